What follows belongs to an exercise in optimizing a design on an open flow for small area; a production flow would make more cautious choices. RTL that was checked went through simulation tests only; none was proved equivalent to the original. Order is by start time. A run may have started before the one above it ended, and the first run may already hold edits. Some runs may be left out. An edit can pass the tests and still lose a function that they never use. Only the layout flow was run in runs 17 and 23; the RTL was not checked for function there. The clock cells of runs 12 to 25 come from the design's own scripts or RTL, not from TritonCTS. The clock port is modelled as an ideal driver, which makes a skipped or thinned clock tree look cheaper than it is; a real chip needs a root buffer or a tree.

==> flow/config.mk <==
export PLATFORM = sky130hd
export DESIGN_NAME = ds1302_all_time_rw
export DESIGN_NICKNAME = ds1302_all_time_rw
export VERILOG_FILES = /design/flow/design.v
export SDC_FILE = /design/flow/constraint.sdc
export NUM_CORES = 4
export LEC_CHECK = 0
export CAP_MARGIN = 20
export CORE_MARGIN = 2
export CORE_UTILIZATION = 40
export SLEW_MARGIN = 20
==> flow/constraint.sdc <==
create_clock -name core_clock -period 10.0 [get_ports {sclk}]
set_input_delay 2.0000 -clock core_clock [delete_from_list [all_inputs] [get_ports {sclk}]]
set_output_delay 2.0000 -clock core_clock [all_outputs]
set_load 0.01 [all_outputs]
==> flow/design.v <==
module ds1302_single_byte_rw #(
    parameter sys_clk_freq = 50_000_000,  
    parameter ds1302_clk_speed = 200_000  
)
(
    input wire sclk,  
    input wire nrst,  
    input wire[7:0] addr,  
    input wire[7:0] write_byte,  
    output reg[7:0] read_byte,  
    input wire write_trigger,  
    input wire read_trigger,  
    output reg write_done,  
    output reg read_done,  
    output reg ds1302_ce,  
    output reg ds1302_sclk,  
    output wire ds1302_io_out,  
    output wire ds1302_io_oe,  
    input wire ds1302_io_in  
);
reg io_ctrl;  
reg io_out_reg;  
wire io_in_reg;  
assign ds1302_io_out = io_out_reg;
assign ds1302_io_oe = io_ctrl;
assign io_in_reg = ds1302_io_in;
reg[31:0] cnt_prescaler;
parameter cnt_prescaler_MAX = (sys_clk_freq / ds1302_clk_speed / 4) - 1;
always @(posedge sclk or negedge nrst) begin
    if(nrst == 0) cnt_prescaler <= 0;
    else if(cnt_prescaler == cnt_prescaler_MAX) cnt_prescaler <= 0;
    else cnt_prescaler <= cnt_prescaler + 1;
end
reg signal_prescaler;
parameter cnt_prescaler_MAX_minus_1 = cnt_prescaler_MAX - 1;
always @(posedge sclk or negedge nrst) begin
    if(nrst == 0) signal_prescaler <= 0;
    else if(cnt_prescaler == cnt_prescaler_MAX_minus_1) signal_prescaler <= 1;
    else signal_prescaler <= 0;
end
reg[16:0] rw_step_cnt;  
parameter write_step_cnt_MAX = 65;  
parameter read_step_cnt_MAX = 65;  
reg is_writing;  
reg is_reading;  
always @(posedge sclk or negedge nrst) begin
    if(nrst == 0) rw_step_cnt <= 0;
    else if(is_writing && signal_prescaler && rw_step_cnt == write_step_cnt_MAX) rw_step_cnt <= 0;
    else if(is_writing && signal_prescaler) rw_step_cnt <= rw_step_cnt + 1;
    else if(is_writing) rw_step_cnt <= rw_step_cnt;
    else if(is_reading && signal_prescaler && rw_step_cnt == read_step_cnt_MAX) rw_step_cnt <= 0;
    else if(is_reading && signal_prescaler) rw_step_cnt <= rw_step_cnt + 1;
    else if(is_reading) rw_step_cnt <= rw_step_cnt;
    else rw_step_cnt <= 0;
end
always @(posedge sclk or negedge nrst) begin
    if(nrst == 0) begin
        is_writing <= 0;  
        is_reading <= 0;  
    end
    else if(is_writing && signal_prescaler && rw_step_cnt == write_step_cnt_MAX) is_writing <= 0;
    else if(is_reading && signal_prescaler && rw_step_cnt == read_step_cnt_MAX) is_reading <= 0;
    else if(!is_writing && !is_reading && write_trigger && read_trigger) begin
        is_writing <= is_writing;
        is_reading <= is_reading;
    end
    else if(!is_writing && !is_reading && write_trigger) is_writing <= 1;
    else if(!is_writing && !is_reading && read_trigger) is_reading <= 1;
    else begin
        is_writing <= is_writing;
        is_reading <= is_reading;
    end
end
reg[7:0] reg_send_byte;
reg[7:0] reg_recv_byte;
always @(posedge sclk or negedge nrst) begin
    if(nrst == 0) begin
        ds1302_ce <= 0;  
        ds1302_sclk <= 0;  
        io_ctrl <= 1;  
        io_out_reg <= 1'b0;  
        reg_send_byte <= 8'b1111_1111;
        reg_recv_byte <= 8'b1111_1101;
        read_byte <= 8'b1111_1111;
    end
    else if(is_writing && signal_prescaler) begin
        case(rw_step_cnt)
            0  : begin
                ds1302_ce <= 1;          
                ds1302_sclk <= 0;        
                io_ctrl <= 1;            
                io_out_reg <= 0;         
                reg_send_byte <= addr;   
                end
            1  : begin io_ctrl <= 1; io_out_reg <= reg_send_byte[0];    end
            2  : begin ds1302_sclk <= 1;                                end
            4  : begin ds1302_sclk <= 0;                                end
            5  : begin io_ctrl <= 1; io_out_reg <= reg_send_byte[1];    end
            6  : begin ds1302_sclk <= 1;                                end
            8  : begin ds1302_sclk <= 0;                                end
            9  : begin io_ctrl <= 1; io_out_reg <= reg_send_byte[2];    end
            10 : begin ds1302_sclk <= 1;                                end
            12 : begin ds1302_sclk <= 0;                                end
            13 : begin io_ctrl <= 1; io_out_reg <= reg_send_byte[3];    end
            14 : begin ds1302_sclk <= 1;                                end
            16 : begin ds1302_sclk <= 0;                                end
            17 : begin io_ctrl <= 1; io_out_reg <= reg_send_byte[4];    end
            18 : begin ds1302_sclk <= 1;                                end
            20 : begin ds1302_sclk <= 0;                                end
            21 : begin io_ctrl <= 1; io_out_reg <= reg_send_byte[5];    end
            22 : begin ds1302_sclk <= 1;                                end
            24 : begin ds1302_sclk <= 0;                                end
            25 : begin io_ctrl <= 1; io_out_reg <= reg_send_byte[6];    end
            26 : begin ds1302_sclk <= 1;                                end
            28 : begin ds1302_sclk <= 0;                                end
            29 : begin io_ctrl <= 1; io_out_reg <= reg_send_byte[7];    end
            30 : begin ds1302_sclk <= 1;                                end
            32 : begin ds1302_sclk <= 0; reg_send_byte <= write_byte;   end
            33 : begin io_ctrl <= 1; io_out_reg <= reg_send_byte[0];    end
            34 : begin ds1302_sclk <= 1;                                end
            36 : begin ds1302_sclk <= 0;                                end
            37 : begin io_ctrl <= 1; io_out_reg <= reg_send_byte[1];    end
            38 : begin ds1302_sclk <= 1;                                end
            40 : begin ds1302_sclk <= 0;                                end
            41 : begin io_ctrl <= 1; io_out_reg <= reg_send_byte[2];    end
            42 : begin ds1302_sclk <= 1;                                end
            44 : begin ds1302_sclk <= 0;                                end
            45 : begin io_ctrl <= 1; io_out_reg <= reg_send_byte[3];    end
            46 : begin ds1302_sclk <= 1;                                end
            48 : begin ds1302_sclk <= 0;                                end
            49 : begin io_ctrl <= 1; io_out_reg <= reg_send_byte[4];    end
            50 : begin ds1302_sclk <= 1;                                end
            52 : begin ds1302_sclk <= 0;                                end
            53 : begin io_ctrl <= 1; io_out_reg <= reg_send_byte[5];    end
            54 : begin ds1302_sclk <= 1;                                end
            56 : begin ds1302_sclk <= 0;                                end
            57 : begin io_ctrl <= 1; io_out_reg <= reg_send_byte[6];    end
            58 : begin ds1302_sclk <= 1;                                end
            60 : begin ds1302_sclk <= 0;                                end
            61 : begin io_ctrl <= 1; io_out_reg <= reg_send_byte[7];    end
            62 : begin ds1302_sclk <= 1;                                end
            64 : begin ds1302_sclk <= 0;                                end
            65 : begin
                ds1302_ce <= 0;
                ds1302_sclk <= 0;
                io_ctrl <= 1;
                io_out_reg <= 0;
            end
            default: begin io_out_reg <= io_out_reg; end
        endcase
    end
    else if(is_reading && signal_prescaler) begin
        case (rw_step_cnt)
            0  : begin
                ds1302_ce <= 1;          
                ds1302_sclk <= 0;        
                io_ctrl <= 1;            
                io_out_reg <= 0;         
                reg_send_byte <= addr|8'b0000_0001;   
            end
            1  : begin io_ctrl <= 1; io_out_reg <= reg_send_byte[0];    end
            2  : begin ds1302_sclk <= 1;                                end
            4  : begin ds1302_sclk <= 0;                                end
            5  : begin io_ctrl <= 1; io_out_reg <= reg_send_byte[1];    end
            6  : begin ds1302_sclk <= 1;                                end
            8  : begin ds1302_sclk <= 0;                                end
            9  : begin io_ctrl <= 1; io_out_reg <= reg_send_byte[2];    end
            10 : begin ds1302_sclk <= 1;                                end
            12 : begin ds1302_sclk <= 0;                                end
            13 : begin io_ctrl <= 1; io_out_reg <= reg_send_byte[3];    end
            14 : begin ds1302_sclk <= 1;                                end
            16 : begin ds1302_sclk <= 0;                                end
            17 : begin io_ctrl <= 1; io_out_reg <= reg_send_byte[4];    end
            18 : begin ds1302_sclk <= 1;                                end
            20 : begin ds1302_sclk <= 0;                                end
            21 : begin io_ctrl <= 1; io_out_reg <= reg_send_byte[5];    end
            22 : begin ds1302_sclk <= 1;                                end
            24 : begin ds1302_sclk <= 0;                                end
            25 : begin io_ctrl <= 1; io_out_reg <= reg_send_byte[6];    end
            26 : begin ds1302_sclk <= 1;                                end
            28 : begin ds1302_sclk <= 0;                                end
            29 : begin io_ctrl <= 1; io_out_reg <= reg_send_byte[7];    end
            30 : begin ds1302_sclk <= 1;                                end
            32 : begin
                ds1302_sclk <= 0;
                io_ctrl <= 0;  
                reg_recv_byte <= 8'b1111_1111;  
                end
            33 : begin io_ctrl <= 0; reg_recv_byte[0] <= io_in_reg;     end
            34 : begin ds1302_sclk <= 1;                                end
            36 : begin ds1302_sclk <= 0;                                end
            37 : begin io_ctrl <= 0; reg_recv_byte[1] <= io_in_reg;     end
            38 : begin ds1302_sclk <= 1;                                end
            40 : begin ds1302_sclk <= 0;                                end
            41 : begin io_ctrl <= 0; reg_recv_byte[2] <= io_in_reg;     end
            42 : begin ds1302_sclk <= 1;                                end
            44 : begin ds1302_sclk <= 0;                                end
            45 : begin io_ctrl <= 0; reg_recv_byte[3] <= io_in_reg;     end
            46 : begin ds1302_sclk <= 1;                                end
            48 : begin ds1302_sclk <= 0;                                end
            49 : begin io_ctrl <= 0; reg_recv_byte[4] <= io_in_reg;     end
            50 : begin ds1302_sclk <= 1;                                end
            52 : begin ds1302_sclk <= 0;                                end
            53 : begin io_ctrl <= 0; reg_recv_byte[5] <= io_in_reg;     end
            54 : begin ds1302_sclk <= 1;                                end
            56 : begin ds1302_sclk <= 0;                                end
            57 : begin io_ctrl <= 0; reg_recv_byte[6] <= io_in_reg;     end
            58 : begin ds1302_sclk <= 1;                                end
            60 : begin ds1302_sclk <= 0;                                end
            61 : begin io_ctrl <= 0; reg_recv_byte[7] <= io_in_reg;     end
            64 : begin read_byte <= reg_recv_byte;  end
            65 : begin
                ds1302_ce <= 0;
                ds1302_sclk <= 0;
                io_ctrl <= 1;
                io_out_reg <= 0;
                end
            default: begin io_out_reg <= io_out_reg; end
        endcase
    end
    else begin
        ds1302_ce <= ds1302_ce;
        ds1302_sclk <= ds1302_sclk;
        io_ctrl <= io_ctrl;
        io_out_reg <= io_out_reg;
        reg_send_byte <= reg_send_byte;
        reg_recv_byte <= reg_recv_byte;
        read_byte <= read_byte;
    end
end
always @(posedge sclk or negedge nrst) begin
    if(nrst == 0) begin
        write_done <= 0;
        read_done <= 0;
    end
    else if(signal_prescaler && is_writing && rw_step_cnt == write_step_cnt_MAX) write_done <= 1;
    else if(signal_prescaler && is_reading && rw_step_cnt == read_step_cnt_MAX) read_done <= 1;
    else begin
        write_done <= 0;
        read_done <= 0;
    end
end
endmodule
module ds1302_all_time_rw #(
    parameter sys_clk_freq = 50_000_000,  
    parameter ds1302_clk_speed = 200_000  
)
(
    input wire sclk,
    input wire nrst,
    input wire set_trig,
    input wire get_trig,
    input wire[63:0] bcd_time_set,
    output reg[63:0] bcd_time_get,
    output wire ds1302_ce,  
    output wire ds1302_sclk,  
    output wire ds1302_io_out,  
    output wire ds1302_io_oe,  
    input wire ds1302_io_in  
);
reg[16:0] sg_step_cnt;
parameter set_step_cnt_MAX = 8;
parameter get_step_cnt_MAX = 8;
reg is_setting, is_getting;
wire write_done, read_done;
always @(posedge sclk or negedge nrst) begin
    if(nrst == 0) sg_step_cnt <= 0;
    else if(is_setting && write_done && sg_step_cnt == set_step_cnt_MAX) sg_step_cnt <= 0;
    else if(is_setting && write_done) sg_step_cnt <= sg_step_cnt + 1;
    else if(is_setting) sg_step_cnt <= sg_step_cnt;
    else if(is_getting && read_done && sg_step_cnt == get_step_cnt_MAX) sg_step_cnt <= 0;
    else if(is_getting && read_done) sg_step_cnt <= sg_step_cnt + 1;
    else if(is_getting) sg_step_cnt <= sg_step_cnt;
    else sg_step_cnt <= 0;
end
always @(posedge sclk or negedge nrst) begin
    if(nrst == 0) begin
        is_setting <= 0;
        is_getting <= 0;
    end
    else if(is_setting && write_done && sg_step_cnt == set_step_cnt_MAX) is_setting <= 0;
    else if(is_getting && read_done && sg_step_cnt == get_step_cnt_MAX) is_getting <= 0;
    else if(!is_setting && !is_getting && set_trig && get_trig) begin
        is_setting <= is_setting;
        is_getting <= is_getting;
    end
    else if(!is_setting && !is_getting && set_trig) is_setting <= 1;
    else if(!is_setting && !is_getting && get_trig) is_getting <= 1;
    else begin
        is_setting <= is_setting;
        is_getting <= is_getting;
    end
end
reg first_operation_signal;  
always @(posedge sclk or negedge nrst) begin
    if(nrst == 0) first_operation_signal <= 0;
    else if(!is_setting && !is_getting && set_trig && get_trig) first_operation_signal <= 0;
    else if(!is_setting && !is_getting && (set_trig || get_trig)) first_operation_signal <= 1;
    else first_operation_signal <= 0;
end
localparam DS1302_SECOND_REG = 8'h80;
localparam DS1302_MINUTE_REG = 8'h82;
localparam DS1302_HOUR_REG   = 8'h84;
localparam DS1302_DATE_REG   = 8'h86;
localparam DS1302_MONTH_REG  = 8'h88;
localparam DS1302_DAY_REG    = 8'h8A;
localparam DS1302_YEAR_REG   = 8'h8C;
localparam DS1302_WP_REG     = 8'h8E;
reg[7:0] addr, write_byte;
wire[7:0] read_byte;
reg write_trigger, read_trigger;
always @(posedge sclk or negedge nrst) begin
    if(nrst == 0) begin
        addr <= 0; write_byte <= 0;
        write_trigger <= 0; read_trigger <= 0;
        bcd_time_get <= 0;
    end
    else if(is_setting && (first_operation_signal || write_done)) begin
        case(sg_step_cnt)
            0: begin write_byte <= bcd_time_set[63:56]; addr <= DS1302_WP_REG;     write_trigger <= 1; end
            1: begin write_byte <= bcd_time_set[55:48]; addr <= DS1302_YEAR_REG;   write_trigger <= 1; end
            2: begin write_byte <= bcd_time_set[47:40]; addr <= DS1302_DAY_REG;    write_trigger <= 1; end
            3: begin write_byte <= bcd_time_set[39:32]; addr <= DS1302_MONTH_REG;  write_trigger <= 1; end
            4: begin write_byte <= bcd_time_set[31:24]; addr <= DS1302_DATE_REG;   write_trigger <= 1; end
            5: begin write_byte <= bcd_time_set[23:16]; addr <= DS1302_HOUR_REG;   write_trigger <= 1; end
            6: begin write_byte <= bcd_time_set[15: 8]; addr <= DS1302_MINUTE_REG; write_trigger <= 1; end
            7: begin write_byte <= bcd_time_set[ 7: 0]; addr <= DS1302_SECOND_REG; write_trigger <= 1; end
            8: begin write_byte <= 0; addr <= 0; write_trigger <= 0; end
            default: begin write_byte <= write_byte; addr <= addr; write_trigger <= write_trigger;  end
        endcase
    end
    else if(is_getting && (first_operation_signal || read_done)) begin
        case(sg_step_cnt)
            0: begin addr <= DS1302_WP_REG; read_trigger <= 1; end
            1: begin bcd_time_get[63:56] <= read_byte; addr <= DS1302_YEAR_REG;   read_trigger <= 1; end
            2: begin bcd_time_get[55:48] <= read_byte; addr <= DS1302_DAY_REG;    read_trigger <= 1; end
            3: begin bcd_time_get[47:40] <= read_byte; addr <= DS1302_MONTH_REG;  read_trigger <= 1; end
            4: begin bcd_time_get[39:32] <= read_byte; addr <= DS1302_DATE_REG;   read_trigger <= 1; end
            5: begin bcd_time_get[31:24] <= read_byte; addr <= DS1302_HOUR_REG;   read_trigger <= 1; end
            6: begin bcd_time_get[23:16] <= read_byte; addr <= DS1302_MINUTE_REG; read_trigger <= 1; end
            7: begin bcd_time_get[15: 8] <= read_byte; addr <= DS1302_SECOND_REG; read_trigger <= 1; end
            8: begin bcd_time_get[ 7: 0] <= read_byte; end
            default: begin bcd_time_get <= bcd_time_get; addr <= addr; read_trigger <= read_trigger; end
        endcase
    end
    else begin
        addr <= addr;
        write_byte <= write_byte;
        write_trigger <= 0; read_trigger <= 0;
        bcd_time_get <= bcd_time_get;
    end
end
ds1302_single_byte_rw #(
    .sys_clk_freq (sys_clk_freq),  
    .ds1302_clk_speed (ds1302_clk_speed)  
) ds1302_single_byte_rw_inst (
    .sclk(sclk),  
    .nrst(nrst),  
    .addr(addr),  
    .write_byte(write_byte),  
    .read_byte(read_byte),  
    .write_trigger(write_trigger),  
    .read_trigger(read_trigger),  
    .write_done(write_done),  
    .read_done(read_done),  
    .ds1302_ce(ds1302_ce),  
    .ds1302_sclk(ds1302_sclk),  
    .ds1302_io_out(ds1302_io_out),
    .ds1302_io_oe(ds1302_io_oe),
    .ds1302_io_in(ds1302_io_in)
);
endmodule
==> flow/run.sh <==
#!/bin/bash
# synth_recipe.tcl (not shown) runs the flow's synth.tcl, then flattens the netlist and writes it again
# the make line also repeats each setting of config.mk as NAME=value (left out here)
make -C /OpenROAD-flow-scripts/flow DESIGN_CONFIG=/design/flow/config.mk WORK_HOME=/design/flow/orfs CLKGATE_MAP_FILE= SYNTH_SCRIPT=/design/flow/synth_recipe.tcl finish
==> flow_summary.ini, run 1 <==
[outcome]
outcome = finished clean

[worst_setup_path]
worstPathArrival_ps = 1530
crit_chain = clkdlybuf4s50_1
startpoint_type = flop
worstSetupEndpointType = output pin
critPathSlowestCell = dfstp_2
slowest_delay_ps = 550
r2r_cells = 5
cp_num_buf_inv = 1
crit_family = flip-flops
worstSetupPathType = reg -> out
r2r_end = bcd_time_get[5]$_DFFE_PN0P_
cp_max_fo = 3
cp_data_required_time_ps = 8000
reg2reg_setup_slack_ps = 7060
r2r_start = sg_step_cnt[11]$_DFFE_PN0P_

[clocking]
post_cts_buffers = 0
cts_buffer_depth = 2
cts_resized = 0
h-tree-depth = 4
cts_tree = yes
cts_made_buffers = 17
cts_hold_buf = 0
clkTransAtPathRegs_ps = 80
root_buffer = clkbuf_16
insertion_delay_ps = 440
cts_sinks = 180

[place]
gp_congestion = 0.816
post-dp-hpwl_mm = 15.5
placed_cells = 1198
io_buffers = 136

[cells_and_area]
fill_cells = 2011
antenna_cells = 0
layout-drive-gt1-share_pct = 17.4
layoutNonFillerInstCount = 1230
largest_reg_flops = 64
top_register = bcd_time_get
nNetsFinal = 1017
reg_top3 = bcd_time_get x64, ds1302_single_byte_rw_inst.cnt_prescaler x32
area_growth_pct = 24.7

[global_route]
antenna_found_initial = 0
grt_pass1_wl_mm = 35.6
overflow = 0
grt_pass1_vias = 6480
grt_use_total_pct = 18.8
grt_max_degree = 71

[min_path]
whs_path_depth = 2
hold_end = ds1302_single_byte_rw_inst.reg_send_byte[3]$_DFFE_PN1P_
hp-start = ds1302_single_byte_rw_inst.reg_send_byte[3]$_DFFE_PN1P_
hold_path.class = reg -> reg

[timing]
hold_viol = 0
min_period_ps = 3530
finalCritPeriodShare_pct = 35.3
rsz0062_at_grt = no
fin_tns_setup_ps = 0
slew_viol_final = 0
fin_worst_skew_ps = 11.5
timing.slew.headroom_pct = 39.0
max_freq_ghz = 0.283
setup_viol = 0
tightest_slew_ps = 915

[yosys]
synth_top_area_share_pct = 43.7
synth_mux_area_share_pct = 11.6
synthAdderAreaFrac_pct = 1.54
synth-simple-area-share_pct = 18.2
synth_compound_area_share_pct = 10.6
syn_avg_cell_area_um2 = 11.0
ys_top_cells_by_area = dfrtp_1 (44%), mux2_2 (8.3%), dfstp_2 (7.1%)
ys_ff_latch = 180
seq_area_frac_synth_pct = 50.8
yosysWarningCount = 2
yosysTopAreaCell = dfrtp_1
synth_edf_count = 0
netlist-cell-type-count = 79
synth-xor-area-share_pct = 4.81
syn_nets = 894
synth_top_family_by_area = simple AND/OR/NAND/NOR gates
async_flop_share_pct = 100
synthFlopType = dfrtp_1
mappedNetlistArea_um2 = 8930
netlist_instances = 814

[floorplan]
dieWidth_um = 153
ioPinCount = 137
start_util_pct = 40.8
die-area_um2 = 23500
die_h_um = 153
row_count = 54
core_um2 = 21900

[detailed_routing]
vias = 6657
ant_nets = 0
drc = 0
dr.pass1.iters = 5
drt_wl_total_mm = 21.7
wl_per_cell_um = 17.6
via_per_inst = 5.41
drtIter0Drc = 401

[run]
maxCapViolations = 0
==> layout make-up <==
cell class / instances / area [µm²] / area share [%]
timing repair buffer: 139 / 1390 / 12.4
sequential: 180 / 4530 / 40.7
clock buffer: 17 / 425 / 3.82
multi-input combinational: 582 / 4170 / 37.5
clock inverter: 15 / 199 / 1.79
tap: 280 / 350 / 3.15
inverter: 17 / 63.8 / 0.573
==> synthesized netlist by cell type (all sizes together) (3+ instances only) <==
cell type    n
o21ai       34
a41oi        4
xnor2       28
dfrtp      156
nor2        75
and3        17
nor4        12
o22ai        3
nand4       23
nor3        20
nand3       30
or3          4
a21oi       43
nand2       57
a22oi        7
and2        10
clkbuf      22
a21o         3
a22o         4
o31ai        4
a221oi       8
nor3b        7
ha          11
a31oi       12
or4          3
inv         17
xor2        21
and4         8
mux2i        6
nand2b       3
a222oi       8
nor2b        5
or2          4
mux2        82
dfstp       24
buf         13
==> layer usage <==
metal / routed length [µm] / global-route usage, %
met5: 0 / 0
met2: 9930 / 29.6
met1: 10600 / 26.7
met4: 261 / 4.76
met3: 881 / 3.74
==> worst max-delay path by stage <==
stage / startpoint / to / depth (start not counted)
2_1_floorplan: bcd_time_set[23] / write_byte[7]$_DFFE_PN0P_ / 6
3_3_place_gp: nrst / bcd_time_get[18]$_DFFE_PN0P_ / 3
3_5_place_dp: nrst / bcd_time_get[18]$_DFFE_PN0P_ / 3
4_1_cts: nrst / ds1302_single_byte_rw_inst.cnt_prescaler[14]$_DFF_PN0_ / 3
5_1_grt: nrst / bcd_time_get[62]$_DFFE_PN0P_ / 3
6_report: ds1302_single_byte_rw_inst.io_ctrl$_DFFE_PN1P_ / ds1302_io_oe / 1
==> through the flow <==
stage          setup slack [ps]  hold slack [ps]  instance area, µm²  utilization, %
2_1_floorplan              6890              439                8930               -
3_3_place_gp               5880              449               10500            48.0
3_5_place_dp               5910              453               10500            48.0
4_1_cts                    6390              465               11100            50.9
5_1_grt                    6090              485               11100            50.9
6_report                   6470              465               11100            50.9
==> cells in the final DEF, fill, tap and decap left out, types with 5 or more instances in the layout <==
cell type / count
dfrtp_1: 156
nand2_1: 53
nor3_1: 18
inv_1: 16
nor2b_1: 5
clkinv_8: 7
mux2i_1: 6
and2_1: 8
mux2_2: 66
nor2_1: 70
nor3b_1: 7
clkbuf_16: 17
xnor2_1: 28
mux2_1: 8
a221oi_1: 8
a21oi_1: 42
a222oi_1: 8
and4_1: 8
a22oi_1: 7
a31oi_1: 12
nand3_1: 26
nand4_1: 22
clkdlybuf4s50_1: 135
dfstp_2: 24
ha_1: 11
nor4_1: 11
and3_1: 17
o21ai_0: 32
xor2_1: 21
mux2_4: 8
==> cell families (layout without fill, tap and decap cells) <==
| logic type | count (synthesis) | count (layout) |
|---|---|---|
| mux | 89 | 89 |
| buf+inv | 52 | 188 |
| fa+ha+maj | 11 | 11 |
| simple gates | 287 | 287 |
| flops | 180 | 180 |
| xor+xnor | 49 | 49 |
| compound gates | 146 | 146 |
Power of run 1 is not shown: the default activity estimate is doubtful for this run.
==> inputs of run 2 (changes only) <==
==> flow/design.v (replaced) <==
module ds1302_all_time_rw #(
    parameter sys_clk_freq = 50_000_000,
    parameter ds1302_clk_speed = 200_000
)
(
    input wire sclk,
    input wire nrst,
    input wire set_trig,
    input wire get_trig,
    input wire[63:0] bcd_time_set,
    output reg[63:0] bcd_time_get,
    output wire ds1302_ce,
    output wire ds1302_sclk,
    output wire ds1302_io_out,
    output wire ds1302_io_oe,
    input wire ds1302_io_in
);
localparam PRE_MAX = (sys_clk_freq / ds1302_clk_speed / 4) - 1;
reg [5:0] pre;
wire stp = (pre == PRE_MAX);
always @(posedge sclk or negedge nrst) begin
    if (!nrst) pre <= 0;
    else if (stp) pre <= 0;
    else pre <= pre + 1'b1;
end
reg [6:0] v;
reg [3:0] q;
reg get;
wire idle    = (q == 4'd0) && v[6] && !v[5] && (v[1] || v[0]);
wire accept  = idle && (set_trig ^ get_trig);
wire in_xfer = !v[6] || v[5];
wire post    = v[6] && !v[5] && !(v[1] && v[0]);
wire start   = (v == 7'd67) && stp && (q != 4'd0);
always @(posedge sclk or negedge nrst) begin
    if (!nrst) begin
        v <= 7'd67;
        q <= 4'd0;
    end
    else if (accept) begin
        v <= 7'd65;
        q <= 4'd9;
    end
    else if (post || (in_xfer && stp)) v <= v + 1'b1;
    else if (start) begin
        v <= 7'd127;
        q <= q - 1'b1;
    end
end
always @(posedge sclk)
    if (idle) get <= get_trig;
wire [2:0] r = q[3] ? 3'd7 : q[2:0];
wire [7:0] cmd = {1'b1, 3'b000, r, get};
wire [7:0] dat = bcd_time_set[{r, 3'b000} +: 8];
assign ds1302_ce     = in_xfer;
assign ds1302_sclk   = !v[6] && (v[1] ^ v[0]) && !(get && v[5:2] == 4'b1111);
assign ds1302_io_oe  = !(get && !v[6] && (v[5] || v[4:0] == 5'b11111));
assign ds1302_io_out = !v[6] && (v[5] ? dat[v[4:2]] : cmd[v[4:2]]);
wire shift = get && stp && !v[6] && v[1] && v[0] &&
             (v[5] ? (v[4:2] != 3'b111) : (v[4:2] == 3'b111));
wire [63:0] shifted;
genvar k;
generate
    for (k = 0; k < 8; k = k + 1) begin : g_byte
        assign shifted[8*k+6 -: 7] = bcd_time_get[8*k+7 -: 7];
        if (k == 0) begin : g_in
            assign shifted[7] = ds1302_io_in;
        end else begin : g_link
            assign shifted[8*k+7] = bcd_time_get[8*k-8];
        end
    end
endgenerate
always @(posedge sclk or negedge nrst) begin
    if (!nrst) bcd_time_get <= 64'd0;
    else if (shift) bcd_time_get <= shifted;
end
endmodule
==> flow_summary.ini, run 2 <==
[clocking]
cts_buffer_depth = 2
root_buffer = clkbuf_8
h-tree-depth = 3
cts_hold_buf = 0
cts_resized = 0
clkTransAtPathRegs_ps = 90
cts_sinks = 82
post_cts_buffers = 0
insertion_delay_ps = 350
cts_tree = yes
cts_made_buffers = 9

[timing]
fin_tns_setup_ps = 0
setup_viol = 0
tightest_slew_ps = 977
timing.slew.headroom_pct = 34.2
slew_viol_final = 0
finalCritPeriodShare_pct = 63.5
hold_viol = 0
max_freq_ghz = 0.158
min_period_ps = 6350
rsz0062_at_grt = no
whs_ps = 503
fin_worst_skew_ps = 16.6

[yosys]
ys_top_cells_by_area = dfrtp_1 (48%), mux2_2 (18%), mux2i_1 (2.2%)
yosysTopAreaCell = dfrtp_1
ys_ff_latch = 82
synthTopCellsByCount = dfrtp_1 (78), mux2_2 (66), nand2_1 (18)
seq_area_frac_synth_pct = 50.6
syn_nets = 423
mappedNetlistArea_um2 = 4080
netlist_instances = 348
syn_avg_cell_area_um2 = 11.7
synthFlopType = dfrtp_1
synth_edf_count = 1
yosysMostFrequentCell = dfrtp_1
yosysWarningCount = 1
netlist-cell-type-count = 57
synth_top_area_share_pct = 47.9
async_flop_share_pct = 98.8

[cells_and_area]
largest_reg_flops = 64
area_growth_pct = 41.4
final_common_cell = clkdlybuf4s50_1
layout-drive-gt1-share_pct = 19.8
fin_area_um2 = 5760
final_cell_mix = clkdlybuf4s50_1 (135), dfrtp_1 (78), mux2_2 (66)
reg_top3 = bcd_time_get x64, v x7, pre x6
nNetsFinal = 551
top_register = bcd_time_get
antenna_cells = 0

[floorplan]
start_util_pct = 41.5
row_count = 36
die-area_um2 = 11000
core_um2 = 9820
dieWidth_um = 105
ioPinCount = 137
die_h_um = 105

[worst_setup_path]
cp_data_required_time_ps = 8000
worstSetupEndpointType = output pin
worstPathArrival_ps = 4350
startpoint_type = input port
cp_max_fo = 1
worstSetupPathType = in -> out

[global_route]
grt_use_total_pct = 19.5
antenna_found_initial = 0
overflow = 0
grt_max_degree = 82
grt_pass1_vias = 3201
grt_pass1_wl_mm = 17.3

[detailed_routing]
wl_per_cell_um = 16.6
drc = 0
via_per_inst = 5.24
vias = 3219
drt_wl_total_mm = 10.2
drtIter0Drc = 119
dr.pass1.iters = 5
ant_nets = 0

[place]
gp_congestion = 0.810
post-dp-hpwl_mm = 7.13
io_buffers = 136
placed_cell_area_um2 = 5510

[min_path]
hold_path.class = reg -> reg

[outcome]
outcome = finished clean

[run]
maxCapViolations = 0
-- run 2: changes by cell type after synthesis, moves of 23 or more --
cell / previous run / this run
xnor2_1: 28 / 5
dfrtp_1: 156 / 78
nor2_1: 70 / 17
a21oi_1: 42 / 14
nand2_1: 53 / 18
-- run 2: per-stage QoR --
stage | cells | setup WS (ps) | utilization [%]
floorplan | 348 | 4600 | -
global placement | 597 | 3640 | 56.1
detailed placement | 597 | 3640 | 56.1
CTS | 613 | 3640 | 58.5
global route | 614 | 3550 | 58.7
finish | 614 | 3650 | 58.7
-- run 2: critical path, cell delays in order --
cell             delay (ps)
clkdlybuf4s50_1         390
or2_0                   180
mux4_2                  510
a2111oi_2               350
or4_1                   160
nor3_1                   40
a32o_1                  220
clkdlybuf4s50_1         490
-- run 2: final timing paths --
path | slack, ps | cells past startpoint | from | to
setup / recovery | 3650 | 8 | bcd_time_set[33] | ds1302_io_out
min in group asynchronous | 1590 | 1 | nrst | bcd_time_get[28]$_DFFE_PN0P_
max in group asynchronous | 7810 | 2 | nrst | q[3]$_DFFE_PN0P_
hold reg to reg | 500 | 1 | pre[5]$_DFF_PN0_ | pre[5]$_DFF_PN0_
hold / removal | 500 | 1 | pre[5]$_DFF_PN0_ | pre[5]$_DFF_PN0_
setup reg to reg | 7040 | 7 | q[0]$_DFFE_PN0P_ | v[5]$_DFFE_PN0P_
-- run 2: cell families (layout without fill, tap and decap cells) --
logic type	count (synthesis)	count (layout)	synth area share (%)
AOI/OAI and AO/OA	67	67	11.5
xor gates and xnor gates	7	7	1.50
adders and majority gates	6	6	1.84
buffers and inverters	31	164	3.47
DFF	82	82	50.6
muxes	77	77	21.6
and+or+nand+nor	78	78	9.52
-- run 2: routing by layer --
metal  GRT usage (%)  routed length (µm)
met4            4.95                 138
met3            6.43                 600
met1            27.3                4780
met2            29.2                4660
met5               0                   0
-- run 2: area by class of cell --
cell class	instances	area, µm²
inverter	10	37.5
clock inverter	6	93.8
fill	859	4060
sequential	82	2060
tap	133	166
multi-input combinational	235	1880
clock buffer	10	138
timing repair buffer	138	1390
Power of run 2 is not shown: the default activity estimate is doubtful for this run.
==> inputs of run 3 (changes only) <==
--- a/flow/config.mk
+++ b/flow/config.mk
@@ -9,3 +9,3 @@
 export CORE_MARGIN = 2
-export CORE_UTILIZATION = 40
+export CORE_UTILIZATION = 70
 export SLEW_MARGIN = 20
==> flow_summary.ini, run 3 <==
[outcome]
outcome = did not finish
haltStage = global placement (3_3_place_gp)
stop_error = [ERROR GPL-0301] Utilization 104.030 % exceeds 100%.

[yosys]
syn_avg_cell_area_um2 = 11.7
synthTopCellsByCount = dfrtp_1 (78), mux2_2 (66), nand2_1 (18)
mappedNetlistArea_um2 = 4080
synth_top_area_share_pct = 47.9
yosysTopAreaCell = dfrtp_1
syn_nets = 423
ys_top_cells_by_area = dfrtp_1 (48%), mux2_2 (18%), mux2i_1 (2.2%)
yosysWarningCount = 1
seq_area_frac_synth_pct = 50.6
synthFlopType = dfrtp_1
netlist-cell-type-count = 57
yosysMostFrequentCell = dfrtp_1
netlist_instances = 348
async_flop_share_pct = 98.8
ys_ff_latch = 82
synth_edf_count = 1

[floorplan]
start_util_pct = 73.1
die_h_um = 80.3
ioPinCount = 137
dieWidth_um = 80.3
row_count = 27

[place]
io_buffers = 136
run 3: cell counts after synthesis:
No cell type changed its count.
run 3: logic make-up after synthesis:
group / after synthesis / synth area share (%)
buffers and inverters: 31 / 3.47
muxes: 77 / 21.6
and+or+nand+nor: 78 / 9.52
DFF: 82 / 50.6
xor gates and xnor gates: 7 / 1.50
adders and majority gates: 6 / 1.84
AOI/OAI and AO/OA: 67 / 11.5
==> inputs of run 4 (changes only) <==
==> flow/flow/run.sh (new file) <==
#!/bin/bash
# Standard ORFS layout, with the smallest buffer on every input and output port.
set -euo pipefail
cd "$(dirname "$0")/.."
echo 'export BUFFER_PORTS_ARGS = -buffer_cell sky130_fd_sc_hd__buf_1' >> config.mk
bash standard.sh > standard_flow.log 2>&1
==> flow/standard.sh (new file) <==
#!/bin/bash
# synth_recipe.tcl (not shown) runs the flow's synth.tcl, then flattens the netlist and writes it again
# the make line also repeats each setting of config.mk as NAME=value (left out here)
make -C /OpenROAD-flow-scripts/flow DESIGN_CONFIG=/design/flow/config.mk WORK_HOME=/design/flow/orfs CLKGATE_MAP_FILE= SYNTH_SCRIPT=/design/flow/synth_recipe.tcl "${@:-finish}"
--- a/flow/config.mk
+++ b/flow/config.mk
@@ -9,3 +9,4 @@
 export CORE_MARGIN = 2
-export CORE_UTILIZATION = 70
+export CORE_UTILIZATION = 40
 export SLEW_MARGIN = 20
+export BUFFER_PORTS_ARGS = -buffer_cell sky130_fd_sc_hd__buf_1
removed: flow/run.sh
==> flow_summary.ini, run 4 <==
[cells_and_area]
nNetsFinal = 550
top_register = bcd_time_get
area_growth_pct = 18.9
final_cell_mix = buf_1 (135), dfrtp_1 (78), mux2_2 (66)
reg_top3 = bcd_time_get x64, v x7, pre x6
layout-drive-gt1-share_pct = 19.4
antenna_cells = 0
layoutNonFillerInstCount = 613
fill_cells = 976
final_common_cell = buf_1
largest_reg_flops = 64

[floorplan]
start_util_pct = 41.5
dieWidth_um = 105
row_count = 36
ioPinCount = 137
core_um2 = 9820
die_h_um = 105
die-area_um2 = 11000

[yosys]
seq_area_frac_synth_pct = 50.6
synth_top_area_share_pct = 47.9
ys_ff_latch = 82
async_flop_share_pct = 98.8
netlist_instances = 348
yosysMostFrequentCell = dfrtp_1
syn_nets = 423
yosysWarningCount = 1
mappedNetlistArea_um2 = 4080
ys_top_cells_by_area = dfrtp_1 (48%), mux2_2 (18%), mux2i_1 (2.2%)
netlist-cell-type-count = 57
synthTopCellsByCount = dfrtp_1 (78), mux2_2 (66), nand2_1 (18)
synthFlopType = dfrtp_1
synth_edf_count = 1
syn_avg_cell_area_um2 = 11.7
yosysTopAreaCell = dfrtp_1

[timing]
min_period_ps = 5680
finalWorstSetupSlack_ps = 4320
whs_ps = 492
setup_viol = 0
fin_tns_setup_ps = 0
timing.slew.headroom_pct = 26.7
max_freq_ghz = 0.176
finalCritPeriodShare_pct = 56.8
fin_worst_skew_ps = 10.1
tightest_slew_ps = 1090
hold_viol = 0
slew_viol_final = 0
rsz0062_at_grt = no

[global_route]
grt_max_degree = 82
grt_pass1_wl_mm = 15.7
antenna_found_initial = 0
grt_pass1_vias = 3192
grt_use_total_pct = 17.5
overflow = 0

[clocking]
clkTransAtPathRegs_ps = 80
h-tree-depth = 3
cts_sinks = 82
cts_hold_buf = 0
insertion_delay_ps = 350
cts_tree = yes
cts_buffer_depth = 2
root_buffer = clkbuf_8
cts_made_buffers = 9
post_cts_buffers = 0
cts_resized = 0

[worst_setup_path]
cp_num_buf_inv = 2
startpoint = bcd_time_set[33]
startpoint_type = input port
crit_family = compound AO/OA/AOI/OAI gates
cp_data_required_time_ps = 8000
r2r_cells = 7
worstSetupPathType = in -> out
worst-path-stages = 8
cp-endpoint = ds1302_io_out
r2r_end = v[5]$_DFFE_PN0P_
r2r_start = q[0]$_DFFE_PN0P_
cp_max_fo = 1
critPathMostFrequentCell = buf_1
critPathSlowestCell = mux4_2
worstSetupEndpointType = output pin
worstPathArrival_ps = 3680
crit_chain = buf_1 -> or2_0 -> mux4_2 -> a2111oi_2 -> or4_1 -> nor3_1 -> a32o_1 -> buf_1
slowest_delay_ps = 510
reg2reg_setup_slack_ps = 7040

[detailed_routing]
wl_per_cell_um = 15.2
vias = 3200
drt_wl_total_mm = 9.32
drtIter0Drc = 104
dr.pass1.iters = 4
ant_nets = 0
drc = 0
via_per_inst = 5.22

[outcome]
outcome = finished clean

[min_path]
hold_path.class = reg -> reg

[run]
maxCapViolations = 0

[place]
io_buffers = 136
post-dp-hpwl_mm = 6.59
gp_congestion = 0.851
dp_slack_ps = 4320
placed_cells = 597
run 4: cell counts after synthesis:
No cell type changed its count.
run 4: worst register-to-register path, delay by kind of cell (launching register included):
family          cells  cell delay [ps]
buf+inv             1              560
flops               1              990
compound gates      2              340
fa+ha+maj           1              380
simple gates        3              590
run 4: routing by layer:
metal	GRT usage [%]	vias up	share of wire, %
met5	0	-	0
met4	4.95	0	1.0
met3	4.99	8	6.3
met2	28.9	103	48
met1	22.3	1543	45
li1	-	1546	-
run 4: worst min-delay path by stage:
stage | depth (start not counted) | startpoint | end
2_1_floorplan | 1 | pre[5]$_DFF_PN0_ | pre[5]$_DFF_PN0_
3_3_place_gp | 1 | pre[5]$_DFF_PN0_ | pre[5]$_DFF_PN0_
3_5_place_dp | 1 | pre[5]$_DFF_PN0_ | pre[5]$_DFF_PN0_
4_1_cts | 1 | pre[5]$_DFF_PN0_ | pre[5]$_DFF_PN0_
5_1_grt | 1 | bcd_time_get[56]$_DFFE_PN0P_ | bcd_time_get[56]$_DFFE_PN0P_
6_report | 1 | pre[5]$_DFF_PN0_ | pre[5]$_DFF_PN0_
run 4: area by class of cell:
type | count | area [µm²] | share of cell area, %
flip-flops and latches | 82 | 2060 | 42.5
clock inverters | 6 | 48.8 | 1.01
inverters | 10 | 37.5 | 0.775
well taps | 133 | 166 | 3.43
repair buffers | 137 | 526 | 10.8
multi-input cells | 235 | 1880 | 38.8
clock buffers | 10 | 128 | 2.63
run 4: kinds of logic after synthesis:
family / after synthesis / share of synthesized area, %
AND/OR/NAND/NOR: 78 / 9.52
adder cells (fa/ha/maj): 6 / 1.84
buffers and inverters: 31 / 3.47
flip-flops: 82 / 50.6
multiplexers: 77 / 21.6
XOR/XNOR: 7 / 1.50
AO/OA/AOI/OAI: 67 / 11.5
run 4: metrics by stage:
stage                     utilization (%)  cell area (µm²)
final                                49.3             4840
after global routing                 49.3             4840
after CTS                            49.3             4840
after detailed placement             47.5             4660
after global placement               47.5             4660
after floorplan                         -             4080
Power of run 4 is not shown: the default activity estimate is doubtful for this run.
==> inputs of run 5 (changes only) <==
--- a/flow/design.v
+++ b/flow/design.v
@@ -19,7 +19,6 @@
 reg [5:0] pre;
-wire stp = (pre == PRE_MAX);
+wire stp = (pre == 6'b100000);
 always @(posedge sclk or negedge nrst) begin
-    if (!nrst) pre <= 0;
-    else if (stp) pre <= 0;
-    else pre <= pre + 1'b1;
+    if (!nrst) pre <= 6'b000001;
+    else pre <= {pre[4:0], ~(pre[5] ^ pre[4]) ^ stp};
 end
==> flow/flow/run.sh (replaced) <==
#!/bin/bash
# Standard ORFS layout with two changes: synthesis maps the logic with ABC's
# area-oriented mapper, and every input and output port gets the smallest buffer.
set -euo pipefail
cd "$(dirname "$0")/.."
W=$PWD
echo 'export BUFFER_PORTS_ARGS = -buffer_cell sky130_fd_sc_hd__buf_1' >> config.mk
export AREA_ABC_SCRIPT=$W/flow/area.abc
export FLOW_SYNTH_TCL=$W/synth_recipe.tcl
sed "s|SYNTH_SCRIPT=[^ ]*|SYNTH_SCRIPT=$W/flow/synth.tcl|" standard.sh > own_standard.sh
grep -q "SYNTH_SCRIPT=$W/flow/synth.tcl" own_standard.sh
bash own_standard.sh > own_standard.log 2>&1
==> flow/flow/area.abc (new file) <==
strash
dch -f
amap -m
==> flow/flow/synth.tcl (new file) <==
# The standard synthesis (synth_recipe.tcl), with ABC's technology mapping
# done for area (amap) instead of ORFS's delay-driven script.
proc abc {args} {
  set i [lsearch -exact $args -script]
  set args [lreplace $args [expr {$i + 1}] [expr {$i + 1}] $::env(AREA_ABC_SCRIPT)]
  puts "abc (area script): $args"
  yosys abc {*}$args
}
source $::env(FLOW_SYNTH_TCL)
==> flow_summary.ini, run 5 <==
[yosys]
yosysWarningCount = 1
ys_ff_latch = 82
netlist_instances = 298
synth_top_area_share_pct = 54.8
yosysTopAreaCell = dfrtp_1
ys_top_cells_by_area = dfrtp_1 (55%), o22a_1 (17%), o22ai_1 (5.0%)
synthFlopType = dfrtp_1
mappedNetlistArea_um2 = 3520
seq_area_frac_synth_pct = 58.6
synthTopCellsByCount = dfrtp_1 (77), o22a_1 (67), o22ai_1 (28)
syn_nets = 371
syn_avg_cell_area_um2 = 11.8
yosysMostFrequentCell = dfrtp_1
synth_edf_count = 1
netlist-cell-type-count = 27
async_flop_share_pct = 98.8

[detailed_routing]
drt_wl_total_mm = 8.62
ant_nets = 0
dr.pass1.iters = 4
drtIter0Drc = 165
drc = 0
via_per_inst = 5.61
vias = 3144
wl_per_cell_um = 15.4

[global_route]
grt_pass1_vias = 2974
grt_max_degree = 82
grt_use_total_pct = 17.9
grt_pass1_wl_mm = 14.2
antenna_found_initial = 0
overflow = 0

[floorplan]
ioPinCount = 137
die_h_um = 97.8
start_util_pct = 40.7
die-area_um2 = 9560
row_count = 34
dieWidth_um = 97.8
core_um2 = 8640

[cells_and_area]
area_growth_pct = 25.0
layoutNonFillerInstCount = 560
nNetsFinal = 520
top_register = bcd_time_get
layout-drive-gt1-share_pct = 5.75
final_common_cell = buf_1
antenna_cells = 0
largest_reg_flops = 64
final_cell_mix = buf_1 (135), dfrtp_1 (77), o22a_1 (67)
reg_top3 = bcd_time_get x64, v x7, pre x6

[clocking]
cts_tree = yes
cts_sinks = 82
h-tree-depth = 3
cts_buffer_depth = 2
post_cts_buffers = 0
cts_resized = 0
cts_made_buffers = 9
insertion_delay_ps = 350
cts_hold_buf = 0
root_buffer = clkbuf_8
clkTransAtPathRegs_ps = 90

[place]
io_buffers = 136
gp_congestion = 0.865
placed_cells = 544
post-dp-hpwl_mm = 5.83

[timing]
rsz0062_at_grt = no
fin_tns_setup_ps = 0
setup_viol = 0
hold_viol = 0
max_freq_ghz = 0.177
timing.slew.headroom_pct = 29.0
finalCritPeriodShare_pct = 56.5
tightest_slew_ps = 1060
fin_worst_skew_ps = 14.4
slew_viol_final = 0
min_period_ps = 5650

[worst_setup_path]
worstPathArrival_ps = 3650
critPathSlowestCell = clkinv_1
crit_chain = nor2_1 -> clkinv_1 -> o221ai_1 -> o21ai_0 -> and3_1 -> o32a_1 -> o22ai_1 -> a221oi_1 -> buf_1
startpoint_type = flop
worstSetupEndpointType = output pin
worstSetupPathType = reg -> out
slowest_delay_ps = 740
cp_data_required_time_ps = 8000
cp_max_fo = 22

[outcome]
outcome = finished clean

[min_path]
hold_path.class = reg -> reg

[run]
maxCapViolations = 0
## run 5: cell types whose count changed after synthesis, moves of 7 or more
| cell | change |
|---|---|
| a22oi_1 | +7 |
| buf_2 | -14 |
| clkinv_1 | +21 |
| inv_1 | -8 |
| mux2_2 | -66 |
| mux2i_1 | -9 |
| nand2_1 | -9 |
| nand3_1 | -9 |
| o22a_1 | +67 |
| o22ai_1 | +21 |
## run 5: layout make-up
cell class	instances	area, µm²
Multi-Input combinational cell	193	1380
Inverter	23	86.3
Clock inverter	7	76.3
Fill cell	825	4240
Timing Repair Buffer	138	533
Tap cell	108	135
Sequential cell	82	2060
Clock buffer	9	124
## run 5: metrics by stage
stage	hold WS, ps	cell area, µm²	utilization (%)	setup WS (ps)
final	380	4400	50.9	4350
after global routing	393	4400	50.9	3980
after CTS	383	4390	50.8	3960
after detailed placement	361	4190	48.5	4350
after global placement	356	4190	48.5	4480
after floorplan	346	3520	-	2240
## run 5: final timing paths
path / to / start / slack [ps] / depth (start not counted)
worst max-delay path: ds1302_io_out / q[3]$_DFFE_PN0P_ / 4350 / 9
worst min-delay path: pre[4]$_DFF_PN0_ / pre[3]$_DFF_PN0_ / 380 / 0
worst max register to register: bcd_time_get[43]$_DFFE_PN0P_ / pre[3]$_DFF_PN0_ / 6960 / 7
worst min register to register: pre[4]$_DFF_PN0_ / pre[3]$_DFF_PN0_ / 380 / 0
max in group asynchronous: pre[1]$_DFF_PN0_ / nrst / 7840 / 1
min in group asynchronous: bcd_time_get[9]$_DFFE_PN0P_ / nrst / 1680 / 1
## run 5: cells by family after synthesis
family | synth area share (%)
buffers and inverters | 2.45
AND/OR/NAND/NOR | 4.41
adder cells (fa/ha/maj) | 1.42
flip-flops | 58.6
AO/OA/AOI/OAI | 33.1
## run 5: worst max-delay path, delay by kind of cell (launching register included)
kind	cells	cell delay, ps
AND/OR/NAND/NOR	2	900
buffers and inverters	2	890
AO/OA/AOI/OAI	5	1090
flip-flops	1	440
## run 5: per-layer routing
metal  track usage (%)  vias up  part of all wire [%]
met3              5.73       12                   9.0
met5                 0        -                     0
met1              24.1     1499                    43
met4              7.05        0                   1.4
li1                  -     1517                     -
met2              27.2      116                    46
Power of run 5 is not shown: the default activity estimate is doubtful for this run.
==> inputs of run 6 (changes only) <==
--- a/flow/config.mk
+++ b/flow/config.mk
@@ -10,2 +10,5 @@
 export CORE_UTILIZATION = 40
+export CTS_BUF_LIST = sky130_fd_sc_hd__clkbuf_16
+export CTS_CLUSTER_DIAMETER = 500
+export CTS_CLUSTER_SIZE = 100
 export SLEW_MARGIN = 20
==> flow_summary.ini, run 6 <==
[yosys]
synth_edf_count = 1
netlist-cell-type-count = 27
syn_avg_cell_area_um2 = 11.8
netlist_instances = 298
yosysMostFrequentCell = dfrtp_1
synth_top_area_share_pct = 54.8
ys_ff_latch = 82
yosysWarningCount = 1
synthFlopType = dfrtp_1
yosysTopAreaCell = dfrtp_1
synthTopCellsByCount = dfrtp_1 (77), o22a_1 (67), o22ai_1 (28)
seq_area_frac_synth_pct = 58.6
async_flop_share_pct = 98.8
syn_nets = 371
ys_top_cells_by_area = dfrtp_1 (55%), o22a_1 (17%), o22ai_1 (5.0%)
mappedNetlistArea_um2 = 3520

[timing]
fin_tns_setup_ps = 0
whs_ps = 374
tightest_slew_ps = 895
rsz0062_at_grt = no
fin_worst_skew_ps = 9.61
finalCritPeriodShare_pct = 56.5
timing.slew.headroom_pct = 40.1
hold_viol = 0
setup_viol = 0
max_freq_ghz = 0.177
slew_viol_final = 0
finalWorstSetupSlack_ps = 4350
min_period_ps = 5650

[worst_setup_path]
cp_max_fo = 22
worstSetupPathType = reg -> out
r2r_start = pre[3]$_DFF_PN0_
reg2reg_setup_slack_ps = 7000
worstPathArrival_ps = 3650
r2r_end = bcd_time_get[56]$_DFFE_PN0P_
r2r_cells = 8
startpoint_type = flop
worstSetupEndpointType = output pin
cp_data_required_time_ps = 8000

[detailed_routing]
drtIter0Drc = 169
drc = 0
vias = 3183
wl_per_cell_um = 15.4
drt_wl_total_mm = 8.63
via_per_inst = 5.67
dr.pass1.iters = 4
ant_nets = 0

[clocking]
cts_made_buffers = 9
root_buffer = clkbuf_16
post_cts_buffers = 0
h-tree-depth = 3
cts_hold_buf = 0
cts_buffer_depth = 2
cts_resized = 0
insertion_delay_ps = 330
clkTransAtPathRegs_ps = 60
cts_tree = yes
cts_sinks = 82

[floorplan]
die_h_um = 97.8
core_um2 = 8640
die-area_um2 = 9560
row_count = 34
dieWidth_um = 97.8
ioPinCount = 137
start_util_pct = 40.7

[global_route]
grt_max_degree = 82
grt_pass1_vias = 2967
antenna_found_initial = 0
overflow = 0
grt_use_total_pct = 17.8
grt_pass1_wl_mm = 14.2

[cells_and_area]
final_common_cell = buf_1
layoutNonFillerInstCount = 561
nNetsFinal = 521
largest_reg_flops = 64
area_growth_pct = 28.7
layout-drive-gt1-share_pct = 5.96
antenna_cells = 0
top_register = bcd_time_get
reg_top3 = bcd_time_get x64, v x7, pre x6
final_cell_mix = buf_1 (135), dfrtp_1 (77), o22a_1 (67)

[place]
placed_cells = 544
post-dp-hpwl_mm = 5.83
gp_congestion = 0.865
dp_slack_ps = 4350
io_buffers = 136

[outcome]
outcome = finished clean

[run]
maxCapViolations = 0

[min_path]
hp-start = pre[3]$_DFF_PN0_
hold_end = pre[4]$_DFF_PN0_
hold_path.class = reg -> reg
whs_path_depth = 0
-- run 6: critical path, cell delays in order (launching register included) --
cell and delay, ps:
dfrtp_1 430, nor2_1 710, clkinv_1 740, o221ai_1 390
o21ai_0 130, and3_1 200, o32a_1 320, o22ai_1 150
a221oi_1 100, buf_1 150
-- run 6: worst max path at each step --
stage	depth (start not counted)	slack, ps	from	to
global placement	11	4480	q[3]$_DFFE_PN0P_	ds1302_io_out
CTS	11	4000	q[3]$_DFFE_PN0P_	ds1302_io_out
detailed placement	11	4350	q[3]$_DFFE_PN0P_	ds1302_io_out
finish	9	4350	q[3]$_DFFE_PN0P_	ds1302_io_out
floorplan	6	2240	pre[3]$_DFF_PN0_	bcd_time_get[0]$_DFFE_PN0P_
global route	10	4010	q[3]$_DFFE_PN0P_	ds1302_io_out
-- run 6: metal layers --
| layer | up-vias | wire length (µm) | share of wire [%] | track usage, % |
|---|---|---|---|---|
| li1 | 1525 | - | - | - |
| met1 | 1528 | 3770 | 44 | 24.6 |
| met2 | 118 | 4010 | 46 | 27.0 |
| met3 | 12 | 734 | 8.5 | 6.01 |
| met4 | 0 | 114 | 1.3 | 5.34 |
| met5 | - | 0 | 0 | 0 |
-- run 6: logic make-up after synthesis --
family	Yosys count	synth area share, %
adder cells (fa/ha/maj)	4	1.42
AND/OR/NAND/NOR	35	4.41
AO/OA/AOI/OAI	154	33.1
flip-flops	82	58.6
buffers and inverters	23	2.45
-- run 6: area by class of cell --
| type | count | area [µm²] |
|---|---|---|
| clock buffers | 9 | 225 |
| clock inverters | 7 | 76.3 |
| fillers | 808 | 4110 |
| inverters | 23 | 86.3 |
| multi-input cells | 193 | 1380 |
| flip-flops and latches | 82 | 2060 |
| well taps | 108 | 135 |
| repair buffers | 139 | 561 |
-- run 6: per-stage QoR --
stage | cell area [µm²] | util [%]
after global routing | 4530 | 52.4
after detailed placement | 4190 | 48.5
after floorplan | 3520 | -
after global placement | 4190 | 48.5
after CTS | 4490 | 52.0
final | 4530 | 52.4
Power of run 6 is not shown: the default activity estimate is doubtful for this run.
==> inputs of run 7 (changes only) <==
--- a/flow/flow/run.sh
+++ b/flow/flow/run.sh
@@ -6,2 +6,3 @@
 W=$PWD
+echo 'export CTS_ARGS = -sink_clustering_enable -repair_clock_nets -dont_use_dummy_load -buf_list sky130_fd_sc_hd__clkbuf_8' >> config.mk
 echo 'export BUFFER_PORTS_ARGS = -buffer_cell sky130_fd_sc_hd__buf_1' >> config.mk
--- a/flow/config.mk
+++ b/flow/config.mk
@@ -10,6 +10,4 @@
 export CORE_UTILIZATION = 40
-export CTS_BUF_LIST = sky130_fd_sc_hd__clkbuf_16
-export CTS_CLUSTER_DIAMETER = 500
-export CTS_CLUSTER_SIZE = 100
 export SLEW_MARGIN = 20
+export CTS_ARGS = -sink_clustering_enable -repair_clock_nets -dont_use_dummy_load -buf_list sky130_fd_sc_hd__clkbuf_8
 export BUFFER_PORTS_ARGS = -buffer_cell sky130_fd_sc_hd__buf_1
==> flow_summary.ini, run 7 <==
[clocking]
cts_buffer_depth = 2
cts_sinks = 82
cts_made_buffers = 9
insertion_delay_ps = 350
root_buffer = clkbuf_8
cts_resized = 0
cts_tree = yes
h-tree-depth = 3
post_cts_buffers = 0
clkTransAtPathRegs_ps = 70
cts_hold_buf = 0

[worst_setup_path]
worstSetupEndpointType = output pin
cp_data_required_time_ps = 8000
crit_family = compound AO/OA/AOI/OAI gates
worstSetupPathType = reg -> out
crit_chain = nor2_1 -> clkinv_1 -> o221ai_1 -> o21ai_0 -> and3_1 -> o32a_1 -> o22ai_1 -> a221oi_1 -> buf_1
cp_num_buf_inv = 2
startpoint_type = flop
cp_max_fo = 22
critPathSlowestCell = clkinv_1
worstPathArrival_ps = 3630
slowest_delay_ps = 740

[detailed_routing]
ant_nets = 0
dr.pass1.iters = 4
wl_per_cell_um = 15.5
drc = 0
vias = 3135
drtIter0Drc = 158
drt_wl_total_mm = 8.58
via_per_inst = 5.67

[floorplan]
die_h_um = 97.8
row_count = 34
die-area_um2 = 9560
start_util_pct = 40.7
ioPinCount = 137
core_um2 = 8640
dieWidth_um = 97.8

[place]
io_buffers = 136
post-dp-hpwl_mm = 5.83
gp_congestion = 0.865

[global_route]
grt_use_total_pct = 17.9
grt_max_degree = 82
overflow = 0
grt_pass1_wl_mm = 14.1
antenna_found_initial = 0
grt_pass1_vias = 2951

[yosys]
syn_nets = 371
yosysMostFrequentCell = dfrtp_1
ys_ff_latch = 82
async_flop_share_pct = 98.8
synthTopCellsByCount = dfrtp_1 (77), o22a_1 (67), o22ai_1 (28)
yosysTopAreaCell = dfrtp_1
mappedNetlistArea_um2 = 3520
synth_top_area_share_pct = 54.8
syn_avg_cell_area_um2 = 11.8
synth_edf_count = 1
seq_area_frac_synth_pct = 58.6
netlist_instances = 298
ys_top_cells_by_area = dfrtp_1 (55%), o22a_1 (17%), o22ai_1 (5.0%)
synthFlopType = dfrtp_1
yosysWarningCount = 1
netlist-cell-type-count = 27

[timing]
fin_tns_setup_ps = 0
timing.slew.headroom_pct = 29.2
setup_viol = 0
tightest_slew_ps = 1060
fin_worst_skew_ps = 31.5
finalCritPeriodShare_pct = 56.3
min_period_ps = 5630
hold_viol = 0
whs_ps = 359
rsz0062_at_grt = no
slew_viol_final = 0
max_freq_ghz = 0.178

[cells_and_area]
final_cell_mix = buf_1 (135), dfrtp_1 (77), o22a_1 (67)
nNetsFinal = 520
largest_reg_flops = 64
antenna_cells = 0
layout-drive-gt1-share_pct = 4.27
reg_top3 = bcd_time_get x64, v x7, pre x6
area_growth_pct = 22.9
final_common_cell = buf_1
top_register = bcd_time_get

[outcome]
outcome = finished clean

[min_path]
hold_path.class = reg -> reg

[run]
maxCapViolations = 0
[run 7: cell counts after synthesis]
No cell type changed its count.
[run 7: cell type report]
type / instances / area (µm²)
flip-flops and latches: 82 / 2060
fillers: 839 / 4310
inverters: 23 / 86.3
multi-input cells: 193 / 1380
clock buffers: 9 / 124
repair buffers: 138 / 533
well taps: 108 / 135
[run 7: kinds of logic (layout without fill, tap and decap cells)]
kind of cell,count (synthesis),after routing,share of synthesized area [%]
simple gates,35,35,4.41
fa+ha+maj,4,4,1.42
compound gates,154,154,33.1
flops,82,82,58.6
buf+inv,23,170,2.45
[run 7: per-stage QoR]
stage          utilization (%)  worst slack, ps  cells  area (µm²)
2_1_floorplan                -             2240    298        3520
3_3_place_gp              48.5             4480    544        4190
3_5_place_dp              48.5             4350    544        4190
4_1_cts                   49.9             3990    553        4310
5_1_grt                   50.0             4000    553        4320
6_report                  50.0             4370    553        4320
[run 7: worst paths after layout]
kind | from | to | slack [ps] | cells after the start
min in group asynchronous | nrst | bcd_time_get[9]$_DFFE_PN0P_ | 1690 | 1
hold reg to reg | pre[1]$_DFF_PN0_ | pre[2]$_DFF_PN0_ | 360 | 0
hold / removal | pre[1]$_DFF_PN0_ | pre[2]$_DFF_PN0_ | 360 | 0
setup / recovery | q[3]$_DFFE_PN0P_ | ds1302_io_out | 4370 | 9
setup reg to reg | pre[3]$_DFF_PN0_ | bcd_time_get[43]$_DFFE_PN0P_ | 6970 | 7
max in group asynchronous | nrst | bcd_time_get[61]$_DFFE_PN0P_ | 7810 | 1
[run 7: layer usage]
metal  up-vias  part of all wire (%)  track usage (%)
met5         -                     0                0
met4         0                   1.3             5.02
met3        13                   8.8             7.09
met2       119                    47             27.0
met1      1492                    43             24.2
li1       1511                     -                -
[run 7: worst reg2reg max path, stage by stage, from the launching register on]
cell	delay, ps
dfrtp_1	370
or4_1	510
nor2_1	150
clkinv_1	130
nor3_2	180
buf_4	550
inv_2	640
o22a_1	370
Power of run 7 is not shown: the default activity estimate is doubtful for this run.
==> inputs of run 8 (changes only) <==
--- a/flow/flow/run.sh
+++ b/flow/flow/run.sh
@@ -6,3 +6,3 @@
 W=$PWD
-echo 'export CTS_ARGS = -sink_clustering_enable -repair_clock_nets -dont_use_dummy_load -buf_list sky130_fd_sc_hd__clkbuf_8' >> config.mk
+echo 'export CTS_ARGS = -sink_clustering_enable -repair_clock_nets -dont_use_dummy_load -sink_clustering_size 40 -sink_clustering_max_diameter 300 -sink_clustering_levels 1 -buf_list sky130_fd_sc_hd__clkbuf_16' >> config.mk
 echo 'export BUFFER_PORTS_ARGS = -buffer_cell sky130_fd_sc_hd__buf_1' >> config.mk
--- a/flow/config.mk
+++ b/flow/config.mk
@@ -11,3 +11,3 @@
 export SLEW_MARGIN = 20
-export CTS_ARGS = -sink_clustering_enable -repair_clock_nets -dont_use_dummy_load -buf_list sky130_fd_sc_hd__clkbuf_8
+export CTS_ARGS = -sink_clustering_enable -repair_clock_nets -dont_use_dummy_load -sink_clustering_size 40 -sink_clustering_max_diameter 300 -sink_clustering_levels 1 -buf_list sky130_fd_sc_hd__clkbuf_16
 export BUFFER_PORTS_ARGS = -buffer_cell sky130_fd_sc_hd__buf_1
==> flow_summary.ini, run 8 <==
[global_route]
grt_max_degree = 82
overflow = 0
antenna_found_initial = 0
grt_pass1_wl_mm = 14.2
grt_use_total_pct = 17.9
grt_pass1_vias = 2974

[detailed_routing]
drt_wl_total_mm = 8.55
drtIter0Drc = 155
wl_per_cell_um = 15.5
via_per_inst = 5.71
dr.pass1.iters = 5
vias = 3156
drc = 0
ant_nets = 0

[floorplan]
start_util_pct = 40.7
row_count = 34
die-area_um2 = 9560
dieWidth_um = 97.8
ioPinCount = 137
core_um2 = 8640
die_h_um = 97.8

[worst_setup_path]
slowest_delay_ps = 730
cp_data_required_time_ps = 8000
cp_max_fo = 22
critPathSlowestCell = clkinv_1
worstPathArrival_ps = 3620
r2r_end = bcd_time_get[43]$_DFFE_PN0P_
startpoint = q[3]$_DFFE_PN0P_
r2r_cells = 7
crit_chain = nor2_1 -> clkinv_1 -> o221ai_1 -> o21ai_0 -> and3_1 -> o32a_1 -> o22ai_1 -> a221oi_1 -> buf_1
reg2reg_setup_slack_ps = 6980
r2r_start = pre[3]$_DFF_PN0_
startpoint_type = flop
worstSetupPathType = reg -> out
worstSetupEndpointType = output pin

[yosys]
syn_avg_cell_area_um2 = 11.8
synth_edf_count = 1
ys_ff_latch = 82
yosysMostFrequentCell = dfrtp_1
netlist_instances = 298
seq_area_frac_synth_pct = 58.6
yosysTopAreaCell = dfrtp_1
yosysWarningCount = 1
ys_top_cells_by_area = dfrtp_1 (55%), o22a_1 (17%), o22ai_1 (5.0%)
async_flop_share_pct = 98.8
mappedNetlistArea_um2 = 3520
syn_nets = 371
synthTopCellsByCount = dfrtp_1 (77), o22a_1 (67), o22ai_1 (28)
synthFlopType = dfrtp_1
netlist-cell-type-count = 27
synth_top_area_share_pct = 54.8

[timing]
rsz0062_at_grt = no
fin_worst_skew_ps = 20.0
timing.slew.headroom_pct = 29.8
max_freq_ghz = 0.178
setup_viol = 0
hold_viol = 0
tightest_slew_ps = 1050
fin_tns_setup_ps = 0
finalCritPeriodShare_pct = 56.2
slew_viol_final = 0
min_period_ps = 5620

[place]
gp_congestion = 0.865
post-dp-hpwl_mm = 5.83
placed_cell_area_um2 = 4190
placed_cells = 544
io_buffers = 136

[clocking]
root_buffer = clkbuf_16
cts_buffer_depth = 2
post_cts_buffers = 0
insertion_delay_ps = 330
cts_tree = yes
cts_hold_buf = 0
cts_made_buffers = 9
h-tree-depth = 3
clkTransAtPathRegs_ps = 50
cts_sinks = 82
cts_resized = 0

[cells_and_area]
antenna_cells = 0
fin_util_pct = 51.2
layout-drive-gt1-share_pct = 4.27
top_register = bcd_time_get
final_common_cell = buf_1
nNetsFinal = 520
layoutNonFillerInstCount = 553
area_growth_pct = 25.8
final_cell_mix = buf_1 (135), dfrtp_1 (77), o22a_1 (67)
largest_reg_flops = 64
fill_cells = 825
reg_top3 = bcd_time_get x64, v x7, pre x6
fin_area_um2 = 4420

[min_path]
hold_path.class = reg -> reg
hp-start = pre[1]$_DFF_PN0_
whs_path_depth = 0
hold_end = pre[2]$_DFF_PN0_

[outcome]
outcome = finished clean

[run]
maxCapViolations = 0
[run 8: worst max path at each step]
stage                                             end  slack [ps]  cells past startpoint
after floorplan           bcd_time_get[0]$_DFFE_PN0P_        2240                      6
after global placement                  ds1302_io_out        4480                     11
after detailed placement                ds1302_io_out        4350                     11
after CTS                               ds1302_io_out        4010                     11
after global routing                    ds1302_io_out        4030                     10
final                                   ds1302_io_out        4380                      9
[run 8: logic make-up (layout without fill, tap and decap cells)]
family / after synthesis / after routing / synth area share [%]
and+or+nand+nor: 35 / 35 / 4.41
adders and majority gates: 4 / 4 / 1.42
AOI/OAI and AO/OA: 154 / 154 / 33.1
buffers and inverters: 23 / 170 / 2.45
DFF: 82 / 82 / 58.6
[run 8: through the flow]
| step | worst slack (ps) | hold slack (ps) |
|---|---|---|
| floorplan | 2240 | 346 |
| detailed placement | 4350 | 361 |
| global route | 4030 | 376 |
| CTS | 4010 | 365 |
| global placement | 4480 | 356 |
| finish | 4380 | 360 |
[run 8: layer usage]
metal / part of all wire, % / global-route usage (%) / vias up
met3: 8.9 / 6.66 / 12
met4: 1.3 / 5.02 / 0
met2: 46 / 27.2 / 118
li1: - / - / 1516
met1: 43 / 24.3 / 1510
met5: 0 / 0 / -
[run 8: layout make-up]
cell class | count | area, µm² | share of cell area, %
Sequential cell | 82 | 2060 | 46.6
Multi-Input combinational cell | 193 | 1380 | 31.2
Timing Repair Buffer | 138 | 533 | 12.1
Clock buffer | 9 | 225 | 5.09
Tap cell | 108 | 135 | 3.06
Inverter | 23 | 86.3 | 1.95
[run 8: critical path, delay by kind of cell (launching register included)]
family                 cells  cell delay, ps
AOI/OAI and AO/OA          5            1090
buffers and inverters      2             880
DFF                        1             430
and+or+nand+nor            2             900
Power of run 8 is not shown: the default activity estimate is doubtful for this run.
==> inputs of run 9 (changes only) <==
--- a/flow/design.v
+++ b/flow/design.v
@@ -17,3 +17,2 @@
 );
-localparam PRE_MAX = (sys_clk_freq / ds1302_clk_speed / 4) - 1;
 reg [5:0] pre;
@@ -24,13 +23,16 @@
 end
-reg [6:0] v;
+reg [4:0] u;
+reg [1:0] g;
 reg [3:0] q;
 reg get;
-wire idle    = (q == 4'd0) && v[6] && !v[5] && (v[1] || v[0]);
+wire in_xfer = !u[4] || u[0];
+wire wait_st = u[4] && !u[0] && g[1] && !g[0];
+wire post    = u[4] && !u[0] && !(g[1] && !g[0]);
+wire idle    = (q == 4'd0) && u[4] && !u[0] && (g[1] || g[0]);
 wire accept  = idle && (set_trig ^ get_trig);
-wire in_xfer = !v[6] || v[5];
-wire post    = v[6] && !v[5] && !(v[1] && v[0]);
-wire start   = (v == 7'd67) && stp && (q != 4'd0);
+wire start   = wait_st && stp && (q != 4'd0);
 always @(posedge sclk or negedge nrst) begin
     if (!nrst) begin
-        v <= 7'd67;
+        u <= 5'd16;
+        g <= 2'b10;
         q <= 4'd0;
@@ -38,8 +40,12 @@
     else if (accept) begin
-        v <= 7'd65;
+        u <= 5'd16;
+        g <= 2'b01;
         q <= 4'd9;
     end
-    else if (post || (in_xfer && stp)) v <= v + 1'b1;
+    else if (post || (in_xfer && stp)) begin
+        g <= {g[0], ~g[1]};
+        if (g[1] && !g[0]) u <= u + 1'b1;
+    end
     else if (start) begin
-        v <= 7'd127;
+        u <= 5'd31;
         q <= q - 1'b1;
@@ -53,7 +59,7 @@
 assign ds1302_ce     = in_xfer;
-assign ds1302_sclk   = !v[6] && (v[1] ^ v[0]) && !(get && v[5:2] == 4'b1111);
-assign ds1302_io_oe  = !(get && !v[6] && (v[5] || v[4:0] == 5'b11111));
-assign ds1302_io_out = !v[6] && (v[5] ? dat[v[4:2]] : cmd[v[4:2]]);
-wire shift = get && stp && !v[6] && v[1] && v[0] &&
-             (v[5] ? (v[4:2] != 3'b111) : (v[4:2] == 3'b111));
+assign ds1302_sclk   = !u[4] && g[0] && !(get && u[3:0] == 4'b1111);
+assign ds1302_io_oe  = !(get && !u[4] && (u[3] || (u[2:0] == 3'b111 && g == 2'b10)));
+assign ds1302_io_out = !u[4] && (u[3] ? dat[u[2:0]] : cmd[u[2:0]]);
+wire shift = get && stp && !u[4] && g == 2'b10 &&
+             (u[3] ? (u[2:0] != 3'b111) : (u[2:0] == 3'b111));
 wire [63:0] shifted;
==> flow/flow/run.sh (replaced) <==
#!/bin/bash
# Standard ORFS layout with these changes:
#  - synthesis maps the logic with ABC's area-oriented mapper (flow/synth.tcl);
#  - every input and output port gets the smallest buffer;
#  - CTS inserts no dummy loads, and after CTS the clock tree is rebuilt as a
#    single buffer driving all flip-flops (flow/clock.tcl).
set -euo pipefail
cd "$(dirname "$0")/.."
W=$PWD
cat >> config.mk <<EOC
export BUFFER_PORTS_ARGS = -buffer_cell sky130_fd_sc_hd__buf_1
export CTS_ARGS = -sink_clustering_enable -repair_clock_nets -dont_use_dummy_load -buf_list sky130_fd_sc_hd__clkbuf_8
export POST_CTS_TCL = $W/flow/clock.tcl
EOC
export CLOCK_ROOT_BUF=sky130_fd_sc_hd__clkbuf_16
export CLOCK_PORT=sclk
export AREA_ABC_SCRIPT=$W/flow/area.abc
export FLOW_SYNTH_TCL=$W/synth_recipe.tcl
sed "s|SYNTH_SCRIPT=[^ ]*|SYNTH_SCRIPT=$W/flow/synth.tcl|" standard.sh > own_standard.sh
grep -q "SYNTH_SCRIPT=$W/flow/synth.tcl" own_standard.sh
bash own_standard.sh > own_standard.log 2>&1
==> flow/flow/clock.tcl (new file) <==
# POST_CTS hook: replace the H-tree that CTS built with a single clock buffer
# that the clock port drives and that drives every flip-flop clock pin, so all
# registers see the same clock arrival. Then legalize the placement again.
set block [ord::get_db_block]
set db [ord::get_db]
set buf_master [$db findMaster $::env(CLOCK_ROOT_BUF)]
set port_net [$block findNet $::env(CLOCK_PORT)]

# the clock buffers CTS inserted, and the flip-flop clock pins they drive
set old_bufs {}
set old_nets {}
set sinks {}
proc walk {net} {
  global old_bufs old_nets sinks
  foreach it [$net getITerms] {
    if { ![$it isInputSignal] } { continue }
    set inst [$it getInst]
    set m [[$inst getMaster] getName]
    if { [string match "sky130_fd_sc_hd__clkbuf_*" $m] } {
      lappend old_bufs $inst
      set out [$inst findITerm X]
      set onet [$out getNet]
      if { $onet ne "NULL" } {
        lappend old_nets $onet
        walk $onet
      }
    } else {
      lappend sinks $it
    }
  }
}
walk $port_net
puts "clock.tcl: [llength $old_bufs] CTS buffers, [llength $sinks] clock sinks"

set net [odb::dbNet_create $block clknet_root_$::env(CLOCK_PORT)]
$net setSigType CLOCK
set buf [odb::dbInst_create $block $buf_master clkbuf_root_$::env(CLOCK_PORT)]
[$buf findITerm A] connect $port_net
[$buf findITerm X] connect $net
set sx 0
set sy 0
foreach it $sinks {
  $it disconnect
  $it connect $net
  set b [[$it getInst] getBBox]
  set sx [expr {$sx + ([$b xMin] + [$b xMax]) / 2}]
  set sy [expr {$sy + ([$b yMin] + [$b yMax]) / 2}]
}
foreach inst $old_bufs { odb::dbInst_destroy $inst }
foreach n $old_nets { odb::dbNet_destroy $n }
set n [llength $sinks]
$buf setLocation [expr {$sx / $n}] [expr {$sy / $n}]
$buf setPlacementStatus PLACED
detailed_placement
check_placement -verbose
estimate_parasitics -placement
report_clock_min_period
report_check_types -max_slew -max_capacitance
set worst 0
foreach it $sinks {
  set pin [get_pins [[$it getInst] getName]/[[$it getMTerm] getName]]
  foreach s [get_property $pin slew_max] {
    if { $s > $worst } { set worst $s }
  }
}
puts "clock.tcl: worst clock pin slew (estimate) $worst"
--- a/flow/config.mk
+++ b/flow/config.mk
@@ -11,3 +11,4 @@
 export SLEW_MARGIN = 20
-export CTS_ARGS = -sink_clustering_enable -repair_clock_nets -dont_use_dummy_load -sink_clustering_size 40 -sink_clustering_max_diameter 300 -sink_clustering_levels 1 -buf_list sky130_fd_sc_hd__clkbuf_16
 export BUFFER_PORTS_ARGS = -buffer_cell sky130_fd_sc_hd__buf_1
+export CTS_ARGS = -sink_clustering_enable -repair_clock_nets -dont_use_dummy_load -buf_list sky130_fd_sc_hd__clkbuf_8
+export POST_CTS_TCL = /design/flow/flow/clock.tcl
==> flow_summary.ini, run 9 <==
[place]
gp_congestion = 0.805
placed_cell_area_um2 = 4200
io_buffers = 136
post-dp-hpwl_mm = 5.60

[yosys]
syn_avg_cell_area_um2 = 11.9
yosysWarningCount = 1
netlist_instances = 294
mappedNetlistArea_um2 = 3500
ys_top_cells_by_area = dfrtp_1 (56%), o22a_1 (17%), o22ai_1 (3.9%)
syn_nets = 366
yosysMostFrequentCell = dfrtp_1
synth_top_area_share_pct = 55.8
synthTopCellsByCount = dfrtp_1 (78), o22a_1 (68), clkinv_1 (23)
async_flop_share_pct = 98.8
yosysTopAreaCell = dfrtp_1
netlist-cell-type-count = 31
synthFlopType = dfrtp_1
ys_ff_latch = 82
seq_area_frac_synth_pct = 58.9
synth_edf_count = 1

[floorplan]
ioPinCount = 137
start_util_pct = 40.7
die_h_um = 97.5
row_count = 34
dieWidth_um = 97.5

[outcome]
haltStage = clock tree synthesis (4_1_cts)
outcome = did not finish
stop_error = Error: cts.tcl, 90 divide by zero

[clocking]
cts_sinks = 82
[run 9: per-stage QoR]
stage	std cells	utilization, %	hold WS [ps]	setup WS, ps
2_1_floorplan	294	-	346	2840
3_3_place_gp	542	48.8	358	4690
3_5_place_dp	542	48.8	360	4670
[run 9: cells by family after synthesis]
kind of cell    Yosys count  synth area share (%)
flops                    82                  58.9
compound gates          146                  32.7
fa+ha+maj                 3                  1.07
buf+inv                  23                  2.47
simple gates             40                  4.86
[run 9: how the worst min path moves through the flow]
stage,startpoint,endpoint,slack (ps),depth (start not counted)
detailed placement,pre[3]$_DFF_PN0_,pre[4]$_DFF_PN0_,360,0
global placement,pre[2]$_DFF_PN0_,pre[3]$_DFF_PN0_,360,0
floorplan,pre[2]$_DFF_PN0_,pre[3]$_DFF_PN0_,350,0
==> inputs of run 10 (changes only) <==
--- a/flow/flow/run.sh
+++ b/flow/flow/run.sh
@@ -14,3 +14,4 @@
 EOC
-export CLOCK_ROOT_BUF=sky130_fd_sc_hd__clkbuf_16
+export CLOCK_LEAF_BUF=sky130_fd_sc_hd__clkbuf_8
+export CLOCK_LEAVES=4
 export CLOCK_PORT=sclk
==> flow/flow/clock.tcl (replaced) <==
# POST_CTS hook: replace the tree that CTS built with CLOCK_LEAVES (1, 2 or 4)
# buffers of type CLOCK_LEAF_BUF, each driven straight from the clock port and
# driving the flip-flops of one region of the die (split at the median x, then
# at the median y). Then legalize the placement again.
set block [ord::get_db_block]
set db [ord::get_db]
set buf_master [$db findMaster $::env(CLOCK_LEAF_BUF)]
set port_net [$block findNet $::env(CLOCK_PORT)]
set nleaves $::env(CLOCK_LEAVES)

# the clock buffers CTS inserted, and the clock pins they drive
set old_bufs {}
set old_nets {}
set sinks {}
proc walk {net} {
  global old_bufs old_nets sinks
  foreach it [$net getITerms] {
    if { [$it getIoType] ne "INPUT" } { continue }
    set inst [$it getInst]
    set m [[$inst getMaster] getName]
    if { [string match "sky130_fd_sc_hd__clkbuf_*" $m] } {
      lappend old_bufs $inst
      set onet [[$inst findITerm X] getNet]
      if { $onet ne "NULL" } {
        lappend old_nets $onet
        walk $onet
      }
    } else {
      lappend sinks $it
    }
  }
}
walk $port_net
puts "clock.tcl: [llength $old_bufs] CTS buffers, [llength $sinks] clock sinks"

proc center {it} {
  set b [[$it getInst] getBBox]
  return [list [expr {([$b xMin] + [$b xMax]) / 2}] [expr {([$b yMin] + [$b yMax]) / 2}]]
}
proc split_by {items axis} {
  set keyed {}
  foreach it $items { lappend keyed [list [lindex [center $it] $axis] $it] }
  set keyed [lsort -integer -index 0 $keyed]
  set half [expr {[llength $keyed] / 2}]
  set a {}
  set b {}
  set i 0
  foreach k $keyed {
    if { $i < $half } { lappend a [lindex $k 1] } else { lappend b [lindex $k 1] }
    incr i
  }
  return [list $a $b]
}
if { $nleaves == 1 } {
  set groups [list $sinks]
} elseif { $nleaves == 2 } {
  set groups [split_by $sinks 0]
} else {
  set groups {}
  foreach h [split_by $sinks 0] {
    foreach q [split_by $h 1] { lappend groups $q }
  }
}

foreach inst $old_bufs { odb::dbInst_destroy $inst }
foreach n $old_nets { odb::dbNet_destroy $n }

set k 0
foreach grp $groups {
  set net [odb::dbNet_create $block clknet_leaf_${k}_$::env(CLOCK_PORT)]
  $net setSigType CLOCK
  set buf [odb::dbInst_create $block $buf_master clkbuf_leaf_${k}_$::env(CLOCK_PORT)]
  [$buf findITerm A] connect $port_net
  [$buf findITerm X] connect $net
  set sx 0
  set sy 0
  foreach it $grp {
    $it disconnect
    $it connect $net
    lassign [center $it] x y
    set sx [expr {$sx + $x}]
    set sy [expr {$sy + $y}]
  }
  set n [llength $grp]
  $buf setLocation [expr {$sx / $n}] [expr {$sy / $n}]
  $buf setPlacementStatus PLACED
  puts "clock.tcl: buffer $k drives $n sinks"
  incr k
}
detailed_placement
check_placement -verbose
estimate_parasitics -placement
set worst 0
foreach it $sinks {
  set pin [get_pins [[$it getInst] getName]/[[$it getMTerm] getName]]
  foreach s [get_property $pin slew_max] {
    if { $s > $worst } { set worst $s }
  }
}
puts "clock.tcl: worst clock pin slew (placement estimate) $worst"
--- a/flow/config.mk
+++ b/flow/config.mk
@@ -9,3 +9,3 @@
 export CORE_MARGIN = 2
-export CORE_UTILIZATION = 40
+export CORE_UTILIZATION = 60
 export SLEW_MARGIN = 20
==> flow_summary.ini, run 10 <==
[place]
gp_congestion = 0.819
post-dp-hpwl_mm = 6.05
io_buffers = 136

[yosys]
yosysTopAreaCell = dfrtp_1
synthFlopType = dfrtp_1
seq_area_frac_synth_pct = 58.9
syn_nets = 366
synthTopCellsByCount = dfrtp_1 (78), o22a_1 (68), clkinv_1 (23)
yosysMostFrequentCell = dfrtp_1
syn_avg_cell_area_um2 = 11.9
synth_top_area_share_pct = 55.8
synth_edf_count = 1
async_flop_share_pct = 98.8
netlist-cell-type-count = 31
netlist_instances = 294
yosysWarningCount = 1
ys_ff_latch = 82
mappedNetlistArea_um2 = 3500
ys_top_cells_by_area = dfrtp_1 (56%), o22a_1 (17%), o22ai_1 (3.9%)

[floorplan]
start_util_pct = 62.8
die_h_um = 80.4
ioPinCount = 137
dieWidth_um = 80.4
row_count = 27

[outcome]
outcome = did not finish
haltStage = clock tree synthesis (4_1_cts)
stop_error = Error: cts.tcl, 90 divide by zero

[clocking]
cts_sinks = 82
## run 10: cell counts after synthesis
No cell type changed its count.
## run 10: worst min-delay path by stage
stage                      from          endpoint  slack (ps)  cells past startpoint
3_5_place_dp   pre[1]$_DFF_PN0_  pre[2]$_DFF_PN0_         370                      0
3_3_place_gp   pre[2]$_DFF_PN0_  pre[3]$_DFF_PN0_         360                      0
2_1_floorplan  pre[2]$_DFF_PN0_  pre[3]$_DFF_PN0_         350                      0
## run 10: stage by stage
| stage | cells | hold WS [ps] | setup slack [ps] | utilization [%] | instance area, µm² |
|---|---|---|---|---|---|
| detailed placement | 506 | 368 | 4660 | 74.5 | 4150 |
| global placement | 506 | 356 | 4640 | 74.5 | 4150 |
| floorplan | 294 | 346 | 2840 | - | 3500 |
## run 10: cell families after synthesis
kind of cell / Yosys count / share of synthesized area (%)
AOI/OAI and AO/OA: 146 / 32.7
DFF: 82 / 58.9
and+or+nand+nor: 40 / 4.86
buffers and inverters: 23 / 2.47
adders and majority gates: 3 / 1.07
==> inputs of run 11 (changes only) <==
--- a/flow/flow/run.sh
+++ b/flow/flow/run.sh
@@ -12,6 +12,4 @@
 export CTS_ARGS = -sink_clustering_enable -repair_clock_nets -dont_use_dummy_load -buf_list sky130_fd_sc_hd__clkbuf_8
-export POST_CTS_TCL = $W/flow/clock.tcl
 EOC
-export CLOCK_LEAF_BUF=sky130_fd_sc_hd__clkbuf_8
-export CLOCK_LEAVES=4
+export CLOCK_ROOT_BUF=sky130_fd_sc_hd__clkbuf_16
 export CLOCK_PORT=sclk
--- a/flow/config.mk
+++ b/flow/config.mk
@@ -13,2 +13 @@
 export CTS_ARGS = -sink_clustering_enable -repair_clock_nets -dont_use_dummy_load -buf_list sky130_fd_sc_hd__clkbuf_8
-export POST_CTS_TCL = /design/flow/flow/clock.tcl
==> flow_summary.ini, run 11 <==
[outcome]
outcome = finished clean

[worst_setup_path]
startpoint = bcd_time_set[63]
cp_max_fo = 1
cp_data_required_time_ps = 8000
worstSetupEndpointType = output pin
worstSetupPathType = in -> out
reg2reg_setup_slack_ps = 7060
r2r_end = bcd_time_get[45]$_DFFE_PN0P_
startpoint_type = input port
r2r_cells = 8
worstPathArrival_ps = 3330
cp-endpoint = ds1302_io_out
r2r_start = pre[1]$_DFF_PN0_

[place]
io_buffers = 136
post-dp-hpwl_mm = 6.05
gp_congestion = 0.819
dp_slack_ps = 4660
placed_cell_area_um2 = 4150

[timing]
min_period_ps = 5330
setup_viol = 0
fin_tns_setup_ps = 0
rsz0062_at_grt = no
tightest_slew_ps = 897
timing.slew.headroom_pct = 39.9
hold_viol = 0
slew_viol_final = 0
max_freq_ghz = 0.187
finalCritPeriodShare_pct = 53.3
fin_worst_skew_ps = 20.6
finalWorstSetupSlack_ps = 4670

[yosys]
synth_top_area_share_pct = 55.8
yosysMostFrequentCell = dfrtp_1
synth_edf_count = 1
netlist_instances = 294
netlist-cell-type-count = 31
ys_ff_latch = 82
synthFlopType = dfrtp_1
yosysTopAreaCell = dfrtp_1
yosysWarningCount = 1
syn_avg_cell_area_um2 = 11.9
mappedNetlistArea_um2 = 3500
async_flop_share_pct = 98.8
seq_area_frac_synth_pct = 58.9
ys_top_cells_by_area = dfrtp_1 (56%), o22a_1 (17%), o22ai_1 (3.9%)
syn_nets = 366
synthTopCellsByCount = dfrtp_1 (78), o22a_1 (68), clkinv_1 (23)

[detailed_routing]
ant_nets = 0
vias = 3184
wl_per_cell_um = 16.9
via_per_inst = 6.18
drt_wl_total_mm = 8.71
drc = 0
dr.pass1.iters = 4
drtIter0Drc = 208

[floorplan]
die-area_um2 = 6460
die_h_um = 80.4
core_um2 = 5570
dieWidth_um = 80.4
start_util_pct = 62.8
row_count = 27
ioPinCount = 137

[global_route]
grt_pass1_vias = 2897
overflow = 0
grt_max_degree = 82
grt_pass1_wl_mm = 13.3
antenna_found_initial = 0
grt_use_total_pct = 27.2

[cells_and_area]
nNetsFinal = 517
top_register = bcd_time_get
fill_cells = 414
fin_area_um2 = 4280
final_common_cell = buf_1
area_growth_pct = 22.3
largest_reg_flops = 64
final_cell_mix = buf_1 (135), dfrtp_1 (78), o22a_1 (68)
reg_top3 = bcd_time_get x64, pre x6, u x5
antenna_cells = 0
layout-drive-gt1-share_pct = 4.06

[run]
maxCapViolations = 0

[clocking]
insertion_delay_ps = 350
cts_sinks = 82
clkTransAtPathRegs_ps = 70
cts_tree = yes

[min_path]
hold_path.class = reg -> reg
[run 11: cell counts after synthesis]
Identical to the previous run, type by type.
[run 11: logic make-up after synthesis]
logic type,Yosys count,synth area share (%)
compound gates,146,32.7
flops,82,58.9
simple gates,40,4.86
buf+inv,23,2.47
fa+ha+maj,3,1.07
[run 11: worst max-delay path: stages]
cell	delay, ps
buf_1	70
o221ai_1	220
and3_1	200
a31oi_1	40
o32a_1	290
a221oi_1	290
nor3_1	80
buf_1	140
[run 11: final cells by class, clock buffers not listed]
| class | count | area, µm² | area share [%] |
|---|---|---|---|
| Timing Repair Buffer | 140 | 548 | 12.8 |
| Tap cell | 72 | 90.1 | 2.11 |
| Sequential cell | 82 | 2060 | 48.2 |
| Multi-Input combinational cell | 189 | 1370 | 32.0 |
| Inverter | 23 | 86.3 | 2.02 |
[run 11: routing by layer]
layer	vias to the layer above	wire length [µm]	GRT usage, %	part of all wire [%]
met5	-	0	0	0
met4	0	150	11.4	1.7
met3	17	605	6.85	6.9
met2	130	4220	45.3	48
met1	1543	3740	34.0	43
li1	1494	-	-	-
[run 11: worst min path at each step]
stage / startpoint / endpoint / slack, ps / cells past startpoint
after floorplan: pre[2]$_DFF_PN0_ / pre[3]$_DFF_PN0_ / 350 / 0
after global placement: pre[2]$_DFF_PN0_ / pre[3]$_DFF_PN0_ / 360 / 0
after detailed placement: pre[1]$_DFF_PN0_ / pre[2]$_DFF_PN0_ / 370 / 0
after global routing: pre[1]$_DFF_PN0_ / pre[2]$_DFF_PN0_ / 400 / 0
final: pre[1]$_DFF_PN0_ / pre[2]$_DFF_PN0_ / 380 / 0
[run 11: through the flow]
step           hold WS [ps]  std cells  utilization, %
3_5_place_dp            368        506            74.5
5_1_grt                 398        515            76.8
6_report                380        515            76.8
2_1_floorplan           346        294               -
3_3_place_gp            356        506            74.5
Power of run 11 is not shown: the default activity estimate is doubtful for this run.
==> inputs of run 12 (changes only) <==
--- a/flow/flow/run.sh
+++ b/flow/flow/run.sh
@@ -4,4 +4,5 @@
 #  - every input and output port gets the smallest buffer;
-#  - CTS inserts no dummy loads, and after CTS the clock tree is rebuilt as a
-#    single buffer driving all flip-flops (flow/clock.tcl).
+#  - CTS inserts no dummy loads, and after CTS the clock tree is rebuilt as one
+#    root buffer driving four leaf buffers, each driving the flip-flops of one
+#    quarter of the die (flow/clock.tcl).
 set -euo pipefail
@@ -12,4 +13,7 @@
 export CTS_ARGS = -sink_clustering_enable -repair_clock_nets -dont_use_dummy_load -buf_list sky130_fd_sc_hd__clkbuf_8
+export POST_CTS_TCL = $W/flow/clock.tcl
 EOC
-export CLOCK_ROOT_BUF=sky130_fd_sc_hd__clkbuf_16
+export CLOCK_ROOT_BUF=sky130_fd_sc_hd__clkbuf_4
+export CLOCK_LEAF_BUF=sky130_fd_sc_hd__buf_4
+export CLOCK_LEAVES=8
 export CLOCK_PORT=sclk
==> flow/flow/clock.tcl (replaced) <==
set block [ord::get_db_block]
set db [ord::get_db]
set port_net [$block findNet $::env(CLOCK_PORT)]
set nleaves $::env(CLOCK_LEAVES)

namespace eval ::clkfix {
  variable old_bufs {}
  variable old_nets {}
  variable sinks {}
}

# the clock buffers CTS inserted, and the clock pins they drive
proc ::clkfix::walk {net} {
  variable old_bufs
  variable old_nets
  variable sinks
  foreach it [$net getITerms] {
    if { [$it getIoType] ne "INPUT" } { continue }
    set inst [$it getInst]
    set m [[$inst getMaster] getName]
    if { [string match "sky130_fd_sc_hd__clkbuf_*" $m] } {
      lappend old_bufs $inst
      set onet [[$inst findITerm X] getNet]
      if { $onet ne "NULL" } {
        lappend old_nets $onet
        ::clkfix::walk $onet
      }
    } else {
      lappend sinks $it
    }
  }
}

proc ::clkfix::center {it} {
  set b [[$it getInst] getBBox]
  return [list [expr {([$b xMin] + [$b xMax]) / 2}] [expr {([$b yMin] + [$b yMax]) / 2}]]
}

proc ::clkfix::split_by {items axis} {
  set keyed {}
  foreach it $items { lappend keyed [list [lindex [::clkfix::center $it] $axis] $it] }
  set keyed [lsort -integer -index 0 $keyed]
  set half [expr {[llength $keyed] / 2}]
  set a {}
  set b {}
  set i 0
  foreach k $keyed {
    if { $i < $half } { lappend a [lindex $k 1] } else { lappend b [lindex $k 1] }
    incr i
  }
  return [list $a $b]
}

# a new buffer or inverter cell, its input on net in, its output on net out
proc ::clkfix::add_cell {block master name in out} {
  set inst [odb::dbInst_create $block $master $name]
  foreach m [$master getMTerms] {
    set sig [$m getSigType]
    if { $sig eq "POWER" || $sig eq "GROUND" } { continue }
    if { [$m getIoType] eq "OUTPUT" } {
      [$inst findITerm [$m getName]] connect $out
    } else {
      [$inst findITerm [$m getName]] connect $in
    }
  }
  return $inst
}

::clkfix::walk $port_net
set sinks $::clkfix::sinks
puts "clock.tcl: [llength $::clkfix::old_bufs] CTS buffers, [llength $sinks] clock sinks"

set groups [list $sinks]
set axis 0
while { [llength $groups] < $nleaves } {
  set next {}
  foreach grp $groups {
    foreach h [::clkfix::split_by $grp $axis] { lappend next $h }
  }
  set groups $next
  set axis [expr {1 - $axis}]
}

foreach inst $::clkfix::old_bufs { odb::dbInst_destroy $inst }
foreach n $::clkfix::old_nets { odb::dbNet_destroy $n }

set port $::env(CLOCK_PORT)
set leaf_in $port_net
if { $::env(CLOCK_ROOT_BUF) ne "" } {
  set leaf_in [odb::dbNet_create $block clknet_root_$port]
  $leaf_in setSigType CLOCK
  set root [::clkfix::add_cell $block [$db findMaster $::env(CLOCK_ROOT_BUF)] \
    clkbuf_root_$port $port_net $leaf_in]
}

set leaf_master [$db findMaster $::env(CLOCK_LEAF_BUF)]
set rx 0
set ry 0
set k 0
foreach grp $groups {
  set net [odb::dbNet_create $block clknet_leaf_${k}_$port]
  $net setSigType CLOCK
  set buf [::clkfix::add_cell $block $leaf_master clkbuf_leaf_${k}_$port $leaf_in $net]
  set sx 0
  set sy 0
  foreach it $grp {
    $it disconnect
    $it connect $net
    lassign [::clkfix::center $it] x y
    set sx [expr {$sx + $x}]
    set sy [expr {$sy + $y}]
  }
  set n [llength $grp]
  set bx [expr {$sx / $n}]
  set by [expr {$sy / $n}]
  $buf setLocation $bx $by
  $buf setPlacementStatus PLACED
  set rx [expr {$rx + $bx}]
  set ry [expr {$ry + $by}]
  puts "clock.tcl: leaf $k drives $n sinks"
  incr k
}
if { $::env(CLOCK_ROOT_BUF) ne "" } {
  $root setLocation [expr {$rx / $k}] [expr {$ry / $k}]
  $root setPlacementStatus PLACED
}

detailed_placement
check_placement -verbose
estimate_parasitics -placement
set worst 0
foreach it $sinks {
  set pin [get_pins [[$it getInst] getName]/[[$it getMTerm] getName]]
  foreach s [get_property $pin slew_max] {
    if { $s > $worst } { set worst $s }
  }
}
puts "clock.tcl: worst clock pin slew (placement estimate) $worst"
--- a/flow/config.mk
+++ b/flow/config.mk
@@ -13 +13,2 @@
 export CTS_ARGS = -sink_clustering_enable -repair_clock_nets -dont_use_dummy_load -buf_list sky130_fd_sc_hd__clkbuf_8
+export POST_CTS_TCL = /design/flow/flow/clock.tcl
==> flow_summary.ini, run 12 <==
[place]
placed_cell_area_um2 = 4150
post-dp-hpwl_mm = 6.05
io_buffers = 136
gp_congestion = 0.819
placed_cells = 506

[worst_setup_path]
worstPathArrival_ps = 3380
cp_max_fo = 29
cp_num_buf_inv = 3
startpoint_type = flop
worstSetupEndpointType = output pin
crit_chain = nor2_1 -> buf_4 -> clkinv_1 -> o221ai_1 -> and3_1 -> a31oi_1 -> o32a_1 -> a221oi_1 -> nor3_1 -> buf_1
critPathSlowestCell = clkinv_1
cp_data_required_time_ps = 8000
worstSetupPathType = reg -> out
crit_family = compound AO/OA/AOI/OAI gates
slowest_delay_ps = 600

[cells_and_area]
fill_cells = 416
reg_top3 = bcd_time_get x64, pre x6, u x5
largest_reg_flops = 64
nNetsFinal = 517
top_register = bcd_time_get
layoutNonFillerInstCount = 515
antenna_cells = 0
fin_area_um2 = 4220
area_growth_pct = 20.7
final_cell_mix = buf_1 (135), dfrtp_1 (78), o22a_1 (68)
final_common_cell = buf_1
layout-drive-gt1-share_pct = 4.06

[yosys]
seq_area_frac_synth_pct = 58.9
netlist-cell-type-count = 31
async_flop_share_pct = 98.8
yosysWarningCount = 1
synthFlopType = dfrtp_1
mappedNetlistArea_um2 = 3500
netlist_instances = 294
ys_top_cells_by_area = dfrtp_1 (56%), o22a_1 (17%), o22ai_1 (3.9%)
synthTopCellsByCount = dfrtp_1 (78), o22a_1 (68), clkinv_1 (23)
yosysMostFrequentCell = dfrtp_1
synth_top_area_share_pct = 55.8
syn_avg_cell_area_um2 = 11.9
yosysTopAreaCell = dfrtp_1
ys_ff_latch = 82
syn_nets = 366
synth_edf_count = 1

[clocking]
insertion_delay_ps = 400
cts_sinks = 82
clkTransAtPathRegs_ps = 110

[detailed_routing]
vias = 3145
drc = 0
drt_wl_total_mm = 8.64
dr.pass1.iters = 4
wl_per_cell_um = 16.8
drtIter0Drc = 169
via_per_inst = 6.11
ant_nets = 0

[timing]
fin_worst_skew_ps = 18.8
setup_viol = 0
timing.slew.headroom_pct = 38.7
min_period_ps = 5380
finalCritPeriodShare_pct = 53.8
max_freq_ghz = 0.186
fin_tns_setup_ps = 0
hold_viol = 0
tightest_slew_ps = 916
slew_viol_final = 0
rsz0062_at_grt = no

[global_route]
overflow = 0
grt_pass1_wl_mm = 13.3
grt_pass1_vias = 2892
antenna_found_initial = 0
grt_use_total_pct = 26.1
grt_max_degree = 82

[min_path]
hold_path.class = reg -> reg

[floorplan]
row_count = 27
die_h_um = 80.4
ioPinCount = 137
dieWidth_um = 80.4
die-area_um2 = 6460
start_util_pct = 62.8
core_um2 = 5570

[outcome]
outcome = finished clean

[run]
maxCapViolations = 0
[run 12: cell count changes in the layout (fill, tap and decap cells not counted), sizes merged]
cell / delta
buf: +8
clkbuf: -8
[run 12: through the flow]
stage	setup WS [ps]	hold WS [ps]	util [%]
detailed placement	4660	368	74.5
finish	4620	386	75.8
global placement	4640	356	74.5
global route	4370	403	75.8
floorplan	2840	346	-
[run 12: cells by family (layout without fill, tap and decap cells)]
kind of cell / after synthesis / after routing / share of synthesized area (%)
simple gates: 40 / 40 / 4.86
fa+ha+maj: 3 / 3 / 1.07
flops: 82 / 82 / 58.9
buf+inv: 23 / 172 / 2.47
compound gates: 146 / 146 / 32.7
[run 12: final cells by class]
class	count	area, µm²	share of cell area (%)
Buffer	9	67.6	1.60
Inverter	23	86.3	2.04
Multi-Input combinational cell	189	1370	32.4
Sequential cell	82	2060	48.8
Tap cell	72	90.1	2.13
Timing Repair Buffer	140	548	13.0
[run 12: worst paths after layout]
path | start | endpoint | slack (ps) | cells past startpoint
max | q[0]$_DFFE_PN0P_ | ds1302_io_out | 4620 | 10
min | pre[1]$_DFF_PN0_ | pre[2]$_DFF_PN0_ | 390 | 0
max reg2reg | pre[1]$_DFF_PN0_ | bcd_time_get[43]$_DFFE_PN0P_ | 7060 | 8
min reg2reg | pre[1]$_DFF_PN0_ | pre[2]$_DFF_PN0_ | 390 | 0
max in group asynchronous | nrst | bcd_time_get[19]$_DFFE_PN0P_ | 7890 | 1
min in group asynchronous | nrst | q[2]$_DFFE_PN0P_ | 1640 | 1
[run 12: worst reg2reg max path, stage by stage, from the launching register on]
cell and delay, ps:
dfrtp_1 390, or4_1 520, nor2_1 140, clkinv_1 170
a2111oi_4 220, buf_4 600, clkinv_1 170, buf_4 340
o22a_1 280
[run 12: per-layer routing]
layer  vias up  wire, µm  GRT usage [%]
met1      1507      3600           33.1
met5         -         0              0
met2       132      4230           46.1
li1       1493         -              -
met3        13       677           5.39
met4         0       133           6.10
Power of run 12 is not shown: the default activity estimate is doubtful for this run.
==> inputs of run 13 (changes only) <==
--- a/flow/flow/run.sh
+++ b/flow/flow/run.sh
@@ -15,5 +15,5 @@
 EOC
-export CLOCK_ROOT_BUF=sky130_fd_sc_hd__clkbuf_4
-export CLOCK_LEAF_BUF=sky130_fd_sc_hd__buf_4
-export CLOCK_LEAVES=8
+export CLOCK_ROOT_BUF=sky130_fd_sc_hd__clkbuf_2
+export CLOCK_LEAF_BUF=sky130_fd_sc_hd__buf_8
+export CLOCK_LEAVES=4
 export CLOCK_PORT=sclk
==> flow_summary.ini, run 13 <==
[outcome]
outcome = finished clean

[clocking]
insertion_delay_ps = 430
clkTransAtPathRegs_ps = 110
cts_sinks = 82

[cells_and_area]
reg_top3 = bcd_time_get x64, pre x6, u x5
largest_reg_flops = 64
fill_cells = 416
multiInputGateArea_um2 = 1370
final_cell_mix = buf_1 (135), dfrtp_1 (78), o22a_1 (68)
layout-drive-gt1-share_pct = 3.19
top_register = bcd_time_get
antenna_cells = 0
area_growth_pct = 20.6
regArea_um2 = 2060
nNetsFinal = 513
final_common_cell = buf_1

[worst_setup_path]
crit_chain = nor2_1 -> buf_4 -> clkinv_1 -> o221ai_1 -> and3_1 -> a31oi_1 -> o32a_1 -> a221oi_1 -> nor3_1 -> buf_1
startpoint_type = flop
worstPathArrival_ps = 3420
critPathSlowestCell = clkinv_1
cp_data_required_time_ps = 8000
worstSetupPathType = reg -> out
worstSetupEndpointType = output pin
cp_max_fo = 29
slowest_delay_ps = 610

[yosys]
synth_mux_area_share_pct = 0
synth_top_family_by_area = compound AO/OA/AOI/OAI gates
synth_compound_area_share_pct = 32.7
synthAdderAreaFrac_pct = 1.07
yosysWarningCount = 1
syn_nets = 366
synth-xor-area-share_pct = 0
ys_top_cells_by_area = dfrtp_1 (56%), o22a_1 (17%), o22ai_1 (3.9%)
seq_area_frac_synth_pct = 58.9
synthFlopType = dfrtp_1
synth_top_area_share_pct = 55.8
netlist_instances = 294
synth-simple-area-share_pct = 4.86
yosysMostFrequentCell = dfrtp_1
synth_edf_count = 1
yosysTopAreaCell = dfrtp_1
netlist-cell-type-count = 31
ys_ff_latch = 82
mappedNetlistArea_um2 = 3500
async_flop_share_pct = 98.8
synthTopCellsByCount = dfrtp_1 (78), o22a_1 (68), clkinv_1 (23)
syn_avg_cell_area_um2 = 11.9

[timing]
hold_viol = 0
fin_worst_skew_ps = 13.6
tightest_slew_ps = 898
fin_tns_setup_ps = 0
rsz0062_at_grt = no
slew_viol_final = 0
timing.slew.headroom_pct = 39.9
max_freq_ghz = 0.184
setup_viol = 0
min_period_ps = 5420
finalCritPeriodShare_pct = 54.2

[detailed_routing]
ant_nets = 0
wl_per_cell_um = 16.7
drc = 0
drtIter0Drc = 192
dr.pass1.iters = 4
vias = 3145
via_per_inst = 6.15
drt_wl_total_mm = 8.55

[global_route]
grt_max_degree = 82
grt_pass1_wl_mm = 13.2
antenna_found_initial = 0
grt_pass1_vias = 2866
grt_use_total_pct = 25.7
overflow = 0

[place]
post-dp-hpwl_mm = 6.05
gp_congestion = 0.819
io_buffers = 136

[floorplan]
row_count = 27
start_util_pct = 62.8
ioPinCount = 137
dieWidth_um = 80.4
core_um2 = 5570
die-area_um2 = 6460
die_h_um = 80.4

[run]
maxCapViolations = 0

[min_path]
hold_path.class = reg -> reg
## run 13: path summary, 6_finish.rpt
check | startpoint | end | slack, ps | depth (start not counted)
worst max-delay path | q[0]$_DFFE_PN0P_ | ds1302_io_out | 4580 | 10
worst min-delay path | pre[4]$_DFF_PN0_ | pre[5]$_DFF_PN0_ | 380 | 0
max in group asynchronous | nrst | bcd_time_get[22]$_DFFE_PN0P_ | 7920 | 1
worst min register to register | pre[4]$_DFF_PN0_ | pre[5]$_DFF_PN0_ | 380 | 0
worst max register to register | pre[1]$_DFF_PN0_ | bcd_time_get[18]$_DFFE_PN0P_ | 7080 | 8
min in group asynchronous | nrst | bcd_time_get[5]$_DFFE_PN0P_ | 1590 | 1
## run 13: logic make-up (layout without fill, tap and decap cells)
group,Yosys count,in the layout
buffers and inverters,23,168
adder cells (fa/ha/maj),3,3
flip-flops,82,82
AND/OR/NAND/NOR,40,40
AO/OA/AOI/OAI,146,146
## run 13: routing by layer
layer  share of wire (%)  GRT usage [%]  vias up
met4                 1.5           5.25        0
met3                 7.0           4.61       14
met2                  49           45.3      125
met5                   0              0        -
met1                  42           33.6     1515
li1                    -              -     1491
## run 13: through the flow
stage	worst slack (ps)	cells	hold WS, ps	cell area (µm²)	util (%)
6_report	4580	511	375	4220	75.7
5_1_grt	4340	511	387	4220	75.7
3_5_place_dp	4660	506	368	4150	74.5
3_3_place_gp	4640	506	356	4150	74.5
2_1_floorplan	2840	294	346	3500	-
## run 13: cell type report
type / instances / share of cell area, %
sequential: 82 / 48.8
timing repair buffer: 140 / 13.0
buffer: 5 / 1.54
tap: 72 / 2.13
inverter: 23 / 2.05
multi-input combinational: 189 / 32.5
## run 13: critical path, delay by kind of cell, from the launching register on
kind | cells | cell delay (ps)
buf+inv | 3 | 1040
compound gates | 4 | 1070
simple gates | 3 | 410
flops | 1 | 480
Power of run 13 is not shown: the default activity estimate is doubtful for this run.
==> inputs of run 14 (changes only) <==
--- a/flow/flow/run.sh
+++ b/flow/flow/run.sh
@@ -2,3 +2,4 @@
 # Standard ORFS layout with these changes:
-#  - synthesis maps the logic with ABC's area-oriented mapper (flow/synth.tcl);
+#  - synthesis maps the logic with ABC's area-oriented mapper, keeping the
+#    smallest of a few ABC scripts (flow/synth.tcl, flow/abc/);
 #  - every input and output port gets the smallest buffer;
@@ -16,6 +17,6 @@
 export CLOCK_ROOT_BUF=sky130_fd_sc_hd__clkbuf_2
-export CLOCK_LEAF_BUF=sky130_fd_sc_hd__buf_8
+export CLOCK_LEAF_BUF=sky130_fd_sc_hd__buf_12
 export CLOCK_LEAVES=4
 export CLOCK_PORT=sclk
-export AREA_ABC_SCRIPT=$W/flow/area.abc
+export AREA_ABC_DIR=$W/flow/abc
 export FLOW_SYNTH_TCL=$W/synth_recipe.tcl
==> flow/flow/abc/amap.abc (new file) <==
strash
dch -f
amap
==> flow/flow/abc/amap_long.abc (new file) <==
strash
dch -f
amap -m -F 4 -A 10 -C 1000
==> flow/flow/abc/amap_mux.abc (new file) <==
strash
dch -f
amap -m
==> flow/flow/abc/amap_twice.abc (new file) <==
strash
dch -f
amap -m
strash
dch -f
amap -m
==> flow/flow/abc/resyn_amap.abc (new file) <==
strash
balance
rewrite
refactor
balance
rewrite
rewrite -z
balance
refactor -z
rewrite -z
balance
balance
rewrite
refactor
balance
rewrite
rewrite -z
balance
refactor -z
rewrite -z
balance
dch -f
amap -m
==> flow/flow/abc/synch_amap.abc (new file) <==
strash
&get -n
&synch2
&put
dch -f
amap -m
==> flow/flow/synth.tcl (replaced) <==
# The standard synthesis (synth_recipe.tcl), with ABC's technology mapping
# done for area: each script in flow/abc/ maps the logic with ABC's
# area-oriented mapper (amap) after a different restructuring, and the
# smallest result (by the library's cell areas) is kept. Only the
# combinational logic changes; the flip-flops are mapped before this step.
proc abc {args} {
  set i [lsearch -exact $args -script]
  set lib_args {}
  foreach lib $::env(LIB_FILES) { lappend lib_args -liberty $lib }
  yosys design -save before_abc
  set best ""
  set best_area 0
  foreach script [lsort [glob $::env(AREA_ABC_DIR)/*.abc]] {
    yosys design -load before_abc
    yosys abc {*}[lreplace $args [expr {$i + 1}] [expr {$i + 1}] $script]
    set stat_file $::env(OBJECTS_DIR)/abc_area_[file rootname [file tail $script]].json
    yosys tee -q -o $stat_file stat -json {*}$lib_args
    set f [open $stat_file r]
    set text [read $f]
    close $f
    if { ![regexp {"area":\s*([0-9.eE+-]+)} $text -> area] } {
      error "no area in $stat_file"
    }
    puts "abc script [file tail $script]: area $area"
    if { $best eq "" || $area < $best_area } {
      set best $script
      set best_area $area
    }
  }
  puts "abc: keeping [file tail $best] (area $best_area)"
  yosys design -load before_abc
  yosys abc {*}[lreplace $args [expr {$i + 1}] [expr {$i + 1}] $best]
}
source $::env(FLOW_SYNTH_TCL)
removed: flow/flow/area.abc
==> flow_summary.ini, run 14 <==
[floorplan]
dieWidth_um = 80.2
die-area_um2 = 6430
ioPinCount = 137
start_util_pct = 62.9
die_h_um = 80.2
core_um2 = 5540
row_count = 27

[cells_and_area]
antenna_cells = 0
top_register = bcd_time_get
final_cell_mix = buf_1 (135), dfrtp_1 (78), o22a_1 (65)
final_common_cell = buf_1
reg_top3 = bcd_time_get x64, pre x6, u x5
largest_reg_flops = 64
area_growth_pct = 20.9
nNetsFinal = 518
layout-drive-gt1-share_pct = 3.15

[min_path]
whs_path_depth = 0
hold_path.class = reg -> reg
hold_end = pre[4]$_DFF_PN0_
hp-start = pre[3]$_DFF_PN0_

[place]
io_buffers = 136
gp_congestion = 0.905
post-dp-hpwl_mm = 6.16

[detailed_routing]
drtIter0Drc = 173
via_per_inst = 6.09
dr.pass1.iters = 6
wl_met1_mm = 3.66
drt_wl_total_mm = 8.64
vias = 3144
wl_per_cell_um = 16.8
top_layer = met4
drc = 0
met3_length_um = 591
met2_length_mm = 4.28
ant_nets = 0

[worst_setup_path]
cp_data_required_time_ps = 8000
reg2reg_setup_slack_ps = 6640
critPathSlowestCell = a311oi_1
worstPathArrival_ps = 3380
startpoint_type = input port
worstSetupPathType = in -> out
crit_family = compound AO/OA/AOI/OAI gates
worstSetupEndpointType = output pin
r2r_start = q[3]$_DFFE_PN0P_
cp_max_fo = 1
cp_num_buf_inv = 2
slowest_delay_ps = 270
r2r_end = u[4]$_DFFE_PN1P_
crit_chain = buf_1 -> o22ai_1 -> o22ai_1 -> nor2_1 -> a31oi_1 -> nor2_1 -> a221oi_1 -> a311oi_1 -> a311oi_1 -> buf_1
r2r_cells = 11

[yosys]
seq_area_frac_synth_pct = 59.2
yosysWarningCount = 1
synthFlopType = dfrtp_1
async_flop_share_pct = 98.8
yosysTopAreaCell = dfrtp_1
ys_ff_latch = 82
synth_edf_count = 1
netlist-cell-type-count = 26
syn_avg_cell_area_um2 = 11.6
netlist_instances = 300
yosysMostFrequentCell = dfrtp_1
synthTopCellsByCount = dfrtp_1 (78), o22a_1 (65), o22ai_1 (31)
mappedNetlistArea_um2 = 3480
syn_nets = 372
ys_top_cells_by_area = dfrtp_1 (56%), o22a_1 (16%), o22ai_1 (5.6%)
synth_top_area_share_pct = 56.1

[timing]
finalCritPeriodShare_pct = 53.8
timing.slew.headroom_pct = 36.8
setup_viol = 0
min_period_ps = 5380
fin_worst_skew_ps = 10.6
fin_tns_setup_ps = 0
max_freq_ghz = 0.186
tightest_slew_ps = 948
slew_viol_final = 0
hold_viol = 0
rsz0062_at_grt = no

[clocking]
clkTransAtPathRegs_ps = 80
insertion_delay_ps = 450
cts_sinks = 82

[outcome]
outcome = finished clean

[global_route]
antenna_found_initial = 0
grt_use_total_pct = 26.4
grt_max_degree = 82
overflow = 0
grt_pass1_vias = 2867
grt_pass1_wl_mm = 13.5

[run]
maxCapViolations = 0
[run 14: cell count changes in the layout (fill, tap and decap cells not counted), sizes merged, moves of 3 or more]
cell / previous run / this run
o22a: 68 / 65
o221ai: 12 / 3
o21ai: 5 / 8
a221oi: 8 / 12
o22ai: 22 / 31
a21oi: 13 / 17
[run 14: routing by layer]
layer,GRT usage (%),vias to the layer above
li1,-,1497
met1,36.1,1514
met4,4.92,0
met2,45.5,123
met5,0,-
met3,3.93,10
[run 14: stage by stage]
step	util (%)	hold WS, ps	worst slack [ps]	cells	instance area [µm²]
2_1_floorplan	-	346	4650	300	3480
3_3_place_gp	74.1	359	4620	510	4100
3_5_place_dp	74.4	358	4610	511	4120
5_1_grt	76.0	380	4400	516	4210
6_report	76.0	367	4620	516	4210
[run 14: cell families after synthesis]
logic type | Yosys count | share of synthesized area, %
AOI/OAI and AO/OA | 148 | 32.0
DFF | 82 | 59.2
and+or+nand+nor | 44 | 5.28
buffers and inverters | 23 | 2.48
adders and majority gates | 3 | 1.08
[run 14: worst max path at each step]
stage / startpoint / endpoint / depth (start not counted)
floorplan: q[0]$_DFFE_PN0P_ / ds1302_io_out / 8
global placement: bcd_time_set[15] / ds1302_io_out / 10
detailed placement: bcd_time_set[15] / ds1302_io_out / 10
global route: q[0]$_DFFE_PN0P_ / ds1302_io_out / 10
finish: bcd_time_set[7] / ds1302_io_out / 10
[run 14: area by class of cell]
class                           instances  area [µm²]
Timing Repair Buffer                  139         549
Tap cell                               72        90.1
Buffer                                  5        85.1
Fill cell                             424        1330
Multi-Input combinational cell        195        1340
Sequential cell                        82        2060
Inverter                               23        86.3
Power of run 14 is not shown: the default activity estimate is doubtful for this run.
==> inputs of run 15 (changes only) <==
--- a/flow/design.v
+++ b/flow/design.v
@@ -23,4 +23,6 @@
 end
-reg [4:0] u;
-reg [1:0] g;
+reg [4:0] ux;
+reg [1:0] gx;
+wire [4:0] u = ux ^ 5'b10000;
+wire [1:0] g = gx ^ 2'b10;
 reg [3:0] q;
@@ -35,4 +37,4 @@
     if (!nrst) begin
-        u <= 5'd16;
-        g <= 2'b10;
+        ux <= 5'd0;
+        gx <= 2'b00;
         q <= 4'd0;
@@ -40,4 +42,4 @@
     else if (accept) begin
-        u <= 5'd16;
-        g <= 2'b01;
+        ux <= 5'd0;
+        gx <= 2'b11;
         q <= 4'd9;
@@ -45,7 +47,7 @@
     else if (post || (in_xfer && stp)) begin
-        g <= {g[0], ~g[1]};
-        if (g[1] && !g[0]) u <= u + 1'b1;
+        gx <= {g[0], ~g[1]} ^ 2'b10;
+        if (g[1] && !g[0]) ux <= (u + 1'b1) ^ 5'b10000;
     end
     else if (start) begin
-        u <= 5'd31;
+        ux <= 5'd15;
         q <= q - 1'b1;
--- a/flow/config.mk
+++ b/flow/config.mk
@@ -7,6 +7,6 @@
 export LEC_CHECK = 0
-export CAP_MARGIN = 20
+export CAP_MARGIN = 10
 export CORE_MARGIN = 2
 export CORE_UTILIZATION = 60
-export SLEW_MARGIN = 20
+export SLEW_MARGIN = 10
 export BUFFER_PORTS_ARGS = -buffer_cell sky130_fd_sc_hd__buf_1
==> flow_summary.ini, run 15 <==
[detailed_routing]
wl_met1_mm = 3.54
via_per_inst = 6.15
drtIter0Drc = 136
met2_length_mm = 4.15
top_layer = met4
drc = 0
dr.pass1.iters = 5
drt_wl_total_mm = 8.40
wl_per_cell_um = 16.8
ant_nets = 0
vias = 3075
met3_length_um = 639

[floorplan]
die_h_um = 80.1
die-area_um2 = 6410
dieWidth_um = 80.1
ioPinCount = 137
core_um2 = 5540
row_count = 27
start_util_pct = 62.7

[global_route]
grt_pass1_vias = 2824
grt_use_total_pct = 26.0
grt_pass1_wl_mm = 13.3
antenna_found_initial = 0
grt_max_degree = 82
overflow = 0

[timing]
tightest_slew_ps = 1040
max_freq_ghz = 0.187
finalCritPeriodShare_pct = 53.4
fin_worst_skew_ps = 8.52
rsz0062_at_grt = no
hold_viol = 0
slew_viol_final = 0
min_period_ps = 5340
fin_tns_setup_ps = 0
setup_viol = 0
timing.slew.headroom_pct = 30.8
whs_ps = 395

[cells_and_area]
nNetsFinal = 502
largest_reg_flops = 64
reg_top3 = bcd_time_get x64, pre x6, ux x5
final_cell_mix = buf_1 (135), dfrtp_1 (80), o22a_1 (65)
top_register = bcd_time_get
fill_cells = 400
layout-drive-gt1-share_pct = 2.80
area_growth_pct = 21.2
final_common_cell = buf_1
antenna_cells = 0

[clocking]
cts_sinks = 82
insertion_delay_ps = 460
clkTransAtPathRegs_ps = 90

[yosys]
yosysWarningCount = 1
yosysMostFrequentCell = dfrtp_1
mappedNetlistArea_um2 = 3470
synth_edf_count = 1
synthFlopType = dfrtp_1
ys_top_cells_by_area = dfrtp_1 (58%), o22a_1 (16%), o221ai_1 (3.8%)
async_flop_share_pct = 98.8
synth_top_area_share_pct = 57.7
yosysTopAreaCell = dfrtp_1
netlist_instances = 283
seq_area_frac_synth_pct = 59.3
syn_nets = 355
syn_avg_cell_area_um2 = 12.3
ys_ff_latch = 82
netlist-cell-type-count = 32
synthTopCellsByCount = dfrtp_1 (80), o22a_1 (65), clkinv_1 (20)

[worst_setup_path]
cp_data_required_time_ps = 8000
cp_num_buf_inv = 3
critPathSlowestCell = clkinv_1
cp_max_fo = 30
crit_family = compound AO/OA/AOI/OAI gates
r2r_start = q[3]$_DFFE_PN0P_
startpoint = q[3]$_DFFE_PN0P_
startpoint_type = flop
crit_chain = nor2_1 -> buf_4 -> clkinv_1 -> a221oi_1 -> a21oi_1 -> o221ai_1 -> nand2_1 -> a311oi_1 -> a311oi_1 -> buf_1
critPathMostFrequentCell = a311oi_1
worstSetupEndpointType = output pin
slowest_delay_ps = 650
worstSetupPathType = reg -> out
worstPathArrival_ps = 3340

[run]
maxCapViolations = 0

[min_path]
hp-start = pre[2]$_DFF_PN0_
hold_path.class = reg -> reg

[place]
post-dp-hpwl_mm = 5.87
io_buffers = 136
gp_congestion = 0.844

[outcome]
outcome = finished clean
[run 15: through the flow]
step / utilization, % / setup WS, ps / instances / area [µm²]
detailed placement: 74.4 / 4740 / 495 / 4120
finish: 76.0 / 4660 / 500 / 4210
global placement: 74.4 / 4760 / 495 / 4120
global route: 76.0 / 4400 / 500 / 4210
floorplan: - / 3960 / 283 / 3470
[run 15: worst paths after layout]
path                                               endpoint  slack, ps  cells past startpoint
worst max register to register            ux[4]$_DFFE_PN0P_       6590                     11
max in group asynchronous       bcd_time_get[7]$_DFFE_PN0P_       7600                      1
min in group asynchronous                  pre[3]$_DFF_PN0_       1730                      1
worst min register to register             pre[3]$_DFF_PN0_        400                      0
worst min-delay path                       pre[3]$_DFF_PN0_        400                      0
worst max-delay path                          ds1302_io_out       4660                     10
[run 15: kinds of logic (layout without fill, tap and decap cells)]
group	Yosys count	count (layout)	share of synthesized area (%)
compound gates	148	148	33.7
flops	82	82	59.3
simple gates	30	30	3.82
buf+inv	20	165	2.16
fa+ha+maj	3	3	1.08
[run 15: final cells by class]
cell class | count | area, µm² | area share [%]
timing repair buffer | 140 | 544 | 12.9
inverter | 20 | 75.1 | 1.78
sequential | 82 | 2060 | 48.9
buffer | 5 | 85.1 | 2.02
tap | 72 | 90.1 | 2.14
multi-input combinational | 181 | 1360 | 32.2
[run 15: worst register-to-register path, cell delays in order (launching register included)]
cell and delay (ps):
dfrtp_1 430, nor2_1 620, clkinv_1 500, nor2b_1 280, nand2_1 70, a21oi_1 200
o211ai_1 220, clkinv_1 220, o32ai_1 230, nor2_1 210, nor2_1 60, a2111oi_0 260
[run 15: routing by layer]
layer	GRT usage (%)	vias up
met1	34.9	1490
met3	5.73	7
met5	0	-
met2	44.5	107
met4	4.58	0
li1	-	1471
Power of run 15 is not shown: the default activity estimate is doubtful for this run.
==> inputs of run 16 (changes only) <==
--- a/flow/config.mk
+++ b/flow/config.mk
@@ -7,6 +7,6 @@
 export LEC_CHECK = 0
-export CAP_MARGIN = 10
+export CAP_MARGIN = 0
 export CORE_MARGIN = 2
 export CORE_UTILIZATION = 60
-export SLEW_MARGIN = 10
+export SLEW_MARGIN = 0
 export BUFFER_PORTS_ARGS = -buffer_cell sky130_fd_sc_hd__buf_1
==> flow_summary.ini, run 16 <==
[worst_setup_path]
worstPathArrival_ps = 3340
cp_data_required_time_ps = 8000
cp_max_fo = 30
startpoint_type = flop
worstSetupPathType = reg -> out
worstSetupEndpointType = output pin

[floorplan]
ioPinCount = 137
die-area_um2 = 6410
die_h_um = 80.1
row_count = 27
start_util_pct = 62.7
core_um2 = 5540
dieWidth_um = 80.1

[timing]
finalWorstSetupSlack_ps = 4660
fin_tns_setup_ps = 0
timing.slew.headroom_pct = 30.8
finalCritPeriodShare_pct = 53.4
whs_ps = 395
fin_worst_skew_ps = 8.52
tightest_slew_ps = 1040
min_period_ps = 5340
max_freq_ghz = 0.187
hold_viol = 0
rsz0062_at_grt = no
slew_viol_final = 0
setup_viol = 0

[clocking]
cts_sinks = 82
insertion_delay_ps = 460
clkTransAtPathRegs_ps = 90

[global_route]
grt_max_degree = 82
antenna_found_initial = 0
grt_pass1_wl_mm = 13.3
overflow = 0
grt_use_total_pct = 26.0
grt_pass1_vias = 2824

[yosys]
async_flop_share_pct = 98.8
mappedNetlistArea_um2 = 3470
yosysTopAreaCell = dfrtp_1
netlist-cell-type-count = 32
yosysMostFrequentCell = dfrtp_1
synth_top_area_share_pct = 57.7
ys_top_cells_by_area = dfrtp_1 (58%), o22a_1 (16%), o221ai_1 (3.8%)
syn_avg_cell_area_um2 = 12.3
synth_edf_count = 1
syn_nets = 355
netlist_instances = 283
ys_ff_latch = 82
seq_area_frac_synth_pct = 59.3
yosysWarningCount = 1
synthTopCellsByCount = dfrtp_1 (80), o22a_1 (65), clkinv_1 (20)
synthFlopType = dfrtp_1

[cells_and_area]
area_growth_pct = 21.2
fin_util_pct = 76.0
final_cell_mix = buf_1 (135), dfrtp_1 (80), o22a_1 (65)
nNetsFinal = 502
final_common_cell = buf_1
regArea_um2 = 2060
antenna_cells = 0
layout-drive-gt1-share_pct = 2.80
multiInputGateArea_um2 = 1360
top_register = bcd_time_get
reg_top3 = bcd_time_get x64, pre x6, ux x5
largest_reg_flops = 64
fill_cells = 400

[detailed_routing]
ant_nets = 0
drt_wl_total_mm = 8.40
vias = 3075
via_per_inst = 6.15
wl_per_cell_um = 16.8
dr.pass1.iters = 5
drtIter0Drc = 136
drc = 0

[min_path]
hold_path.class = reg -> reg

[outcome]
outcome = finished clean

[run]
maxCapViolations = 0

[place]
dp_slack_ps = 4740
post-dp-hpwl_mm = 5.87
gp_congestion = 0.844
io_buffers = 136
[run 16: cell counts in the layout (fill, tap and decap cells not counted)]
No cell type changed its count.
[run 16: metrics by stage]
| stage | cells | area [µm²] |
|---|---|---|
| after floorplan | 283 | 3470 |
| after global placement | 495 | 4120 |
| after detailed placement | 495 | 4120 |
| after global routing | 500 | 4210 |
| final | 500 | 4210 |
[run 16: cell type report]
type / instances / share of cell area, %
buffer: 5 / 2.02
inverter: 20 / 1.78
multi-input combinational: 181 / 32.2
sequential: 82 / 48.9
tap: 72 / 2.14
timing repair buffer: 140 / 12.9
[run 16: worst max-delay path: stages (launching register included)]
cell and delay (ps):
dfrtp_1 430, nor2_1 130, buf_4 290, clkinv_1 650
a221oi_1 500, a21oi_1 90, o221ai_1 190, nand2_1 80
a311oi_1 270, a311oi_1 80, buf_1 150
[run 16: cell families after synthesis]
group                      count (synthesis)  share of synthesized area, %
DFF                                       82                          59.3
buffers and inverters                     20                          2.16
adders and majority gates                  3                          1.08
and+or+nand+nor                           30                          3.82
AOI/OAI and AO/OA                        148                          33.7
[run 16: per-layer routing]
metal	track usage, %	routed length, µm	up-vias
met1	34.9	3540	1490
met2	44.5	4150	107
met3	5.73	639	7
met4	4.58	68	0
li1	-	-	1471
met5	0	0	-
[run 16: path summary, 6_finish.rpt]
check                      slack, ps                          end  cells after the start              from
setup reg to reg                6590            ux[4]$_DFFE_PN0P_                     11  q[3]$_DFFE_PN0P_
min in group asynchronous       1730             pre[3]$_DFF_PN0_                      1              nrst
hold reg to reg                  400             pre[3]$_DFF_PN0_                      0  pre[2]$_DFF_PN0_
hold / removal                   400             pre[3]$_DFF_PN0_                      0  pre[2]$_DFF_PN0_
max in group asynchronous       7600  bcd_time_get[7]$_DFFE_PN0P_                      1              nrst
setup / recovery                4660                ds1302_io_out                     10  q[3]$_DFFE_PN0P_
Power of run 16 is not shown: the default activity estimate is doubtful for this run.
==> inputs of run 17 (changes only) <==
--- a/flow/design.v
+++ b/flow/design.v
@@ -25,12 +25,13 @@
 reg [1:0] gx;
-wire [4:0] u = ux ^ 5'b10000;
-wire [1:0] g = gx ^ 2'b10;
+wire [4:0] u = ux ^ 5'd17;
+wire [1:0] g = gx ^ 2'b01;
 reg [3:0] q;
 reg get;
-wire in_xfer = !u[4] || u[0];
-wire wait_st = u[4] && !u[0] && g[1] && !g[0];
-wire post    = u[4] && !u[0] && !(g[1] && !g[0]);
-wire idle    = (q == 4'd0) && u[4] && !u[0] && (g[1] || g[0]);
+wire in_xfer = !u[4] || u[3];
+wire idle    = u[4] && !u[3] && u[0] && !g[1] && g[0];
+wire wait_st = u[4] && !u[3] && !u[0] && g[1] && !g[0];
+wire post    = u[4] && !u[3] && (u[0] ? (g == 2'b00) : !(g[1] && !g[0]));
 wire accept  = idle && (set_trig ^ get_trig);
-wire start   = wait_st && stp && (q != 4'd0);
+wire start   = wait_st && stp;
+wire last65  = stp && u == 5'd15 && g == 2'b10 && q == 4'd0;
 always @(posedge sclk or negedge nrst) begin
@@ -39,17 +40,22 @@
         gx <= 2'b00;
-        q <= 4'd0;
     end
     else if (accept) begin
-        ux <= 5'd0;
-        gx <= 2'b11;
-        q <= 4'd9;
+        ux <= 5'd16 ^ 5'd17;
+        gx <= 2'b01 ^ 2'b01;
+    end
+    else if (last65) begin
+        ux <= 5'd17 ^ 5'd17;
+        gx <= 2'b00 ^ 2'b01;
     end
     else if (post || (in_xfer && stp)) begin
-        gx <= {g[0], ~g[1]} ^ 2'b10;
-        if (g[1] && !g[0]) ux <= (u + 1'b1) ^ 5'b10000;
+        gx <= {g[0], ~g[1]} ^ 2'b01;
+        if (g[1] && !g[0]) ux <= (u + 1'b1) ^ 5'd17;
     end
     else if (start) begin
-        ux <= 5'd15;
-        q <= q - 1'b1;
+        ux <= 5'd31 ^ 5'd17;
     end
+end
+always @(posedge sclk) begin
+    if (accept) q <= 4'd9;
+    else if (start) q <= q - 1'b1;
 end
--- a/flow/config.mk
+++ b/flow/config.mk
@@ -7,6 +7,6 @@
 export LEC_CHECK = 0
-export CAP_MARGIN = 0
+export CAP_MARGIN = 20
 export CORE_MARGIN = 2
 export CORE_UTILIZATION = 60
-export SLEW_MARGIN = 0
+export SLEW_MARGIN = 20
 export BUFFER_PORTS_ARGS = -buffer_cell sky130_fd_sc_hd__buf_1
==> flow_summary.ini, run 17 <==
[cells_and_area]
regArea_um2 = 2040
fill_cells = 416
layout-drive-gt1-share_pct = 2.97
reg_top3 = bcd_time_get x64, pre x6, ux x5
area_growth_pct = 21.4
antenna_cells = 0
nNetsFinal = 514
fin_area_um2 = 4230
final_cell_mix = buf_1 (135), dfrtp_1 (76), o22a_1 (65)
final_common_cell = buf_1
multiInputGateArea_um2 = 1390
largest_reg_flops = 64
top_register = bcd_time_get

[yosys]
yosysMostFrequentCell = dfrtp_1
synth_edf_count = 1
synth_top_area_share_pct = 54.6
netlist_instances = 292
ys_ff_latch = 82
synthFlopType = dfrtp_1
async_flop_share_pct = 93.9
mappedNetlistArea_um2 = 3480
syn_avg_cell_area_um2 = 11.9
syn_nets = 366
seq_area_frac_synth_pct = 58.5
ys_top_cells_by_area = dfrtp_1 (55%), o22a_1 (16%), o22ai_1 (5.4%)
netlist-cell-type-count = 31
yosysWarningCount = 1
synthTopCellsByCount = dfrtp_1 (76), o22a_1 (65), o22ai_1 (30)
yosysTopAreaCell = dfrtp_1

[detailed_routing]
wl_per_cell_um = 15.8
ant_nets = 0
drtIter0Drc = 108
met2_length_mm = 3.92
vias = 3100
top_layer = met4
drc = 0
via_per_inst = 6.08
met3_length_um = 570
drt_wl_total_mm = 8.06
wl_met1_mm = 3.42
dr.pass1.iters = 4

[floorplan]
die_h_um = 80.2
start_util_pct = 62.5
dieWidth_um = 80.2
core_um2 = 5570
row_count = 27
ioPinCount = 137
die-area_um2 = 6430

[timing]
min_period_ps = 5520
hold_viol = 0
timing.slew.headroom_pct = 38.8
finalCritPeriodShare_pct = 55.2
tightest_slew_ps = 917
fin_worst_skew_ps = 5.85
slew_viol_final = 0
max_freq_ghz = 0.181
fin_tns_setup_ps = 0
rsz0062_at_grt = no
setup_viol = 0

[global_route]
grt_pass1_vias = 2723
grt_use_total_pct = 24.3
overflow = 0
grt_max_degree = 78
antenna_found_initial = 0
grt_pass1_wl_mm = 12.5

[worst_setup_path]
critPathSlowestCell = a221oi_1
slowest_delay_ps = 310
cp_num_buf_inv = 2
crit_family = compound AO/OA/AOI/OAI gates
cp_data_required_time_ps = 8000
worstPathArrival_ps = 3520
crit_chain = buf_1 -> a221oi_1 -> a21oi_1 -> o22ai_1 -> nand2_1 -> o21ai_0 -> o221ai_1 -> o311ai_0 -> a221oi_1 -> buf_1
startpoint_type = input port
worstSetupEndpointType = output pin
cp_max_fo = 1
worstSetupPathType = in -> out

[outcome]
outcome = finished clean

[clocking]
cts_sinks = 82
insertion_delay_ps = 460
clkTransAtPathRegs_ps = 80

[min_path]
hold_path.class = reg -> reg

[run]
maxCapViolations = 0

[place]
post-dp-hpwl_mm = 5.70
io_buffers = 136
placed_cell_area_um2 = 4150
gp_congestion = 0.824
-- run 17: cell count changes after synthesis, moves of 3 or more --
cell | before | now
o22ai_1 | 15 | 30
a221oi_1 | 5 | 10
dfxtp_1 | 0 | 4
o32ai_1 | 6 | 1
a21oi_1 | 14 | 11
nand2_1 | 6 | 9
o221ai_1 | 15 | 7
dfrtp_1 | 80 | 76
-- run 17: worst paths after layout --
path                                                      to  cells after the start         startpoint  slack [ps]
worst max-delay path                           ds1302_io_out                     10    bcd_time_set[8]        4480
worst min-delay path                        pre[4]$_DFF_PN0_                      0   pre[3]$_DFF_PN0_         390
worst max register to register  bcd_time_get[50]$_DFFE_PN0P_                      8  ux[0]$_DFFE_PN0P_        6340
worst min register to register              pre[4]$_DFF_PN0_                      0   pre[3]$_DFF_PN0_         390
max in group asynchronous       bcd_time_get[63]$_DFFE_PN0P_                      1               nrst        7740
min in group asynchronous       bcd_time_get[56]$_DFFE_PN0P_                      1               nrst        1660
-- run 17: final cells by class --
class	count	area share (%)
timing repair buffer	141	13.0
inverter	20	1.77
multi-input combinational	190	32.9
tap	72	2.13
buffer	5	2.01
sequential	82	48.2
-- run 17: cell families after synthesis --
logic type / Yosys count / share of synthesized area [%]
flip-flops: 82 / 58.5
AO/OA/AOI/OAI: 150 / 33.1
adder cells (fa/ha/maj): 5 / 1.80
buffers and inverters: 20 / 2.15
AND/OR/NAND/NOR: 35 / 4.45
-- run 17: per-layer routing --
layer	up-vias	global-route usage (%)
met2	121	41.3
met5	-	0
met4	0	5.42
met3	13	4.72
met1	1465	32.7
li1	1501	-
-- run 17: per-stage QoR --
step	setup WS [ps]	hold slack, ps	utilization (%)	instances
finish	4480	386	75.9	510
global route	4340	398	75.9	510
detailed placement	4510	368	74.4	505
global placement	4540	366	74.4	505
floorplan	2890	354	-	292
Power of run 17 is not shown: the default activity estimate is doubtful for this run.
==> inputs of run 18 (changes only) <==
--- a/flow/design.v
+++ b/flow/design.v
@@ -25,13 +25,12 @@
 reg [1:0] gx;
-wire [4:0] u = ux ^ 5'd17;
-wire [1:0] g = gx ^ 2'b01;
+wire [4:0] u = ux ^ 5'b10000;
+wire [1:0] g = gx ^ 2'b10;
 reg [3:0] q;
 reg get;
-wire in_xfer = !u[4] || u[3];
-wire idle    = u[4] && !u[3] && u[0] && !g[1] && g[0];
-wire wait_st = u[4] && !u[3] && !u[0] && g[1] && !g[0];
-wire post    = u[4] && !u[3] && (u[0] ? (g == 2'b00) : !(g[1] && !g[0]));
+wire in_xfer = !u[4] || u[0];
+wire wait_st = u[4] && !u[0] && g[1] && !g[0];
+wire post    = u[4] && !u[0] && !(g[1] && !g[0]);
+wire idle    = (q == 4'd0) && u[4] && !u[0] && (g[1] || g[0]);
 wire accept  = idle && (set_trig ^ get_trig);
-wire start   = wait_st && stp;
-wire last65  = stp && u == 5'd15 && g == 2'b10 && q == 4'd0;
+wire start   = wait_st && stp && (q != 4'd0);
 always @(posedge sclk or negedge nrst) begin
@@ -40,22 +39,17 @@
         gx <= 2'b00;
+        q <= 4'd0;
     end
     else if (accept) begin
-        ux <= 5'd16 ^ 5'd17;
-        gx <= 2'b01 ^ 2'b01;
-    end
-    else if (last65) begin
-        ux <= 5'd17 ^ 5'd17;
-        gx <= 2'b00 ^ 2'b01;
+        ux <= 5'd0;
+        gx <= 2'b11;
+        q <= 4'd9;
     end
     else if (post || (in_xfer && stp)) begin
-        gx <= {g[0], ~g[1]} ^ 2'b01;
-        if (g[1] && !g[0]) ux <= (u + 1'b1) ^ 5'd17;
+        gx <= {g[0], ~g[1]} ^ 2'b10;
+        if (g[1] && !g[0]) ux <= (u + 1'b1) ^ 5'b10000;
     end
     else if (start) begin
-        ux <= 5'd31 ^ 5'd17;
+        ux <= 5'd15;
+        q <= q - 1'b1;
     end
-end
-always @(posedge sclk) begin
-    if (accept) q <= 4'd9;
-    else if (start) q <= q - 1'b1;
 end
--- a/flow/flow/run.sh
+++ b/flow/flow/run.sh
@@ -16,5 +16,5 @@
 EOC
-export CLOCK_ROOT_BUF=sky130_fd_sc_hd__clkbuf_2
-export CLOCK_LEAF_BUF=sky130_fd_sc_hd__buf_12
-export CLOCK_LEAVES=4
+export CLOCK_ROOT_BUF=sky130_fd_sc_hd__clkbuf_4
+export CLOCK_LEAF_BUF=sky130_fd_sc_hd__buf_4
+export CLOCK_LEAVES=8
 export CLOCK_PORT=sclk
==> flow_summary.ini, run 18 <==
[outcome]
outcome = finished clean

[place]
io_buffers = 136
gp_congestion = 0.844
post-dp-hpwl_mm = 5.87

[detailed_routing]
drc = 0
via_per_inst = 6.10
met2_length_mm = 4.17
drt_wl_total_mm = 8.37
met3_length_um = 673
top_layer = met4
wl_met1_mm = 3.48
ant_nets = 0
wl_per_cell_um = 16.6
drtIter0Drc = 133
vias = 3075
dr.pass1.iters = 4

[timing]
finalCritPeriodShare_pct = 52.6
max_freq_ghz = 0.190
rsz0062_at_grt = no
min_period_ps = 5260
hold_viol = 0
setup_viol = 0
fin_tns_setup_ps = 0
fin_worst_skew_ps = 23.0
timing.slew.headroom_pct = 47.2
slew_viol_final = 0
tightest_slew_ps = 789

[yosys]
netlist_instances = 283
ys_top_cells_by_area = dfrtp_1 (58%), o22a_1 (16%), o221ai_1 (3.8%)
mappedNetlistArea_um2 = 3470
ys_ff_latch = 82
synth_compound_area_share_pct = 33.7
yosysTopAreaCell = dfrtp_1
synthFlopType = dfrtp_1
syn_avg_cell_area_um2 = 12.3
synthTopCellsByCount = dfrtp_1 (80), o22a_1 (65), clkinv_1 (20)
syn_nets = 355
netlist-cell-type-count = 32
synth_top_family_by_area = compound AO/OA/AOI/OAI gates
yosysWarningCount = 1
synth_edf_count = 1
seq_area_frac_synth_pct = 59.3
synth_top_area_share_pct = 57.7
yosysMostFrequentCell = dfrtp_1
synth-xor-area-share_pct = 0
synth_mux_area_share_pct = 0
async_flop_share_pct = 98.8
synth-simple-area-share_pct = 3.82
synthAdderAreaFrac_pct = 1.08

[floorplan]
ioPinCount = 137
die_h_um = 80.1
die-area_um2 = 6410
core_um2 = 5540
start_util_pct = 62.7
dieWidth_um = 80.1
row_count = 27

[worst_setup_path]
worstPathArrival_ps = 3260
cp_num_buf_inv = 3
critPathMostFrequentCell = a311oi_1
slowest_delay_ps = 650
critPathSlowestCell = clkinv_1
r2r_cells = 11
worstSetupPathType = reg -> out
r2r_start = q[3]$_DFFE_PN0P_
cp_data_required_time_ps = 8000
startpoint_type = flop
reg2reg_setup_slack_ps = 6640
crit_family = compound AO/OA/AOI/OAI gates
worstSetupEndpointType = output pin
cp_max_fo = 30
r2r_end = ux[4]$_DFFE_PN0P_
crit_chain = nor2_1 -> buf_4 -> clkinv_1 -> a221oi_1 -> a21oi_1 -> o221ai_1 -> nand2_1 -> a311oi_1 -> a311oi_1 -> buf_1

[global_route]
grt_pass1_vias = 2862
overflow = 0
grt_max_degree = 82
antenna_found_initial = 0
grt_pass1_wl_mm = 13.2
grt_use_total_pct = 25.9

[cells_and_area]
reg_top3 = bcd_time_get x64, pre x6, ux x5
fill_cells = 403
final_common_cell = buf_1
area_growth_pct = 20.8
antenna_cells = 0
layout-drive-gt1-share_pct = 3.70
largest_reg_flops = 64
top_register = bcd_time_get
nNetsFinal = 506
final_cell_mix = buf_1 (135), dfrtp_1 (80), o22a_1 (65)

[min_path]
whs_path_depth = 0
hold_end = pre[3]$_DFF_PN0_
hp-start = pre[2]$_DFF_PN0_
hold_path.class = reg -> reg

[clocking]
cts_sinks = 82
insertion_delay_ps = 390
clkTransAtPathRegs_ps = 110

[run]
maxCapViolations = 0
run 18: changes by cell type after synthesis, moves of 3 or more:
cell and change:
o221ai_1 +8, dfrtp_1 +4, o22ai_1 -15, a21oi_1 +3, nand2_1 -3, o32ai_1 +5
a221oi_1 -5, dfxtp_1 -4
run 18: cell type report:
| type | count | area [µm²] | share of cell area [%] |
|---|---|---|---|
| Buffer | 9 | 67.6 | 1.61 |
| Inverter | 20 | 75.1 | 1.79 |
| Multi-Input combinational cell | 181 | 1360 | 32.3 |
| Sequential cell | 82 | 2060 | 49.1 |
| Tap cell | 72 | 90.1 | 2.15 |
| Timing Repair Buffer | 140 | 548 | 13.1 |
run 18: metal layers:
layer  GRT usage (%)  vias to the layer above
li1                -                     1481
met1            34.0                     1490
met2            44.5                       98
met3            6.18                        6
met4            5.25                        0
met5               0                        -
run 18: cell families after synthesis:
group | Yosys count
buffers and inverters | 20
DFF | 82
and+or+nand+nor | 30
AOI/OAI and AO/OA | 148
adders and majority gates | 3
run 18: how the worst max path moves through the flow:
stage | from | to | slack, ps | depth (start not counted)
final | q[3]$_DFFE_PN0P_ | ds1302_io_out | 4740 | 10
after global placement | bcd_time_set[14] | ds1302_io_out | 4760 | 8
after floorplan | ux[0]$_DFFE_PN0P_ | bcd_time_get[0]$_DFFE_PN0P_ | 3960 | 6
after detailed placement | bcd_time_set[15] | ds1302_io_out | 4740 | 8
after global routing | q[0]$_DFFE_PN0P_ | ds1302_io_out | 4490 | 10
run 18: through the flow:
stage	std cells	utilization (%)	cell area (µm²)	setup slack, ps	hold WS (ps)
2_1_floorplan	283	-	3470	3960	354
3_3_place_gp	495	74.4	4120	4760	358
3_5_place_dp	495	74.4	4120	4740	370
5_1_grt	504	75.7	4200	4490	380
6_report	504	75.7	4200	4740	372
Power of run 18 is not shown: the default activity estimate is doubtful for this run.
==> inputs of run 19 (changes only) <==
--- a/flow/flow/run.sh
+++ b/flow/flow/run.sh
@@ -16,5 +16,5 @@
 EOC
-export CLOCK_ROOT_BUF=sky130_fd_sc_hd__clkbuf_4
-export CLOCK_LEAF_BUF=sky130_fd_sc_hd__buf_4
-export CLOCK_LEAVES=8
+export CLOCK_ROOT_BUF=sky130_fd_sc_hd__clkbuf_2
+export CLOCK_LEAF_BUF=sky130_fd_sc_hd__buf_8
+export CLOCK_LEAVES=4
 export CLOCK_PORT=sclk
==> flow_summary.ini, run 19 <==
[outcome]
outcome = finished clean

[detailed_routing]
top_layer = met4
via_per_inst = 6.13
wl_met1_mm = 3.49
drtIter0Drc = 142
drc = 0
wl_per_cell_um = 16.6
met2_length_mm = 4.13
met3_length_um = 634
drt_wl_total_mm = 8.32
ant_nets = 0
vias = 3065
dr.pass1.iters = 4

[yosys]
async_flop_share_pct = 98.8
synth_top_area_share_pct = 57.7
yosysWarningCount = 1
yosysTopAreaCell = dfrtp_1
seq_area_frac_synth_pct = 59.3
synth_edf_count = 1
netlist-cell-type-count = 32
ys_ff_latch = 82
synthTopCellsByCount = dfrtp_1 (80), o22a_1 (65), clkinv_1 (20)
syn_avg_cell_area_um2 = 12.3
synthFlopType = dfrtp_1
yosysMostFrequentCell = dfrtp_1
netlist_instances = 283
syn_nets = 355
mappedNetlistArea_um2 = 3470
ys_top_cells_by_area = dfrtp_1 (58%), o22a_1 (16%), o221ai_1 (3.8%)

[floorplan]
die_h_um = 80.1
die-area_um2 = 6410
ioPinCount = 137
dieWidth_um = 80.1
row_count = 27
core_um2 = 5540
start_util_pct = 62.7

[timing]
fin_worst_skew_ps = 15.3
hold_viol = 0
finalWorstSetupSlack_ps = 4660
timing.slew.headroom_pct = 46.4
max_freq_ghz = 0.187
min_period_ps = 5340
setup_viol = 0
rsz0062_at_grt = no
tightest_slew_ps = 802
finalCritPeriodShare_pct = 53.4
fin_tns_setup_ps = 0
slew_viol_final = 0

[worst_setup_path]
startpoint_type = flop
critPathSlowestCell = clkinv_1
cp_max_fo = 30
crit_chain = nor2_1 -> buf_4 -> clkinv_1 -> a221oi_1 -> a21oi_1 -> o221ai_1 -> nand2_1 -> a311oi_1 -> a311oi_1 -> buf_1
crit_family = compound AO/OA/AOI/OAI gates
critPathMostFrequentCell = a311oi_1
cp_num_buf_inv = 3
slowest_delay_ps = 650
worstSetupEndpointType = output pin
worstPathArrival_ps = 3340
cp_data_required_time_ps = 8000
worstSetupPathType = reg -> out

[place]
io_buffers = 136
post-dp-hpwl_mm = 5.87
dp_slack_ps = 4740
gp_congestion = 0.844
placed_cell_area_um2 = 4120

[cells_and_area]
top_register = bcd_time_get
area_growth_pct = 20.8
layout-drive-gt1-share_pct = 2.80
final_common_cell = buf_1
reg_top3 = bcd_time_get x64, pre x6, ux x5
antenna_cells = 0
largest_reg_flops = 64
nNetsFinal = 502
fin_area_um2 = 4190
final_cell_mix = buf_1 (135), dfrtp_1 (80), o22a_1 (65)

[clocking]
clkTransAtPathRegs_ps = 120
cts_sinks = 82
insertion_delay_ps = 450

[global_route]
grt_use_total_pct = 25.7
grt_max_degree = 82
grt_pass1_vias = 2808
antenna_found_initial = 0
overflow = 0
grt_pass1_wl_mm = 13.1

[run]
maxCapViolations = 0

[min_path]
hold_path.class = reg -> reg
## run 19: cell counts after synthesis
No cell type changed its count.
## run 19: metal layers
layer / track usage, % / vias up
met3: 5.17 / 5
met2: 43.9 / 105
met1: 34.7 / 1481
li1: - / 1474
met5: 0 / -
met4: 4.75 / 0
## run 19: stage by stage
| stage | hold slack, ps | instances | utilization [%] |
|---|---|---|---|
| 2_1_floorplan | 354 | 283 | - |
| 3_3_place_gp | 358 | 495 | 74.4 |
| 3_5_place_dp | 370 | 495 | 74.4 |
| 5_1_grt | 391 | 500 | 75.7 |
| 6_report | 387 | 500 | 75.7 |
## run 19: worst paths after layout
| kind | start | to | slack [ps] | cells past startpoint |
|---|---|---|---|---|
| setup / recovery | q[3]$_DFFE_PN0P_ | ds1302_io_out | 4660 | 10 |
| max in group asynchronous | nrst | bcd_time_get[8]$_DFFE_PN0P_ | 7960 | 1 |
| min in group asynchronous | nrst | pre[3]$_DFF_PN0_ | 1560 | 1 |
| hold reg to reg | pre[2]$_DFF_PN0_ | pre[3]$_DFF_PN0_ | 390 | 0 |
| setup reg to reg | q[3]$_DFFE_PN0P_ | ux[4]$_DFFE_PN0P_ | 6620 | 11 |
| hold / removal | pre[2]$_DFF_PN0_ | pre[3]$_DFF_PN0_ | 390 | 0 |
## run 19: area by class of cell
cell class / instances / area, µm²
Timing Repair Buffer: 140 / 548
Fill cell: 404 / 1350
Sequential cell: 82 / 2060
Inverter: 20 / 75.1
Tap cell: 72 / 90.1
Buffer: 5 / 65.1
Multi-Input combinational cell: 181 / 1360
## run 19: logic make-up after synthesis
logic type / Yosys count / synth area share, %
AO/OA/AOI/OAI: 148 / 33.7
flip-flops: 82 / 59.3
AND/OR/NAND/NOR: 30 / 3.82
buffers and inverters: 20 / 2.16
adder cells (fa/ha/maj): 3 / 1.08
Power of run 19 is not shown: the default activity estimate is doubtful for this run.
==> inputs of run 20 (changes only) <==
--- a/flow/flow/run.sh
+++ b/flow/flow/run.sh
@@ -17,3 +17,3 @@
 export CLOCK_ROOT_BUF=sky130_fd_sc_hd__clkbuf_2
-export CLOCK_LEAF_BUF=sky130_fd_sc_hd__buf_8
+export CLOCK_LEAF_BUF=sky130_fd_sc_hd__buf_12
 export CLOCK_LEAVES=4
==> flow_summary.ini, run 20 <==
[floorplan]
die_h_um = 80.1
row_count = 27
dieWidth_um = 80.1
ioPinCount = 137
start_util_pct = 62.7
die-area_um2 = 6410
core_um2 = 5540

[global_route]
grt_use_total_pct = 26.0
grt_pass1_vias = 2824
grt_max_degree = 82
antenna_found_initial = 0
overflow = 0
grt_pass1_wl_mm = 13.3

[worst_setup_path]
critPathSlowestCell = clkinv_1
cp_data_required_time_ps = 8000
r2r_start = q[3]$_DFFE_PN0P_
worstSetupEndpointType = output pin
slowest_delay_ps = 640
worstSetupPathType = reg -> out
reg2reg_setup_slack_ps = 6540
r2r_cells = 11
crit_chain = nor2_1 -> buf_4 -> clkinv_1 -> a221oi_1 -> a21oi_1 -> o221ai_1 -> nand2_1 -> a311oi_1 -> a311oi_1 -> buf_1
startpoint_type = flop
cp_max_fo = 30
cp-endpoint = ds1302_io_out
startpoint = q[3]$_DFFE_PN0P_
worstPathArrival_ps = 3320
critPathMostFrequentCell = a311oi_1
r2r_end = ux[4]$_DFFE_PN0P_

[yosys]
syn_avg_cell_area_um2 = 12.3
seq_area_frac_synth_pct = 59.3
async_flop_share_pct = 98.8
ys_top_cells_by_area = dfrtp_1 (58%), o22a_1 (16%), o221ai_1 (3.8%)
synthFlopType = dfrtp_1
yosysWarningCount = 1
synth_edf_count = 1
synth_top_area_share_pct = 57.7
netlist-cell-type-count = 32
netlist_instances = 283
mappedNetlistArea_um2 = 3470
syn_nets = 355
synthTopCellsByCount = dfrtp_1 (80), o22a_1 (65), clkinv_1 (20)
yosysTopAreaCell = dfrtp_1
ys_ff_latch = 82
yosysMostFrequentCell = dfrtp_1

[outcome]
outcome = finished clean

[timing]
fin_tns_setup_ps = 0
whs_ps = 398
setup_viol = 0
hold_viol = 0
slew_viol_final = 0
fin_worst_skew_ps = 9.13
max_freq_ghz = 0.188
tightest_slew_ps = 795
min_period_ps = 5320
finalCritPeriodShare_pct = 53.2
rsz0062_at_grt = no
timing.slew.headroom_pct = 46.9

[cells_and_area]
area_growth_pct = 22.0
final_common_cell = buf_1
antenna_cells = 0
nNetsFinal = 503
largest_reg_flops = 64
top_register = bcd_time_get
final_cell_mix = buf_1 (135), dfrtp_1 (80), o22a_1 (65)
reg_top3 = bcd_time_get x64, pre x6, ux x5
layout-drive-gt1-share_pct = 3.03
fill_cells = 400

[place]
post-dp-hpwl_mm = 5.87
io_buffers = 136
gp_congestion = 0.844

[detailed_routing]
dr.pass1.iters = 4
drt_wl_total_mm = 8.44
wl_per_cell_um = 16.8
via_per_inst = 6.14
drc = 0
drtIter0Drc = 154
vias = 3078
ant_nets = 0

[clocking]
clkTransAtPathRegs_ps = 90
cts_sinks = 82
insertion_delay_ps = 460

[run]
maxCapViolations = 0

[min_path]
hold_path.class = reg -> reg
run 20: worst min-delay path by stage:
stage	from	slack (ps)	to	cells past startpoint
floorplan	pre[1]$_DFF_PN0_	350	pre[2]$_DFF_PN0_	0
global placement	pre[2]$_DFF_PN0_	360	pre[3]$_DFF_PN0_	0
detailed placement	pre[3]$_DFF_PN0_	370	pre[4]$_DFF_PN0_	0
global route	pre[2]$_DFF_PN0_	400	pre[3]$_DFF_PN0_	0
finish	pre[2]$_DFF_PN0_	400	pre[3]$_DFF_PN0_	0
run 20: final cells by class:
type / count / area [µm²] / share of cell area [%]
sequential: 82 / 2060 / 48.6
multi-input combinational: 181 / 1360 / 32.0
timing repair buffer: 141 / 572 / 13.5
tap: 72 / 90.1 / 2.13
buffer: 5 / 85.1 / 2.01
inverter: 20 / 75.1 / 1.77
run 20: logic make-up (layout without fill, tap and decap cells):
family | Yosys count | count (layout) | synth area share, %
adders and majority gates | 3 | 3 | 1.08
and+or+nand+nor | 30 | 30 | 3.82
buffers and inverters | 20 | 166 | 2.16
DFF | 82 | 82 | 59.3
AOI/OAI and AO/OA | 148 | 148 | 33.7
run 20: stage by stage:
step	setup WS [ps]	util [%]	cells	cell area, µm²
6_report	4680	76.5	501	4240
5_1_grt	4400	76.5	501	4240
3_5_place_dp	4740	74.4	495	4120
3_3_place_gp	4760	74.4	495	4120
2_1_floorplan	3960	-	283	3470
run 20: layer usage:
| metal | up-vias | track usage [%] | routed length (µm) |
|---|---|---|---|
| met3 | 5 | 5.73 | 626 |
| met2 | 98 | 44.5 | 4260 |
| met5 | - | 0 | 0 |
| met1 | 1507 | 34.9 | 3490 |
| met4 | 0 | 4.58 | 57 |
| li1 | 1468 | - | - |
run 20: worst max-delay path, delay by kind of cell, from the launching register on:
family / cells / cell delay, ps
flops: 1 / 430
buf+inv: 3 / 1080
simple gates: 2 / 210
compound gates: 5 / 1130
Power of run 20 is not shown: the default activity estimate is doubtful for this run.
==> inputs of run 21 (changes only) <==
--- a/flow/config.mk
+++ b/flow/config.mk
@@ -9,3 +9,3 @@
 export CORE_MARGIN = 2
-export CORE_UTILIZATION = 60
+export CORE_UTILIZATION = 70
 export SLEW_MARGIN = 20
==> flow_summary.ini, run 21 <==
[global_route]
grt_pass1_vias = 2894
grt_pass1_wl_mm = 13.7
antenna_found_initial = 0
grt_use_total_pct = 32.4
overflow = 0
grt_max_degree = 82

[timing]
min_period_ps = 5420
rsz0062_at_grt = no
slew_viol_final = 0
tightest_slew_ps = 839
setup_viol = 0
max_freq_ghz = 0.184
timing.slew.headroom_pct = 43.4
hold_viol = 0
whs_ps = 397
finalWorstSetupSlack_ps = 4580
fin_tns_setup_ps = 0
fin_worst_skew_ps = 6.62
finalCritPeriodShare_pct = 54.2

[cells_and_area]
layout-drive-gt1-share_pct = 3.26
largest_reg_flops = 64
fill_cells = 220
area_growth_pct = 22.1
final_common_cell = buf_1
top_register = bcd_time_get
regArea_um2 = 2060
final_cell_mix = buf_1 (135), dfrtp_1 (80), o22a_1 (65)
reg_top3 = bcd_time_get x64, pre x6, ux x5
multiInputGateArea_um2 = 1360
fin_area_um2 = 4240
antenna_cells = 0
nNetsFinal = 504

[clocking]
cts_sinks = 82
insertion_delay_ps = 460
clkTransAtPathRegs_ps = 90

[yosys]
ys_ff_latch = 82
yosysWarningCount = 1
synth_edf_count = 1
netlist_instances = 283
synth_top_area_share_pct = 57.7
yosysMostFrequentCell = dfrtp_1
ys_top_cells_by_area = dfrtp_1 (58%), o22a_1 (16%), o221ai_1 (3.8%)
yosysTopAreaCell = dfrtp_1
async_flop_share_pct = 98.8
seq_area_frac_synth_pct = 59.3
synthFlopType = dfrtp_1
syn_avg_cell_area_um2 = 12.3
mappedNetlistArea_um2 = 3470
syn_nets = 355
synthTopCellsByCount = dfrtp_1 (80), o22a_1 (65), clkinv_1 (20)
netlist-cell-type-count = 32

[floorplan]
start_util_pct = 73.0
ioPinCount = 137
dieWidth_um = 74.4
core_um2 = 4750
die_h_um = 74.4
row_count = 25
die-area_um2 = 5540

[place]
gp_congestion = 0.921
dp_slack_ps = 4720
placed_cell_area_um2 = 4130
io_buffers = 136
post-dp-hpwl_mm = 6.04

[detailed_routing]
wl_per_cell_um = 19.1
ant_nets = 0
dr.pass1.iters = 5
via_per_inst = 6.40
drc = 0
drtIter0Drc = 234
drt_wl_total_mm = 9.47
vias = 3182

[run]
maxCapViolations = 0

[min_path]
hold_path.class = reg -> reg

[outcome]
outcome = finished clean

[worst_setup_path]
worstSetupPathType = reg -> out
cp_max_fo = 30
cp_data_required_time_ps = 8000
worstSetupEndpointType = output pin
worstPathArrival_ps = 3420
startpoint_type = flop
run 21: per-stage QoR:
step | cells | utilization, %
after floorplan | 283 | -
after global placement | 491 | 86.8
after detailed placement | 491 | 86.8
after global routing | 497 | 89.1
final | 497 | 89.1
run 21: per-layer routing:
layer  vias to the layer above  wire length (µm)  track usage [%]
met1                      1514              3500             40.7
met4                         0               202             9.52
met2                       175              5090             58.7
met5                         -                 0                0
li1                       1473                 -                -
met3                        20               686             4.74
run 21: final timing paths:
path | from | endpoint | slack [ps] | cells after the start
setup reg to reg | q[3]$_DFFE_PN0P_ | ux[4]$_DFFE_PN0P_ | 6730 | 11
min in group asynchronous | nrst | q[0]$_DFFE_PN0P_ | 1400 | 1
hold reg to reg | pre[2]$_DFF_PN0_ | pre[3]$_DFF_PN0_ | 400 | 0
hold / removal | pre[2]$_DFF_PN0_ | pre[3]$_DFF_PN0_ | 400 | 0
setup / recovery | q[3]$_DFFE_PN0P_ | ds1302_io_out | 4580 | 10
max in group asynchronous | nrst | pre[0]$_DFF_PN1_ | 7980 | 2
run 21: cell families after synthesis:
| group | Yosys count | synth area share (%) |
|---|---|---|
| simple gates | 30 | 3.82 |
| buf+inv | 20 | 2.16 |
| compound gates | 148 | 33.7 |
| flops | 82 | 59.3 |
| fa+ha+maj | 3 | 1.08 |
run 21: cell type report:
| class | instances | area share [%] |
|---|---|---|
| flip-flops and latches | 82 | 48.6 |
| repair buffers | 142 | 13.7 |
| inverters | 20 | 1.77 |
| plain buffers | 5 | 2.01 |
| multi-input cells | 181 | 32.0 |
| well taps | 67 | 1.98 |
run 21: critical path: stages (launching register included):
cell and delay, ps:
dfrtp_1 420, nor2_1 120, buf_4 290, clkinv_1 650
o221ai_1 480, a21oi_1 120, nor4_1 340, a311oi_1 90
a311oi_1 220, a311oi_1 80, buf_1 150
Power of run 21 is not shown: the default activity estimate is doubtful for this run.
==> inputs of run 22 (changes only) <==
--- a/flow/config.mk
+++ b/flow/config.mk
@@ -9,3 +9,3 @@
 export CORE_MARGIN = 2
-export CORE_UTILIZATION = 70
+export CORE_UTILIZATION = 50
 export SLEW_MARGIN = 20
==> flow_summary.ini, run 22 <==
[cells_and_area]
reg_top3 = bcd_time_get x64, pre x6, ux x5
antenna_cells = 0
final_cell_mix = buf_1 (135), dfrtp_1 (80), o22a_1 (65)
fill_cells = 595
largest_reg_flops = 64
area_growth_pct = 22.1
final_common_cell = buf_1
nNetsFinal = 504
top_register = bcd_time_get
layout-drive-gt1-share_pct = 3.26

[worst_setup_path]
startpoint = q[3]$_DFFE_PN0P_
worstPathArrival_ps = 3360
startpoint_type = flop
cp_max_fo = 30
worstSetupPathType = reg -> out
r2r_start = q[3]$_DFFE_PN0P_
worstSetupEndpointType = output pin
cp_data_required_time_ps = 8000

[floorplan]
dieWidth_um = 87.3
die_h_um = 87.3
die-area_um2 = 7630
ioPinCount = 137
core_um2 = 6760
start_util_pct = 51.4
row_count = 30

[detailed_routing]
drt_wl_total_mm = 7.99
vias = 2996
ant_nets = 0
drtIter0Drc = 151
wl_per_cell_um = 15.7
dr.pass1.iters = 4
drc = 0
via_per_inst = 5.87

[global_route]
grt_pass1_vias = 2649
grt_use_total_pct = 19.9
grt_max_degree = 82
overflow = 0
grt_pass1_wl_mm = 12.4
antenna_found_initial = 0

[timing]
hold_viol = 0
tightest_slew_ps = 796
finalCritPeriodShare_pct = 53.6
min_period_ps = 5360
setup_viol = 0
fin_tns_setup_ps = 0
timing.slew.headroom_pct = 46.7
rsz0062_at_grt = no
slew_viol_final = 0
max_freq_ghz = 0.187
fin_worst_skew_ps = 5.65

[yosys]
syn_nets = 355
seq_area_frac_synth_pct = 59.3
synth_edf_count = 1
yosysWarningCount = 1
synthTopCellsByCount = dfrtp_1 (80), o22a_1 (65), clkinv_1 (20)
ys_ff_latch = 82
netlist-cell-type-count = 32
async_flop_share_pct = 98.8
yosysMostFrequentCell = dfrtp_1
netlist_instances = 283
synth_top_area_share_pct = 57.7
ys_top_cells_by_area = dfrtp_1 (58%), o22a_1 (16%), o221ai_1 (3.8%)
synthFlopType = dfrtp_1
syn_avg_cell_area_um2 = 12.3
yosysTopAreaCell = dfrtp_1
mappedNetlistArea_um2 = 3470

[clocking]
clkTransAtPathRegs_ps = 80
cts_sinks = 82
insertion_delay_ps = 460

[place]
post-dp-hpwl_mm = 5.52
io_buffers = 136
gp_congestion = 0.819

[min_path]
hold_path.class = reg -> reg
hp-start = pre[2]$_DFF_PN0_

[run]
maxCapViolations = 0

[outcome]
outcome = finished clean
run 22: cell types whose count changed in the layout (fill, tap and decap cells not counted):
cell / previous run / this run
buf_4: 6 / 5
clkbuf_4: 0 / 1
buf_16: 1 / 0
buf_6: 0 / 1
run 22: cell families (layout without fill, tap and decap cells):
| group | after synthesis | after routing | share of synthesized area, % |
|---|---|---|---|
| fa+ha+maj | 3 | 3 | 1.08 |
| buf+inv | 20 | 167 | 2.16 |
| flops | 82 | 82 | 59.3 |
| simple gates | 30 | 30 | 3.82 |
| compound gates | 148 | 148 | 33.7 |
run 22: layer usage:
layer  share of wire, %  wire length (µm)  vias up  track usage (%)
met3                7.0               562        7             3.41
met4                1.3               102        0             3.64
met5                  0                 0        -                0
met2                 47              3740      105             33.0
met1                 45              3590     1414             28.1
li1                   -                 -     1470                -
run 22: worst paths after layout:
kind / end / slack (ps) / depth (start not counted)
max: ds1302_io_out / 4640 / 10
min: pre[3]$_DFF_PN0_ / 380 / 0
max reg2reg: ux[4]$_DFFE_PN0P_ / 7000 / 11
min reg2reg: pre[3]$_DFF_PN0_ / 380 / 0
max in group asynchronous: bcd_time_get[16]$_DFFE_PN0P_ / 7830 / 2
min in group asynchronous: q[0]$_DFFE_PN0P_ / 1680 / 2
run 22: area by class of cell:
| class | instances | area, µm² | area share (%) |
|---|---|---|---|
| tap | 80 | 100 | 2.36 |
| sequential | 82 | 2060 | 48.6 |
| inverter | 20 | 75.1 | 1.77 |
| timing repair buffer | 142 | 563 | 13.3 |
| buffer | 5 | 85.1 | 2.01 |
| multi-input combinational | 181 | 1360 | 32.0 |
run 22: critical path: stages, from the launching register on:
cell      delay (ps)
dfrtp_1          420
nor2_1           110
buf_4            290
clkinv_1         670
o221ai_1         440
a21oi_1          110
nor4_1           330
a311oi_1          90
a311oi_1         210
a311oi_1          80
buf_1            150
run 22: per-stage QoR:
step                      util [%]  worst slack (ps)  hold WS, ps  instance area, µm²  cells
after floorplan                  -              3960          354                3470    283
after global placement        61.4              4790          365                4150    505
after detailed placement      61.4              4750          362                4150    505
after global routing          62.7              4360          391                4240    510
final                         62.7              4640          384                4240    510
Power of run 22 is not shown: the default activity estimate is doubtful for this run.
==> inputs of run 23 (changes only) <==
--- a/flow/design.v
+++ b/flow/design.v
@@ -66,3 +66,2 @@
              (u[3] ? (u[2:0] != 3'b111) : (u[2:0] == 3'b111));
-wire [63:0] shifted;
 genvar k;
@@ -70,7 +69,6 @@
     for (k = 0; k < 8; k = k + 1) begin : g_byte
-        assign shifted[8*k+6 -: 7] = bcd_time_get[8*k+7 -: 7];
-        if (k == 0) begin : g_in
-            assign shifted[7] = ds1302_io_in;
-        end else begin : g_link
-            assign shifted[8*k+7] = bcd_time_get[8*k-8];
+        always @(posedge sclk or negedge nrst) begin
+            if (!nrst) bcd_time_get[8*k+7 -: 8] <= 8'd0;
+            else if (shift && r == k)
+                bcd_time_get[8*k+7 -: 8] <= {ds1302_io_in, bcd_time_get[8*k+7 -: 7]};
         end
@@ -78,6 +76,2 @@
 endgenerate
-always @(posedge sclk or negedge nrst) begin
-    if (!nrst) bcd_time_get <= 64'd0;
-    else if (shift) bcd_time_get <= shifted;
-end
 endmodule
--- a/flow/config.mk
+++ b/flow/config.mk
@@ -9,3 +9,3 @@
 export CORE_MARGIN = 2
-export CORE_UTILIZATION = 50
+export CORE_UTILIZATION = 60
 export SLEW_MARGIN = 20
==> flow_summary.ini, run 23 <==
[timing]
finalCritPeriodShare_pct = 55.1
fin_worst_skew_ps = 9.14
slew_viol_final = 0
fin_tns_setup_ps = 0
hold_viol = 0
rsz0062_at_grt = no
max_freq_ghz = 0.182
tightest_slew_ps = 1050
setup_viol = 0
timing.slew.headroom_pct = 29.2
min_period_ps = 5510
whs_ps = 388

[cells_and_area]
top_register = bcd_time_get
nNetsFinal = 526
antenna_cells = 0
area_growth_pct = 19.9
final_common_cell = buf_1
fin_util_pct = 75.7
fill_cells = 417
reg_top3 = bcd_time_get x64, pre x6, ux x5
layout-drive-gt1-share_pct = 1.99
largest_reg_flops = 64
layoutNonFillerInstCount = 524
final_cell_mix = buf_1 (135), dfrtp_1 (80), o22a_1 (67)

[floorplan]
dieWidth_um = 80.6
die-area_um2 = 6500
row_count = 27
core_um2 = 5570
start_util_pct = 63.2
die_h_um = 80.6
ioPinCount = 137

[worst_setup_path]
startpoint = q[3]$_DFFE_PN0P_
reg2reg_setup_slack_ps = 6380
cp_data_required_time_ps = 8000
r2r_cells = 7
startpoint_type = flop
r2r_end = bcd_time_get[12]$_DFFE_PN0P_
r2r_start = q[3]$_DFFE_PN0P_
cp-endpoint = ds1302_io_out
worstSetupEndpointType = output pin
worstSetupPathType = reg -> out
worstPathArrival_ps = 3510
cp_max_fo = 13

[yosys]
netlist_instances = 310
synthFlopType = dfrtp_1
synth_edf_count = 1
yosysMostFrequentCell = dfrtp_1
yosysWarningCount = 1
syn_nets = 382
async_flop_share_pct = 98.8
synthTopCellsByCount = dfrtp_1 (80), o22a_1 (67), clkinv_1 (32)
yosysTopAreaCell = dfrtp_1
syn_avg_cell_area_um2 = 11.4
netlist-cell-type-count = 30
ys_ff_latch = 82
ys_top_cells_by_area = dfrtp_1 (57%), o22a_1 (17%), o22ai_1 (4.6%)
mappedNetlistArea_um2 = 3520
synth_top_area_share_pct = 56.8
seq_area_frac_synth_pct = 58.4

[detailed_routing]
dr.pass1.iters = 4
drt_wl_total_mm = 8.93
vias = 3167
via_per_inst = 6.04
wl_per_cell_um = 17.0
drc = 0
drtIter0Drc = 181
ant_nets = 0

[global_route]
grt_use_total_pct = 27.2
overflow = 0
grt_max_degree = 82
grt_pass1_wl_mm = 13.8
antenna_found_initial = 0
grt_pass1_vias = 2960

[place]
io_buffers = 136
post-dp-hpwl_mm = 6.56
placed_cells = 518
gp_congestion = 0.880

[outcome]
outcome = finished clean

[clocking]
cts_sinks = 82
clkTransAtPathRegs_ps = 80
insertion_delay_ps = 460

[min_path]
hold_path.class = reg -> reg

[run]
maxCapViolations = 0
run 23: changes by cell type after synthesis, moves of 4 or more:
cell / delta
o221ai_1: -9
a221oi_1: -4
nor3_1: +9
nor2_1: +15
o22ai_1: +11
clkinv_1: +12
a21oi_1: -6
run 23: worst min-delay path by stage:
stage | startpoint | endpoint | slack (ps) | depth (start not counted)
2_1_floorplan | pre[1]$_DFF_PN0_ | pre[2]$_DFF_PN0_ | 350 | 0
3_3_place_gp | pre[3]$_DFF_PN0_ | pre[4]$_DFF_PN0_ | 360 | 0
3_5_place_dp | pre[1]$_DFF_PN0_ | pre[2]$_DFF_PN0_ | 370 | 0
5_1_grt | pre[3]$_DFF_PN0_ | pre[4]$_DFF_PN0_ | 400 | 0
6_report | pre[2]$_DFF_PN0_ | pre[3]$_DFF_PN0_ | 390 | 0
run 23: area by class of cell:
type                    instances  area [µm²]  area share [%]
plain buffers                   5        85.1            2.02
inverters                      32         120            2.85
multi-input cells             196        1350            32.0
flip-flops and latches         82        2060            48.8
well taps                      72        90.1            2.13
repair buffers                137         519            12.3
run 23: per-layer routing:
layer	global-route usage, %	part of all wire [%]
met1	34.6	41
met2	49.3	50
met3	3.60	7.0
met4	6.61	1.8
met5	0	0
run 23: metrics by stage:
step | area [µm²] | setup WS [ps]
after floorplan | 3520 | 4940
after global placement | 4130 | 4680
final | 4220 | 4490
after global routing | 4220 | 4210
after detailed placement | 4130 | 4660
run 23: worst max-delay path, stage by stage, from the launching register on:
cell and delay, ps:
dfrtp_1 440, nor2_1 390, clkinv_1 280, nor2_1 250, clkinv_1 440, o22a_1 360, o221ai_1 80, o221ai_1 200
o41a_1 150, a211oi_1 230, a311oi_1 80, buf_1 140
run 23: cells by family (layout without fill, tap and decap cells):
kind of cell,Yosys count,in the layout,share of synthesized area (%)
compound gates,138,138,30.4
simple gates,55,55,6.68
fa+ha+maj,3,3,1.07
buf+inv,32,174,3.41
flops,82,82,58.4
Power of run 23 is not shown: the default activity estimate is doubtful for this run.
==> inputs of run 24 (changes only) <==
--- a/flow/design.v
+++ b/flow/design.v
@@ -66,2 +66,3 @@
              (u[3] ? (u[2:0] != 3'b111) : (u[2:0] == 3'b111));
+wire [63:0] shifted;
 genvar k;
@@ -69,6 +70,7 @@
     for (k = 0; k < 8; k = k + 1) begin : g_byte
-        always @(posedge sclk or negedge nrst) begin
-            if (!nrst) bcd_time_get[8*k+7 -: 8] <= 8'd0;
-            else if (shift && r == k)
-                bcd_time_get[8*k+7 -: 8] <= {ds1302_io_in, bcd_time_get[8*k+7 -: 7]};
+        assign shifted[8*k+6 -: 7] = bcd_time_get[8*k+7 -: 7];
+        if (k == 0) begin : g_in
+            assign shifted[7] = ds1302_io_in;
+        end else begin : g_link
+            assign shifted[8*k+7] = bcd_time_get[8*k-8];
         end
@@ -76,2 +78,6 @@
 endgenerate
+always @(posedge sclk or negedge nrst) begin
+    if (!nrst) bcd_time_get <= 64'd0;
+    else if (shift) bcd_time_get <= shifted;
+end
 endmodule
--- a/flow/config.mk
+++ b/flow/config.mk
@@ -10,2 +10,3 @@
 export CORE_UTILIZATION = 60
+export GPL_TIMING_DRIVEN = 0
 export SLEW_MARGIN = 20
==> flow_summary.ini, run 24 <==
[outcome]
outcome = finished clean

[floorplan]
die-area_um2 = 6410
row_count = 27
core_um2 = 5540
die_h_um = 80.1
dieWidth_um = 80.1
ioPinCount = 137
start_util_pct = 62.7

[worst_setup_path]
critPathMostFrequentCell = a311oi_1
cp_num_buf_inv = 2
r2r_cells = 11
critPathSlowestCell = clkinv_1
worstSetupPathType = reg -> out
cp_data_required_time_ps = 8000
r2r_end = ux[4]$_DFFE_PN0P_
r2r_start = q[3]$_DFFE_PN0P_
crit_chain = nor2_2 -> clkinv_1 -> o221ai_1 -> a21oi_1 -> nor4_1 -> a311oi_1 -> a311oi_1 -> a311oi_1 -> buf_1
worstSetupEndpointType = output pin
worst-path-stages = 9
slowest_delay_ps = 760
startpoint_type = flop
reg2reg_setup_slack_ps = 6640
cp_max_fo = 30
crit_family = compound AO/OA/AOI/OAI gates
worstPathArrival_ps = 3600

[yosys]
synthTopCellsByCount = dfrtp_1 (80), o22a_1 (65), clkinv_1 (20)
yosysWarningCount = 1
ys_ff_latch = 82
ys_top_cells_by_area = dfrtp_1 (58%), o22a_1 (16%), o221ai_1 (3.8%)
syn_avg_cell_area_um2 = 12.3
syn_nets = 355
synth_top_area_share_pct = 57.7
yosysMostFrequentCell = dfrtp_1
synth_edf_count = 1
synthFlopType = dfrtp_1
seq_area_frac_synth_pct = 59.3
netlist_instances = 283
netlist-cell-type-count = 32
mappedNetlistArea_um2 = 3470
async_flop_share_pct = 98.8
yosysTopAreaCell = dfrtp_1

[min_path]
whs_path_depth = 0
hold_path.class = reg -> reg
hp-start = pre[4]$_DFF_PN0_
hold_end = pre[5]$_DFF_PN0_

[cells_and_area]
reg_top3 = bcd_time_get x64, pre x6, ux x5
fin_area_um2 = 4340
largest_reg_flops = 64
final_cell_mix = buf_1 (135), dfrtp_1 (80), o22a_1 (65)
layout-drive-gt1-share_pct = 4.18
antenna_cells = 0
final_common_cell = buf_1
top_register = bcd_time_get
area_growth_pct = 24.9
nNetsFinal = 505

[timing]
slew_viol_final = 0
rsz0062_at_grt = no
fin_worst_skew_ps = 5.25
finalCritPeriodShare_pct = 56.0
min_period_ps = 5600
setup_viol = 0
max_freq_ghz = 0.178
hold_viol = 0
timing.slew.headroom_pct = 43.1
tightest_slew_ps = 844
fin_tns_setup_ps = 0

[place]
post-dp-hpwl_mm = 5.97
placed_cell_area_um2 = 4250
gp_congestion = 0.866
io_buffers = 136

[detailed_routing]
ant_nets = 0
dr.pass1.iters = 4
via_per_inst = 6.12
drt_wl_total_mm = 8.23
wl_per_cell_um = 16.4
drc = 0
drtIter0Drc = 171
vias = 3076

[global_route]
grt_max_degree = 41
overflow = 0
grt_pass1_wl_mm = 12.9
antenna_found_initial = 0
grt_pass1_vias = 2817
grt_use_total_pct = 25.2

[clocking]
insertion_delay_ps = 460
cts_sinks = 82
clkTransAtPathRegs_ps = 80

[run]
maxCapViolations = 0
run 24: area by class of cell:
cell class	instances	area [µm²]
well taps	72	90.1
flip-flops and latches	82	2060
inverters	20	76.3
plain buffers	5	85.1
multi-input cells	181	1360
fillers	399	1200
repair buffers	143	666
run 24: how the worst max path moves through the flow:
stage / start / end / slack, ps
after floorplan: ux[0]$_DFFE_PN0P_ / bcd_time_get[0]$_DFFE_PN0P_ / 3960
after global placement: ux[3]$_DFFE_PN0P_ / bcd_time_get[42]$_DFFE_PN0P_ / 1730
after detailed placement: bcd_time_set[15] / ds1302_io_out / 4670
after global routing: q[3]$_DFFE_PN0P_ / ds1302_io_out / 4020
final: q[3]$_DFFE_PN0P_ / ds1302_io_out / 4400
run 24: cell families (layout without fill, tap and decap cells):
group	after synthesis	count (layout)	share of synthesized area, %
AO/OA/AOI/OAI	148	148	33.7
adder cells (fa/ha/maj)	3	3	1.08
buffers and inverters	20	168	2.16
flip-flops	82	82	59.3
AND/OR/NAND/NOR	30	30	3.82
run 24: metal layers:
layer  vias to the layer above  track usage (%)  routed length, µm  part of all wire [%]
met1                      1479             33.4               3390                    41
li1                       1471                -                  -                     -
met2                       116             43.4               4120                    50
met5                         -                0                  0                     0
met4                         0             5.93                102                   1.2
met3                        10             4.83                622                   7.6
run 24: metrics by stage:
| step | worst slack, ps | utilization [%] | cells | hold slack, ps |
|---|---|---|---|---|
| floorplan | 3960 | - | 283 | 354 |
| finish | 4400 | 78.3 | 503 | 395 |
| global route | 4020 | 78.3 | 503 | 410 |
| detailed placement | 4670 | 76.7 | 498 | 383 |
| global placement | 1730 | 73.5 | 491 | 365 |
run 24: worst reg2reg max path, stage by stage (launching register included):
cell       delay [ps]
dfrtp_1           450
nor2_1            600
clkinv_1          480
nor2b_1           250
nand2_1            70
a21oi_1           190
o211ai_1          210
clkinv_1          220
o32ai_1           230
nor2_1            210
nor2_1             50
a2111oi_0         270
Power of run 24 is not shown: the default activity estimate is doubtful for this run.
==> inputs of run 25 (changes only) <==
--- a/flow/design.v
+++ b/flow/design.v
@@ -71,4 +71,4 @@
         assign shifted[8*k+6 -: 7] = bcd_time_get[8*k+7 -: 7];
-        if (k == 0) begin : g_in
-            assign shifted[7] = ds1302_io_in;
+        if (k == 0 || k == 4) begin : g_in
+            assign shifted[8*k+7] = ds1302_io_in;
         end else begin : g_link
@@ -79,4 +79,8 @@
 always @(posedge sclk or negedge nrst) begin
-    if (!nrst) bcd_time_get <= 64'd0;
-    else if (shift) bcd_time_get <= shifted;
+    if (!nrst) bcd_time_get[63:32] <= 32'd0;
+    else if (shift && r[2]) bcd_time_get[63:32] <= shifted[63:32];
+end
+always @(posedge sclk or negedge nrst) begin
+    if (!nrst) bcd_time_get[31:0] <= 32'd0;
+    else if (shift && !r[2]) bcd_time_get[31:0] <= shifted[31:0];
 end
--- a/flow/config.mk
+++ b/flow/config.mk
@@ -10,3 +10,2 @@
 export CORE_UTILIZATION = 60
-export GPL_TIMING_DRIVEN = 0
 export SLEW_MARGIN = 20
==> flow_summary.ini, run 25 <==
[yosys]
seq_area_frac_synth_pct = 59.1
syn_avg_cell_area_um2 = 12.1
synth_top_area_share_pct = 57.5
ys_top_cells_by_area = dfrtp_1 (58%), o22a_1 (16%), o221ai_1 (3.5%)
syn_nets = 360
ys_ff_latch = 82
netlist_instances = 288
yosysMostFrequentCell = dfrtp_1
synthTopCellsByCount = dfrtp_1 (80), o22a_1 (64), clkinv_1 (21)
synthFlopType = dfrtp_1
yosysTopAreaCell = dfrtp_1
yosysWarningCount = 1
netlist-cell-type-count = 31
async_flop_share_pct = 98.8
mappedNetlistArea_um2 = 3480
synth_edf_count = 1

[place]
post-dp-hpwl_mm = 5.74
placed_cell_area_um2 = 4120
io_buffers = 136
gp_congestion = 0.830
placed_cells = 500

[timing]
whs_ps = 380
fin_tns_setup_ps = 0
tightest_slew_ps = 1000
rsz0062_at_grt = no
setup_viol = 0
min_period_ps = 5440
timing.slew.headroom_pct = 32.9
fin_worst_skew_ps = 8.24
finalCritPeriodShare_pct = 54.4
slew_viol_final = 0
hold_viol = 0
max_freq_ghz = 0.184

[min_path]
hold_path.class = reg -> reg

[global_route]
grt_max_degree = 82
antenna_found_initial = 0
overflow = 0
grt_pass1_vias = 2738
grt_pass1_wl_mm = 12.6
grt_use_total_pct = 24.4

[detailed_routing]
vias = 3093
wl_per_cell_um = 16.4
drt_wl_total_mm = 8.28
drc = 0
drtIter0Drc = 166
dr.pass1.iters = 4
via_per_inst = 6.12
ant_nets = 0

[worst_setup_path]
worstPathArrival_ps = 3440
worstSetupEndpointType = output pin
worstSetupPathType = reg -> out
startpoint_type = flop
cp_data_required_time_ps = 8000
cp_max_fo = 30

[cells_and_area]
top_register = bcd_time_get
largest_reg_flops = 64
final_common_cell = buf_1
layout-drive-gt1-share_pct = 3.00
final_cell_mix = buf_1 (135), dfrtp_1 (80), o22a_1 (64)
nNetsFinal = 507
antenna_cells = 0
fill_cells = 425
fin_area_um2 = 4210
reg_top3 = bcd_time_get x64, pre x6, ux x5
layoutNonFillerInstCount = 505
area_growth_pct = 20.8

[floorplan]
start_util_pct = 62.8
row_count = 27
dieWidth_um = 80.2
core_um2 = 5540
die-area_um2 = 6430
ioPinCount = 137
die_h_um = 80.2

[outcome]
outcome = finished clean

[clocking]
clkTransAtPathRegs_ps = 90
cts_sinks = 82
insertion_delay_ps = 480

[run]
maxCapViolations = 0
run 25: worst max-delay path: stages, from the launching register on:
cell and delay [ps]:
dfrtp_1 420, nor2_1 110, buf_4 290, clkinv_1 670, a221oi_1 550, a21oi_1 90, o22ai_1 150, nor2_1 60
nor2_1 80, a311oi_1 50, a311oi_1 240, a311oi_1 80, buf_1 150
run 25: final cells by class:
cell class                 count  area (µm²)  share of cell area, %
multi-input combinational    185        1350                   32.1
tap                           72        90.1                   2.14
sequential                    82        2060                   48.9
inverter                      21        78.8                   1.87
buffer                         5        85.1                   2.02
timing repair buffer         140         544                   12.9
run 25: cell families after synthesis:
group / synth area share, %
flip-flops: 59.1
AO/OA/AOI/OAI: 33.6
buffers and inverters: 2.26
adder cells (fa/ha/maj): 1.08
AND/OR/NAND/NOR: 3.92
run 25: worst paths after layout:
kind                                  start                           end  slack [ps]  cells after the start
max                        q[3]$_DFFE_PN0P_                 ds1302_io_out        4560                     12
max in group asynchronous              nrst  bcd_time_get[42]$_DFFE_PN0P_        7710                      1
min                        pre[1]$_DFF_PN0_              pre[2]$_DFF_PN0_         380                      0
min in group asynchronous              nrst              pre[5]$_DFF_PN0_        1670                      1
max reg2reg                q[3]$_DFFE_PN0P_             ux[4]$_DFFE_PN0P_        6300                     11
min reg2reg                pre[1]$_DFF_PN0_              pre[2]$_DFF_PN0_         380                      0
run 25: per-stage QoR:
step | setup WS, ps | util [%]
after floorplan | 4650 | -
after global placement | 4630 | 74.4
after detailed placement | 4610 | 74.4
after global routing | 4320 | 75.9
final | 4560 | 75.9
run 25: routing by layer:
metal  vias to the layer above  wire [µm]  track usage, %
met3                        18        518            4.61
li1                       1474          -               -
met2                       104       4210            41.7
met4                         0        190            7.29
met5                         -          0               0
met1                      1497       3360            31.8
Power of run 25 is not shown: the default activity estimate is doubtful for this run.

==> afterwards: timing with drivers on the ports <==
No port has a modelled driver above. Below, the same layouts with a new extraction and two added sets of constraints.
Step 1 assumes that a clkbuf_16 drives the clock port and a buf_2 every other input.
Step 2 times the ports against the registers' clock, not the clock port: input delays grow and output delays shrink by t, the midpoint of the rising clock arrivals with the driver on.
a / b / c = no drivers / after step 1 / after step 2; a / b = the first two.
run	t, ns	setup slack, ns	hold WS [ns]
run 1	0.479	6.473 / 6.426 / 6.018	0.465 / 0.465 / 0.465
run 2	0.369	3.653 / 3.621 / 3.621	0.503 / 0.503 / 0.503
run 4	0.379	4.322 / 4.302 / 4.302	0.492 / 0.492 / 0.492
run 5	0.369	4.346 / 4.320 / 4.583	0.380 / 0.380 / 0.380
run 6	0.353	4.350 / 4.319 / 4.585	0.374 / 0.374 / 0.374
run 7	0.360	4.368 / 4.342 / 4.582	0.359 / 0.359 / 0.359
run 8	0.349	4.383 / 4.352 / 4.583	0.360 / 0.360 / 0.360
run 11	0.369	4.665 / 4.638 / 4.638	0.380 / 0.380 / 0.380
run 12	0.412	4.618 / 4.591 / 4.624	0.386 / 0.386 / 0.386
run 13	0.447	4.576 / 4.550 / 4.631	0.375 / 0.375 / 0.375
run 14	0.469	4.623 / 4.598 / 4.598	0.367 / 0.367 / 0.367
run 15	0.484	4.656 / 4.631 / 4.717	0.395 / 0.395 / 0.395
run 16	0.484	4.656 / 4.631 / 4.717	0.395 / 0.395 / 0.395
run 17	0.483	4.484 / 4.455 / 4.455	0.386 / 0.386 / 0.386
run 18	0.400	4.741 / 4.716 / 4.725	0.372 / 0.372 / 0.372
run 19	0.465	4.661 / 4.636 / 4.725	0.387 / 0.387 / 0.387
run 20	0.485	4.680 / 4.655 / 4.719	0.398 / 0.398 / 0.398
run 21	0.477	4.580 / 4.556 / 4.675	0.397 / 0.397 / 0.397
run 22	0.485	4.639 / 4.611 / 4.702	0.384 / 0.384 / 0.384
run 23	0.481	4.493 / 4.467 / 4.626	0.388 / 0.388 / 0.388
run 24	0.480	4.395 / 4.369 / 4.597	0.395 / 0.395 / 0.395
run 25	0.502	4.561 / 4.534 / 4.557	0.380 / 0.380 / 0.380
After both steps setup and hold are still met in every run listed. For run 1, which loses most, drivers alone change the setup slack by -0.047 ns; drivers and shift together by -0.455 ns. The worst setup slack also covers recovery checks on asynchronous resets.
